This is an optimization exercise on Yosys and OpenROAD, whose aim is small area, not a production implementation. At most, simulation tests tie the RTL to the original design; equivalence was not proved. The runs stand in the order in which they began. Some may have run side by side, so a run need not build on the results above it, and the first need not be the original design. Not every run is shown, and edits may drop behaviour that the tests do not exercise. The RTL of runs 3, 12, 15, 16 and 20 was laid out without a check of its function. The flow treats the clock pin as an ideal source, which a real chip does not have.

## constraint.sdc

```tcl
create_clock -name core_clock -period 5.0 [get_ports {i_local_clk}]
set_input_delay 1.0000 -clock core_clock [delete_from_list [all_inputs] [get_ports {i_local_clk}]]
set_output_delay 1.0000 -clock core_clock [all_outputs]
set_load 0.01 [all_outputs]
```

## run.sh

```bash
#!/bin/bash
# synth_recipe.tcl (not shown) runs the flow's synth.tcl, then flattens the netlist and writes it again
# the make line also repeats each setting of config.mk as NAME=value (left out here)
make -C /OpenROAD-flow-scripts/flow DESIGN_CONFIG=/design/flow/config.mk WORK_HOME=/design/flow/orfs CLKGATE_MAP_FILE= SYNTH_SCRIPT=/design/flow/synth_recipe.tcl finish
```

## config.mk

```make
export PLATFORM = sky130hd
export DESIGN_NAME = i2c_master
export DESIGN_NICKNAME = i2c_master
export VERILOG_FILES = /design/flow/design.v
export SDC_FILE = /design/flow/constraint.sdc
export NUM_CORES = 4
export LEC_CHECK = 0
export CAP_MARGIN = 20
export CORE_MARGIN = 2
export CORE_UTILIZATION = 40
export PLACE_DENSITY = 0.6
export SLEW_MARGIN = 20
```

## design.v

```verilog
module i2c_master #(
 parameter [15:0]  p_DIV = 16'd500
) (
 input                           i_rst_n
,input                           i_local_clk
,input                           i_start
,input         [8:0]             i_req_num
,input         [7:0]             i_device_addr
,input         [7:0]             i_reg_addr
,input         [7:0]             i_wr_data
,output reg                      o_wr_done
,output reg    [7:0]             o_rd_data
,output                          o_rd_valid
,output                          o_busy
,output        [7:0]             o_reg_addr
,output reg    [7:0]             o_ack_erro
,output reg                      o_erro_valid
,output                          o_scl
,input                           i_sda
,output                          o_sda
);
parameter        S_IDLE        = 4'h0     ;
parameter        S_START       = 4'h1     ;
parameter        S_DEV_ADDR    = 4'h2     ;
parameter        S_DEV_ACK     = 4'h3     ;
parameter        S_REG_ADDR    = 4'h4     ;
parameter        S_REG_ACK     = 4'h5     ;
parameter        S_WR_DATA     = 4'h6     ;
parameter        S_WR_DATA_ACK = 4'h7     ;
parameter        S_START2      = 4'h8     ;
parameter        S_DEV_ADDR_RD = 4'h9     ;
parameter        S_DEV_ACK_RD  = 4'ha     ;
parameter        S_RD_DATA     = 4'hb     ;
parameter        S_RD_DATA_ACK = 4'hc     ;
parameter        S_STOP        = 4'hd     ;
reg    [3:0]     r_cs                     ;
reg    [3:0]     r_ns                     ;
reg    [15:0]    r_div_cnt                ;
reg    [2:0]     r_bit_cnt                ;
reg    [8:0]     r_req_cnt                ;
reg    [7:0]     r_device_addr_temp       ;
reg    [7:0]     r_reg_addr_temp          ;
reg    [7:0]     r_device_addr            ;
reg    [7:0]     r_reg_addr_shift         ;
reg              r_scl                    ;
reg              r_sda                    ;
reg              r_scl_dly                ;
wire             w_scl_pos                ;
reg              r_scl_pos_dly            ;
reg    [3:0]     ri_sda                   ;
reg              r_sda_ack                ;
reg    [7:0]     r_rd_data                ;
reg              r_rd_valid               ;
reg    [7:0]     r_wr_data                ;
reg              r_wr_done                ;
wire             w_wr_rd                  ;
assign o_rd_valid  = r_rd_valid           ;
assign w_wr_rd     = r_device_addr_temp[0];
assign o_busy      = (r_cs != S_IDLE)     ;
assign o_reg_addr  = r_reg_addr_temp      ;
assign o_scl       = r_scl                ;
assign o_sda       = r_sda                ;
assign w_scl_pos   = ~r_scl_dly & r_scl   ;
always @(posedge i_local_clk or negedge i_rst_n) begin
	if(~i_rst_n)
		ri_sda <= 'd0;
	else
		ri_sda <= {ri_sda[2:0],i_sda};
end
always @(posedge i_local_clk or negedge i_rst_n) begin
	if(~i_rst_n)
		r_div_cnt <= 'd0;
	else if(r_ns == S_IDLE)
		r_div_cnt <= 'd0;
	else if(r_div_cnt == p_DIV-1)
		r_div_cnt <= 'd0;
	else
		r_div_cnt <= r_div_cnt+1;
end
always @(posedge i_local_clk or negedge i_rst_n) begin
	if(~i_rst_n)
		r_bit_cnt <= 'd0;
	else case(r_cs)
		S_DEV_ADDR,S_REG_ADDR,S_WR_DATA,S_DEV_ADDR_RD,S_RD_DATA:
			if(r_div_cnt == p_DIV-1)
				r_bit_cnt <= r_bit_cnt+1;
			else;
		default:r_bit_cnt <= 'd0;
	endcase
end
always @(posedge i_local_clk or negedge i_rst_n) begin
	if(~i_rst_n)
		r_req_cnt <= 'd0;
	else case(r_cs)
		S_IDLE:
			if(i_start)
				r_req_cnt <= 'd0;
		S_RD_DATA,S_WR_DATA:
			if(r_bit_cnt >= 8-1 && r_div_cnt == p_DIV-1)
				r_req_cnt <= r_req_cnt + 1;
		default:r_req_cnt <= r_req_cnt;
	endcase
end
always @(posedge i_local_clk or negedge i_rst_n) begin
	if(~i_rst_n) begin
		r_device_addr_temp <= 'd0;
		r_reg_addr_temp    <= 'd0;
	end else case(r_cs)
		S_IDLE:
			if(i_start) begin
				r_device_addr_temp <= i_device_addr;
				r_reg_addr_temp    <= i_reg_addr;
			end else ;
		S_WR_DATA_ACK:
			if(r_scl_pos_dly && ~r_sda_ack)
				r_reg_addr_temp    <= r_reg_addr_temp + 1;
			else ;
		S_RD_DATA_ACK:
			if(r_div_cnt == p_DIV[15:1]-1)
				r_reg_addr_temp    <= r_reg_addr_temp + 1;
			else ;
		default: begin
			r_device_addr_temp <= r_device_addr_temp;
			r_reg_addr_temp    <= r_reg_addr_temp;
		end
	endcase
end
always @(posedge i_local_clk or negedge i_rst_n) begin
	if(~i_rst_n)
		r_device_addr <= 'd0;
	else if(r_cs==S_START)
		r_device_addr <= {r_device_addr_temp[7:1],1'b0};
	else if(r_cs==S_START2)
		r_device_addr <= r_device_addr_temp;
	else if((r_cs==S_DEV_ADDR) || (r_cs==S_DEV_ADDR_RD))
		if(r_div_cnt == p_DIV[15:2]-1)
			r_device_addr <= {r_device_addr[6:0],1'b0};
		else ;
	else ;
end
always @(posedge i_local_clk or negedge i_rst_n) begin
	if(~i_rst_n)
		r_reg_addr_shift <= 'd0;
	else if(r_cs==S_START || r_cs==S_WR_DATA_ACK || r_cs==S_RD_DATA_ACK)
		r_reg_addr_shift <= r_reg_addr_temp;
	else if(r_cs==S_REG_ADDR)
		if(r_div_cnt == p_DIV[15:2]-1)
			r_reg_addr_shift <= {r_reg_addr_shift[6:0],1'b0};
		else ;
	else ;
end
always @(posedge i_local_clk or negedge i_rst_n) begin
	if(~i_rst_n)
		r_wr_data <= 'd0;
	else case(r_cs)
		S_REG_ACK,S_WR_DATA_ACK:
			r_wr_data <= i_wr_data;
		S_WR_DATA:
			if(r_div_cnt == p_DIV[15:2]-1)
				r_wr_data <= {r_wr_data[6:0],1'b0};
			else ;
		default:r_wr_data <= 'd0;
	endcase
end
always @(posedge i_local_clk or negedge i_rst_n) begin
	if(~i_rst_n)
		o_wr_done <= 'd0;
	else if(r_cs == S_WR_DATA_ACK && (r_div_cnt == p_DIV[15:1]+p_DIV[15:2]-1) && ~r_sda_ack)
		o_wr_done <= 'd1;
	else
		o_wr_done <= 'd0;
end
always @(posedge i_local_clk or negedge i_rst_n) begin
	if(~i_rst_n)
		r_sda_ack <= 'd1;
	else case(r_cs)
		S_DEV_ACK,S_REG_ACK,S_WR_DATA_ACK,S_DEV_ACK_RD:
			if(w_scl_pos)
				r_sda_ack <= ri_sda[3];
			else ;
		default:r_sda_ack <= 'd1;
	endcase
end
always @(posedge i_local_clk or negedge i_rst_n) begin
	if(~i_rst_n)
		r_rd_data <= 'd0;
	else if(r_ns == S_RD_DATA && r_div_cnt == p_DIV[15:1]-1)
		r_rd_data <= {r_rd_data[6:0],ri_sda[3]};
	else ;
end
always @(posedge i_local_clk or negedge i_rst_n) begin
	if(~i_rst_n)
		o_rd_data <= 'd0;
	else if(r_cs == S_RD_DATA && r_bit_cnt >= 8-1 && r_div_cnt == p_DIV-1)
		o_rd_data <= r_rd_data;
	else ;
end
always @(posedge i_local_clk or negedge i_rst_n) begin
	if(~i_rst_n)
		r_rd_valid <= 'd0;
	else if(r_cs == S_RD_DATA && r_bit_cnt >= 8-1 && r_div_cnt == p_DIV-1)
		r_rd_valid <= 'd1;
	else
		r_rd_valid <= 'd0;
end
always @(posedge i_local_clk or negedge i_rst_n) begin
	if(~i_rst_n) begin
		o_ack_erro   <= 'h0;
		o_erro_valid <= 'd0;
	end else case(r_cs)
		S_DEV_ACK:
			if(r_div_cnt == p_DIV-1 && r_sda_ack) begin
				o_ack_erro   <= 'h1;
				o_erro_valid <= 'd1;
			end else begin
				o_ack_erro   <= 'h0;
				o_erro_valid <= 'd0;
			end
		S_REG_ACK:
			if(r_div_cnt == p_DIV-1 && r_sda_ack) begin
				o_ack_erro   <= 'h2;
				o_erro_valid <= 'd1;
			end else begin
				o_ack_erro   <= 'h0;
				o_erro_valid <= 'd0;
			end
		S_WR_DATA_ACK:
			if(r_div_cnt == p_DIV-1 && r_sda_ack) begin
				o_ack_erro   <= 'h4;
				o_erro_valid <= 'd1;
			end else begin
				o_ack_erro   <= 'h0;
				o_erro_valid <= 'd0;
			end
		S_DEV_ACK_RD:
			if(r_div_cnt == p_DIV-1 && r_sda_ack) begin
				o_ack_erro   <= 'h8;
				o_erro_valid <= 'd1;
			end else begin
				o_ack_erro   <= 'h0;
				o_erro_valid <= 'd0;
			end
		default: begin
			o_ack_erro   <= 'd0;
			o_erro_valid <= 'd0;
		end
	endcase
end
always @(posedge i_local_clk or negedge i_rst_n) begin
	if(~i_rst_n) begin
		r_scl <= 'd1;
		r_sda <= 'd1;
	end else case(r_cs)
		S_IDLE: begin
			r_scl <= 'd1;
			r_sda <= 'd1;
		end
		S_START: begin
			if(r_div_cnt <= p_DIV[15:2]-1)
				r_sda <= 'd1;
			else
				r_sda <= 'd0;
			if(r_div_cnt <= p_DIV[15:1]-1)
				r_scl <= 'd1;
			else
				r_scl <= 'd0;
		end
		S_DEV_ADDR: begin
			if(r_div_cnt <= p_DIV[15:1]-1)
				r_scl <= 0;
			else
				r_scl <= 1;
			if(r_div_cnt == p_DIV[15:2]-1)
				r_sda <= r_device_addr[7];
			else ;
		end
		S_DEV_ACK: begin
			if(r_div_cnt <= p_DIV[15:1]-1)
				r_scl <= 0;
			else
				r_scl <= 1;
			if(r_div_cnt == p_DIV[15:2]-1)
				r_sda <= 1;
			else ;
		end
		S_REG_ADDR: begin
			if(r_div_cnt <= p_DIV[15:1]-1)
				r_scl <= 0;
			else
				r_scl <= 1;
			if(r_div_cnt == p_DIV[15:2]-1)
				r_sda <= r_reg_addr_shift[7];
			else ;
		end
		S_REG_ACK: begin
			if(r_div_cnt <= p_DIV[15:1]-1)
				r_scl <= 0;
			else
				r_scl <= 1;
			if(r_div_cnt == p_DIV[15:2]-1)
				r_sda <= 1;
			else ;
		end
		S_WR_DATA: begin
			if(r_div_cnt <= p_DIV[15:1]-1)
				r_scl <= 0;
			else
				r_scl <= 1;
			if(r_div_cnt == p_DIV[15:2]-1)
				r_sda <= r_wr_data[7];
			else ;
		end
		S_WR_DATA_ACK: begin
			if(r_div_cnt <= p_DIV[15:1]-1)
				r_scl <= 0;
			else
				r_scl <= 1;
			if(r_div_cnt == p_DIV[15:2]-1)
				r_sda <= 1;
			else ;
		end
		S_START2: begin
			if(r_div_cnt <= p_DIV[15:1]-1)
				r_sda <= 'd1;
			else
				r_sda <= 'd0;
			if(r_div_cnt <= p_DIV[15:2]-1 || r_div_cnt > p_DIV[15:1]+p_DIV[15:2]-1)
				r_scl <= 'd0;
			else
				r_scl <= 'd1;
		end
		S_DEV_ADDR_RD: begin
			if(r_div_cnt <= p_DIV[15:1]-1)
				r_scl <= 0;
			else
				r_scl <= 1;
			if(r_div_cnt == p_DIV[15:2]-1)
				r_sda <= r_device_addr[7];
			else ;
		end
		S_DEV_ACK_RD: begin
			if(r_div_cnt <= p_DIV[15:1]-1)
				r_scl <= 0;
			else
				r_scl <= 1;
			if(r_div_cnt == p_DIV[15:2]-1)
				r_sda <= 1;
			else ;
		end
		S_RD_DATA: begin
			if(r_div_cnt <= p_DIV[15:1]-1)
				r_scl <= 0;
			else
				r_scl <= 1;
			if(r_div_cnt == p_DIV[15:2]-1)
				r_sda <= 1;
			else ;
		end
		S_RD_DATA_ACK: begin
			if(r_div_cnt <= p_DIV[15:1]-1)
				r_scl <= 0;
			else
				r_scl <= 1;
			if(r_div_cnt == p_DIV[15:2]-1)
				if(i_req_num == r_req_cnt)
					r_sda <= 1;
				else
					r_sda <= 0;
			else ;
		end
		S_STOP: begin
			if(r_div_cnt == p_DIV[15:2]-1)
				r_sda <= 'd0;
			else if(r_div_cnt == p_DIV[15:1]+p_DIV[15:2]-1)
				r_sda <= 'd1;
			else ;
			if(r_div_cnt <= p_DIV[15:1]-1)
				r_scl <= 'd0;
			else
				r_scl <= 'd1;
		end
		default: begin
			r_scl <= 1;
			r_sda <= 1;
		end
	endcase
end
always @(posedge i_local_clk or negedge i_rst_n) begin
	if(~i_rst_n)
		r_scl_dly <= 'd0;
	else
		r_scl_dly <= r_scl;
end
always @(posedge i_local_clk or negedge i_rst_n) begin
	if(~i_rst_n)
		r_scl_pos_dly <= 'd0;
	else
		r_scl_pos_dly <= w_scl_pos;
end
always @(posedge i_local_clk or negedge i_rst_n) begin
	if(~i_rst_n)
		r_cs <= S_IDLE;
	else
		r_cs <= r_ns;
end
always @(*) begin
	if(~i_rst_n)
		r_ns = S_IDLE;
	else case(r_cs)
		S_IDLE:
			if(i_start)
				r_ns = S_START;
			else
				r_ns = S_IDLE;
		S_START:
			if(r_div_cnt == p_DIV-1)
				r_ns = S_DEV_ADDR;
			else
				r_ns = S_START;
		S_DEV_ADDR:
			if(r_bit_cnt >= 8-1 && r_div_cnt == p_DIV-1)
				r_ns = S_DEV_ACK;
			else
				r_ns = S_DEV_ADDR;
		S_DEV_ACK:
			if(r_div_cnt == p_DIV-1 && r_sda_ack)
				r_ns = S_STOP;
			else if(r_div_cnt == p_DIV-1 && ~r_sda_ack)
				r_ns = S_REG_ADDR;
			else
				r_ns = S_DEV_ACK;
		S_REG_ADDR:
			if(r_bit_cnt >= 8-1 && r_div_cnt == p_DIV-1)
				r_ns = S_REG_ACK;
			else
				r_ns = S_REG_ADDR;
		S_REG_ACK:
			if(r_div_cnt == p_DIV-1 && r_sda_ack)
				r_ns = S_STOP;
			else if(r_div_cnt == p_DIV-1 && ~r_sda_ack)
				if(~w_wr_rd)
					r_ns = S_WR_DATA;
				else
					r_ns = S_START2;
			else
				r_ns = S_REG_ACK;
		S_WR_DATA:
			if(r_bit_cnt >= 8-1 && r_div_cnt == p_DIV-1)
				r_ns = S_WR_DATA_ACK;
			else
				r_ns = S_WR_DATA;
		S_WR_DATA_ACK:
			if(r_div_cnt == p_DIV-1)
				if(r_sda_ack)
					r_ns = S_STOP;
				else if(i_req_num == r_req_cnt)
					r_ns = S_STOP;
				else
					r_ns = S_WR_DATA;
			else
				r_ns = S_WR_DATA_ACK;
		S_START2:
			if(r_div_cnt == p_DIV-1)
				r_ns = S_DEV_ADDR_RD;
			else
				r_ns = S_START2;
		S_DEV_ADDR_RD:
			if(r_bit_cnt >= 8-1 && r_div_cnt == p_DIV-1)
				r_ns = S_DEV_ACK_RD;
			else
				r_ns = S_DEV_ADDR_RD;
		S_DEV_ACK_RD:
			if(r_div_cnt == p_DIV-1 && r_sda_ack)
				r_ns = S_STOP;
			else if(r_div_cnt == p_DIV-1 && ~r_sda_ack)
				r_ns = S_RD_DATA;
			else
				r_ns = S_DEV_ACK_RD;
		S_RD_DATA:
			if(r_bit_cnt >= 8-1 && r_div_cnt == p_DIV-1)
				r_ns = S_RD_DATA_ACK;
			else
				r_ns = S_RD_DATA;
		S_RD_DATA_ACK:
			if(r_div_cnt == p_DIV-1)
				if(i_req_num == r_req_cnt)
					r_ns = S_STOP;
				else
					r_ns = S_RD_DATA;
			else
				r_ns = S_RD_DATA_ACK;
		S_STOP:
			if(r_div_cnt == p_DIV-1)
				r_ns = S_IDLE;
			else
				r_ns = S_STOP;
		default:
			r_ns = S_IDLE;
	endcase
end
endmodule
```

==> reports/qor.yml, run 1 <==
status: "timing/DRC/antenna clean"
overflow: 0
cts.sinks: 104
ant_nets: 0
grt_pass1_vias: 4255
min_from: "ri_sda[0]$_DFF_PN0_"
cp_max_fo: 29
setup_tns_ns: 0
pin_count: 67
post_drt_wl_per_cell_microns: 15.3
finalWirelength_microns: 12100
start_kind: "register"
arrival_ns: 3.63
initial_utilization: 0.411
whs_path_depth: 0
cap_violations: 0
nets: 657
cts_tree: "done"
row_count: 42
synth_top_family_by_area: "simple AND/OR/NAND/NOR gates"
setup_viol: 0
numCtsBuffers: 9
cts_resized: 0
required_ns: 5.24
max-slew-margin-rel: 0.382
fin_skew_ns: 0.00732
hold_viol_final: 0
synth_top_cell_area_share: 0.464
grt_pass1_wl_microns: 20900
grt_usage: 0.180
via_per_inst: 5.46
h-tree-depth: 3
portBuffers: 62
drt_iter0_drc: 317
synth_edf_count: 0
yosysTopAreaCell: "dfrtp_1"
worstMarginPinSlew_ns: 0.921
cts_root_buffer: "clkbuf_16"
synthFlopType: "dfrtp_1"
ctsHoldBuffers: 0
antenna_found_initial: 0
die_w_microns: 121
synthMuxAreaShare: 0.0814
rsz0062_at_grt: "no"
whs_ns: 0.352
min_path_type: "register to register"
num_vias: 4327
synth_xor_area_frac: 0.0499
synth_seq_area_share: 0.479
grt_max_degree: 73
period_minus_slack_ns: 3.39
maxSlewViolCount: 0
rr_worst_depth: 7
finalCritPeriodShare: 0.679
utilization: 0.489
clkSlewWorstSetupHoldPaths_ns: 0.07
cts_setup_buffers: 0
syn_area_sq_um: 5440
fmax_mhz: 295
setup.worst_path.start: "r_cs[0]$_DFF_PN0_"
synth_seq_cells: 104
yosys.cell_types.count: 65
whs_endpoint: "ri_sda[1]$_DFF_PN0_"
gp_congestion: 0.920
synth-simple-area-share: 0.209
area_growth_syn_to_layout_pct: 18.9
drive_gt1_frac: 0.107
ys_async_sr_fraction: 1.00
reg2reg_to: "r_rd_data[2]$_DFFE_PN0P_"
cts_buffer_depth: 2
dr.pass1.iters: 6
clk_latency_ns: 0.35
yosys.area_share.adder: 0.0184
synth_compound_area_frac: 0.131
core_sq_um: 13200
antenna_cells: 0
synth_area_leaders: "dfrtp_1 (46%), mux2_2 (5.4%), nor2_1 (5.1%)"
synth.avg_cell_area_sq_um: 9.70
yosysWarnings: 1
dp_hpwl_microns: 8440
reg2reg_from: "r_cs[0]$_DFF_PN0_"
fp.dieH_microns: 121
worstSetupPathType: "register to register"
ff2ff_setup_slack_ns: 1.61
drc: 0
dieArea_sq_um: 14600
postSynthCellCount: 561
end_kind: "register"
-- synthesized netlist by cell type, types with 2 or more instances --
library cell	n
nand3_1	19
nand2b_1	5
o21ai_0	21
a211o_1	2
or2_2	3
buf_4	5
and4_1	3
nand4_1	7
dfrtp_1	101
a211oi_1	3
ha_1	8
a32o_1	2
nor2b_1	9
nor3b_1	3
a21o_1	2
nor4_1	2
mux2i_1	15
nor2_1	74
nand3b_1	3
nand2_1	55
nor3_1	21
a21oi_1	54
o32ai_1	2
buf_1	3
xor2_1	15
a31oi_1	2
o221ai_1	2
or3_1	2
inv_1	9
nor4_4	2
xnor2_1	16
buf_2	3
dfstp_2	3
and3_1	7
clkbuf_1	18
o31ai_1	2
nor3_2	2
mux2_2	26
o22ai_1	4
-- flip-flops by register name (all words and copies together) (netlist names), 8 cells and up --
signal and flops:
r_wr_data 8, r_reg_addr_shift 8, r_div_cnt 16, r_rd_data 8, o_rd_data 8, r_req_cnt 9, r_device_addr_temp 8, r_reg_addr_temp 8
r_device_addr 8
-- worst max-delay path by stage --
stage | end | slack [ns]
after global placement | r_rd_data[1]$_DFFE_PN0P_ | 1.51
after floorplan | r_rd_data[0]$_DFFE_PN0P_ | 1.79
after global routing | r_div_cnt[2]$_DFF_PN0_ | 1.34
after CTS | r_div_cnt[4]$_DFF_PN0_ | 1.59
final | r_rd_data[2]$_DFFE_PN0P_ | 1.61
after detailed placement | r_rd_data[6]$_DFFE_PN0P_ | 1.39
-- per-layer routing --
layer / vias up / global-route usage / routed length, microns
li1: 2078 / - / -
met1: 2084 / 0.262 / 5860
met2: 147 / 0.264 / 5410
met3: 18 / 0.0453 / 713
met4: 0 / 0.0552 / 164
met5: - / 0 / 0
-- critical path, stage by stage, from the launching register on --
cell	delay [ns]
dfrtp_1	0.95
nand2b_1	0.29
nor2_1	0.60
o21a_1	0.22
o311ai_0	0.15
a21oi_2	0.28
and4bb_2	0.42
mux2_2	0.37
-- final cells by class --
cell class                 count  area (sq um)
clock buffer                  10           229
clock inverter                 6          46.3
fill                        1278          6770
inverter                       9          33.8
multi-input combinational    422          2690
sequential                   104          2610
tap                          176           220
timing repair buffer          66           648
-- metrics by stage --
step                      cell area [sq um]  setup slack [ns]  std cells
after CTS                              6470              1.59        793
final                                  6470              1.61        793
after global routing                   6470              1.34        793
after global placement                 6190              1.51        777
after floorplan                        5460              1.79        564
after detailed placement               6190              1.39        777
-- logic make-up (layout without fill, tap and decap cells) --
group | Yosys count | after routing
buffers and inverters | 38 | 91
AOI/OAI and AO/OA | 112 | 112
adders and majority gates | 8 | 8
DFF | 104 | 104
xor gates and xnor gates | 31 | 31
other | 1 | 4
and+or+nand+nor | 226 | 226
muxes | 41 | 41
-- layout by cell type (no fill, tap or decap), types with 8 or more instances in the layout --
cell	n
nor2b_1	9
nor3_1	21
mux2_2	26
clkbuf_16	9
ha_1	8
xor2_1	15
nor2_1	74
nand2_1	55
mux2i_1	15
inv_1	9
dfrtp_1	101
a21oi_1	53
nand3_1	19
xnor2_1	16
o21ai_0	20
clkdlybuf4s50_1	61
Power of run 1 is not shown: the default activity estimate is doubtful for this run.
==> run 2: changes to the inputs <==
==> design.v (replaced) <==
module i2c_master #(
 parameter [15:0]  p_DIV = 16'd500
) (
 input                           i_rst_n
,input                           i_local_clk
,input                           i_start
,input         [8:0]             i_req_num
,input         [7:0]             i_device_addr
,input         [7:0]             i_reg_addr
,input         [7:0]             i_wr_data
,output                          o_wr_done
,output        [7:0]             o_rd_data
,output                          o_rd_valid
,output                          o_busy
,output        [7:0]             o_reg_addr
,output        [7:0]             o_ack_erro
,output                          o_erro_valid
,output                          o_scl
,input                           i_sda
,output                          o_sda
);
localparam [3:0] S_IDLE   = 4'd0 ;
localparam [3:0] S_START  = 4'd1 ;
localparam [3:0] S_DEV    = 4'd2 ;
localparam [3:0] S_DACK   = 4'd3 ;
localparam [3:0] S_REG    = 4'd4 ;
localparam [3:0] S_RACK   = 4'd5 ;
localparam [3:0] S_DATA   = 4'd6 ;
localparam [3:0] S_DTACK  = 4'd7 ;
localparam [3:0] S_START2 = 4'd8 ;
localparam [3:0] S_DEVR   = 4'd9 ;
localparam [3:0] S_DACKR  = 4'd10;
localparam [3:0] S_STOPD  = 4'd11;   
localparam [3:0] S_STOP1  = 4'd12;   
localparam [3:0] S_STOP2  = 4'd13;   
localparam [3:0] S_STOP8  = 4'd14;   
reg    [3:0]     r_st     ;
reg    [6:0]     r_q      ;
reg    [1:0]     r_p      ;
reg    [2:0]     r_bit    ;
reg    [8:0]     r_cnt    ;
reg    [7:0]     r_rd_data;
reg              r_scl    ;
reg              r_sda    ;
wire   w_rd    = i_device_addr[0];
wire   w_qend  = (r_q == 7'd124);
wire   w_q0    = (r_q == 7'd0);
wire   w_e499  = w_qend & (r_p == 2'd3);
wire   w_d0    = w_q0 & (r_p == 2'd0);
wire   w_last  = (i_req_num == r_cnt);
wire   w_idle  = (r_st == S_IDLE);
wire   w_stop  = (r_st == S_STOPD) | (r_st == S_STOP1) | (r_st == S_STOP2) | (r_st == S_STOP8);
wire   w_shift = (r_st == S_DEV) | (r_st == S_REG) | (r_st == S_DATA) | (r_st == S_DEVR);
assign o_busy       = ~w_idle;
assign o_scl        = r_scl;
assign o_sda        = r_sda;
assign o_rd_data    = r_rd_data;
assign o_reg_addr   = i_reg_addr + r_cnt[7:0];
assign o_rd_valid   = (r_st == S_DTACK) & w_rd & w_d0;
assign o_wr_done    = (r_st == S_DTACK) & ~w_rd & w_q0 & (r_p == 2'd3) & ~i_sda;
assign o_erro_valid = w_d0 & ((r_st == S_STOP1) | (r_st == S_STOP2) | (r_st == S_STOP8) |
                              ((r_st == S_STOPD) & ~w_rd & i_sda));
assign o_ack_erro   = {4'd0, r_st == S_STOP8, r_st == S_STOPD, r_st == S_STOP2, r_st == S_STOP1};
always @(posedge i_local_clk or negedge i_rst_n) begin
	if(~i_rst_n) begin
		r_q <= 'd0;
		r_p <= 'd0;
	end else if(w_idle & ~i_start) begin
		r_q <= 'd0;
		r_p <= 'd0;
	end else if(w_qend) begin
		r_q <= 'd0;
		r_p <= r_p + 1'b1;
	end else
		r_q <= r_q + 1'b1;
end
always @(posedge i_local_clk or negedge i_rst_n) begin
	if(~i_rst_n)
		r_bit <= 'd0;
	else if(w_shift & w_e499)
		r_bit <= r_bit + 1'b1;
end
always @(posedge i_local_clk or negedge i_rst_n) begin
	if(~i_rst_n)
		r_cnt <= 'd0;
	else if(w_idle)
		r_cnt <= 'd0;
	else if((r_st == S_DTACK) & w_d0)
		r_cnt <= r_cnt + 1'b1;
end
always @(posedge i_local_clk) begin
	if(w_e499)
		r_rd_data <= {r_rd_data[6:0], i_sda};
end
reg w_bit;
always @(*) begin
	case(r_st)
		S_DEV, S_DEVR: w_bit = i_device_addr[~r_bit] & ~((r_st == S_DEV) & (r_bit == 3'd7));
		S_REG:         w_bit = i_reg_addr[~r_bit];
		default:       w_bit = i_wr_data[~r_bit] | w_rd;
	endcase
end
always @(posedge i_local_clk or negedge i_rst_n) begin
	if(~i_rst_n)
		r_sda <= 1'b1;
	else case(r_st)
		S_START:  r_sda <= (r_p == 2'd0);
		S_START2: r_sda <= ~r_p[1];
		default: if(w_qend) case(r_p)
			2'd0: case(r_st)
				S_STOPD, S_STOP1, S_STOP2, S_STOP8: r_sda <= 1'b0;
				S_DEV, S_DEVR, S_REG, S_DATA:       r_sda <= w_bit;
				S_DTACK:                            r_sda <= ~w_rd | w_last;
				default:                            r_sda <= 1'b1;
			endcase
			2'd2: if(w_stop) r_sda <= 1'b1;
			default: ;
		endcase
	endcase
end
always @(posedge i_local_clk or negedge i_rst_n) begin
	if(~i_rst_n)
		r_scl <= 1'b1;
	else case(r_st)
		S_IDLE:   r_scl <= 1'b1;
		S_START:  r_scl <= ~r_p[1];
		S_START2: r_scl <= r_p[1] ^ r_p[0];
		default:  r_scl <= r_p[1];
	endcase
end
always @(posedge i_local_clk or negedge i_rst_n) begin
	if(~i_rst_n)
		r_st <= S_IDLE;
	else case(r_st)
		S_IDLE:   if(i_start) r_st <= S_START;
		S_START:  if(w_e499) r_st <= S_DEV;
		S_DEV:    if(w_e499 & (r_bit == 3'd7)) r_st <= S_DACK;
		S_DACK:   if(w_e499) r_st <= i_sda ? S_STOP1 : S_REG;
		S_REG:    if(w_e499 & (r_bit == 3'd7)) r_st <= S_RACK;
		S_RACK:   if(w_e499) r_st <= i_sda ? S_STOP2 : (w_rd ? S_START2 : S_DATA);
		S_DATA:   if(w_e499 & (r_bit == 3'd7)) r_st <= S_DTACK;
		S_DTACK:  if(w_e499) r_st <= (w_last | (~w_rd & i_sda)) ? S_STOPD : S_DATA;
		S_START2: if(w_e499) r_st <= S_DEVR;
		S_DEVR:   if(w_e499 & (r_bit == 3'd7)) r_st <= S_DACKR;
		S_DACKR:  if(w_e499) r_st <= i_sda ? S_STOP8 : S_DATA;
		default:  if(w_e499) r_st <= S_IDLE;
	endcase
end
endmodule
==> run 2 against run 1 <==
Compared with the run above:
- still clean
- utilization up 4.6 points
- clock skew up 0.0025 ns
- synthesized area down 51%
- die area down 50%
- design area down 47%
- fmax down 24%
- global-route usage up 0.69 points
- highest routed layer unchanged
==> reports/qor.yml, run 2 <==
worstSetupPathType: "input pin to output port"
cts_buffer_depth: 2  # unchanged
grt_max_degree: 28  # -62%
finalWirelength_microns: 6510  # -46%
antenna_cells: 0  # unchanged
max-slew-margin-rel: 0.455  # +0.0727
period_minus_slack_ns: 4.46  # +1.07 ns
cts_setup_buffers: 0  # unchanged
grt_usage: 0.187  # +0.00690
synthFlopType: "dfrtp_1"
drc: 0  # unchanged
yosysTopAreaCell: "dfrtp_1"
setup_tns_ns: 0  # unchanged
cp_max_fo: 2  # -93%
via_per_inst: 5.27  # -3.3%
drt_iter0_drc: 139  # -56%
arrival_ns: 3.46  # -0.17 ns
clkSlewWorstSetupHoldPaths_ns: 0.07  # about the same
ctsHoldBuffers: 0  # unchanged
yosysWarnings: 1  # unchanged
clk_latency_ns: 0.29  # -0.06 ns
status: "timing/DRC/antenna clean"
end_kind: "output port"
synth_common_cells: "nor2_1 (37), dfrtp_1 (25), xnor2_1 (19), inv_1 (16), nand2_1 (16)"
h-tree-depth: 2  # -1
final_common_cell: "clkdlybuf4s50_1"
postSynthCellCount: 278  # -50%
syn_area_sq_um: 2670  # -51%
synth_edf_count: 8  # +8
synth_seq_cells: 35  # -66%
dieArea_sq_um: 7340  # -50%
dr.pass1.iters: 4  # -2
cts.sinks: 35  # -66%
grt_pass1_vias: 2133  # -50%
layout_common_cells: "clkdlybuf4s50_1 (62), nor2_1 (37), dfrtp_1 (25), xnor2_1 (19)"
area_growth_syn_to_layout_pct: 27.8
gp_congestion: 0.887  # -3.7%
worstMarginPinSlew_ns: 0.818  # -0.103 ns
synth_top_cell_area_share: 0.234  # -0.230
fin_skew_ns: 0.00978  # +0.00246 ns
fillers: 580  # -55%
min_path_type: "register to register"
dp_hpwl_microns: 4900  # -42%
synth_area_leaders: "dfrtp_1 (23%), edfxtp_1 (9.0%), ha_1 (7.0%)"
rr_worst_depth: 5  # -2
portBuffers: 62  # unchanged
die_w_microns: 85.7  # -29%
numCtsBuffers: 5  # -4
antenna_found_initial: 0  # unchanged
cap_violations: 0  # unchanged
hold_viol_final: 0  # unchanged
cts_tree: "done"
drive_gt1_frac: 0.0740  # -0.0330
top_register: "r_cnt"
num_vias: 2189  # -49%
required_ns: 4.00  # -1.24 ns
grt_pass1_wl_microns: 10900  # -48%
synth_seq_area_share: 0.344  # -0.135
post-synth-top-count-cell: "nor2_1"
reg_top3: "r_cnt: 9 flops, r_rd_data: 8 flops, r_q: 7 flops"
synth.avg_cell_area_sq_um: 9.60  # -1.0%
ant_nets: 0  # unchanged
row_count: 29  # -31%
nets: 390  # -41%
overflow: 0  # unchanged
fp.dieH_microns: 85.7  # -29%
whs_path_depth: 0  # unchanged
cts_resized: 0  # unchanged
initial_utilization: 0.418  # +0.00701
core_sq_um: 6390  # -52%
fmax_mhz: 224  # -24%
ys_async_sr_fraction: 0.771  # -0.229
pin_count: 67  # unchanged
start_kind: "input pin"
largest_register_ffs: 9  # -7
maxSlewViolCount: 0  # unchanged
rsz0062_at_grt: "no"
finalCritPeriodShare: 0.892  # +0.213
setup_viol: 0  # unchanged
cts_root_buffer: "clkbuf_8"
yosys.cell_types.count: 61  # -6.2%
post_drt_wl_per_cell_microns: 15.7  # +2.4%
## run 2: layout make-up
type                       count  area, sq um  share of cell area
sequential                    35          918               0.269
tap                           77         96.3              0.0282
clock buffer                   5         68.8              0.0202
multi-input combinational    214         1580               0.464
inverter                      16         60.1              0.0176
clock inverter                 3         43.8              0.0128
timing repair buffer          65          643               0.188
## run 2: path summary, 6_finish.rpt
kind,endpoint,slack [ns],start
max,o_reg_addr[6],0.54,i_reg_addr[0]
min,r_rd_data[6]$_DFFE_PP_,0.45,r_rd_data[5]$_DFFE_PP_
max reg2reg,r_cnt[8]$_DFFE_PN0P_,2.63,r_st[2]$_DFFE_PN0P_
min reg2reg,r_rd_data[6]$_DFFE_PP_,0.45,r_rd_data[5]$_DFFE_PP_
max in group asynchronous,r_scl$_DFF_PN1_,3.60,i_rst_n
min in group asynchronous,r_cnt[4]$_DFFE_PN0P_,1.08,i_rst_n
## run 2: metrics by stage
stage	worst slack (ns)	cell area [sq um]	cells	util	hold WS, ns
final	0.541	3410	415	0.534	0.451
after global routing	0.378	3410	415	0.534	0.466
after CTS	0.547	3410	415	0.534	0.455
after detailed placement	0.561	3300	407	0.517	0.437
after global placement	0.634	3300	407	0.517	0.437
after floorplan	1.67	2680	281	-	0.455
## run 2: cell families after synthesis
kind of cell               share of synthesized area
AOI/OAI and AO/OA                              0.115
and+or+nand+nor                                0.203
adders and majority gates                     0.0778
buffers and inverters                         0.0698
DFF                                            0.344
xor gates and xnor gates                       0.102
other                                        0.00140
muxes                                         0.0872
## run 2: worst max-delay path, cell delays in order
cell and delay, ns:
clkdlybuf4s50_1 0.48, ha_1 0.18, inv_1 0.07, fa_1 0.41
nor2b_1 0.12, o21ai_0 0.11, a21oi_1 0.22, o21a_1 0.13
nor2_1 0.04, xnor2_1 0.14, clkdlybuf4s50_1 0.56
## run 2: per-layer routing
metal,vias up,part of all wire,global-route usage
li1,1095,-,-
met1,1031,0.48,0.262
met2,56,0.47,0.301
met3,7,0.043,0.0318
met4,0,0.011,0.0491
met5,-,0,0
Power of run 2 is not shown: the default activity estimate is doubtful for this run.
==> run 3: changes to the inputs <==
--- a/design.v
+++ b/design.v
@@ -45,3 +45,3 @@
 wire   w_rd    = i_device_addr[0];
-wire   w_qend  = (r_q == 7'd124);
+wire   w_qend  = (r_q == 7'b1010000);   
 wire   w_q0    = (r_q == 7'd0);
@@ -74,3 +74,3 @@
 	end else
-		r_q <= r_q + 1'b1;
+		r_q <= {r_q[5:0], ~(r_q[6] ^ r_q[5])};
 end
==> flow/run.sh (new file) <==
#!/bin/bash
# Standard layout, with the port buffers made from the smallest buffer cell.
set -euo pipefail
export BUFFER_PORTS_ARGS="-buffer_cell sky130_fd_sc_hd__buf_1"
bash standard.sh > standard.log 2>&1
==> standard.sh (new file) <==
#!/bin/bash
# synth_recipe.tcl (not shown) runs the flow's synth.tcl, then flattens the netlist and writes it again
# the make line also repeats each setting of config.mk as NAME=value (left out here)
make -C /OpenROAD-flow-scripts/flow DESIGN_CONFIG=/design/flow/config.mk WORK_HOME=/design/flow/orfs CLKGATE_MAP_FILE= SYNTH_SCRIPT=/design/flow/synth_recipe.tcl "${@:-finish}"
removed: run.sh
==> run 3 against run 2 <==
Compared with the run above:
- via count shrank 5.1%
- first-iteration DRC count shrank 24%
- global-route usage is 1.4 points lower
- critical path depth unchanged
- fmax up 21%
- die area decreased by 5.7%
==> reports/qor.yml, run 3 <==
arrival_ns: 2.70  # -0.76 ns
post_drt_wl_per_cell_microns: 14.5  # -7.4%
fillers: 611  # +5.3%
cts_root_buffer: "clkbuf_8"
cts.sinks: 35  # unchanged
setup_viol: 0  # unchanged
whs_path_depth: 0  # unchanged
cts_tree: "done"
top_register: "r_cnt"
synth_edf_count: 8  # unchanged
die_w_microns: 83.2  # -2.9%
worstMarginPinSlew_ns: 0.706  # -0.112 ns
finalCritPeriodShare: 0.740  # -0.152
rr_worst_depth: 6  # +1
ctsHoldBuffers: 0  # unchanged
synth_common_cells: "nor2_1 (30), dfrtp_1 (25), nand2_1 (16), inv_1 (14)"
pin_count: 67  # unchanged
end_kind: "output port"
slowest_stage: "fa_1"
antenna_cells: 0  # unchanged
status: "timing/DRC/antenna clean"
final_common_cell: "buf_1"
ff2ff_setup_slack_ns: 2.28  # -0.35 ns
fin_skew_ns: 0.0134  # +0.00366 ns
synth_area_leaders: "dfrtp_1 (25%), edfxtp_1 (9.6%), ha_1 (6.5%)"
cts_setup_buffers: 0  # unchanged
max-slew-margin-rel: 0.529  # +0.0747
reg2reg_from: "r_st[0]$_DFFE_PN0P_"
synth.avg_cell_area_sq_um: 9.58  # -0.26%
initial_utilization: 0.419  # +0.000861
cts_buffer_depth: 2  # unchanged
cp_slowest_stage_delay_ns: 0.40  # -0.16 ns
yosysWarnings: 1  # unchanged
reg2reg_to: "r_st[2]$_DFFE_PN0P_"
setup_tns_ns: 0  # unchanged
drt_iter0_drc: 106  # -24%
overflow: 0  # unchanged
path_cells: "buf_1 > ha_1 > inv_1 > fa_1 > nor2b_1 > o21ai_0 > a21boi_0 > o21a_1 > nor2_1 > xnor2_1 > buf_1"
postSynthCellCount: 262  # -5.8%
portBuffers: 62  # unchanged
path_buf_inv: 3  # unchanged
core_sq_um: 5990  # -6.2%
ys_async_sr_fraction: 0.771  # unchanged
fmax_mhz: 270  # +21%
ant_nets: 0  # unchanged
syn_area_sq_um: 2510  # -6.0%
cpMostUsedCell: "buf_1"
cp.depth: 11  # unchanged
clkSlewWorstSetupHoldPaths_ns: 0.07  # about the same
dr.pass1.iters: 5  # +1
synth_top_cell_area_share: 0.249  # +0.0150
numCtsBuffers: 5  # unchanged
regArea_sq_um: 918  # unchanged
worstSetupPathType: "input pin to output port"
yosysTopAreaCell: "dfrtp_1"
rsz0062_at_grt: "no"
h-tree-depth: 2  # unchanged
area_growth_syn_to_layout_pct: 14.5
synth_seq_area_share: 0.366  # +0.0219
drc: 0  # unchanged
dp_hpwl_microns: 4370  # -11%
multi_input_area_sq_um: 1470  # -7.0%
yosys.cell_types.count: 55  # -9.8%
grt_max_degree: 28  # unchanged
nets: 372  # -4.6%
antenna_found_initial: 0  # unchanged
layout_common_cells: "buf_1 (62), nor2_1 (30), dfrtp_1 (25), nand2_1 (16), inv_1 (14)"
required_ns: 4.00  # about the same
grt_usage: 0.174  # -0.0137
min_from: "r_rd_data[2]$_DFFE_PP_"
drive_gt1_frac: 0.0839  # +0.00989
whs_endpoint: "r_rd_data[3]$_DFFE_PP_"
synthFlopType: "dfrtp_1"
critPathTopFamily: "adder cells"
cp_max_fo: 2  # unchanged
dieArea_sq_um: 6920  # -5.7%
row_count: 28  # -3.4%
via_per_inst: 5.23  # -0.81%
clk_latency_ns: 0.30  # about the same
cts_resized: 0  # unchanged
period_minus_slack_ns: 3.70  # -0.759 ns
post-synth-top-count-cell: "nor2_1"
grt_pass1_wl_microns: 9790  # -10%
cap_violations: 0  # unchanged
start_kind: "input pin"
largest_register_ffs: 9  # unchanged
synth_seq_cells: 35  # unchanged
hold_viol_final: 0  # unchanged
num_vias: 2077  # -5.1%
min_path_type: "register to register"
finalWirelength_microns: 5760  # -11%
reg_top3: "r_cnt: 9 flops, r_rd_data: 8 flops, r_q: 7 flops"
maxSlewViolCount: 0  # unchanged
grt_pass1_vias: 1997  # -6.4%
gp_congestion: 0.876  # -1.2%
fp.dieH_microns: 83.2  # -2.9%
run 3: cell count changes after synthesis, sizes merged, moves of 3 or more:
cell and delta:
nor2b +7, nand3b -3, xnor2 -8, a21oi -3
or3 +3, nor2 -6
run 3: logic make-up (layout without fill, tap and decap cells):
family / Yosys count / after routing / share of synthesized area
simple gates: 102 / 102 / 0.221
flops: 35 / 35 / 0.366
mux: 14 / 14 / 0.0877
fa+ha+maj: 14 / 14 / 0.0728
compound gates: 43 / 43 / 0.115
xor+xnor: 24 / 24 / 0.0837
other cells: 1 / 4 / 0.00149
buf+inv: 29 / 86 / 0.0523
run 3: worst reg2reg max path, stage by stage, from the launching register on:
cell	delay (ns)
dfrtp_1	0.62
nor4_4	0.65
inv_1	0.17
a222oi_1	0.52
buf_2	0.28
o41ai_1	0.11
a22o_1	0.26
run 3: cell type report:
type,instances,share of cell area
timing repair buffer,64,0.0854
multi-input combinational,201,0.512
inverter,14,0.0183
sequential,35,0.320
clock buffer,7,0.0301
tap,75,0.0327
clock inverter,1,0.00174
run 3: worst max path at each step:
stage | slack (ns) | startpoint | endpoint
6_report | 1.30 | i_reg_addr[0] | o_reg_addr[6]
5_1_grt | 1.09 | i_reg_addr[0] | o_reg_addr[6]
4_1_cts | 1.28 | i_reg_addr[0] | o_reg_addr[6]
3_5_place_dp | 1.29 | i_reg_addr[0] | o_reg_addr[6]
3_3_place_gp | 1.36 | i_reg_addr[0] | o_reg_addr[6]
2_1_floorplan | 1.63 | i_reg_addr[0] | o_reg_addr[6]
run 3: per-layer routing:
| layer | global-route usage | routed length, microns | vias up |
|---|---|---|---|
| li1 | - | - | 1046 |
| met1 | 0.245 | 2680 | 966 |
| met2 | 0.268 | 2750 | 58 |
| met3 | 0.0348 | 274 | 7 |
| met4 | 0.0551 | 59 | 0 |
| met5 | 0 | 0 | - |
run 3: stage by stage:
step	instances	instance area (sq um)	utilization	hold WS [ns]	setup WS, ns
3_5_place_dp	388	2780	0.463	0.437	1.29
3_3_place_gp	388	2780	0.463	0.431	1.36
5_1_grt	397	2870	0.480	0.466	1.09
6_report	397	2870	0.480	0.455	1.30
2_1_floorplan	265	2520	-	0.465	1.63
4_1_cts	396	2870	0.479	0.455	1.28
Power of run 3 is not shown: the default activity estimate is doubtful for this run.
==> run 4: changes to the inputs <==
==> design.v (replaced) <==
module i2c_master #(
 parameter [15:0]  p_DIV = 16'd500
) (
 input                           i_rst_n
,input                           i_local_clk
,input                           i_start
,input         [8:0]             i_req_num
,input         [7:0]             i_device_addr
,input         [7:0]             i_reg_addr
,input         [7:0]             i_wr_data
,output                          o_wr_done
,output        [7:0]             o_rd_data
,output                          o_rd_valid
,output                          o_busy
,output        [7:0]             o_reg_addr
,output        [7:0]             o_ack_erro
,output                          o_erro_valid
,output                          o_scl
,input                           i_sda
,output                          o_sda
);
localparam [1:0] K_SPEC = 2'b00;
localparam [1:0] K_BIT  = 2'b01;
localparam [1:0] K_ACK  = 2'b10;
localparam [1:0] K_STOP = 2'b11;
localparam [1:0] P_DEV  = 2'b00;
localparam [1:0] P_REG  = 2'b01;
localparam [1:0] P_DATA = 2'b10;
localparam [1:0] P_DEVR = 2'b11;
localparam [3:0] S_IDLE   = 4'b0000;
localparam [3:0] S_START  = 4'b0001;
localparam [3:0] S_START2 = 4'b0011;
reg    [3:0]     r_st     ;
reg    [6:0]     r_q      ;
reg    [1:0]     r_p      ;
reg    [2:0]     r_bit    ;
reg    [8:0]     r_cnt    ;
reg    [7:0]     r_rd_data;
reg              r_scl    ;
reg              r_sda    ;
wire   [1:0] w_k = r_st[3:2];
wire   [1:0] w_ph = r_st[1:0];
wire   w_rd    = i_device_addr[0];
wire   w_qend  = (r_q == 7'b1010000);   
wire   w_q0    = (r_q == 7'd0);
wire   w_e499  = w_qend & (r_p == 2'd3);
wire   w_d0    = w_q0 & (r_p == 2'd0);
wire   w_last  = (i_req_num == r_cnt);
wire   w_idle  = (r_st == S_IDLE);
wire   w_dtack = (r_st == {K_ACK, P_DATA});
wire   w_nack  = i_sda & ~((w_ph == P_DATA) & w_rd);
assign o_busy       = ~w_idle;
assign o_scl        = r_scl;
assign o_sda        = r_sda;
assign o_rd_data    = r_rd_data;
assign o_reg_addr   = i_reg_addr + r_cnt[7:0];
assign o_rd_valid   = w_dtack & w_rd & w_d0;
assign o_wr_done    = w_dtack & ~w_rd & w_q0 & (r_p == 2'd3) & ~i_sda;
assign o_erro_valid = w_d0 & (w_k == K_STOP) & ((w_ph != P_DATA) | (~w_rd & i_sda));
assign o_ack_erro   = {4'd0, w_ph == 2'd3, w_ph == 2'd2, w_ph == 2'd1, w_ph == 2'd0};
always @(posedge i_local_clk) begin
	if(w_idle) begin
		r_q <= {6'd0, i_start};
		r_p <= 'd0;
	end else if(w_qend) begin
		r_q <= 'd0;
		r_p <= r_p + 1'b1;
	end else
		r_q <= {r_q[5:0], ~(r_q[6] ^ r_q[5])};
end
always @(posedge i_local_clk or negedge i_rst_n) begin
	if(~i_rst_n)
		r_bit <= 'd0;
	else if((w_k == K_BIT) & w_e499)
		r_bit <= r_bit + 1'b1;
end
always @(posedge i_local_clk) begin
	if(w_idle)
		r_cnt <= 'd0;
	else if(w_dtack & w_d0)
		r_cnt <= r_cnt + 1'b1;
end
always @(posedge i_local_clk) begin
	if(w_e499)
		r_rd_data <= {r_rd_data[6:0], i_sda};
end
reg w_bit;
always @(*) begin
	case(w_ph)
		P_DEV:   w_bit = i_device_addr[~r_bit] & (r_bit != 3'd7);
		P_REG:   w_bit = i_reg_addr[~r_bit];
		P_DATA:  w_bit = i_wr_data[~r_bit] | w_rd;
		default: w_bit = i_device_addr[~r_bit];
	endcase
end
always @(posedge i_local_clk or negedge i_rst_n) begin
	if(~i_rst_n)
		r_sda <= 1'b1;
	else if(r_st == S_START)
		r_sda <= (r_p == 2'd0);
	else if(r_st == S_START2)
		r_sda <= ~r_p[1];
	else if(w_qend) case(r_p)
		2'd0: case(w_k)
			K_BIT:   r_sda <= w_bit;
			K_ACK:   r_sda <= ~((w_ph == P_DATA) & w_rd) | w_last;
			K_STOP:  r_sda <= 1'b0;
			default: r_sda <= 1'b1;
		endcase
		2'd2: if(w_k == K_STOP) r_sda <= 1'b1;
		default: ;
	endcase
end
always @(posedge i_local_clk or negedge i_rst_n) begin
	if(~i_rst_n)
		r_scl <= 1'b1;
	else case(r_st)
		S_IDLE:   r_scl <= 1'b1;
		S_START:  r_scl <= ~r_p[1];
		S_START2: r_scl <= r_p[1] ^ r_p[0];
		default:  r_scl <= r_p[1];
	endcase
end
always @(posedge i_local_clk or negedge i_rst_n) begin
	if(~i_rst_n)
		r_st <= S_IDLE;
	else if(w_idle) begin
		if(i_start) r_st <= S_START;
	end else if(w_e499) case(w_k)
		K_SPEC:  r_st <= (r_st == S_START) ? {K_BIT, P_DEV} : {K_BIT, P_DEVR};
		K_BIT:   if(r_bit == 3'd7) r_st <= {K_ACK, w_ph};
		K_ACK:
			if(w_nack)
				r_st <= {K_STOP, w_ph};
			else case(w_ph)
				P_DEV:   r_st <= {K_BIT, P_REG};
				P_REG:   r_st <= w_rd ? S_START2 : {K_BIT, P_DATA};
				P_DATA:  r_st <= w_last ? {K_STOP, P_DATA} : {K_BIT, P_DATA};
				default: r_st <= {K_BIT, P_DATA};
			endcase
		default: r_st <= S_IDLE;
	endcase
end
endmodule
--- a/config.mk
+++ b/config.mk
@@ -10,2 +10,5 @@
 export CORE_UTILIZATION = 40
+export CTS_BUF_LIST = sky130_fd_sc_hd__clkbuf_8 sky130_fd_sc_hd__clkbuf_16
+export CTS_CLUSTER_DIAMETER = 200
+export CTS_CLUSTER_SIZE = 40
 export PLACE_DENSITY = 0.6
==> run 4 against run 3 <==
Compared with the run above:
- design area decreased by 9.6%
- first-iteration DRC count decreased by 4.7%
- global-route usage increased by 0.36 points
- critical path depth decreased by 3
- fmax increased by 1.2%
- clock skew decreased by 0.0081 ns
- critical path type unchanged
==> reports/qor.yml, run 4 <==
pin_count: 67  # unchanged
ctsHoldBuffers: 0  # unchanged
yosysWarnings: 1  # unchanged
cts_resized: 0  # unchanged
status: "timing/DRC/antenna clean"
numCtsBuffers: 5  # unchanged
fmax_mhz: 274  # +1.2%
dieArea_sq_um: 6180  # -11%
cts_buffer_depth: 2  # unchanged
finalWirelength_microns: 5170  # -10%
top_register: "r_cnt"
yosysTopAreaCell: "dfxtp_1"
worstSetupPathType: "input pin to output port"
setup_tns_ns: 0  # unchanged
final_area_sq_um: 2600  # -9.6%
arrival_ns: 2.66  # -0.04 ns
post-synth-top-count-cell: "nand2_1"
reg_top3: "r_cnt: 9 flops, r_rd_data: 8 flops, r_q: 7 flops"
maxSlewViolCount: 0  # unchanged
synth_seq_cells: 35  # unchanged
synth_edf_count: 8  # unchanged
via_per_inst: 5.09  # -2.8%
synth_area_leaders: "dfxtp_1 (16%), edfxtp_1 (11%), dfrtp_1 (7.9%)"
initial_utilization: 0.409  # -0.00972
portBuffers: 62  # unchanged
clk_latency_ns: 0.28  # -0.02 ns
fp.dieH_microns: 78.6  # -5.6%
h-tree-depth: 2  # unchanged
grt_usage: 0.177  # +0.00361
die_w_microns: 78.6  # -5.6%
grt_pass1_wl_microns: 8550  # -13%
dp_hpwl_microns: 4040  # -7.4%
cts_root_buffer: "clkbuf_8"
num_vias: 1851  # -11%
antenna_found_initial: 0  # unchanged
setup_viol: 0  # unchanged
grt_max_degree: 18  # -36%
fin_skew_ns: 0.00538  # -0.00806 ns
rsz0062_at_grt: "no"
synth_common_cells: "nand2_1 (19), dfxtp_1 (18), nor2_1 (17)"
overflow: 0  # unchanged
cap_violations: 0  # unchanged
synth_top_cell_area_share: 0.162  # -0.0874
synthMuxAreaShare: 0.0978  # +0.0101
whs_ns: 0.452  # -0.00282 ns
nets: 342  # -8.1%
row_count: 27  # -3.6%
synth-simple-area-share: 0.196  # -0.0252
drc: 0  # unchanged
clkSlewWorstSetupHoldPaths_ns: 0.07  # about the same
post_drt_wl_per_cell_microns: 14.2  # -2.3%
cts.sinks: 35  # unchanged
drive_gt1_frac: 0.0753  # -0.00851
dr.pass1.iters: 4  # -1
cts_setup_buffers: 0  # unchanged
period_minus_slack_ns: 3.66  # -0.0455 ns
synthFlopType: "dfxtp_1"
postSynthCellCount: 229  # -13%
layout_common_cells: "buf_1 (62), nand2_1 (19), dfxtp_1 (18), nor2_1 (17), inv_1 (16)"
synth.avg_cell_area_sq_um: 9.72  # +1.5%
ant_nets: 0  # unchanged
cp_max_fo: 3  # +1
start_kind: "input pin"
synth_xor_area_frac: 0.102  # +0.0186
required_ns: 4.00  # about the same
hold_viol_final: 0  # unchanged
end_kind: "output port"
area_growth_syn_to_layout_pct: 16.7
core_sq_um: 5440  # -9.2%
finalCritPeriodShare: 0.731  # -0.00911
grt_pass1_vias: 1838  # -8.0%
ys_async_sr_fraction: 0.257  # -0.514
dpl_cell_area_sq_um: 2520  # -9.4%
largest_register_ffs: 9  # unchanged
yosys.area_share.adder: 0.0821  # +0.00929
synth_seq_area_share: 0.372  # +0.00622
synth_compound_area_frac: 0.0989  # -0.0162
yosys.cell_types.count: 44  # -20%
cts_tree: "done"
fillers: 540  # -12%
drt_iter0_drc: 101  # -4.7%
syn_area_sq_um: 2230  # -11%
antenna_cells: 0  # unchanged
gp_congestion: 0.830  # -5.2%
final_common_cell: "buf_1"
synth_top_family_by_area: "simple AND/OR/NAND/NOR gates"
min_path_type: "register to register"
run 4: per-stage QoR:
stage                     worst slack (ns)  utilization  std cells
final                                 1.34        0.478        364
after global routing                  1.22        0.478        364
after CTS                             1.34        0.478        364
after detailed placement              1.35        0.463        356
after global placement                1.42        0.463        356
after floorplan                       1.74            -        232
run 4: critical path, stage by stage:
cell and delay, ns:
buf_1 0.11, ha_1 0.30, a21o_1 0.18, a21oi_1 0.20
o21ai_0 0.16, o41ai_1 0.38, xnor2_1 0.16, buf_1 0.16
run 4: worst paths after layout:
kind | cells after the start | slack, ns | from | endpoint
worst min-delay path | 0 | 0.45 | r_rd_data[5]$_DFFE_PP_ | r_rd_data[6]$_DFFE_PP_
worst max register to register | 6 | 2.68 | r_q[1]$_SDFF_PP0_ | r_bit[2]$_DFFE_PN0P_
max in group asynchronous | 1 | 4.01 | i_rst_n | r_sda$_DFFE_PN1P_
worst min register to register | 0 | 0.45 | r_rd_data[5]$_DFFE_PP_ | r_rd_data[6]$_DFFE_PP_
worst max-delay path | 8 | 1.34 | i_reg_addr[1] | o_reg_addr[7]
min in group asynchronous | 1 | 0.64 | i_rst_n | r_st[1]$_DFFE_PN0P_
run 4: logic make-up (layout without fill, tap and decap cells):
kind of cell / after synthesis / after routing
simple gates: 78 / 78
other cells: 1 / 4
fa+ha+maj: 14 / 14
compound gates: 36 / 36
flops: 35 / 35
buf+inv: 25 / 85
mux: 14 / 14
xor+xnor: 26 / 26
run 4: area by class of cell:
cell class | count | area (sq um) | area share
multi-input cells | 172 | 1310 | 0.502
flip-flops and latches | 35 | 828 | 0.319
repair buffers | 63 | 240 | 0.0925
well taps | 72 | 90.1 | 0.0347
clock buffers | 5 | 68.8 | 0.0265
inverters | 14 | 52.6 | 0.0202
clock inverters | 3 | 12.5 | 0.00482
run 4: layer usage:
layer	vias up	share of wire	routed length [microns]	GRT usage
li1	924	-	-	-
met1	870	0.44	2290	0.222
met2	51	0.50	2570	0.295
met3	6	0.047	245	0.0414
met4	0	0.012	63	0.0684
met5	-	0	0	0
Power of run 4 is not shown: the default activity estimate is doubtful for this run.
==> run 5: changes to the inputs <==
--- a/config.mk
+++ b/config.mk
@@ -10,5 +10,2 @@
 export CORE_UTILIZATION = 40
-export CTS_BUF_LIST = sky130_fd_sc_hd__clkbuf_8 sky130_fd_sc_hd__clkbuf_16
-export CTS_CLUSTER_DIAMETER = 200
-export CTS_CLUSTER_SIZE = 40
 export PLACE_DENSITY = 0.6
==> run 5 against run 4 <==
Compared with the run above:
- first-iteration DRC count stayed put
- still clean
- worst hold slack hardly changed
- largest cell class unchanged
- final cell count stayed put
- critical path type unchanged
- wire length hardly changed
==> reports/qor.yml, run 5 <==
status: "timing/DRC/antenna clean"
num_vias: 1841  # -0.54%
postSynthCellCount: 229  # unchanged
hold_viol_final: 0  # unchanged
die_w_microns: 78.6  # unchanged
cp.depth: 8  # unchanged
clk_latency_ns: 0.28  # about the same
fp.dieH_microns: 78.6  # unchanged
yosys.cell_types.count: 44  # unchanged
end_kind: "output port"
portBuffers: 62  # unchanged
arrival_ns: 2.66  # about the same
whs_path_depth: 0  # unchanged
cp_max_fo: 3  # unchanged
period_minus_slack_ns: 3.66  # unchanged
synth_seq_cells: 35  # unchanged
path_cells: "buf_1 > ha_1 > a21o_1 > a21oi_1 > o21ai_0 > o41ai_1 > xnor2_1 > buf_1"
post-synth-top-count-cell: "nand2_1"
core_sq_um: 5440  # unchanged
grt_usage: 0.177  # unchanged
fin_ws_ns: 1.34  # unchanged
layout_common_cells: "buf_1 (62), nand2_1 (19), dfxtp_1 (18), nor2_1 (17)"
rr_worst_depth: 6  # unchanged
cts_root_buffer: "clkbuf_8"
reg_top3: "r_cnt: 9 flops, r_rd_data: 8 flops, r_q: 7 flops"
synth_top_family_by_area: "simple AND/OR/NAND/NOR gates"
dieArea_sq_um: 6180  # unchanged
h-tree-depth: 2  # unchanged
yosysTopAreaCell: "dfxtp_1"
drt_iter0_drc: 101  # unchanged
ff2ff_setup_slack_ns: 2.68  # about the same
cts_buffer_depth: 2  # unchanged
area_growth_syn_to_layout_pct: 16.7  # unchanged
clkSlewWorstSetupHoldPaths_ns: 0.07  # about the same
min_path_type: "register to register"
dp_cells: 356  # unchanged
numCtsBuffers: 5  # unchanged
setup_viol: 0  # unchanged
grt_pass1_vias: 1838  # unchanged
syn_area_sq_um: 2230  # unchanged
setup_tns_ns: 0  # unchanged
synth_common_cells: "nand2_1 (19), dfxtp_1 (18), nor2_1 (17)"
cpMostUsedCell: "buf_1"
critPathTopFamily: "compound AO/OA/AOI/OAI gates"
start_kind: "input pin"
synthMuxAreaShare: 0.0978  # unchanged
antenna_cells: 0  # unchanged
ant_nets: 0  # unchanged
synth_compound_area_frac: 0.0989  # unchanged
cts_resized: 0  # unchanged
synth_area_leaders: "dfxtp_1 (16%), edfxtp_1 (11%), dfrtp_1 (7.9%)"
ctsHoldBuffers: 0  # unchanged
synth_xor_area_frac: 0.102  # unchanged
cts.sinks: 35  # unchanged
cts_tree: "done"
slowest_stage: "o41ai_1"
fmax_mhz: 274  # unchanged
required_ns: 4.00  # about the same
initial_utilization: 0.409  # unchanged
synth_top_cell_area_share: 0.162  # unchanged
nets: 342  # unchanged
synthFlopType: "dfxtp_1"
gp_congestion: 0.830  # unchanged
path_buf_inv: 2  # unchanged
via_per_inst: 5.06  # -0.54%
dp_hpwl_microns: 4040  # unchanged
maxSlewViolCount: 0  # unchanged
fin_skew_ns: 0.00462  # -0.000756 ns
synth.avg_cell_area_sq_um: 9.72  # unchanged
synth-simple-area-share: 0.196  # unchanged
yosysWarnings: 1  # unchanged
top_register: "r_cnt"
synth_edf_count: 8  # unchanged
grt_pass1_wl_microns: 8550  # unchanged
drive_gt1_frac: 0.0753  # unchanged
place_ws_ns: 1.35  # unchanged
grt_max_degree: 18  # unchanged
ys_async_sr_fraction: 0.257  # unchanged
rsz0062_at_grt: "no"
overflow: 0  # unchanged
largest_register_ffs: 9  # unchanged
cp_slowest_stage_delay_ns: 0.38  # about the same
row_count: 27  # unchanged
cts_setup_buffers: 0  # unchanged
final_common_cell: "buf_1"
dr.pass1.iters: 4  # unchanged
stdcell_count: 364  # unchanged
drc: 0  # unchanged
pin_count: 67  # unchanged
cap_violations: 0  # unchanged
finalWirelength_microns: 5170  # about the same
finalCritPeriodShare: 0.731  # unchanged
antenna_found_initial: 0  # unchanged
worstSetupPathType: "input pin to output port"
synth_seq_area_share: 0.372  # unchanged
yosys.area_share.adder: 0.0821  # unchanged
post_drt_wl_per_cell_microns: 14.2  # about the same
run 5: cell families after synthesis:
group                    Yosys count
buffers and inverters             25
flip-flops                        35
AND/OR/NAND/NOR                   78
XOR/XNOR                          26
multiplexers                      14
other                              1
AO/OA/AOI/OAI                     36
adder cells (fa/ha/maj)           14
run 5: routing by layer:
layer  up-vias  wire [microns]  GRT usage
met5         -               0          0
met4         0              63     0.0684
met3         6             224     0.0414
met2        41            2570      0.295
met1       870            2310      0.222
li1        924               -          -
run 5: final timing paths:
kind / to / start
worst max register to register: r_bit[2]$_DFFE_PN0P_ / r_q[1]$_SDFF_PP0_
worst min register to register: r_rd_data[6]$_DFFE_PP_ / r_rd_data[5]$_DFFE_PP_
worst max-delay path: o_reg_addr[7] / i_reg_addr[1]
min in group asynchronous: r_st[1]$_DFFE_PN0P_ / i_rst_n
max in group asynchronous: r_sda$_DFFE_PN1P_ / i_rst_n
worst min-delay path: r_rd_data[6]$_DFFE_PP_ / r_rd_data[5]$_DFFE_PP_
run 5: final cells by class:
cell class | instances | area [sq um]
tap | 72 | 90.1
clock buffer | 7 | 76.3
sequential | 35 | 828
fill | 540 | 2840
timing repair buffer | 63 | 240
multi-input combinational | 172 | 1310
inverter | 14 | 52.6
clock inverter | 1 | 5.00
run 5: through the flow:
stage / util / hold WS, ns / instance area, sq um
2_1_floorplan: - / 0.431 / 2240
3_5_place_dp: 0.463 / 0.441 / 2520
3_3_place_gp: 0.463 / 0.426 / 2520
5_1_grt: 0.478 / 0.472 / 2600
6_report: 0.478 / 0.452 / 2600
4_1_cts: 0.478 / 0.459 / 2600
run 5: worst reg2reg max path, delay by kind of cell (launching register included):
| kind | cells | cell delay [ns] |
|---|---|---|
| muxes | 1 | 0.31 |
| buffers and inverters | 1 | 0.33 |
| and+or+nand+nor | 4 | 1.27 |
| DFF | 1 | 0.31 |
Power of run 5 is not shown: the default activity estimate is doubtful for this run.
==> run 6: changes to the inputs <==
==> run.sh (new file) <==
#!/bin/bash
# synth_recipe.tcl (not shown) runs the flow's synth.tcl, then flattens the netlist and writes it again
# the make line also repeats each setting of config.mk as NAME=value (left out here)
make -C /OpenROAD-flow-scripts/flow DESIGN_CONFIG=/design/flow/config.mk WORK_HOME=/design/flow/orfs CLKGATE_MAP_FILE= SYNTH_SCRIPT=/design/flow/synth_recipe.tcl finish
removed: flow/run.sh
removed: standard.sh
==> run 6 against run 5 <==
Compared with the run above:
- clock-buffer cell count decreased by 1
- fmax is 16% lower
- wire length increased by 5.3%
- final cell count unchanged
- clock skew about the same
- flip-flop and latch count stayed put
==> reports/qor.yml, run 6 <==
status: "timing/DRC/antenna clean"
reg2reg_to: "r_cnt[7]$_SDFFE_PP0P_"
grt_usage: 0.189  # +0.0114
start_kind: "input pin"
path_buf_inv: 3  # +1
clk_latency_ns: 0.28  # about the same
final_common_cell: "clkdlybuf4s50_1"
ant_nets: 0  # unchanged
path_cells: "clkdlybuf4s50_1 > ha_1 > inv_1 > fa_1 > nor2b_1 > o21ai_0 > nand2b_1 > a21o_1 > a21oi_1 > xnor2_1 > clkdlybuf4s50_1"
cp_max_fo: 2  # -1
arrival_ns: 3.36  # +0.70 ns
fillers: 499  # -7.6%
synth_xor_area_frac: 0.102  # unchanged
synth_seq_cells: 35  # unchanged
cp_slowest_stage_delay_ns: 0.56  # +0.18 ns
cts_resized: 0  # unchanged
dpl_cell_area_sq_um: 2900  # +15%
num_vias: 1808  # -1.8%
syn_area_sq_um: 2230  # unchanged
cts_root_buffer: "clkbuf_8"
final_area_sq_um: 3020  # +16%
portBuffers: 62  # unchanged
dr.pass1.iters: 4  # unchanged
ys_async_sr_fraction: 0.257  # unchanged
synth_seq_area_share: 0.372  # unchanged
ctsHoldBuffers: 0  # unchanged
rr_worst_depth: 5  # -1
synthMuxAreaShare: 0.0978  # unchanged
reg_top3: "r_cnt: 9 flops, r_rd_data: 8 flops, r_q: 7 flops"
grt_pass1_wl_microns: 9190  # +7.5%
cap_violations: 0  # unchanged
gp_congestion: 0.814  # -1.9%
nets: 342  # unchanged
antenna_cells: 0  # unchanged
slowest_stage: "clkdlybuf4s50_1"
clkSlewWorstSetupHoldPaths_ns: 0.07  # about the same
place_ws_ns: 0.638  # -0.713 ns
grt_pass1_vias: 1800  # -2.1%
synth_top_family_by_area: "simple AND/OR/NAND/NOR gates"
worstSetupPathType: "input pin to output port"
numCtsBuffers: 5  # unchanged
synth_edf_count: 8  # unchanged
yosysTopAreaCell: "dfxtp_1"
antenna_found_initial: 0  # unchanged
yosys.area_share.adder: 0.0821  # unchanged
whs_path_depth: 0  # unchanged
period_minus_slack_ns: 4.36  # +0.710 ns
setup_viol: 0  # unchanged
synth_common_cells: "nand2_1 (19), dfxtp_1 (18), nor2_1 (17)"
post-synth-top-count-cell: "nand2_1"
synth-simple-area-share: 0.196  # unchanged
synthFlopType: "dfxtp_1"
setup_tns_ns: 0  # unchanged
via_per_inst: 4.97  # -1.8%
synth.avg_cell_area_sq_um: 9.72  # unchanged
ff2ff_setup_slack_ns: 2.66  # -0.02 ns
largest_register_ffs: 9  # unchanged
top_register: "r_cnt"
fin_ws_ns: 0.635  # -0.710 ns
cts_tree: "done"
postSynthCellCount: 229  # unchanged
fin_skew_ns: 0.00472  # +0.000100 ns
drc: 0  # unchanged
layout_common_cells: "clkdlybuf4s50_1 (62), nand2_1 (19), dfxtp_1 (18), nor2_1 (17)"
dieArea_sq_um: 6180  # unchanged
row_count: 27  # unchanged
maxSlewViolCount: 0  # unchanged
cts_buffer_depth: 2  # unchanged
h-tree-depth: 2  # unchanged
reg2reg_from: "r_st[3]$_DFFE_PN0P_"
pin_count: 67  # unchanged
area_growth_syn_to_layout_pct: 35.8
synth_area_leaders: "dfxtp_1 (16%), edfxtp_1 (11%), dfrtp_1 (7.9%)"
critPathTopFamily: "buffers and inverters"
cpMostUsedCell: "clkdlybuf4s50_1"
fp.dieH_microns: 78.6  # unchanged
drive_gt1_frac: 0.0822  # +0.00685
finalWirelength_microns: 5440  # +5.3%
whs_endpoint: "r_rd_data[3]$_DFFE_PP_"
dp_hpwl_microns: 4300  # +6.3%
min_from: "r_rd_data[2]$_DFFE_PP_"
synth_compound_area_frac: 0.0989  # unchanged
yosysWarnings: 1  # unchanged
fmax_mhz: 229  # -16%
cts_setup_buffers: 0  # unchanged
min_path_type: "register to register"
yosys.cell_types.count: 44  # unchanged
finalCritPeriodShare: 0.873  # +0.142
die_w_microns: 78.6  # unchanged
overflow: 0  # unchanged
initial_utilization: 0.409  # unchanged
required_ns: 4.00  # about the same
synth_top_cell_area_share: 0.162  # unchanged
post_drt_wl_per_cell_microns: 14.9  # +5.3%
grt_max_degree: 18  # unchanged
end_kind: "output port"
rsz0062_at_grt: "no"
drt_iter0_drc: 122  # +21%
core_sq_um: 5440  # unchanged
cts.sinks: 35  # unchanged
hold_viol_final: 0  # unchanged
[run 6: cell counts after synthesis]
Identical to the previous run, type by type.
[run 6: routing by layer]
metal / wire length (microns) / vias to the layer above / global-route usage
li1: - / 928 / -
met1: 2650 / 845 / 0.272
met2: 2580 / 31 / 0.296
met3: 181 / 4 / 0.0356
met4: 28 / 0 / 0.0368
met5: 0 / - / 0
[run 6: worst max path at each step]
stage,endpoint,slack (ns),depth (start not counted),from
2_1_floorplan,o_reg_addr[7],1.74,6,i_reg_addr[1]
3_3_place_gp,o_reg_addr[7],0.71,8,i_reg_addr[1]
3_5_place_dp,o_reg_addr[6],0.64,11,i_reg_addr[0]
4_1_cts,o_reg_addr[6],0.63,11,i_reg_addr[0]
5_1_grt,o_reg_addr[7],0.41,8,i_reg_addr[1]
6_report,o_reg_addr[6],0.64,11,i_reg_addr[0]
[run 6: logic make-up after synthesis]
| family | Yosys count |
|---|---|
| buffers and inverters | 25 |
| AO/OA/AOI/OAI | 36 |
| multiplexers | 14 |
| flip-flops | 35 |
| XOR/XNOR | 26 |
| AND/OR/NAND/NOR | 78 |
| adder cells (fa/ha/maj) | 14 |
| other | 1 |
[run 6: final cells by class]
type | instances | area (sq um) | area share
timing repair buffer | 63 | 628 | 0.208
clock inverter | 2 | 35.0 | 0.0116
clock buffer | 6 | 82.6 | 0.0273
tap | 72 | 90.1 | 0.0298
sequential | 35 | 828 | 0.274
multi-input combinational | 172 | 1310 | 0.432
inverter | 14 | 52.6 | 0.0174
[run 6: through the flow]
stage,std cells,utilization,hold WS (ns)
after floorplan,232,-,0.431
after global placement,356,0.534,0.429
after detailed placement,356,0.534,0.437
after CTS,364,0.556,0.456
after global routing,364,0.556,0.461
final,364,0.556,0.452
Power of run 6 is not shown: the default activity estimate is doubtful for this run.
==> run 7: changes to the inputs <==
==> flow/run.sh (new file) <==
#!/bin/bash
# Standard layout, with the port buffers made from the smallest buffer cell
# and a clock tree of fewer, larger buffers.
set -euo pipefail
export BUFFER_PORTS_ARGS="-buffer_cell sky130_fd_sc_hd__buf_1"
export CTS_ARGS="-sink_clustering_enable -repair_clock_nets -sink_clustering_size 50 -sink_clustering_max_diameter 400 -buf_list sky130_fd_sc_hd__clkbuf_16"
bash standard.sh > standard.log 2>&1
==> standard.sh (new file) <==
#!/bin/bash
# synth_recipe.tcl (not shown) runs the flow's synth.tcl, then flattens the netlist and writes it again
# the make line also repeats each setting of config.mk as NAME=value (left out here)
make -C /OpenROAD-flow-scripts/flow DESIGN_CONFIG=/design/flow/config.mk WORK_HOME=/design/flow/orfs CLKGATE_MAP_FILE= SYNTH_SCRIPT=/design/flow/synth_recipe.tcl "${@:-finish}"
removed: run.sh
==> run 7 against run 6 <==
Compared with the run above:
- clock-buffer cell count fell by 1
- flip-flop and latch count unchanged
- wire length fell by 3.9%
- final cell count unchanged
- worst hold slack worse by 0.0023 ns
- fmax up 19%
- sequential share of layout area is 3.8 points higher
- critical endpoint is now o_reg_addr[7]
- setup slack better by 0.71 ns
- global-route usage fell by 0.58 points
- utilization is 6.8 points lower
- critical path depth fell by 3
==> reports/qor.yml, run 7 <==
area_growth_syn_to_layout_pct: 19.2
numCtsBuffers: 5  # unchanged
final_common_cell: "buf_1"
portBuffers: 62  # unchanged
maxSlewViolCount: 0  # unchanged
setup_viol: 0  # unchanged
cts_resized: 0  # unchanged
synth_seq_area_share: 0.372  # unchanged
ys_async_sr_fraction: 0.257  # unchanged
final_area_sq_um: 2650  # -12%
hold_viol_final: 0  # unchanged
ctsHoldBuffers: 0  # unchanged
required_ns: 4.00  # about the same
drc: 0  # unchanged
postSynthCellCount: 229  # unchanged
core_sq_um: 5440  # unchanged
regArea_sq_um: 828  # unchanged
clkSlewWorstSetupHoldPaths_ns: 0.05  # -0.02 ns
initial_utilization: 0.409  # unchanged
max-slew-margin-rel: 0.666
cp_max_fo: 3  # +1
cts_tree: "done"
grt_pass1_wl_microns: 8700  # -5.3%
yosysWarnings: 1  # unchanged
rsz0062_at_grt: "no"
synth_area_leaders: "dfxtp_1 (16%), edfxtp_1 (11%), dfrtp_1 (7.9%)"
start_kind: "input pin"
min_path_type: "register to register"
row_count: 27  # unchanged
yosys.cell_types.count: 44  # unchanged
dpl_cell_area_sq_um: 2520  # -13%
post_drt_wl_per_cell_microns: 14.4  # -3.9%
ant_nets: 0  # unchanged
fp.dieH_microns: 78.6  # unchanged
yosysTopAreaCell: "dfxtp_1"
post-synth-top-count-cell: "nand2_1"
clk_latency_ns: 0.28  # about the same
setup_tns_ns: 0  # unchanged
fin_skew_ns: 0.00475  # +0.0000263 ns
grt_usage: 0.183  # -0.00578
cts_buffer_depth: 2  # unchanged
overflow: 0  # unchanged
pin_count: 67  # unchanged
synth_common_cells: "nand2_1 (19), dfxtp_1 (18), nor2_1 (17)"
cts.sinks: 35  # unchanged
finalWirelength_microns: 5230  # -3.9%
dieArea_sq_um: 6180  # unchanged
finalCritPeriodShare: 0.732  # -0.141
drive_gt1_frac: 0.0753  # -0.00685
fillers: 541  # +8.4%
drt_iter0_drc: 73  # -40%
synth_seq_cells: 35  # unchanged
reg_top3: "r_cnt: 9 flops, r_rd_data: 8 flops, r_q: 7 flops"
antenna_cells: 0  # unchanged
multi_input_area_sq_um: 1310  # unchanged
synth_top_cell_area_share: 0.162  # unchanged
end_kind: "output port"
synth.avg_cell_area_sq_um: 9.72  # unchanged
dr.pass1.iters: 4  # unchanged
worstMarginPinSlew_ns: 0.501
gp_congestion: 0.830  # +2.0%
dp_hpwl_microns: 4040  # -6.0%
status: "timing/DRC/antenna clean"
synthFlopType: "dfxtp_1"
largest_register_ffs: 9  # unchanged
cap_violations: 0  # unchanged
h-tree-depth: 2  # unchanged
fmax_mhz: 273  # +19%
grt_pass1_vias: 1854  # +3.0%
period_minus_slack_ns: 3.66  # -0.707 ns
via_per_inst: 5.09  # +2.4%
syn_area_sq_um: 2230  # unchanged
arrival_ns: 2.66  # -0.70 ns
layout_common_cells: "buf_1 (62), nand2_1 (19), dfxtp_1 (18), nor2_1 (17), inv_1 (16)"
nets: 342  # unchanged
cts_setup_buffers: 0  # unchanged
synth_edf_count: 8  # unchanged
worstSetupPathType: "input pin to output port"
top_register: "r_cnt"
antenna_found_initial: 0  # unchanged
grt_max_degree: 18  # unchanged
cts_root_buffer: "clkbuf_16"
die_w_microns: 78.6  # unchanged
num_vias: 1851  # +2.4%
## run 7: critical path, stage by stage
cell     delay [ns]
buf_1          0.11
ha_1           0.30
a21o_1         0.18
a21oi_1        0.20
o21ai_0        0.16
o41ai_1        0.38
xnor2_1        0.16
buf_1          0.16
## run 7: stage by stage
stage,instances,setup slack (ns),hold slack [ns],utilization
floorplan,232,1.74,0.431,-
global placement,356,1.42,0.426,0.463
detailed placement,356,1.35,0.441,0.463
CTS,364,1.34,0.454,0.488
global route,364,1.22,0.467,0.488
finish,364,1.34,0.449,0.488
## run 7: layer usage
layer,part of all wire,GRT usage,vias up
met1,0.44,0.222,868
met2,0.49,0.302,45
met3,0.044,0.0448,8
li1,-,-,930
met4,0.019,0.0895,0
met5,0,0,-
## run 7: worst paths after layout
kind,startpoint,to,slack [ns],cells after the start
worst max-delay path,i_reg_addr[1],o_reg_addr[7],1.34,8
worst min-delay path,r_rd_data[5]$_DFFE_PP_,r_rd_data[6]$_DFFE_PP_,0.45,0
worst max register to register,r_st[3]$_DFFE_PN0P_,r_cnt[7]$_SDFFE_PP0P_,2.67,5
worst min register to register,r_rd_data[5]$_DFFE_PP_,r_rd_data[6]$_DFFE_PP_,0.45,0
max in group asynchronous,i_rst_n,r_sda$_DFFE_PN1P_,4.00,1
min in group asynchronous,i_rst_n,r_st[1]$_DFFE_PN0P_,0.65,1
## run 7: cells by family after synthesis
logic type	after synthesis	share of synthesized area
other cells	1	0.00168
compound gates	36	0.0989
fa+ha+maj	14	0.0821
mux	14	0.0978
simple gates	78	0.196
flops	35	0.372
xor+xnor	26	0.102
buf+inv	25	0.0495
## run 7: layout make-up
class	instances	share of cell area
Tap cell	72	0.0339
Multi-Input combinational cell	172	0.492
Inverter	14	0.0198
Clock buffer	5	0.0471
Timing Repair Buffer	63	0.0905
Sequential cell	35	0.312
Clock inverter	3	0.00471
Power of run 7 is not shown: the default activity estimate is doubtful for this run.
==> run 8: changes to the inputs <==
==> flow/run.sh (replaced) <==
#!/bin/bash
# Standard layout, with the port buffers made from the smallest buffer cell
# and non-critical gates downsized after global routing.
set -euo pipefail
export BUFFER_PORTS_ARGS="-buffer_cell sky130_fd_sc_hd__buf_1"
export RECOVER_POWER=100
bash standard.sh > standard.log 2>&1
==> run 8 against run 7 <==
Compared with the run above:
- still clean on timing, DRC and antenna
- register-to-register slack worse by 0.46 ns
- setup slack better by 0.0019 ns
- synthesized cell count stayed put
- non-clock buffer count stayed put
- wire length is 0.59% lower
- critical path depth stayed put
==> reports/qor.yml, run 8 <==
overflow: 0  # unchanged
fmax_mhz: 274  # about the same
whs_endpoint: "r_rd_data[6]$_DFFE_PP_"
cts_resized: 0  # unchanged
drt_iter0_drc: 97  # +33%
pin_count: 67  # unchanged
end_kind: "output port"
start_kind: "input pin"
initial_utilization: 0.409  # unchanged
grt_max_degree: 18  # unchanged
gp_congestion: 0.830  # unchanged
dpl_cell_area_sq_um: 2520  # unchanged
numCtsBuffers: 5  # unchanged
period_minus_slack_ns: 3.66  # -0.00194 ns
synth.avg_cell_area_sq_um: 9.72  # unchanged
finalCritPeriodShare: 0.731  # about the same
setup_viol: 0  # unchanged
yosys.cell_types.count: 44  # unchanged
arrival_ns: 2.66  # about the same
nets: 342  # unchanged
layout_common_cells: "buf_1 (60), nand2_1 (19), dfxtp_1 (18), nor2_1 (17)"
drive_gt1_frac: 0.0582  # -0.0171
area_growth_syn_to_layout_pct: 14.9
cts_root_buffer: "clkbuf_8"
postSynthCellCount: 229  # unchanged
ctsHoldBuffers: 0  # unchanged
reg2reg_to: "r_cnt[7]$_SDFFE_PP0P_"
row_count: 27  # unchanged
synth_seq_area_share: 0.372  # unchanged
drc: 0  # unchanged
antenna_cells: 0  # unchanged
cts_tree: "done"
portBuffers: 62  # unchanged
stdcell_count: 364  # unchanged
die_w_microns: 78.6  # unchanged
synthFlopType: "dfxtp_1"
dp_hpwl_microns: 4040  # unchanged
synth_edf_count: 8  # unchanged
worstMarginPinSlew_ns: 1.02  # +0.519 ns
dr.pass1.iters: 4  # unchanged
clkSlewWorstSetupHoldPaths_ns: 0.07  # +0.02 ns
final_area_sq_um: 2560  # -3.6%
synth_area_leaders: "dfxtp_1 (16%), edfxtp_1 (11%), dfrtp_1 (7.9%)"
reg2reg_from: "r_st[3]$_DFFE_PN0P_"
cts_setup_buffers: 0  # unchanged
setup_tns_ns: 0  # unchanged
top_register: "r_cnt"
status: "timing/DRC/antenna clean"
syn_area_sq_um: 2230  # unchanged
hold_viol_final: 0  # unchanged
via_per_inst: 5.06  # -0.43%
ys_async_sr_fraction: 0.257  # unchanged
slowest_stage: "o41ai_1"
whs_path_depth: 0  # unchanged
min_from: "r_rd_data[5]$_DFFE_PP_"
cts.sinks: 35  # unchanged
ant_nets: 0  # unchanged
min_path_type: "register to register"
cts_buffer_depth: 2  # unchanged
max-slew-margin-rel: 0.314  # -0.352
cpMostUsedCell: "buf_1"
largest_register_ffs: 9  # unchanged
rr_worst_depth: 5  # unchanged
clk_latency_ns: 0.29  # about the same
cp_slowest_stage_delay_ns: 0.38  # about the same
grt_pass1_wl_microns: 8550  # -1.7%
post-synth-top-count-cell: "nand2_1"
place_ws_ns: 1.35  # unchanged
grt_pass1_vias: 1838  # -0.86%
final_common_cell: "buf_1"
h-tree-depth: 2  # unchanged
cp_max_fo: 3  # unchanged
num_vias: 1843  # -0.43%
synth_seq_cells: 35  # unchanged
required_ns: 4.00  # about the same
post_drt_wl_per_cell_microns: 14.3  # -0.59%
fp.dieH_microns: 78.6  # unchanged
fillers: 545  # +0.74%
ff2ff_setup_slack_ns: 2.21  # -0.46 ns
worstSetupPathType: "input pin to output port"
cap_violations: 0  # unchanged
fin_skew_ns: 0.00457  # -0.000176 ns
grt_usage: 0.177  # -0.00566
dp_cells: 356  # unchanged
rsz0062_at_grt: "no"
maxSlewViolCount: 0  # unchanged
yosysTopAreaCell: "dfxtp_1"
finalWirelength_microns: 5200  # -0.59%
dieArea_sq_um: 6180  # unchanged
fin_ws_ns: 1.34  # +0.00194 ns
reg_top3: "r_cnt: 9 flops, r_rd_data: 8 flops, r_q: 7 flops"
yosysWarnings: 1  # unchanged
synth_common_cells: "nand2_1 (19), dfxtp_1 (18), nor2_1 (17)"
core_sq_um: 5440  # unchanged
path_cells: "buf_1 > ha_1 > a21o_1 > a21oi_1 > o21ai_0 > o41ai_1 > xnor2_1 > buf_1"
synth_top_cell_area_share: 0.162  # unchanged
antenna_found_initial: 0  # unchanged
run 8: cell counts after synthesis:
No cell type changed its count.
run 8: logic make-up (layout without fill, tap and decap cells):
group / count (synthesis) / in the layout / share of synthesized area
xor gates and xnor gates: 26 / 26 / 0.102
AOI/OAI and AO/OA: 36 / 36 / 0.0989
adders and majority gates: 14 / 14 / 0.0821
other: 1 / 4 / 0.00168
and+or+nand+nor: 78 / 78 / 0.196
muxes: 14 / 14 / 0.0978
DFF: 35 / 35 / 0.372
buffers and inverters: 25 / 85 / 0.0495
run 8: worst max-delay path by stage:
stage	end	cells past startpoint	slack, ns	from
final	o_reg_addr[7]	8	1.34	i_reg_addr[1]
after detailed placement	o_reg_addr[7]	8	1.35	i_reg_addr[1]
after floorplan	o_reg_addr[7]	6	1.74	i_reg_addr[1]
after global routing	o_reg_addr[7]	8	1.22	i_reg_addr[1]
after global placement	o_reg_addr[7]	8	1.42	i_reg_addr[1]
after CTS	o_reg_addr[7]	8	1.34	i_reg_addr[1]
run 8: per-stage QoR:
stage	utilization	hold WS (ns)
finish	0.470	0.452
global route	0.470	0.472
CTS	0.478	0.459
detailed placement	0.463	0.441
global placement	0.463	0.426
floorplan	-	0.431
run 8: worst max-delay path, delay by kind of cell:
family,cells,cell delay (ns)
adders and majority gates,1,0.30
buffers and inverters,2,0.27
AOI/OAI and AO/OA,4,0.92
xor gates and xnor gates,1,0.16
run 8: area by class of cell:
class | count | area (sq um) | share of cell area
sequential | 35 | 828 | 0.324
clock inverter | 1 | 5.00 | 0.00196
clock buffer | 7 | 76.3 | 0.0298
tap | 72 | 90.1 | 0.0352
inverter | 14 | 52.6 | 0.0205
multi-input combinational | 172 | 1270 | 0.496
timing repair buffer | 63 | 236 | 0.0925
run 8: metal layers:
metal  up-vias  global-route usage  routed length [microns]
met5         -                   0                        0
met4         0              0.0684                       57
met3         4              0.0414                      207
met2        37               0.295                     2610
met1       876               0.222                     2330
li1        926                   -                        -
Power of run 8 is not shown: the default activity estimate is doubtful for this run.
==> run 9: changes to the inputs <==
==> flow/run.sh (replaced) <==
#!/bin/bash
# Standard layout with three changes to how it is made:
#  - synthesis maps the logic with an area-oriented ABC script
#    (flow/abc_area.script) in place of ORFS's speed script; everything else
#    in the standard flow's synthesis script (synth_recipe.tcl) is kept as it is;
#  - the port buffers are made from the smallest buffer cell;
#  - non-critical gates are downsized after global routing.
set -euo pipefail
here=$(pwd)
{
  echo "proc abc {args} {"
  echo "  set i [lsearch \$args -script]"
  echo "  lset args [expr {\$i + 1}] $here/flow/abc_area.script"
  echo "  yosys abc {*}\$args"
  echo "}"
  cat synth_recipe.tcl
} > synth_area.tcl
export BUFFER_PORTS_ARGS="-buffer_cell sky130_fd_sc_hd__buf_1"
export RECOVER_POWER=100
bash standard.sh SYNTH_SCRIPT=$here/synth_area.tcl finish > standard.log 2>&1
==> flow/abc_area.script (new file) <==
&get -n
&st
&dch -f
&nf -R 1000 -p
&put
topo
dnsize -c
==> run 9 against run 8 <==
Compared with the run above:
- still clean on timing, DRC and antenna
- design area decreased by 3.0%
- worst hold slack got worse by 0.0025 ns
- sequential share of layout area up 1.0 points
- global-route usage decreased by 0.22 points
- die area down 6.0%
- flip-flop and latch count did not move
- clock skew increased by 0.0097 ns
- register-to-register slack better by 0.03 ns
- first-iteration DRC count down 31%
- wire length down 7.9%
- largest cell class unchanged
==> reports/qor.yml, run 9 <==
setup_viol: 0  # unchanged
ant_nets: 0  # unchanged
h-tree-depth: 2  # unchanged
fin_skew_ns: 0.0143  # +0.00974 ns
portBuffers: 62  # unchanged
whs_path_depth: 0  # unchanged
pin_count: 67  # unchanged
cts.sinks: 35  # unchanged
postSynthCellCount: 210  # -8.3%
multi_input_area_sq_um: 1200  # -5.3%
maxSlewViolCount: 0  # unchanged
dieArea_sq_um: 5810  # -6.0%
grt_pass1_vias: 1745  # -5.1%
rsz0062_at_grt: "no"
antenna_cells: 0  # unchanged
area_growth_syn_to_layout_pct: 18.9
cp_slowest_stage_delay_ns: 0.35  # -0.03 ns
syn_area_sq_um: 2090  # -6.3%
rr_worst_depth: 9  # +4
worstMarginPinSlew_ns: 0.561  # -0.459 ns
synth_area_leaders: "dfxtp_1 (17%), edfxtp_1 (12%), dfrtp_1 (8.4%)"
via_per_inst: 5.13  # +1.2%
critPathTopFamily: "compound AO/OA/AOI/OAI gates"
drt_iter0_drc: 67  # -31%
start_kind: "input pin"
status: "timing/DRC/antenna clean"
layout_common_cells: "buf_1 (60), dfxtp_1 (18), a21oi_1 (14), xor2_1 (14), o21ai_0 (14)"
nets: 330  # -3.5%
yosys.cell_types.count: 39  # -11%
largest_register_ffs: 9  # unchanged
period_minus_slack_ns: 3.74  # +0.0831 ns
reg_top3: "r_cnt: 9 flops, r_rd_data: 8 flops, r_q: 7 flops"
cts_root_buffer: "clkbuf_8"
clk_latency_ns: 0.29  # about the same
finalWirelength_microns: 4780  # -7.9%
antenna_found_initial: 0  # unchanged
gp_congestion: 0.826  # -0.54%
dr.pass1.iters: 4  # unchanged
grt_pass1_wl_microns: 8220  # -3.8%
top_register: "r_cnt"
final_common_cell: "buf_1"
row_count: 26  # -3.7%
hold_viol_final: 0  # unchanged
path_buf_inv: 2  # unchanged
cp_max_fo: 4  # +1
fp.dieH_microns: 76.2  # -3.0%
grt_usage: 0.175  # -0.00218
clkSlewWorstSetupHoldPaths_ns: 0.08  # about the same
core_sq_um: 5070  # -6.7%
drive_gt1_frac: 0.0571  # -0.00108
yosysTopAreaCell: "dfxtp_1"
ff2ff_setup_slack_ns: 2.24  # +0.03 ns
cap_violations: 0  # unchanged
cpMostUsedCell: "a21o_1"
synth.avg_cell_area_sq_um: 9.93  # +2.2%
synthFlopType: "dfxtp_1"
synth_edf_count: 8  # unchanged
max-slew-margin-rel: 0.625  # +0.311
cts_resized: 0  # unchanged
synth_common_cells: "dfxtp_1 (18), a21oi_1 (14), o21ai_0 (14), xor2_1 (14)"
ys_async_sr_fraction: 0.257  # unchanged
fmax_mhz: 267  # -2.2%
cts_buffer_depth: 2  # unchanged
initial_utilization: 0.411  # +0.00175
drc: 0  # unchanged
regArea_sq_um: 828  # unchanged
finalCritPeriodShare: 0.748  # +0.0166
dp_hpwl_microns: 3700  # -8.5%
cts_tree: "done"
overflow: 0  # unchanged
synth_seq_area_share: 0.397  # +0.0250
synth_seq_cells: 35  # unchanged
grt_max_degree: 15  # -3
setup_tns_ns: 0  # unchanged
numCtsBuffers: 5  # unchanged
fillers: 525  # -3.7%
cp.depth: 10  # +2
post_drt_wl_per_cell_microns: 13.7  # -4.3%
post-synth-top-count-cell: "dfxtp_1"
worstSetupPathType: "input pin to output port"
min_path_type: "register to register"
ctsHoldBuffers: 0  # unchanged
yosysWarnings: 1  # unchanged
cts_setup_buffers: 0  # unchanged
arrival_ns: 2.74  # +0.08 ns
end_kind: "output port"
path_cells: "buf_1 > ha_1 > a21oi_1 > nand2_1 > a21o_1 > a21o_1 > a21o_1 > a21oi_1 > xnor2_1 > buf_1"
die_w_microns: 76.2  # -3.0%
num_vias: 1794  # -2.7%
synth_top_cell_area_share: 0.173  # +0.0109
required_ns: 4.00  # about the same
slowest_stage: "ha_1"
run 9: cell types whose count changed after synthesis, sizes merged, moves of 4 or more:
cell,change
nor3,+4
xnor2,-6
and3,+4
mux2i,-5
nor2,-5
nand2,-6
a21oi,+7
a21o,+4
inv,-14
clkbuf,-5
clkinv,+10
run 9: worst paths after layout:
path                                   startpoint                     end
min in group asynchronous                 i_rst_n     r_st[3]$_DFFE_PN0P_
max reg2reg                   r_st[1]$_DFFE_PN0P_   r_cnt[8]$_SDFFE_PP0P_
min                        r_rd_data[3]$_DFFE_PP_  r_rd_data[4]$_DFFE_PP_
min reg2reg                r_rd_data[3]$_DFFE_PP_  r_rd_data[4]$_DFFE_PP_
max                                 i_reg_addr[2]           o_reg_addr[7]
max in group asynchronous                 i_rst_n         r_scl$_DFF_PN1_
run 9: routing by layer:
metal	part of all wire	routed length, microns	GRT usage
met4	0.0096	46	0.0491
met2	0.48	2310	0.285
met5	0	0	0
met1	0.47	2260	0.231
met3	0.036	171	0.0450
run 9: worst reg2reg max path, delay by kind of cell, from the launching register on:
kind / cells / cell delay, ns
AND/OR/NAND/NOR: 7 / 1.99
flip-flops: 1 / 0.46
AO/OA/AOI/OAI: 2 / 0.22
run 9: stage by stage:
stage                     instance area [sq um]  hold WS [ns]  setup slack [ns]  std cells   util
after floorplan                            2100         0.443              1.59        213      -
after global placement                     2390         0.433              1.31        342  0.472
after detailed placement                   2390         0.434              1.28        342  0.472
after CTS                                  2480         0.452              1.28        350  0.489
after global routing                       2480         0.462              1.20        350  0.489
final                                      2480         0.449              1.26        350  0.489
run 9: final cells by class:
class,instances,share of cell area
clock buffer,5,0.0277
clock inverter,3,0.00807
inverter,10,0.0151
multi-input combinational,164,0.484
sequential,35,0.334
tap,70,0.0353
timing repair buffer,63,0.0954
run 9: kinds of logic (layout without fill, tap and decap cells):
logic type,after synthesis,count (layout),share of synthesized area
multiplexers,11,11,0.0912
AO/OA/AOI/OAI,47,47,0.135
flip-flops,35,35,0.397
AND/OR/NAND/NOR,68,68,0.171
buffers and inverters,14,81,0.0324
adder cells (fa/ha/maj),14,14,0.0876
XOR/XNOR,20,20,0.0840
other,1,4,0.00180
Power of run 9 is not shown: the default activity estimate is doubtful for this run.
==> run 10: changes to the inputs <==
--- a/design.v
+++ b/design.v
@@ -70,6 +70,6 @@
 end
-always @(posedge i_local_clk or negedge i_rst_n) begin
-	if(~i_rst_n)
+always @(posedge i_local_clk) begin
+	if(w_k != K_BIT)
 		r_bit <= 'd0;
-	else if((w_k == K_BIT) & w_e499)
+	else if(w_e499)
 		r_bit <= r_bit + 1'b1;
==> run 10 against run 9 <==
Compared with the run above:
- first-iteration DRC count grew 88%
- clock-buffer cell count rose by 2
- sequential share of layout area down 0.25 points
- synthesized cell count up 2.4%
- setup slack better by 0.058 ns
- wire length is 5.9% lower
- flip-flop and latch count stayed put
- global-route usage is essentially flat
- non-clock buffer count is the same
- fmax is 1.6% higher
- critical endpoint unchanged
==> reports/qor.yml, run 10 <==
place_ws_ns: 1.32  # +0.0425 ns
fmax_mhz: 272  # +1.6%
cts_tree: "done"
clkSlewWorstSetupHoldPaths_ns: 0.07  # about the same
multi_input_area_sq_um: 1180  # -1.5%
drc: 0  # unchanged
fin_ws_ns: 1.32  # +0.0578 ns
setup_tns_ns: 0  # unchanged
yosysWarnings: 1  # unchanged
finalCritPeriodShare: 0.736  # -0.0116
grt_usage: 0.175  # about the same
layout_common_cells: "buf_1 (61), dfxtp_1 (21), nor2_1 (18), nand2_1 (17), a21oi_1 (16)"
end_kind: "output port"
dp_hpwl_microns: 3520  # -4.8%
path_cells: "buf_1 > ha_1 > a21oi_1 > nand2_1 > a21o_1 > a21o_1 > a21o_1 > a21oi_1 > xnor2_1 > buf_1"
row_count: 26  # unchanged
max-slew-margin-rel: 0.621  # -0.00396
rsz0062_at_grt: "no"
drive_gt1_frac: 0.0526  # -0.00451
dr.pass1.iters: 4  # unchanged
via_per_inst: 5.01  # -2.2%
hold_viol_final: 0  # unchanged
overflow: 0  # unchanged
syn_area_sq_um: 2060  # -1.4%
num_vias: 1780  # -0.78%
numCtsBuffers: 5  # unchanged
post-synth-top-count-cell: "dfxtp_1"
arrival_ns: 2.68  # -0.06 ns
grt_max_degree: 16  # +1
dieArea_sq_um: 5730  # -1.3%
slowest_stage: "ha_1"
clk_latency_ns: 0.28  # about the same
fp.dieH_microns: 75.7  # -0.66%
synth_seq_area_share: 0.395  # -0.00174
grt_pass1_wl_microns: 7420  # -9.7%
reg_top3: "r_cnt: 9 flops, r_rd_data: 8 flops, r_q: 7 flops"
synth_area_leaders: "dfxtp_1 (20%), edfxtp_1 (12%), ha_1 (7.9%)"
required_ns: 4.00  # about the same
dpl_cell_area_sq_um: 2370  # -1.2%
fin_skew_ns: 0.00359  # -0.0107 ns
cap_violations: 0  # unchanged
yosysTopAreaCell: "dfxtp_1"
ctsHoldBuffers: 0  # unchanged
final_common_cell: "buf_1"
maxSlewViolCount: 0  # unchanged
start_kind: "input pin"
h-tree-depth: 2  # unchanged
setup_viol: 0  # unchanged
postSynthCellCount: 215  # +2.4%
die_w_microns: 75.7  # -0.66%
worstMarginPinSlew_ns: 0.566  # +0.00500 ns
cts.sinks: 35  # unchanged
finalWirelength_microns: 4500  # -5.9%
portBuffers: 62  # unchanged
fillers: 487  # -7.2%
synth.avg_cell_area_sq_um: 9.57  # -3.7%
post_drt_wl_per_cell_microns: 12.7  # -7.2%
synth_common_cells: "dfxtp_1 (21), nor2_1 (18), nand2_1 (17), a21oi_1 (16), xor2_1 (14)"
ant_nets: 0  # unchanged
drt_iter0_drc: 126  # +88%
cts_root_buffer: "clkbuf_8"
worstSetupPathType: "input pin to output port"
synth_seq_cells: 35  # unchanged
min_path_type: "register to register"
yosys.cell_types.count: 37  # -5.1%
final_area_sq_um: 2450  # -1.1%
cp_max_fo: 4  # unchanged
antenna_found_initial: 0  # unchanged
cp_slowest_stage_delay_ns: 0.34  # about the same
nets: 335  # +1.5%
antenna_cells: 0  # unchanged
largest_register_ffs: 9  # unchanged
cts_resized: 0  # unchanged
synth_edf_count: 8  # unchanged
cts_setup_buffers: 0  # unchanged
synthFlopType: "dfxtp_1"
gp_congestion: 0.852  # +3.1%
period_minus_slack_ns: 3.68  # -0.0578 ns
ys_async_sr_fraction: 0.171  # -0.0857
top_register: "r_cnt"
initial_utilization: 0.408  # -0.00306
cpMostUsedCell: "a21o_1"
cts_buffer_depth: 2  # unchanged
area_growth_syn_to_layout_pct: 19.3
regArea_sq_um: 813  # -1.8%
synth_top_cell_area_share: 0.204  # +0.0316
core_sq_um: 5040  # -0.64%
status: "timing/DRC/antenna clean"
grt_pass1_vias: 1610  # -7.7%
pin_count: 67  # unchanged
run 10: cell count changes in the layout (fill, tap and decap cells not counted), moves of 2 or more:
cell	previous run	this run
nand2_1	13	17
nor3_1	9	7
dfxtp_1	18	21
clkinvlp_4	2	0
a21o_1	6	4
o31ai_1	1	3
nor2_1	12	18
a21oi_1	14	16
dfrtp_1	7	4
mux2_1	4	1
run 10: cell families after synthesis:
family	after synthesis	synth area share
flip-flops	35	0.395
other	1	0.00182
AND/OR/NAND/NOR	75	0.182
buffers and inverters	15	0.0347
multiplexers	8	0.0760
AO/OA/AOI/OAI	47	0.136
adder cells (fa/ha/maj)	14	0.0888
XOR/XNOR	20	0.0852
run 10: final cells by class:
| type | instances | area share |
|---|---|---|
| clock buffer | 7 | 0.0352 |
| inverter | 11 | 0.0168 |
| multi-input combinational | 168 | 0.482 |
| clock inverter | 1 | 0.00204 |
| tap | 70 | 0.0357 |
| timing repair buffer | 63 | 0.0964 |
| sequential | 35 | 0.331 |
run 10: per-layer routing:
metal	track usage	vias up	part of all wire
met2	0.271	60	0.44
li1	-	911	-
met4	0.0819	0	0.019
met1	0.226	799	0.48
met5	0	-	0
met3	0.0503	10	0.065
run 10: per-stage QoR:
step           utilization  instances  hold WS, ns
5_1_grt              0.487        355        0.467
2_1_floorplan            -        218        0.443
3_5_place_dp         0.469        347        0.439
3_3_place_gp         0.469        347        0.435
4_1_cts              0.487        355        0.456
6_report             0.487        355        0.456
run 10: critical path: cells and delay by family:
kind	cells	cell delay, ns
compound gates	5	0.85
xor+xnor	1	0.14
fa+ha+maj	1	0.34
buf+inv	2	0.26
simple gates	1	0.09
run 10: path summary, 6_finish.rpt:
kind                                             start                      to  slack [ns]  cells past startpoint
worst max-delay path                     i_reg_addr[2]           o_reg_addr[7]        1.32                     10
worst min-delay path            r_rd_data[2]$_DFFE_PP_  r_rd_data[3]$_DFFE_PP_        0.46                      0
worst max register to register     r_st[2]$_DFFE_PN0P_     r_st[0]$_DFFE_PN0P_        2.34                      6
worst min register to register  r_rd_data[2]$_DFFE_PP_  r_rd_data[3]$_DFFE_PP_        0.46                      0
max in group asynchronous                      i_rst_n       r_sda$_DFFE_PN1P_        4.14                      1
min in group asynchronous                      i_rst_n     r_st[3]$_DFFE_PN0P_        0.57                      1
Power of run 10 is not shown: the default activity estimate is doubtful for this run.
==> run 11: changes to the inputs <==
--- a/design.v
+++ b/design.v
@@ -29,5 +29,5 @@
 localparam [1:0] P_DEVR = 2'b11;
-localparam [3:0] S_IDLE   = 4'b0000;
-localparam [3:0] S_START  = 4'b0001;
-localparam [3:0] S_START2 = 4'b0011;
+localparam [3:0] S_IDLE   = {K_SPEC, 2'b00};
+localparam [3:0] S_START  = {K_SPEC, 2'b01};
+localparam [3:0] S_START2 = {K_SPEC, 2'b11};
 reg    [3:0]     r_st     ;
@@ -59,3 +59,3 @@
 assign o_erro_valid = w_d0 & (w_k == K_STOP) & ((w_ph != P_DATA) | (~w_rd & i_sda));
-assign o_ack_erro   = {4'd0, w_ph == 2'd3, w_ph == 2'd2, w_ph == 2'd1, w_ph == 2'd0};
+assign o_ack_erro   = {4'd0, w_ph == P_DEVR, w_ph == P_DATA, w_ph == P_REG, w_ph == P_DEV};
 always @(posedge i_local_clk) begin
--- a/flow/run.sh
+++ b/flow/run.sh
@@ -1,3 +1,3 @@
 #!/bin/bash
-# Standard layout with three changes to how it is made:
+# Standard layout with four changes to how it is made:
 #  - synthesis maps the logic with an area-oriented ABC script
@@ -6,3 +6,6 @@
 #  - the port buffers are made from the smallest buffer cell;
+#  - the clock tree is built by flow/clktree.tcl (a balanced two-level tree
+#    of four buffers) just before ORFS's CTS step;
 #  - non-critical gates are downsized after global routing.
+# Each tool's output is in standard.log (and ORFS's own logs under orfs/).
 set -euo pipefail
@@ -18,2 +21,3 @@
 export BUFFER_PORTS_ARGS="-buffer_cell sky130_fd_sc_hd__buf_1"
+export PRE_CTS_TCL=$here/flow/clktree.tcl
 export RECOVER_POWER=100
==> flow/clktree.tcl (new file) <==
# Run before CTS (PRE_CTS_TCL): a hand-made two-level clock tree. The
# flip-flops are split into three groups of about equal size by position
# (sorted along x); each group is driven by one clkbuf_8 placed at the
# group's centre, and the three leaf buffers by one clkbuf_2 root buffer on
# the clock port. The tree is balanced (every flip-flop is two buffers from
# the port); CTS then finds no unbuffered clock net left to build.
proc build_clock_tree { ngroups leaf_cell root_cell } {
  set block [ord::get_db_block]
  set sinks {}
  foreach iterm [[$block findNet i_local_clk] getITerms] {
    set inst [$iterm getInst]
    lassign [$inst getLocation] x y
    lappend sinks [list $x $y [$inst getName]/[[$iterm getMTerm] getName]]
  }
  set sinks [lsort -real -index 0 $sinks]
  set n [llength $sinks]
  set sumx 0
  set sumy 0
  for {set g 0} {$g < $ngroups} {incr g} {
    set lo [expr {$g * $n / $ngroups}]
    set hi [expr {($g + 1) * $n / $ngroups - 1}]
    set pins {}
    set sx 0
    set sy 0
    foreach s [lrange $sinks $lo $hi] {
      lappend pins [get_pins [lindex $s 2]]
      set sx [expr {$sx + [lindex $s 0]}]
      set sy [expr {$sy + [lindex $s 1]}]
    }
    set k [llength $pins]
    set cx [expr {$sx / $k / 1000.0}]
    set cy [expr {$sy / $k / 1000.0}]
    set sumx [expr {$sumx + $cx}]
    set sumy [expr {$sumy + $cy}]
    insert_buffer -buffer_cell $leaf_cell -net i_local_clk -load_pins $pins \
      -location [list $cx $cy] -buffer_name clkleaf_$g -net_name clkleaf_net_$g
  }
  insert_buffer -buffer_cell $root_cell -net i_local_clk \
    -location [list [expr {$sumx / $ngroups}] [expr {$sumy / $ngroups}]] \
    -buffer_name clkroot -net_name clkroot_net
}
build_clock_tree 3 sky130_fd_sc_hd__clkbuf_8 sky130_fd_sc_hd__clkbuf_2
==> run 11 against run 10 <==
Compared with the run above:
- still clean on timing, DRC and antenna
- design area shrank 1.8%
- setup slack is essentially flat
- sequential share of layout area grew 0.62 points
- wire length shrank 0.58%
- first-iteration DRC count shrank 39%
- global-route usage shrank 1.4 points
- synthesized area is the same
==> reports/qor.yml, run 11 <==
synth_edf_count: 8  # unchanged
pin_count: 67  # unchanged
cp_max_fo: 4  # unchanged
via_per_inst: 5.10  # +1.7%
cts_setup_buffers: 0  # unchanged
overflow: 0  # unchanged
post-synth-top-count-cell: "dfxtp_1"
fp.dieH_microns: 75.7  # unchanged
cpMostUsedCell: "a21o_1"
min_path_type: "register to register"
dp_cells: 347  # unchanged
final_common_cell: "buf_1"
yosysWarnings: 1  # unchanged
drt_iter0_drc: 77  # -39%
portBuffers: 62  # unchanged
synth_seq_cells: 35  # unchanged
regArea_sq_um: 813  # unchanged
finalCritPeriodShare: 0.736  # about the same
critPathTopFamily: "compound AO/OA/AOI/OAI gates"
grt_max_degree: 16  # unchanged
rsz0062_at_grt: "no"
synth_area_leaders: "dfxtp_1 (20%), edfxtp_1 (12%), ha_1 (7.9%)"
arrival_ns: 2.68  # about the same
antenna_cells: 0  # unchanged
path_cells: "buf_1 > ha_1 > a21oi_1 > nand2_1 > a21o_1 > a21o_1 > a21o_1 > a21oi_1 > xnor2_1 > buf_1"
required_ns: 4.00  # about the same
clkSlewWorstSetupHoldPaths_ns: 0.07  # about the same
drc: 0  # unchanged
core_sq_um: 5040  # unchanged
start_kind: "input pin"
cap_violations: 0  # unchanged
drive_gt1_frac: 0.0427  # -0.00993
end_kind: "output port"
initial_utilization: 0.408  # unchanged
gp_congestion: 0.852  # unchanged
post_drt_wl_per_cell_microns: 12.8  # +0.56%
stdcell_count: 351  # -1.1%
ant_nets: 0  # unchanged
fin_ws_ns: 1.32  # +0.0000700 ns
cp_slowest_stage_delay_ns: 0.34  # about the same
yosys.cell_types.count: 37  # unchanged
finalWirelength_microns: 4480  # -0.58%
reg_top3: "r_cnt: 9 flops, r_rd_data: 8 flops, r_q: 7 flops"
synthFlopType: "dfxtp_1"
synth.avg_cell_area_sq_um: 9.57  # unchanged
setup_viol: 0  # unchanged
row_count: 26  # unchanged
postSynthCellCount: 215  # unchanged
slowest_stage: "ha_1"
status: "timing/DRC/antenna clean"
area_growth_syn_to_layout_pct: 17.1
num_vias: 1789  # +0.51%
top_register: "r_cnt"
clk_latency_ns: 0.33  # +0.05 ns
hold_viol_final: 0  # unchanged
setup_tns_ns: 0  # unchanged
antenna_found_initial: 0  # unchanged
grt_usage: 0.160  # -0.0144
syn_area_sq_um: 2060  # unchanged
largest_register_ffs: 9  # unchanged
synth_common_cells: "dfxtp_1 (21), nor2_1 (18), nand2_1 (17), a21oi_1 (16), xor2_1 (14)"
dieArea_sq_um: 5730  # unchanged
worstMarginPinSlew_ns: 0.562  # -0.00451 ns
place_ws_ns: 1.32  # unchanged
ctsHoldBuffers: 0  # unchanged
yosysTopAreaCell: "dfxtp_1"
ys_async_sr_fraction: 0.171  # unchanged
die_w_microns: 75.7  # unchanged
layout_common_cells: "buf_1 (61), dfxtp_1 (21), nor2_1 (18), nand2_1 (17), a21oi_1 (16)"
fillers: 489  # +0.41%
utilization: 0.478  # -0.00893
grt_pass1_vias: 1610  # unchanged
maxSlewViolCount: 0  # unchanged
grt_pass1_wl_microns: 7330  # -1.2%
fin_skew_ns: 0.00800  # +0.00441 ns
synth_top_cell_area_share: 0.204  # unchanged
cts_resized: 0  # unchanged
max-slew-margin-rel: 0.624  # +0.00302
fmax_mhz: 272  # about the same
dp_hpwl_microns: 3520  # unchanged
worstSetupPathType: "input pin to output port"
nets: 334  # -0.30%
period_minus_slack_ns: 3.68  # -0.0000700 ns
synth_seq_area_share: 0.395  # unchanged
path_buf_inv: 2  # unchanged
multi_input_area_sq_um: 1180  # unchanged
dr.pass1.iters: 4  # unchanged
run 11: cell counts after synthesis:
Identical to the previous run, type by type.
run 11: cell type report, clock buffers not listed:
class | instances | share of cell area
inverter | 11 | 0.0171
multi-input combinational | 168 | 0.491
sequential | 35 | 0.338
tap | 70 | 0.0364
timing repair buffer | 63 | 0.0982
run 11: worst reg2reg max path: cells and delay by family (launching register included):
family	cells	cell delay, ns
buffers and inverters	2	0.89
and+or+nand+nor	2	0.52
AOI/OAI and AO/OA	2	0.66
DFF	1	0.49
run 11: stage by stage:
step           hold WS, ns  instance area (sq um)
6_report             0.459                   2410
5_1_grt              0.470                   2410
4_1_cts              0.439                   2410
3_5_place_dp         0.439                   2370
3_3_place_gp         0.435                   2370
2_1_floorplan        0.443                   2070
run 11: path summary, 6_finish.rpt:
| kind | startpoint | to | slack [ns] | cells after the start |
|---|---|---|---|---|
| max | i_reg_addr[2] | o_reg_addr[7] | 1.32 | 10 |
| min | r_rd_data[2]$_DFFE_PP_ | r_rd_data[3]$_DFFE_PP_ | 0.46 | 0 |
| max reg2reg | r_st[2]$_DFFE_PN0P_ | r_st[0]$_DFFE_PN0P_ | 2.34 | 6 |
| min reg2reg | r_rd_data[2]$_DFFE_PP_ | r_rd_data[3]$_DFFE_PP_ | 0.46 | 0 |
| max in group asynchronous | i_rst_n | r_scl$_DFF_PN1_ | 4.19 | 1 |
| min in group asynchronous | i_rst_n | r_st[2]$_DFFE_PN0P_ | 0.52 | 1 |
run 11: cells by family after synthesis:
logic type / after synthesis / synth area share
buffers and inverters: 15 / 0.0347
AOI/OAI and AO/OA: 47 / 0.136
adders and majority gates: 14 / 0.0888
and+or+nand+nor: 75 / 0.182
muxes: 8 / 0.0760
other: 1 / 0.00182
DFF: 35 / 0.395
xor gates and xnor gates: 20 / 0.0852
run 11: per-layer routing:
layer,track usage,part of all wire,vias up
met2,0.273,0.45,64
met4,0.0273,0.014,0
met1,0.223,0.48,812
met5,0,0,-
li1,-,-,906
met3,0.0198,0.065,7
Power of run 11 is not shown: the default activity estimate is doubtful for this run.
==> run 12: changes to the inputs <==
==> design.v (replaced) <==
module i2c_master #(
 parameter [15:0]  p_DIV = 16'd500
) (
 input                           i_rst_n
,input                           i_local_clk
,input                           i_start
,input         [8:0]             i_req_num
,input         [7:0]             i_device_addr
,input         [7:0]             i_reg_addr
,input         [7:0]             i_wr_data
,output                          o_wr_done
,output        [7:0]             o_rd_data
,output                          o_rd_valid
,output                          o_busy
,output        [7:0]             o_reg_addr
,output        [7:0]             o_ack_erro
,output                          o_erro_valid
,output                          o_scl
,input                           i_sda
,output                          o_sda
);
localparam [3:0] T_ACK   = 4'd8 ;
localparam [3:0] T_STOP  = 4'd9 ;
localparam [3:0] T_IDLE  = 4'd10;
localparam [3:0] T_START = 4'd15;
localparam [1:0] F_DEV  = 2'd0;
localparam [1:0] F_REG  = 2'd1;
localparam [1:0] F_DATA = 2'd2;
localparam [1:0] F_DEVR = 2'd3;
reg    [3:0]     r_slot   ;
reg    [1:0]     r_frame  ;
reg    [6:0]     r_q      ;
reg    [1:0]     r_p      ;
reg    [8:0]     r_cnt    ;
reg    [7:0]     r_rd_data;
reg              r_scl    ;
reg              r_sda    ;
wire   w_rd    = i_device_addr[0];
wire   w_qend  = (r_q == 7'b1010000);   
wire   w_q0    = (r_q == 7'd0);
wire   w_e499  = w_qend & (r_p == 2'd3);
wire   w_d0    = w_q0 & (r_p == 2'd0);
wire   w_last  = (i_req_num == r_cnt);
wire   w_idle  = (r_slot == T_IDLE);
wire   w_bits  = ~r_slot[3];
wire   w_ack   = (r_slot == T_ACK);
wire   w_stop  = (r_slot == T_STOP);
wire   w_st    = (r_slot == T_START);
wire   w_data  = (r_frame == F_DATA);
wire   w_dtack = w_ack & w_data;
wire   w_nack  = i_sda & ~(w_data & w_rd);
assign o_busy       = ~w_idle;
assign o_scl        = r_scl;
assign o_sda        = r_sda;
assign o_rd_data    = r_rd_data;
assign o_reg_addr   = i_reg_addr + r_cnt[7:0];
assign o_rd_valid   = w_dtack & w_rd & w_d0;
assign o_wr_done    = w_dtack & ~w_rd & w_q0 & (r_p == 2'd3) & ~i_sda;
assign o_erro_valid = w_d0 & w_stop & (~w_data | (~w_rd & i_sda));
assign o_ack_erro   = {4'd0, r_frame == F_DEVR, r_frame == F_DATA, r_frame == F_REG, r_frame == F_DEV};
always @(posedge i_local_clk) begin
	if(w_idle) begin
		r_q <= {6'd0, i_start};
		r_p <= 'd0;
	end else if(w_qend) begin
		r_q <= 'd0;
		r_p <= r_p + 1'b1;
	end else
		r_q <= {r_q[5:0], ~(r_q[6] ^ r_q[5])};
end
always @(posedge i_local_clk) begin
	if(w_idle)
		r_cnt <= 'd0;
	else if(w_dtack & w_d0)
		r_cnt <= r_cnt + 1'b1;
end
always @(posedge i_local_clk) begin
	if(w_e499)
		r_rd_data <= {r_rd_data[6:0], i_sda};
end
reg w_bit;
always @(*) begin
	case(r_frame)
		F_DEV:   w_bit = i_device_addr[~r_slot[2:0]] & (r_slot[2:0] != 3'd7);
		F_REG:   w_bit = i_reg_addr[~r_slot[2:0]];
		F_DATA:  w_bit = i_wr_data[~r_slot[2:0]] | w_rd;
		default: w_bit = i_device_addr[~r_slot[2:0]];
	endcase
end
always @(posedge i_local_clk or negedge i_rst_n) begin
	if(~i_rst_n)
		r_sda <= 1'b1;
	else if(w_st & (r_frame == F_DEV))
		r_sda <= (r_p == 2'd0);
	else if(w_st)
		r_sda <= ~r_p[1];
	else if(w_qend) case(r_p)
		2'd0:
			if(w_bits)
				r_sda <= w_bit;
			else if(w_ack)
				r_sda <= ~(w_data & w_rd) | w_last;
			else if(w_stop)
				r_sda <= 1'b0;
		2'd2: if(w_stop) r_sda <= 1'b1;
		default: ;
	endcase
end
always @(posedge i_local_clk or negedge i_rst_n) begin
	if(~i_rst_n)
		r_scl <= 1'b1;
	else if(w_idle)
		r_scl <= 1'b1;
	else if(w_st & (r_frame == F_DEV))
		r_scl <= ~r_p[1];
	else if(w_st)
		r_scl <= r_p[1] ^ r_p[0];
	else
		r_scl <= r_p[1];
end
always @(posedge i_local_clk or negedge i_rst_n) begin
	if(~i_rst_n)
		r_slot <= T_IDLE;
	else if(w_idle) begin
		if(i_start) r_slot <= T_START;
	end else if(w_e499) begin
		if(w_ack & ~w_nack & ~(w_data & w_last))
			r_slot <= ((r_frame == F_REG) & w_rd) ? T_START : 4'd0;
		else
			r_slot <= r_slot + 1'b1;
	end
end
always @(posedge i_local_clk) begin
	if(w_idle)
		r_frame <= F_DEV;
	else if(w_e499 & w_ack & ~w_nack) case(r_frame)
		F_DEV:   r_frame <= F_REG;
		F_REG:   r_frame <= w_rd ? F_DEVR : F_DATA;
		default: r_frame <= F_DATA;
	endcase
end
endmodule
==> run 12 against run 11 <==
Compared with the run above:
- still clean on timing, DRC and antenna
- final cell count up 0.85%
- wire length about the same
- global-route usage fell by 0.90 points
==> reports/qor.yml, run 12 <==
dieArea_sq_um: 5830  # +1.7%
start_kind: "input pin"
yosysWarnings: 1  # unchanged
initial_utilization: 0.412  # +0.00453
largest_register_ffs: 9  # unchanged
yosys.cell_types.count: 40  # +8.1%
grt_max_degree: 15  # -1
synth_top_family_by_area: "compound AO/OA/AOI/OAI gates"
row_count: 26  # unchanged
via_per_inst: 4.98  # -2.3%
synth_common_cells: "dfxtp_1 (20), nor2_1 (18), a21oi_1 (17), ha_1 (16), nand2_1 (16)"
yosysTopAreaCell: "dfxtp_1"
arrival_ns: 2.70  # +0.02 ns
cp_max_fo: 4  # unchanged
drt_iter0_drc: 97  # +26%
post_drt_wl_per_cell_microns: 12.7  # -0.78%
synth_seq_cells: 34  # -2.9%
fin_ws_ns: 1.30  # -0.0202 ns
status: "timing/DRC/antenna clean"
max-slew-margin-rel: 0.543  # -0.0812
drc: 0  # unchanged
overflow: 0  # unchanged
synth_area_leaders: "dfxtp_1 (19%), edfxtp_1 (11%), ha_1 (9.6%)"
regArea_sq_um: 796  # -2.2%
pin_count: 67  # unchanged
grt_pass1_vias: 1640  # +1.9%
synth_seq_area_share: 0.380  # -0.0152
dp_hpwl_microns: 3560  # +1.0%
drive_gt1_frac: 0.0423  # -0.000451
end_kind: "output port"
cap_violations: 0  # unchanged
portBuffers: 62  # unchanged
setup_tns_ns: 0  # unchanged
hold_viol_final: 0  # unchanged
fillers: 527  # +7.8%
worstMarginPinSlew_ns: 0.685  # +0.123 ns
gp_congestion: 0.825  # -3.1%
die_w_microns: 76.3  # +0.83%
nets: 340  # +1.8%
grt_usage: 0.152  # -0.00898
synth_compound_area_frac: 0.160  # +0.0233
fp.dieH_microns: 76.3  # +0.83%
top_register: "r_cnt"
clkSlewWorstSetupHoldPaths_ns: 0.08  # about the same
ant_nets: 0  # unchanged
reg_top3: "r_cnt: 9 flops, r_rd_data: 8 flops, r_q: 7 flops"
finalCritPeriodShare: 0.740  # +0.00404
dr.pass1.iters: 4  # unchanged
place_ws_ns: 1.29  # -0.0330 ns
fin_skew_ns: 0.00802  # +0.0000232 ns
fmax_mhz: 270  # -0.55%
ff2ff_setup_slack_ns: 2.40  # +0.06 ns
rsz0062_at_grt: "no"
synthFlopType: "dfxtp_1"
ctsHoldBuffers: 0  # unchanged
grt_pass1_wl_microns: 7570  # +3.2%
layout_common_cells: "buf_1 (61), dfxtp_1 (20), nor2_1 (18), a21oi_1 (17)"
synth-simple-area-share: 0.154  # -0.0283
worstSetupPathType: "input pin to output port"
synth_top_cell_area_share: 0.191  # -0.0131
core_sq_um: 5070  # +0.65%
cts_setup_buffers: 0  # unchanged
synthMuxAreaShare: 0.0789  # +0.00287
required_ns: 4.00  # about the same
syn_area_sq_um: 2090  # +1.8%
clk_latency_ns: 0.32  # about the same
area_growth_syn_to_layout_pct: 16.4
cts_resized: 0  # unchanged
post-synth-top-count-cell: "dfxtp_1"
synth.avg_cell_area_sq_um: 9.56  # about the same
finalWirelength_microns: 4480  # about the same
period_minus_slack_ns: 3.70  # +0.0202 ns
antenna_cells: 0  # unchanged
yosys.area_share.adder: 0.105  # +0.0164
setup_viol: 0  # unchanged
multi_input_area_sq_um: 1220  # +3.3%
maxSlewViolCount: 0  # unchanged
synth_xor_area_frac: 0.0795  # -0.00566
final_common_cell: "buf_1"
min_path_type: "register to register"
ys_async_sr_fraction: 0.176  # +0.00504
antenna_found_initial: 0  # unchanged
synth_edf_count: 8  # unchanged
num_vias: 1762  # -1.5%
postSynthCellCount: 219  # +1.9%
-- run 12: changes by cell type in the layout (fill, tap and decap cells not counted), sizes merged, moves of 3 or more --
cell and change:
a211oi -3, a31oi +6, and2 +8, and3 -7, ha +3, nand2b -6
nor3 -4
-- run 12: kinds of logic (layout without fill, tap and decap cells) --
logic type      count (synthesis)  in the layout
compound gates                 55             55
xor+xnor                       19             19
fa+ha+maj                      17             17
buf+inv                        18             80
flops                          34             34
mux                            10             10
other cells                     1              4
simple gates                   65             65
-- run 12: metrics by stage --
step	instance area (sq um)	util	std cells	hold slack [ns]
after floorplan	2100	-	222	0.431
after global placement	2390	0.472	350	0.434
after detailed placement	2390	0.472	350	0.441
after CTS	2440	0.481	354	0.442
after global routing	2440	0.480	354	0.475
final	2440	0.480	354	0.454
-- run 12: worst paths after layout --
path | startpoint | endpoint | depth (start not counted)
worst max-delay path | i_reg_addr[2] | o_reg_addr[7] | 10
worst min-delay path | r_q[3]$_SDFF_PP0_ | r_q[4]$_SDFF_PP0_ | 1
worst max register to register | r_q[0]$_DFF_P_ | r_cnt[8]$_SDFFE_PP0P_ | 7
worst min register to register | r_q[3]$_SDFF_PP0_ | r_q[4]$_SDFF_PP0_ | 1
max in group asynchronous | i_rst_n | r_scl$_DFF_PN1_ | 1
min in group asynchronous | i_rst_n | r_slot[2]$_DFFE_PN0P_ | 1
-- run 12: worst max-delay path, stage by stage --
cell	delay [ns]
buf_1	0.09
ha_1	0.35
a21oi_1	0.16
nand2_1	0.08
a21o_1	0.18
a21o_1	0.19
a21o_1	0.17
a21oi_1	0.17
xnor2_1	0.14
buf_1	0.17
-- run 12: final cells by class, clock buffers not listed --
cell class / instances / share of cell area
inverters: 13 / 0.0200
repair buffers: 63 / 0.0970
flip-flops and latches: 34 / 0.326
multi-input cells: 170 / 0.502
well taps: 70 / 0.0359
-- run 12: layer usage --
metal | part of all wire | track usage | wire length, microns
met2 | 0.49 | 0.272 | 2200
met3 | 0.043 | 0.0178 | 192
met4 | 0 | 0.00727 | 0
met1 | 0.47 | 0.207 | 2090
met5 | 0 | 0 | 0
Power of run 12 is not shown: the default activity estimate is doubtful for this run.
==> run 13: changes to the inputs <==
==> design.v: back to that of run 11 <==
--- a/flow/run.sh
+++ b/flow/run.sh
@@ -7,3 +7,3 @@
 #  - the clock tree is built by flow/clktree.tcl (a balanced two-level tree
-#    of four buffers) just before ORFS's CTS step;
+#    of five buffers) just before ORFS's CTS step;
 #  - non-critical gates are downsized after global routing.
--- a/flow/clktree.tcl
+++ b/flow/clktree.tcl
@@ -1,5 +1,5 @@
 # Run before CTS (PRE_CTS_TCL): a hand-made two-level clock tree. The
-# flip-flops are split into three groups of about equal size by position
-# (sorted along x); each group is driven by one clkbuf_8 placed at the
-# group's centre, and the three leaf buffers by one clkbuf_2 root buffer on
+# flip-flops are split into four groups of about equal size by position
+# (sorted along x); each group is driven by one clkbuf_4 placed at the
+# group's centre, and the four leaf buffers by one clkbuf_2 root buffer on
 # the clock port. The tree is balanced (every flip-flop is two buffers from
@@ -41,2 +41,2 @@
 }
-build_clock_tree 3 sky130_fd_sc_hd__clkbuf_8 sky130_fd_sc_hd__clkbuf_2
+build_clock_tree 4 sky130_fd_sc_hd__clkbuf_4 sky130_fd_sc_hd__clkbuf_2
--- a/config.mk
+++ b/config.mk
@@ -7,3 +7,3 @@
 export LEC_CHECK = 0
-export CAP_MARGIN = 20
+export CAP_MARGIN = 0
 export CORE_MARGIN = 2
@@ -11,2 +11,2 @@
 export PLACE_DENSITY = 0.6
-export SLEW_MARGIN = 20
+export SLEW_MARGIN = 0
==> run 13 against run 12 <==
Compared with the run above:
- still clean on timing, DRC and antenna
- clock skew is 0.0082 ns higher
- die area shrank 1.6%
- synthesized area is 1.7% lower
- global-route usage grew 1.0 points
- synthesized cell count shrank 1.8%
- largest cell class unchanged
- highest routed layer is now met4
==> reports/qor.yml, run 13 <==
num_vias: 1799  # +2.1%
path_cells: "buf_1 > ha_1 > a21oi_1 > nand2_1 > a21o_1 > a21o_1 > a21o_1 > a21oi_1 > xnor2_1 > buf_1"
syn_area_sq_um: 2060  # -1.7%
dr.pass1.iters: 4  # unchanged
via_per_inst: 5.11  # +2.7%
period_minus_slack_ns: 3.68  # -0.0202 ns
synth_edf_count: 8  # unchanged
synth_top_cell_area_share: 0.204  # +0.0131
initial_utilization: 0.408  # -0.00453
whs_path_depth: 0  # -1
maxSlewViolCount: 0  # unchanged
wl_met2_microns: 2010  # -8.7%
reg2reg_to: "r_st[0]$_DFFE_PN0P_"
cap_violations: 0  # unchanged
hold_viol_final: 0  # unchanged
reg2reg_from: "r_st[2]$_DFFE_PN0P_"
drc: 0  # unchanged
drt_iter0_drc: 126  # +30%
fp.dieH_microns: 75.7  # -0.83%
synth_area_leaders: "dfxtp_1 (20%), edfxtp_1 (12%), ha_1 (7.9%)"
grt_pass1_vias: 1621  # -1.2%
ctsHoldBuffers: 0  # unchanged
nets: 335  # -1.5%
dp_hpwl_microns: 3520  # -0.99%
postSynthCellCount: 215  # -1.8%
die_w_microns: 75.7  # -0.83%
dieArea_sq_um: 5730  # -1.6%
rsz0062_at_grt: "no"
met3_length_microns: 299  # +56%
finalCritPeriodShare: 0.736  # -0.00404
reg_top3: "r_cnt: 9 flops, r_rd_data: 8 flops, r_q: 7 flops"
min_from: "r_rd_data[3]$_DFFE_PP_"
ys_async_sr_fraction: 0.171  # -0.00504
row_count: 26  # unchanged
core_sq_um: 5040  # -0.64%
portBuffers: 62  # unchanged
critPathTopFamily: "compound AO/OA/AOI/OAI gates"
clkSlewWorstSetupHoldPaths_ns: 0.09  # about the same
overflow: 0  # unchanged
whs_endpoint: "r_rd_data[4]$_DFFE_PP_"
whs_ns: 0.466  # +0.0117 ns
fin_skew_ns: 0.0162  # +0.00821 ns
cp_max_fo: 4  # unchanged
cp_slowest_stage_delay_ns: 0.34  # about the same
worstMarginPinSlew_ns: 0.618  # -0.0669 ns
grt_max_degree: 16  # +1
setup.worst_path.start: "i_reg_addr[2]"
wl_met1_microns: 2130  # +1.8%
yosysTopAreaCell: "dfxtp_1"
synth.avg_cell_area_sq_um: 9.57  # about the same
synth_common_cells: "dfxtp_1 (21), nor2_1 (18), nand2_1 (17), a21oi_1 (16), xor2_1 (14)"
top_register: "r_cnt"
grt_pass1_wl_microns: 7390  # -2.4%
ant_nets: 0  # unchanged
fillers: 489  # -7.2%
cpMostUsedCell: "a21o_1"
slowest_stage: "ha_1"
worstSetupPathType: "input pin to output port"
path_buf_inv: 2  # unchanged
setup_viol: 0  # unchanged
yosysWarnings: 1  # unchanged
arrival_ns: 2.68  # -0.02 ns
rr_worst_depth: 6  # -1
end_kind: "output port"
area_growth_syn_to_layout_pct: 16.5  # about the same
layout_common_cells: "buf_1 (61), dfxtp_1 (21), nor2_1 (18), nand2_1 (17), a21oi_1 (16)"
finalWirelength_microns: 4490  # +0.29%
max-slew-margin-rel: 0.586  # +0.0433
start_kind: "input pin"
min_path_type: "register to register"
required_ns: 4.00  # about the same
post-synth-top-count-cell: "dfxtp_1"
synth_seq_area_share: 0.395  # +0.0152
cts_setup_buffers: 0  # unchanged
ff2ff_setup_slack_ns: 2.31  # -0.09 ns
final_common_cell: "buf_1"
cts_resized: 0  # unchanged
largest_register_ffs: 9  # unchanged
drive_gt1_frac: 0.0461  # +0.00385
gp_congestion: 0.852  # +3.2%
status: "timing/DRC/antenna clean"
synth_seq_cells: 35  # +2.9%
fmax_mhz: 272  # +0.55%
pin_count: 67  # unchanged
top_layer: "met4"
synthFlopType: "dfxtp_1"
post_drt_wl_per_cell_microns: 12.8  # +0.86%
clk_latency_ns: 0.34  # +0.02 ns
setup_tns_ns: 0  # unchanged
antenna_found_initial: 0  # unchanged
yosys.cell_types.count: 37  # -7.5%
antenna_cells: 0  # unchanged
grt_usage: 0.162  # +0.0101
[run 13: logic make-up (layout without fill, tap and decap cells)]
kind of cell,after synthesis,after routing,synth area share
AO/OA/AOI/OAI,47,47,0.136
XOR/XNOR,20,20,0.0852
adder cells (fa/ha/maj),14,14,0.0888
buffers and inverters,15,79,0.0347
flip-flops,35,35,0.395
multiplexers,8,8,0.0760
other,1,4,0.00182
AND/OR/NAND/NOR,75,75,0.182
[run 13: worst max path at each step]
stage / cells past startpoint / slack, ns / to
2_1_floorplan: 8 / 1.59 / o_reg_addr[7]
3_3_place_gp: 10 / 1.34 / o_reg_addr[7]
3_5_place_dp: 10 / 1.32 / o_reg_addr[7]
4_1_cts: 10 / 1.32 / o_reg_addr[7]
5_1_grt: 9 / 1.13 / o_reg_addr[6]
6_report: 10 / 1.32 / o_reg_addr[7]
[run 13: worst reg2reg max path: stages (launching register included)]
cell      delay [ns]
dfrtp_1         0.50
nor4_1          0.31
clkbuf_1        0.41
clkinv_1        0.48
a21oi_1         0.38
nand3b_1        0.21
o31ai_1         0.29
[run 13: layout make-up, clock buffers not listed]
type / instances / area [sq um] / area share
Inverter: 11 / 41.3 / 0.0172
Multi-Input combinational cell: 168 / 1180 / 0.494
Sequential cell: 35 / 813 / 0.339
Tap cell: 70 / 87.6 / 0.0365
Timing Repair Buffer: 63 / 236 / 0.0986
[run 13: layer usage]
metal / global-route usage / up-vias
met3: 0.0198 / 6
met1: 0.222 / 806
li1: - / 914
met4: 0.0312 / 0
met2: 0.276 / 73
met5: 0 / -
[run 13: through the flow]
stage          std cells   util  cell area [sq um]  setup WS (ns)
2_1_floorplan        218      -               2070           1.59
3_3_place_gp         347  0.469               2370           1.34
3_5_place_dp         347  0.469               2370           1.32
4_1_cts              352  0.476               2400           1.32
5_1_grt              352  0.475               2400           1.13
6_report             352  0.475               2400           1.32
Power of run 13 is not shown: the default activity estimate is doubtful for this run.
==> run 14: changes to the inputs <==
--- a/config.mk
+++ b/config.mk
@@ -7,3 +7,3 @@
 export LEC_CHECK = 0
-export CAP_MARGIN = 0
+export CAP_MARGIN = 20
 export CORE_MARGIN = 2
@@ -11,2 +11,2 @@
 export PLACE_DENSITY = 0.6
-export SLEW_MARGIN = 0
+export SLEW_MARGIN = 20
==> run 14 against run 13 <==
Compared with the run above:
- clock skew unchanged
- final cell count unchanged
- critical path depth unchanged
- wire length unchanged
- design area unchanged
- synthesized cell count unchanged
- synthesized area unchanged
- highest routed layer unchanged
==> reports/qor.yml, run 14 <==
setup_viol: 0  # unchanged
grt_pass1_wl_microns: 7390  # unchanged
ant_nets: 0  # unchanged
fin_skew_ns: 0.0162  # unchanged
fp.dieH_microns: 75.7  # unchanged
antenna_found_initial: 0  # unchanged
die_w_microns: 75.7  # unchanged
maxSlewViolCount: 0  # unchanged
cts_setup_buffers: 0  # unchanged
status: "timing/DRC/antenna clean"
start_kind: "input pin"
area_growth_syn_to_layout_pct: 16.5  # unchanged
postSynthCellCount: 215  # unchanged
pin_count: 67  # unchanged
dieArea_sq_um: 5730  # unchanged
dpl_cell_area_sq_um: 2370  # unchanged
yosysWarnings: 1  # unchanged
drt_iter0_drc: 126  # unchanged
synth_common_cells: "dfxtp_1 (21), nor2_1 (18), nand2_1 (17), a21oi_1 (16), xor2_1 (14)"
clk_latency_ns: 0.34  # about the same
dr.pass1.iters: 4  # unchanged
post_drt_wl_per_cell_microns: 12.8  # unchanged
synth_edf_count: 8  # unchanged
layout_common_cells: "buf_1 (61), dfxtp_1 (21), nor2_1 (18), nand2_1 (17), a21oi_1 (16)"
post-synth-top-count-cell: "dfxtp_1"
overflow: 0  # unchanged
ys_async_sr_fraction: 0.171  # unchanged
final_area_sq_um: 2400  # unchanged
grt_pass1_vias: 1621  # unchanged
synth_seq_area_share: 0.395  # unchanged
drc: 0  # unchanged
synthFlopType: "dfxtp_1"
worstMarginPinSlew_ns: 0.618  # unchanged
syn_area_sq_um: 2060  # unchanged
period_minus_slack_ns: 3.68  # unchanged
final_common_cell: "buf_1"
initial_utilization: 0.408  # unchanged
yosysTopAreaCell: "dfxtp_1"
gp_congestion: 0.852  # unchanged
fillers: 489  # unchanged
largest_register_ffs: 9  # unchanged
clkSlewWorstSetupHoldPaths_ns: 0.09  # about the same
row_count: 26  # unchanged
portBuffers: 62  # unchanged
synth_seq_cells: 35  # unchanged
grt_max_degree: 16  # unchanged
reg_top3: "r_cnt: 9 flops, r_rd_data: 8 flops, r_q: 7 flops"
antenna_cells: 0  # unchanged
cts_resized: 0  # unchanged
finalWirelength_microns: 4490  # unchanged
min_path_type: "register to register"
max-slew-margin-rel: 0.586  # unchanged
yosys.cell_types.count: 37  # unchanged
synth_area_leaders: "dfxtp_1 (20%), edfxtp_1 (12%), ha_1 (7.9%)"
ctsHoldBuffers: 0  # unchanged
via_per_inst: 5.11  # unchanged
worstSetupPathType: "input pin to output port"
fmax_mhz: 272  # unchanged
rsz0062_at_grt: "no"
synth_top_cell_area_share: 0.204  # unchanged
nets: 335  # unchanged
cp_max_fo: 4  # unchanged
grt_usage: 0.162  # unchanged
setup_tns_ns: 0  # unchanged
drive_gt1_frac: 0.0461  # unchanged
whs_ns: 0.466  # unchanged
arrival_ns: 2.68  # about the same
hold_viol_final: 0  # unchanged
end_kind: "output port"
top_register: "r_cnt"
finalCritPeriodShare: 0.736  # unchanged
required_ns: 4.00  # about the same
core_sq_um: 5040  # unchanged
dp_hpwl_microns: 3520  # unchanged
synth.avg_cell_area_sq_um: 9.57  # unchanged
num_vias: 1799  # unchanged
cap_violations: 0  # unchanged
[run 14: cell counts in the layout (fill, tap and decap cells not counted)]
Identical to the previous run, type by type.
[run 14: area by class of cell, clock buffers not listed]
class	instances	area (sq um)	share of cell area
Multi-Input combinational cell	168	1180	0.494
Sequential cell	35	813	0.339
Timing Repair Buffer	63	236	0.0986
Tap cell	70	87.6	0.0365
Inverter	11	41.3	0.0172
[run 14: cells by family after synthesis]
kind of cell,synth area share
multiplexers,0.0760
flip-flops,0.395
buffers and inverters,0.0347
XOR/XNOR,0.0852
AND/OR/NAND/NOR,0.182
AO/OA/AOI/OAI,0.136
adder cells (fa/ha/maj),0.0888
other,0.00182
[run 14: worst paths after layout]
path                                     endpoint  cells after the start  slack, ns              startpoint
min in group asynchronous     r_st[2]$_DFFE_PN0P_                      1       0.50                 i_rst_n
hold / removal             r_rd_data[4]$_DFFE_PP_                      0       0.47  r_rd_data[3]$_DFFE_PP_
setup / recovery                    o_reg_addr[7]                     10       1.32           i_reg_addr[2]
hold reg to reg            r_rd_data[4]$_DFFE_PP_                      0       0.47  r_rd_data[3]$_DFFE_PP_
setup reg to reg              r_st[0]$_DFFE_PN0P_                      6       2.31     r_st[2]$_DFFE_PN0P_
max in group asynchronous         r_scl$_DFF_PN1_                      1       4.19                 i_rst_n
[run 14: through the flow]
stage,utilization,worst slack (ns),std cells
after global routing,0.475,1.13,352
after floorplan,-,1.59,218
after global placement,0.469,1.34,347
after detailed placement,0.469,1.32,347
final,0.475,1.32,352
after CTS,0.476,1.32,352
[run 14: worst max-delay path, stage by stage]
cell and delay (ns):
buf_1 0.09, ha_1 0.34, a21oi_1 0.15, nand2_1 0.09, a21o_1 0.18, a21o_1 0.19
a21o_1 0.17, a21oi_1 0.16, xnor2_1 0.14, buf_1 0.17
[run 14: layer usage]
layer	track usage	part of all wire
met2	0.276	0.45
met1	0.222	0.47
met5	0	0
met4	0.0312	0.013
met3	0.0198	0.067
Power of run 14 is not shown: the default activity estimate is doubtful for this run.
==> run 15: changes to the inputs <==
--- a/design.v
+++ b/design.v
@@ -29,2 +29,6 @@
 localparam [1:0] P_DEVR = 2'b11;
+localparam [1:0] Q_0 = 2'b00;
+localparam [1:0] Q_1 = 2'b01;
+localparam [1:0] Q_2 = 2'b11;
+localparam [1:0] Q_3 = 2'b10;
 localparam [3:0] S_IDLE   = {K_SPEC, 2'b00};
@@ -34,3 +38,3 @@
 reg    [6:0]     r_q      ;
-reg    [1:0]     r_p      ;
+reg    [1:0]     r_p      ;   
 reg    [2:0]     r_bit    ;
@@ -45,4 +49,4 @@
 wire   w_q0    = (r_q == 7'd0);
-wire   w_e499  = w_qend & (r_p == 2'd3);
-wire   w_d0    = w_q0 & (r_p == 2'd0);
+wire   w_e499  = w_qend & (r_p == Q_3);
+wire   w_d0    = w_q0 & (r_p == Q_0);
 wire   w_last  = (i_req_num == r_cnt);
@@ -57,3 +61,3 @@
 assign o_rd_valid   = w_dtack & w_rd & w_d0;
-assign o_wr_done    = w_dtack & ~w_rd & w_q0 & (r_p == 2'd3) & ~i_sda;
+assign o_wr_done    = w_dtack & ~w_rd & w_q0 & (r_p == Q_3) & ~i_sda;
 assign o_erro_valid = w_d0 & (w_k == K_STOP) & ((w_ph != P_DATA) | (~w_rd & i_sda));
@@ -66,3 +70,3 @@
 		r_q <= 'd0;
-		r_p <= r_p + 1'b1;
+		r_p <= {r_p[0], ~r_p[1]};
 	end else
@@ -99,3 +103,3 @@
 	else if(r_st == S_START)
-		r_sda <= (r_p == 2'd0);
+		r_sda <= (r_p == Q_0);
 	else if(r_st == S_START2)
@@ -103,3 +107,3 @@
 	else if(w_qend) case(r_p)
-		2'd0: case(w_k)
+		Q_0: case(w_k)
 			K_BIT:   r_sda <= w_bit;
@@ -109,3 +113,3 @@
 		endcase
-		2'd2: if(w_k == K_STOP) r_sda <= 1'b1;
+		Q_2: if(w_k == K_STOP) r_sda <= 1'b1;
 		default: ;
@@ -119,3 +123,3 @@
 		S_START:  r_scl <= ~r_p[1];
-		S_START2: r_scl <= r_p[1] ^ r_p[0];
+		S_START2: r_scl <= r_p[0];
 		default:  r_scl <= r_p[1];
--- a/flow/run.sh
+++ b/flow/run.sh
@@ -7,3 +7,3 @@
 #  - the clock tree is built by flow/clktree.tcl (a balanced two-level tree
-#    of five buffers) just before ORFS's CTS step;
+#    of four buffers) just before ORFS's CTS step;
 #  - non-critical gates are downsized after global routing.
--- a/flow/clktree.tcl
+++ b/flow/clktree.tcl
@@ -1,5 +1,5 @@
 # Run before CTS (PRE_CTS_TCL): a hand-made two-level clock tree. The
-# flip-flops are split into four groups of about equal size by position
-# (sorted along x); each group is driven by one clkbuf_4 placed at the
-# group's centre, and the four leaf buffers by one clkbuf_2 root buffer on
+# flip-flops are split into three groups of about equal size by position
+# (sorted along x); each group is driven by one clkbuf_8 placed at the
+# group's centre, and the three leaf buffers by one clkbuf_2 root buffer on
 # the clock port. The tree is balanced (every flip-flop is two buffers from
@@ -41,2 +41,2 @@
 }
-build_clock_tree 4 sky130_fd_sc_hd__clkbuf_4 sky130_fd_sc_hd__clkbuf_2
+build_clock_tree 3 sky130_fd_sc_hd__clkbuf_8 sky130_fd_sc_hd__clkbuf_2
==> run 15 against run 14 <==
Compared with the run above:
- now fails the layout checks on capacitance limit, slew limit
- global-route usage about the same
- critical path type unchanged
- wire length increased by 3.2%
- critical path depth unchanged
- sequential share of layout area decreased by 0.14 points
- design area increased by 0.42%
- final cell count decreased by 0.57%
==> reports/qor.yml, run 15 <==
setup_tns_ns: 0  # unchanged
path_cells: "buf_1 > ha_1 > a21oi_1 > nand2_1 > a21o_1 > a21o_1 > a21o_1 > a21oi_1 > xnor2_1 > buf_1"
yosys.cell_types.count: 42  # +14%
multi_input_area_sq_um: 1200  # +1.2%
post-synth-top-count-cell: "nor2_1"
synth_area_leaders: "dfxtp_1 (20%), edfxtp_1 (12%), mux4_2 (6.6%)"
via_per_inst: 5.14  # +0.63%
cp_max_fo: 4  # unchanged
drt_iter0_drc: 116  # -7.9%
ff2ff_setup_slack_ns: 1.50  # -0.81 ns
synth_seq_area_share: 0.396  # about the same
cap_violations: 1  # +1
antenna_found_initial: 0  # unchanged
period_minus_slack_ns: 3.71  # +0.0283 ns
cpMostUsedCell: "a21o_1"
grt_pass1_vias: 1609  # -0.74%
arrival_ns: 2.71  # +0.03 ns
regArea_sq_um: 813  # unchanged
final_common_cell: "buf_1"
nets: 330  # -1.5%
synth_seq_cells: 35  # unchanged
portBuffers: 62  # unchanged
synth_top_family_by_area: "simple AND/OR/NAND/NOR gates"
clkSlewWorstSetupHoldPaths_ns: 0.08  # about the same
synth_edf_count: 8  # unchanged
dp_hpwl_microns: 3540  # +0.51%
end_kind: "output port"
clk_latency_ns: 0.33  # about the same
required_ns: 4.00  # about the same
die_w_microns: 75.7  # about the same
reg_top3: "r_cnt: 9 flops, r_rd_data: 8 flops, r_q: 7 flops"
synth-simple-area-share: 0.188  # +0.00620
grt_max_degree: 15  # -1
synth_compound_area_frac: 0.141  # +0.00434
post_drt_wl_per_cell_microns: 13.2  # +3.8%
syn_area_sq_um: 2060  # about the same
initial_utilization: 0.408  # about the same
setup.worst_path.start: "i_reg_addr[2]"
drc: 0  # unchanged
yosysWarnings: 1  # unchanged
fmax_mhz: 270  # -0.76%
yosys.area_share.adder: 0.0706  # -0.0182
max-slew-margin-rel: -0.223  # -0.809
synth_top_cell_area_share: 0.205  # about the same
start_kind: "input pin"
synthMuxAreaShare: 0.0907  # +0.0147
grt_usage: 0.162  # about the same
overflow: 0  # unchanged
slowest_stage: "ha_1"
dr.pass1.iters: 4  # unchanged
row_count: 26  # unchanged
ctsHoldBuffers: 0  # unchanged
largest_register_ffs: 9  # unchanged
layout_common_cells: "buf_1 (59), nor2_1 (23), dfxtp_1 (21), a21oi_1 (16), nand2_1 (16)"
top_register: "r_cnt"
gp_congestion: 0.771  # -9.4%
min_from: "r_rd_data[2]$_DFFE_PP_"
worstSetupPathType: "input pin to output port"
antenna_cells: 0  # unchanged
yosysTopAreaCell: "dfxtp_1"
cts_resized: 0  # unchanged
synth.avg_cell_area_sq_um: 9.61  # +0.41%
reg2reg_from: "r_q[1]$_SDFF_PP0_"
maxSlewViolCount: 13  # +13
postSynthCellCount: 214  # -0.47%
finalWirelength_microns: 4640  # +3.2%
ant_nets: 0  # unchanged
cts_setup_buffers: 0  # unchanged
num_vias: 1800  # +0.056%
area_growth_syn_to_layout_pct: 17.1
synthFlopType: "dfxtp_1"
rsz0062_at_grt: "no"
cp_slowest_stage_delay_ns: 0.35  # about the same
finalCritPeriodShare: 0.742  # +0.00567
synth_xor_area_frac: 0.0852  # about the same
setup_viol: 0  # unchanged
status: "complete, but fails checks"
pin_count: 67  # unchanged
grt_pass1_wl_microns: 7400  # about the same
violations: "capacitance limit, slew limit"
path_buf_inv: 2  # unchanged
fillers: 524  # +7.2%
worstMarginPinSlew_ns: 1.82  # +1.20 ns
drive_gt1_frac: 0.0393  # -0.00681
core_sq_um: 5040  # unchanged
fin_skew_ns: 0.00573  # -0.0105 ns
ys_async_sr_fraction: 0.171  # unchanged
hold_viol_final: 0  # unchanged
synth_common_cells: "nor2_1 (23), dfxtp_1 (21), a21oi_1 (16), nand2_1 (16), xor2_1 (14)"
critPathTopFamily: "compound AO/OA/AOI/OAI gates"
min_path_type: "register to register"
dieArea_sq_um: 5730  # about the same
fp.dieH_microns: 75.7  # about the same
run 15: cell count changes in the layout (fill, tap and decap cells not counted), moves of 3 or more:
cell      delta
nand2b_1     -4
clkbuf_8     +3
clkbuf_4     -4
ha_1         -3
clkinv_1     -4
o21ai_0      -3
mux2i_1      +3
nor2_1       +5
run 15: layout make-up, clock buffers not listed:
class,instances,area share
multi-input combinational,171,0.497
tap,70,0.0364
inverter,7,0.0109
timing repair buffer,63,0.0982
sequential,35,0.338
run 15: routing by layer:
| layer | vias up | global-route usage | share of wire |
|---|---|---|---|
| li1 | 913 | - | - |
| met1 | 824 | 0.223 | 0.47 |
| met2 | 59 | 0.282 | 0.46 |
| met3 | 4 | 0.0238 | 0.063 |
| met4 | 0 | 0.0117 | 0.0078 |
| met5 | - | 0 | 0 |
run 15: cell families after synthesis:
group,count (synthesis)
simple gates,79
compound gates,46
xor+xnor,20
buf+inv,11
flops,35
fa+ha+maj,11
other cells,1
mux,11
run 15: path summary, 6_finish.rpt:
path                                                to  cells after the start
worst max register to register     r_st[0]$_DFFE_PN0P_                      9
worst min-delay path            r_rd_data[3]$_DFFE_PP_                      0
worst min register to register  r_rd_data[3]$_DFFE_PP_                      0
min in group asynchronous          r_st[2]$_DFFE_PN0P_                      1
worst max-delay path                     o_reg_addr[7]                     10
max in group asynchronous              r_scl$_DFF_PN1_                      1
run 15: metrics by stage:
stage	utilization	setup slack, ns	cell area (sq um)	std cells	hold slack [ns]
3_3_place_gp	0.470	1.32	2370	346	0.428
6_report	0.477	1.29	2410	350	0.452
2_1_floorplan	-	1.59	2070	217	0.443
5_1_grt	0.477	1.13	2410	350	0.455
3_5_place_dp	0.470	1.30	2370	346	0.438
4_1_cts	0.479	1.29	2420	350	0.438
Power of run 15 is not shown: the default activity estimate is doubtful for this run.
==> run 16: changes to the inputs <==
--- a/flow/run.sh
+++ b/flow/run.sh
@@ -8,3 +8,4 @@
 #    of four buffers) just before ORFS's CTS step;
-#  - non-critical gates are downsized after global routing.
+#  - gates with slack to spare are downsized (flow/recover.tcl) just before
+#    global routing, ahead of ORFS's post-route repair of slew and load.
 # Each tool's output is in standard.log (and ORFS's own logs under orfs/).
@@ -22,3 +23,3 @@
 export PRE_CTS_TCL=$here/flow/clktree.tcl
-export RECOVER_POWER=100
+export PRE_GLOBAL_ROUTE_TCL=$here/flow/recover.tcl
 bash standard.sh SYNTH_SCRIPT=$here/synth_area.tcl finish > standard.log 2>&1
==> flow/recover.tcl (new file) <==
# Run before global routing (PRE_GLOBAL_ROUTE_TCL): downsize gates that have
# timing slack to spare. ORFS's own repair_design after global routing then
# fixes any slew or capacitance limit this leaves violated.
estimate_parasitics -placement
repair_timing -recover_power 100
==> run 16 against run 15 <==
Compared with the run above:
- the run now finishes clean
- design area grew 0.52%
- final cell count up 0.29%
- global-route usage stayed put
- sequential share of layout area fell by 0.17 points
- critical endpoint unchanged
- first-iteration DRC count up 6.0%
==> reports/qor.yml, run 16 <==
drt_iter0_drc: 123  # +6.0%
reg_top3: "r_cnt: 9 flops, r_rd_data: 8 flops, r_q: 7 flops"
clk_latency_ns: 0.33  # about the same
setup_tns_ns: 0  # unchanged
cts_resized: 0  # unchanged
stdcell_count: 351  # +0.29%
synth_top_cell_area_share: 0.205  # unchanged
min_path_type: "register to register"
initial_utilization: 0.408  # unchanged
die_w_microns: 75.7  # unchanged
ys_async_sr_fraction: 0.171  # unchanged
portBuffers: 62  # unchanged
ctsHoldBuffers: 0  # unchanged
drive_gt1_frac: 0.0498  # +0.0105
synth_area_leaders: "dfxtp_1 (20%), edfxtp_1 (12%), mux4_2 (6.6%)"
row_count: 26  # unchanged
yosysWarnings: 1  # unchanged
fin_skew_ns: 0.00420  # -0.00153 ns
antenna_found_initial: 0  # unchanged
end_kind: "output port"
maxSlewViolCount: 0  # -13
hold_viol_final: 0  # unchanged
synth_common_cells: "nor2_1 (23), dfxtp_1 (21), a21oi_1 (16), nand2_1 (16), xor2_1 (14)"
dp_hpwl_microns: 3540  # unchanged
path_buf_inv: 2  # unchanged
grt_usage: 0.162  # unchanged
cap_violations: 0  # -1
grt_max_degree: 15  # unchanged
critPathTopFamily: "compound AO/OA/AOI/OAI gates"
synthFlopType: "dfxtp_1"
path_cells: "buf_1 > ha_1 > a21oi_1 > nand2_1 > a21o_1 > a21o_1 > a21o_1 > a21oi_1 > xnor2_1 > buf_1"
required_ns: 4.00  # about the same
cpMostUsedCell: "a21o_1"
finalWirelength_microns: 4630  # about the same
post_drt_wl_per_cell_microns: 13.2  # -0.35%
period_minus_slack_ns: 3.71  # +0.0000300 ns
syn_area_sq_um: 2060  # unchanged
cts_setup_buffers: 0  # unchanged
status: "timing/DRC/antenna clean"
postSynthCellCount: 214  # unchanged
synth_seq_area_share: 0.396  # unchanged
yosysTopAreaCell: "dfxtp_1"
yosys.cell_types.count: 42  # unchanged
dieArea_sq_um: 5730  # unchanged
layout_common_cells: "buf_1 (59), nor2_1 (23), dfxtp_1 (21), a21oi_1 (16), nand2_1 (16)"
slowest_stage: "ha_1"
area_growth_syn_to_layout_pct: 17.7
worstSetupPathType: "input pin to output port"
max-slew-margin-rel: 0.573  # +0.796
core_sq_um: 5040  # unchanged
fmax_mhz: 270  # about the same
grt_pass1_wl_microns: 7400  # unchanged
setup_viol: 0  # unchanged
synth_seq_cells: 35  # unchanged
worstMarginPinSlew_ns: 0.637  # -1.18 ns
synth.avg_cell_area_sq_um: 9.61  # unchanged
via_per_inst: 5.16  # +0.38%
finalCritPeriodShare: 0.742  # about the same
ant_nets: 0  # unchanged
top_register: "r_cnt"
ff2ff_setup_slack_ns: 2.22  # +0.72 ns
antenna_cells: 0  # unchanged
num_vias: 1812  # +0.67%
largest_register_ffs: 9  # unchanged
fp.dieH_microns: 75.7  # unchanged
post-synth-top-count-cell: "nor2_1"
pin_count: 67  # unchanged
overflow: 0  # unchanged
cp_slowest_stage_delay_ns: 0.35  # about the same
grt_pass1_vias: 1609  # unchanged
drc: 0  # unchanged
rsz0062_at_grt: "no"
cp_max_fo: 4  # unchanged
clkSlewWorstSetupHoldPaths_ns: 0.08  # about the same
dp_cells: 346  # unchanged
gp_congestion: 0.771  # unchanged
synth_edf_count: 8  # unchanged
final_common_cell: "buf_1"
arrival_ns: 2.71  # about the same
dr.pass1.iters: 4  # unchanged
start_kind: "input pin"
nets: 331  # +0.30%
==> run 16: changes by cell type in the layout (fill, tap and decap cells not counted) <==
cell     previous run  this run
buf_4               0         1
nor3_2              0         1
dfstp_2             1         2
nor3_1              7         6
dfstp_1             1         0
==> run 16: path summary, 6_finish.rpt <==
| kind | from | endpoint | cells after the start |
|---|---|---|---|
| setup / recovery | i_reg_addr[2] | o_reg_addr[7] | 10 |
| hold reg to reg | r_rd_data[2]$_DFFE_PP_ | r_rd_data[3]$_DFFE_PP_ | 0 |
| max in group asynchronous | i_rst_n | r_scl$_DFF_PN1_ | 1 |
| hold / removal | r_rd_data[2]$_DFFE_PP_ | r_rd_data[3]$_DFFE_PP_ | 0 |
| min in group asynchronous | i_rst_n | r_st[2]$_DFFE_PN0P_ | 1 |
| setup reg to reg | r_st[1]$_DFFE_PN0P_ | r_cnt[8]$_SDFFE_PP0P_ | 9 |
==> run 16: logic make-up (layout without fill, tap and decap cells) <==
logic type | after synthesis | in the layout | share of synthesized area
adder cells (fa/ha/maj) | 11 | 11 | 0.0706
AND/OR/NAND/NOR | 79 | 79 | 0.188
flip-flops | 35 | 35 | 0.396
multiplexers | 11 | 11 | 0.0907
buffers and inverters | 11 | 75 | 0.0274
AO/OA/AOI/OAI | 46 | 46 | 0.141
XOR/XNOR | 20 | 20 | 0.0852
other | 1 | 4 | 0.00182
==> run 16: layout make-up, clock buffers not listed <==
class	instances	area, sq um
multi-input combinational	171	1200
timing repair buffer	64	244
sequential	35	813
tap	70	87.6
inverter	7	26.3
fill	523	2620
==> run 16: through the flow <==
step	utilization	worst slack, ns	cell area [sq um]	hold WS, ns
after floorplan	-	1.59	2070	0.443
after detailed placement	0.470	1.30	2370	0.438
after global routing	0.480	1.13	2420	0.455
after CTS	0.479	1.29	2420	0.438
final	0.480	1.29	2420	0.451
after global placement	0.470	1.32	2370	0.428
==> run 16: routing by layer <==
metal,wire (microns),track usage
met5,0,0
met4,47,0.0117
met3,307,0.0238
met2,2130,0.282
met1,2150,0.223
Power of run 16 is not shown: the default activity estimate is doubtful for this run.
==> run 17: changes to the inputs <==
--- a/design.v
+++ b/design.v
@@ -29,6 +29,2 @@
 localparam [1:0] P_DEVR = 2'b11;
-localparam [1:0] Q_0 = 2'b00;
-localparam [1:0] Q_1 = 2'b01;
-localparam [1:0] Q_2 = 2'b11;
-localparam [1:0] Q_3 = 2'b10;
 localparam [3:0] S_IDLE   = {K_SPEC, 2'b00};
@@ -38,3 +34,3 @@
 reg    [6:0]     r_q      ;
-reg    [1:0]     r_p      ;   
+reg    [1:0]     r_p      ;
 reg    [2:0]     r_bit    ;
@@ -49,4 +45,4 @@
 wire   w_q0    = (r_q == 7'd0);
-wire   w_e499  = w_qend & (r_p == Q_3);
-wire   w_d0    = w_q0 & (r_p == Q_0);
+wire   w_e499  = w_qend & (r_p == 2'd3);
+wire   w_d0    = w_q0 & (r_p == 2'd0);
 wire   w_last  = (i_req_num == r_cnt);
@@ -61,3 +57,3 @@
 assign o_rd_valid   = w_dtack & w_rd & w_d0;
-assign o_wr_done    = w_dtack & ~w_rd & w_q0 & (r_p == Q_3) & ~i_sda;
+assign o_wr_done    = w_dtack & ~w_rd & w_q0 & (r_p == 2'd3) & ~i_sda;
 assign o_erro_valid = w_d0 & (w_k == K_STOP) & ((w_ph != P_DATA) | (~w_rd & i_sda));
@@ -70,3 +66,3 @@
 		r_q <= 'd0;
-		r_p <= {r_p[0], ~r_p[1]};
+		r_p <= r_p + 1'b1;
 	end else
@@ -103,3 +99,3 @@
 	else if(r_st == S_START)
-		r_sda <= (r_p == Q_0);
+		r_sda <= (r_p == 2'd0);
 	else if(r_st == S_START2)
@@ -107,3 +103,3 @@
 	else if(w_qend) case(r_p)
-		Q_0: case(w_k)
+		2'd0: case(w_k)
 			K_BIT:   r_sda <= w_bit;
@@ -113,3 +109,3 @@
 		endcase
-		Q_2: if(w_k == K_STOP) r_sda <= 1'b1;
+		2'd2: if(w_k == K_STOP) r_sda <= 1'b1;
 		default: ;
@@ -123,3 +119,3 @@
 		S_START:  r_scl <= ~r_p[1];
-		S_START2: r_scl <= r_p[0];
+		S_START2: r_scl <= r_p[1] ^ r_p[0];
 		default:  r_scl <= r_p[1];
==> run 17 against run 16 <==
Compared with the run above:
- synthesized area hardly changed
- fmax is 0.77% higher
- still clean
- register-to-register slack improved by 0.12 ns
- setup slack gained 0.028 ns
- final cell count unchanged
- first-iteration DRC count down 37%
- utilization is 0.22 points lower
- flip-flop and latch count unchanged
- synthesized cell count increased by 0.47%
- global-route usage shrank 0.10 points
- largest cell class unchanged
- wire length decreased by 3.4%
- clock skew is 0.0038 ns higher
==> reports/qor.yml, run 17 <==
path_cells: "buf_1 > ha_1 > a21oi_1 > nand2_1 > a21o_1 > a21o_1 > a21o_1 > a21oi_1 > xnor2_1 > buf_1"
hold_viol_final: 0  # unchanged
drt_iter0_drc: 77  # -37%
dr.pass1.iters: 4  # unchanged
min_path_type: "register to register"
largest_register_ffs: 9  # unchanged
antenna_cells: 0  # unchanged
fin_skew_ns: 0.00800  # +0.00380 ns
critPathTopFamily: "compound AO/OA/AOI/OAI gates"
stdcell_count: 351  # unchanged
synth_top_cell_area_share: 0.204  # about the same
gp_congestion: 0.852  # +10%
drc: 0  # unchanged
cap_violations: 0  # unchanged
regArea_sq_um: 813  # unchanged
cts_setup_buffers: 0  # unchanged
dp_cells: 347  # +0.29%
finalCritPeriodShare: 0.736  # -0.00567
status: "timing/DRC/antenna clean"
ctsHoldBuffers: 0  # unchanged
antenna_found_initial: 0  # unchanged
initial_utilization: 0.408  # about the same
worstMarginPinSlew_ns: 0.562  # -0.0759 ns
overflow: 0  # unchanged
synth_seq_cells: 35  # unchanged
grt_pass1_vias: 1610  # +0.062%
yosys.cell_types.count: 37  # -12%
post-synth-top-count-cell: "dfxtp_1"
setup_tns_ns: 0  # unchanged
required_ns: 4.00  # about the same
period_minus_slack_ns: 3.68  # -0.0284 ns
start_kind: "input pin"
row_count: 26  # unchanged
synth_area_leaders: "dfxtp_1 (20%), edfxtp_1 (12%), ha_1 (7.9%)"
clk_latency_ns: 0.33  # about the same
postSynthCellCount: 215  # +0.47%
drive_gt1_frac: 0.0427  # -0.00712
yosysWarnings: 1  # unchanged
nets: 334  # +0.91%
ys_async_sr_fraction: 0.171  # unchanged
worstSetupPathType: "input pin to output port"
rsz0062_at_grt: "no"
multi_input_area_sq_um: 1180  # -1.6%
grt_usage: 0.160  # -0.00101
grt_max_degree: 16  # +1
area_growth_syn_to_layout_pct: 17.1
maxSlewViolCount: 0  # unchanged
cp_max_fo: 4  # unchanged
fillers: 489  # -6.5%
yosysTopAreaCell: "dfxtp_1"
portBuffers: 62  # unchanged
synth.avg_cell_area_sq_um: 9.57  # -0.40%
core_sq_um: 5040  # unchanged
synth_seq_area_share: 0.395  # about the same
cts_resized: 0  # unchanged
synth_edf_count: 8  # unchanged
clkSlewWorstSetupHoldPaths_ns: 0.07  # about the same
via_per_inst: 5.10  # -1.3%
post_drt_wl_per_cell_microns: 12.7  # -3.4%
cpMostUsedCell: "a21o_1"
end_kind: "output port"
dp_hpwl_microns: 3520  # -0.50%
num_vias: 1789  # -1.3%
final_common_cell: "buf_1"
grt_pass1_wl_microns: 7330  # -0.84%
die_w_microns: 75.7  # about the same
top_register: "r_cnt"
reg_top3: "r_cnt: 9 flops, r_rd_data: 8 flops, r_q: 7 flops"
arrival_ns: 2.68  # -0.03 ns
slowest_stage: "ha_1"
finalWirelength_microns: 4480  # -3.4%
dieArea_sq_um: 5730  # about the same
setup_viol: 0  # unchanged
cp_slowest_stage_delay_ns: 0.34  # about the same
fp.dieH_microns: 75.7  # about the same
synthFlopType: "dfxtp_1"
syn_area_sq_um: 2060  # about the same
pin_count: 67  # unchanged
max-slew-margin-rel: 0.624  # +0.0508
path_buf_inv: 2  # unchanged
synth_common_cells: "dfxtp_1 (21), nor2_1 (18), nand2_1 (17), a21oi_1 (16), xor2_1 (14)"
layout_common_cells: "buf_1 (60), dfxtp_1 (21), nor2_1 (18), nand2_1 (17), a21oi_1 (16)"
fmax_mhz: 272  # +0.77%
ant_nets: 0  # unchanged
-- run 17: cell count changes after synthesis, sizes merged, moves of 3 or more --
| cell | change |
|---|---|
| ha | +3 |
| o21ai | +3 |
| nor2 | -5 |
| nand2b | +4 |
| mux2i | -3 |
| clkinv | +4 |
-- run 17: worst paths after layout --
kind                                               end  cells after the start  slack (ns)                    from
worst min-delay path            r_rd_data[3]$_DFFE_PP_                      0        0.46  r_rd_data[2]$_DFFE_PP_
min in group asynchronous          r_st[2]$_DFFE_PN0P_                      1        0.52                 i_rst_n
max in group asynchronous              r_scl$_DFF_PN1_                      1        4.19                 i_rst_n
worst max-delay path                     o_reg_addr[7]                     10        1.32           i_reg_addr[2]
worst max register to register     r_st[0]$_DFFE_PN0P_                      6        2.34     r_st[2]$_DFFE_PN0P_
worst min register to register  r_rd_data[3]$_DFFE_PP_                      0        0.46  r_rd_data[2]$_DFFE_PP_
-- run 17: logic make-up after synthesis --
kind of cell	share of synthesized area
AND/OR/NAND/NOR	0.182
AO/OA/AOI/OAI	0.136
flip-flops	0.395
XOR/XNOR	0.0852
buffers and inverters	0.0347
adder cells (fa/ha/maj)	0.0888
multiplexers	0.0760
other	0.00182
-- run 17: cell type report, clock buffers not listed --
class	instances	area share
timing repair buffer	63	0.0982
tap	70	0.0364
inverter	11	0.0171
sequential	35	0.338
multi-input combinational	168	0.491
-- run 17: per-layer routing --
metal | track usage | vias to the layer above | routed length [microns]
met5 | 0 | - | 0
met4 | 0.0273 | 0 | 63
met3 | 0.0198 | 7 | 289
met2 | 0.273 | 64 | 2000
met1 | 0.223 | 812 | 2130
li1 | - | 906 | -
-- run 17: per-stage QoR --
| step | hold WS [ns] | utilization | setup WS [ns] | cell area [sq um] |
|---|---|---|---|---|
| after floorplan | 0.443 | - | 1.59 | 2070 |
| after CTS | 0.439 | 0.478 | 1.32 | 2410 |
| after detailed placement | 0.439 | 0.469 | 1.32 | 2370 |
| after global placement | 0.435 | 0.469 | 1.34 | 2370 |
| final | 0.459 | 0.478 | 1.32 | 2410 |
| after global routing | 0.470 | 0.478 | 1.13 | 2410 |
Power of run 17 is not shown: the default activity estimate is doubtful for this run.
==> run 18: changes to the inputs <==
--- a/flow/run.sh
+++ b/flow/run.sh
@@ -7,5 +7,4 @@
 #  - the clock tree is built by flow/clktree.tcl (a balanced two-level tree
-#    of four buffers) just before ORFS's CTS step;
-#  - gates with slack to spare are downsized (flow/recover.tcl) just before
-#    global routing, ahead of ORFS's post-route repair of slew and load.
+#    of five buffers) just before ORFS's CTS step;
+#  - non-critical gates are downsized after global routing.
 # Each tool's output is in standard.log (and ORFS's own logs under orfs/).
@@ -23,3 +22,3 @@
 export PRE_CTS_TCL=$here/flow/clktree.tcl
-export PRE_GLOBAL_ROUTE_TCL=$here/flow/recover.tcl
+export RECOVER_POWER=100
 bash standard.sh SYNTH_SCRIPT=$here/synth_area.tcl finish > standard.log 2>&1
--- a/flow/clktree.tcl
+++ b/flow/clktree.tcl
@@ -1,5 +1,5 @@
 # Run before CTS (PRE_CTS_TCL): a hand-made two-level clock tree. The
-# flip-flops are split into three groups of about equal size by position
-# (sorted along x); each group is driven by one clkbuf_8 placed at the
-# group's centre, and the three leaf buffers by one clkbuf_2 root buffer on
+# flip-flops are split into four groups of about equal size by position
+# (sorted along x); each group is driven by one clkbuf_4 placed at the
+# group's centre, and the four leaf buffers by one clkbuf_2 root buffer on
 # the clock port. The tree is balanced (every flip-flop is two buffers from
@@ -41,2 +41,2 @@
 }
-build_clock_tree 3 sky130_fd_sc_hd__clkbuf_8 sky130_fd_sc_hd__clkbuf_2
+build_clock_tree 4 sky130_fd_sc_hd__clkbuf_4 sky130_fd_sc_hd__clkbuf_2
--- a/config.mk
+++ b/config.mk
@@ -9,4 +9,4 @@
 export CORE_MARGIN = 2
-export CORE_UTILIZATION = 40
-export PLACE_DENSITY = 0.6
+export CORE_UTILIZATION = 60
+export PLACE_DENSITY = 0.8
 export SLEW_MARGIN = 20
removed: flow/recover.tcl
==> run 18 against run 17 <==
Compared with the run above:
- largest cell class unchanged
- via count up 1.1%
- fmax down 0.68%
- flip-flop and latch count unchanged
- register-to-register slack worse by 0.16 ns
- global-route usage grew 7.2 points
- critical path type unchanged
- critical endpoint unchanged
- wire length is 1.3% lower
==> reports/qor.yml, run 18 <==
dr.pass1.iters: 4  # unchanged
reg_top3: "r_cnt: 9 flops, r_rd_data: 8 flops, r_q: 7 flops"
layout_common_cells: "buf_1 (61), dfxtp_1 (21), nor2_1 (18), nand2_1 (17), a21oi_1 (16)"
cp_max_fo: 4  # unchanged
reg2reg_from: "r_st[2]$_DFFE_PN0P_"
ys_async_sr_fraction: 0.171  # unchanged
required_ns: 4.00  # about the same
syn_area_sq_um: 2060  # unchanged
reg2reg_to: "r_st[0]$_DFFE_PN0P_"
row_count: 21  # -19%
grt_usage: 0.232  # +0.0717
cap_violations: 0  # unchanged
portBuffers: 62  # unchanged
yosys.area_share.adder: 0.0888  # unchanged
grt_max_degree: 16  # unchanged
status: "timing/DRC/antenna clean"
area_growth_syn_to_layout_pct: 15.1
finalWirelength_microns: 4420  # -1.3%
antenna_found_initial: 0  # unchanged
synth_xor_area_frac: 0.0852  # unchanged
post_drt_wl_per_cell_microns: 13.5  # +5.6%
maxSlewViolCount: 0  # unchanged
end_kind: "output port"
synth_top_family_by_area: "simple AND/OR/NAND/NOR gates"
drt_iter0_drc: 148  # +92%
core_sq_um: 3310  # -34%
gp_congestion: 0.911  # +7.0%
synth_seq_area_share: 0.395  # unchanged
synth_compound_area_frac: 0.136  # unchanged
die_w_microns: 62.6  # -17%
yosys.cell_types.count: 37  # unchanged
nets: 335  # +0.30%
ff2ff_setup_slack_ns: 2.18  # -0.16 ns
clkSlewWorstSetupHoldPaths_ns: 0.10  # +0.03 ns
fp.dieH_microns: 62.6  # -17%
finalCritPeriodShare: 0.741  # +0.00507
synth_edf_count: 8  # unchanged
dp_hpwl_microns: 3470  # -1.4%
via_per_inst: 5.52  # +8.2%
max-slew-margin-rel: 0.608  # -0.0163
dieArea_sq_um: 3910  # -32%
postSynthCellCount: 215  # unchanged
synthFlopType: "dfxtp_1"
whs_path_depth: 0  # unchanged
pin_count: 67  # unchanged
setup_viol: 0  # unchanged
yosysTopAreaCell: "dfxtp_1"
top_register: "r_cnt"
drc: 0  # unchanged
final_common_cell: "buf_1"
synth_area_leaders: "dfxtp_1 (20%), edfxtp_1 (12%), ha_1 (7.9%)"
fin_skew_ns: 0.0112  # +0.00324 ns
synth-simple-area-share: 0.182  # unchanged
whs_endpoint: "r_rd_data[4]$_DFFE_PP_"
worstSetupPathType: "input pin to output port"
yosysWarnings: 1  # unchanged
setup_tns_ns: 0  # unchanged
arrival_ns: 2.71  # +0.03 ns
antenna_cells: 0  # unchanged
post-synth-top-count-cell: "dfxtp_1"
grt_pass1_wl_microns: 7640  # +4.1%
fmax_mhz: 270  # -0.68%
ctsHoldBuffers: 0  # unchanged
cts_setup_buffers: 0  # unchanged
worstMarginPinSlew_ns: 0.583  # +0.0212 ns
min_path_type: "register to register"
period_minus_slack_ns: 3.71  # +0.0254 ns
rsz0062_at_grt: "no"
overflow: 0  # unchanged
grt_pass1_vias: 1741  # +8.1%
drive_gt1_frac: 0.0461  # +0.00339
num_vias: 1809  # +1.1%
min_from: "r_rd_data[3]$_DFFE_PP_"
synthMuxAreaShare: 0.0760  # unchanged
hold_viol_final: 0  # unchanged
clk_latency_ns: 0.35  # +0.02 ns
synth_common_cells: "dfxtp_1 (21), nor2_1 (18), nand2_1 (17), a21oi_1 (16), xor2_1 (14)"
ant_nets: 0  # unchanged
synth_top_cell_area_share: 0.204  # unchanged
synth_seq_cells: 35  # unchanged
rr_worst_depth: 6  # unchanged
initial_utilization: 0.621  # +0.213
synth.avg_cell_area_sq_um: 9.57  # unchanged
start_kind: "input pin"
cts_resized: 0  # unchanged
largest_register_ffs: 9  # unchanged
==> run 18: kinds of logic (layout without fill, tap and decap cells) <==
kind of cell             Yosys count  count (layout)
AO/OA/AOI/OAI                     47              47
other                              1               4
multiplexers                       8               8
flip-flops                        35              35
AND/OR/NAND/NOR                   75              75
buffers and inverters             15              79
adder cells (fa/ha/maj)           14              14
XOR/XNOR                          20              20
==> run 18: layout make-up, clock buffers not listed <==
type	count	area (sq um)
Fill cell	286	943
Multi-Input combinational cell	168	1180
Sequential cell	35	813
Tap cell	46	57.6
Timing Repair Buffer	63	236
Inverter	11	41.3
==> run 18: worst max path at each step <==
stage	startpoint	end	slack [ns]
2_1_floorplan	i_reg_addr[2]	o_reg_addr[7]	1.59
3_3_place_gp	i_reg_addr[2]	o_reg_addr[7]	1.35
3_5_place_dp	i_reg_addr[2]	o_reg_addr[7]	1.29
4_1_cts	i_reg_addr[2]	o_reg_addr[7]	1.28
5_1_grt	i_reg_addr[2]	o_reg_addr[7]	1.13
6_report	i_reg_addr[2]	o_reg_addr[7]	1.29
==> run 18: layer usage <==
metal  track usage  vias up  share of wire
met4        0.0472        0          0.014
li1              -      907              -
met5             0        -              0
met3        0.0252       11          0.056
met1         0.303      828           0.44
met2         0.418       63           0.49
==> run 18: critical path: stages <==
cell and delay, ns:
buf_1 0.09, ha_1 0.34, a21oi_1 0.15, nand2_1 0.09
a21o_1 0.18, a21o_1 0.19, a21o_1 0.18, a21oi_1 0.18
xnor2_1 0.15, buf_1 0.17
==> run 18: through the flow <==
stage / hold WS (ns) / area (sq um) / utilization / setup slack [ns] / cells
after floorplan: 0.443 / 2070 / - / 1.59 / 218
after global placement: 0.429 / 2340 / 0.706 / 1.35 / 323
after detailed placement: 0.444 / 2340 / 0.706 / 1.29 / 323
after CTS: 0.444 / 2370 / 0.716 / 1.28 / 328
after global routing: 0.486 / 2370 / 0.715 / 1.13 / 328
final: 0.446 / 2370 / 0.715 / 1.29 / 328
Power of run 18 is not shown: the default activity estimate is doubtful for this run.
==> run 19: changes to the inputs <==
--- a/config.mk
+++ b/config.mk
@@ -9,4 +9,4 @@
 export CORE_MARGIN = 2
-export CORE_UTILIZATION = 60
-export PLACE_DENSITY = 0.8
+export CORE_UTILIZATION = 25
+export PLACE_DENSITY = 0.4
 export SLEW_MARGIN = 20
==> run 19 against run 18 <==
Compared with the run above:
- fmax about the same
- design area up 3.1%
- critical path type unchanged
- via count down 1.2%
- still clean on timing, DRC and antenna
- largest cell class unchanged
- synthesized cell count unchanged
- first-iteration DRC count down 66%
- global-route usage down 11 points
==> reports/qor.yml, run 19 <==
status: "timing/DRC/antenna clean"
cp_slowest_stage_delay_ns: 0.34  # about the same
nets: 335  # unchanged
synth_edf_count: 8  # unchanged
synthMuxAreaShare: 0.0760  # unchanged
min_path_type: "register to register"
drc: 0  # unchanged
synth_xor_area_frac: 0.0852  # unchanged
die_w_microns: 94.7  # +51%
synth.avg_cell_area_sq_um: 9.57  # unchanged
clkSlewWorstSetupHoldPaths_ns: 0.09  # about the same
synth_compound_area_frac: 0.136  # unchanged
grt_pass1_wl_microns: 8800  # +15%
pin_count: 67  # unchanged
arrival_ns: 2.71  # about the same
ant_nets: 0  # unchanged
yosysTopAreaCell: "dfxtp_1"
max-slew-margin-rel: 0.593  # -0.0153
cts_resized: 0  # unchanged
hold_viol_final: 0  # unchanged
end_kind: "output port"
drive_gt1_frac: 0.0426  # -0.00355
yosysWarnings: 1  # unchanged
area_growth_syn_to_layout_pct: 18.7
period_minus_slack_ns: 3.71  # -0.00148 ns
drt_iter0_drc: 50  # -66%
dp_hpwl_microns: 4190  # +21%
cts_setup_buffers: 0  # unchanged
finalCritPeriodShare: 0.741  # about the same
utilization: 0.302  # -0.413
postSynthCellCount: 215  # unchanged
synth_top_cell_area_share: 0.204  # unchanged
dieArea_sq_um: 8970  # +130%
cpMostUsedCell: "a21o_1"
overflow: 0  # unchanged
syn_area_sq_um: 2060  # unchanged
worstMarginPinSlew_ns: 0.609  # +0.0261 ns
row_count: 33  # +57%
post_drt_wl_per_cell_microns: 13.7  # +2.1%
synthFlopType: "dfxtp_1"
via_per_inst: 4.62  # -16%
required_ns: 4.00  # about the same
grt_usage: 0.121  # -0.111
cp_max_fo: 4  # unchanged
synth_area_leaders: "dfxtp_1 (20%), edfxtp_1 (12%), ha_1 (7.9%)"
top_register: "r_cnt"
portBuffers: 62  # unchanged
post-synth-top-count-cell: "dfxtp_1"
rsz0062_at_grt: "no"
cap_violations: 0  # unchanged
ctsHoldBuffers: 0  # unchanged
initial_utilization: 0.254  # -0.367
yosys.area_share.adder: 0.0888  # unchanged
finalWirelength_microns: 5320  # +20%
reg_top3: "r_cnt: 9 flops, r_rd_data: 8 flops, r_q: 7 flops"
slowest_stage: "ha_1"
fillers: 926  # +220%
clk_latency_ns: 0.34  # about the same
yosys.cell_types.count: 37  # unchanged
setup_tns_ns: 0  # unchanged
synth_seq_cells: 35  # unchanged
largest_register_ffs: 9  # unchanged
whs_ns: 0.455  # +0.00855 ns
synth_top_family_by_area: "simple AND/OR/NAND/NOR gates"
worstSetupPathType: "input pin to output port"
layout_common_cells: "buf_1 (61), dfxtp_1 (21), nor2_1 (18), nand2_1 (17), a21oi_1 (16)"
dr.pass1.iters: 4  # unchanged
fp.dieH_microns: 94.7  # +51%
fin_skew_ns: 0.0155  # +0.00424 ns
synth_seq_area_share: 0.395  # unchanged
core_sq_um: 8090  # +140%
grt_max_degree: 16  # unchanged
synth_common_cells: "dfxtp_1 (21), nor2_1 (18), nand2_1 (17), a21oi_1 (16), xor2_1 (14)"
start_kind: "input pin"
gp_congestion: 0.824  # -9.6%
synth-simple-area-share: 0.182  # unchanged
grt_pass1_vias: 1811  # +4.0%
num_vias: 1788  # -1.2%
final_common_cell: "buf_1"
fmax_mhz: 270  # about the same
setup_viol: 0  # unchanged
antenna_found_initial: 0  # unchanged
maxSlewViolCount: 0  # unchanged
path_cells: "buf_1 > ha_1 > a21oi_1 > nand2_1 > a21o_1 > a21o_1 > a21o_1 > a21oi_1 > xnor2_1 > buf_1"
antenna_cells: 0  # unchanged
ys_async_sr_fraction: 0.171  # unchanged
==> run 19: worst max-delay path: cells and delay by family <==
family | cells | cell delay, ns
buffers and inverters | 2 | 0.26
and+or+nand+nor | 1 | 0.09
adders and majority gates | 1 | 0.34
AOI/OAI and AO/OA | 5 | 0.89
xor gates and xnor gates | 1 | 0.13
==> run 19: path summary, 6_finish.rpt <==
check	depth (start not counted)	start	slack [ns]	endpoint
max	10	i_reg_addr[2]	1.29	o_reg_addr[7]
min	0	r_rd_data[3]$_DFFE_PP_	0.45	r_rd_data[4]$_DFFE_PP_
max reg2reg	6	r_st[2]$_DFFE_PN0P_	2.25	r_st[0]$_DFFE_PN0P_
min reg2reg	0	r_rd_data[3]$_DFFE_PP_	0.45	r_rd_data[4]$_DFFE_PP_
max in group asynchronous	1	i_rst_n	4.18	r_scl$_DFF_PN1_
min in group asynchronous	1	i_rst_n	0.51	r_st[2]$_DFFE_PN0P_
==> run 19: layout make-up, clock buffers not listed <==
class	count	area, sq um	area share
tap	105	131	0.0538
inverter	11	41.3	0.0169
multi-input combinational	168	1180	0.485
timing repair buffer	63	236	0.0969
sequential	35	813	0.333
==> run 19: cell families (layout without fill, tap and decap cells) <==
group           count (synthesis)  in the layout
buf+inv                        15             79
compound gates                 47             47
fa+ha+maj                      14             14
simple gates                   75             75
mux                             8              8
xor+xnor                       20             20
other cells                     1              4
flops                          35             35
==> run 19: stage by stage <==
| step | cells | instance area [sq um] | setup WS [ns] |
|---|---|---|---|
| after global placement | 382 | 2410 | 1.32 |
| after global routing | 387 | 2440 | 1.15 |
| after CTS | 387 | 2440 | 1.29 |
| after floorplan | 218 | 2070 | 1.59 |
| final | 387 | 2440 | 1.29 |
| after detailed placement | 382 | 2410 | 1.30 |
==> run 19: per-layer routing <==
layer	vias to the layer above	share of wire	GRT usage
li1	908	-	-
met1	831	0.46	0.165
met2	47	0.48	0.212
met3	2	0.056	0.0168
met4	0	0.0066	0.0109
met5	-	0	0
Power of run 19 is not shown: the default activity estimate is doubtful for this run.
==> run 20: changes to the inputs <==
--- a/design.v
+++ b/design.v
@@ -55,3 +55,17 @@
 assign o_rd_data    = r_rd_data;
-assign o_reg_addr   = i_reg_addr + r_cnt[7:0];
+reg    [7:0] w_ra_c;
+integer i;
+always @(*) begin
+	w_ra_c[0] = 1'b0;
+	for(i = 0; i < 7; i = i + 1)
+		w_ra_c[i+1] = (i_reg_addr[i] & r_cnt[i]) | ((i_reg_addr[i] ^ r_cnt[i]) & w_ra_c[i]);
+end
+assign o_reg_addr   = i_reg_addr ^ r_cnt[7:0] ^ w_ra_c;
+reg    [8:0] w_cnt_c;
+integer j;
+always @(*) begin
+	w_cnt_c[0] = w_dtack & w_d0;
+	for(j = 0; j < 8; j = j + 1)
+		w_cnt_c[j+1] = r_cnt[j] & w_cnt_c[j];
+end
 assign o_rd_valid   = w_dtack & w_rd & w_d0;
@@ -79,4 +93,4 @@
 		r_cnt <= 'd0;
-	else if(w_dtack & w_d0)
-		r_cnt <= r_cnt + 1'b1;
+	else
+		r_cnt <= r_cnt ^ w_cnt_c;
 end
--- a/config.mk
+++ b/config.mk
@@ -9,4 +9,4 @@
 export CORE_MARGIN = 2
-export CORE_UTILIZATION = 25
-export PLACE_DENSITY = 0.4
+export CORE_UTILIZATION = 40
+export PLACE_DENSITY = 0.6
 export SLEW_MARGIN = 20
==> run 20 against run 19 <==
Compared with the run above:
- still clean
- register-to-register slack got worse by 0.13 ns
- synthesized cell count down 17%
- wire length shrank 23%
- fmax decreased by 24%
- design area is 4.4% lower
- flip-flop and latch count stayed put
- utilization rose by 19 points
- sequential share of layout area up 1.5 points
- clock skew is 0.0052 ns lower
- first-iteration DRC count increased by 64%
- largest cell class unchanged
- highest routed layer unchanged
==> reports/qor.yml, run 20 <==
fillers: 489  # -47%
num_vias: 1532  # -14%
finalCritPeriodShare: 0.976  # +0.235
fp.dieH_microns: 74.3  # -22%
gp_congestion: 0.806  # -2.2%
drc: 0  # unchanged
postSynthCellCount: 178  # -17%
area_growth_syn_to_layout_pct: 18.1
synth_seq_area_share: 0.411  # +0.0160
path_cells: "buf_1 > ha_1 > fa_1 > fa_2 > fa_2 > fa_2 > fa_2 > fa_2 > xnor2_2 > xnor2_1 > buf_2"
portBuffers: 62  # unchanged
ant_nets: 0  # unchanged
overflow: 0  # unchanged
place_ws_ns: -0.160  # -1.46 ns
post_drt_wl_per_cell_microns: 13.1  # -4.3%
final_common_cell: "buf_1"
dp_hpwl_microns: 3270  # -22%
top_register: "r_cnt"
rsz0062_at_grt: "no"
setup_viol: 0  # unchanged
grt_pass1_vias: 1448  # -20%
yosys.cell_types.count: 38  # +2.7%
fin_skew_ns: 0.0103  # -0.00518 ns
status: "timing/DRC/antenna clean"
min_path_type: "register to register"
arrival_ns: 3.88  # +1.17 ns
path_buf_inv: 2  # unchanged
cp_slowest_stage_delay_ns: 0.38  # +0.04 ns
drive_gt1_frac: 0.0816  # +0.0391
grt_max_degree: 14  # -2
cts_setup_buffers: 0  # unchanged
required_ns: 4.00  # about the same
ys_async_sr_fraction: 0.171  # unchanged
synth.avg_cell_area_sq_um: 11.1  # +16%
fin_ws_ns: 0.121  # -1.17 ns
dr.pass1.iters: 4  # unchanged
yosysTopAreaCell: "dfxtp_1"
synth_area_leaders: "dfxtp_1 (21%), edfxtp_1 (12%), ha_1 (8.9%)"
nets: 304  # -9.3%
antenna_cells: 0  # unchanged
synthFlopType: "dfxtp_1"
row_count: 25  # -24%
clkSlewWorstSetupHoldPaths_ns: 0.08  # about the same
core_sq_um: 4750  # -41%
grt_pass1_wl_microns: 6780  # -23%
die_w_microns: 74.3  # -22%
initial_utilization: 0.416  # +0.162
layout_common_cells: "buf_1 (59), dfxtp_1 (21), ha_1 (14), nor2b_1 (13), nor2_1 (12)"
drt_iter0_drc: 82  # +64%
start_kind: "input pin"
ctsHoldBuffers: 0  # unchanged
finalWirelength_microns: 4100  # -23%
clk_latency_ns: 0.33  # about the same
worstSetupPathType: "input pin to output port"
yosysWarnings: 1  # unchanged
end_kind: "output port"
dieArea_sq_um: 5520  # -38%
max-slew-margin-rel: 0.633  # +0.0400
cp_max_fo: 2  # -2
slowest_stage: "fa_1"
utilization: 0.491  # +0.189
post-synth-top-count-cell: "dfxtp_1"
synth_seq_cells: 35  # unchanged
reg_top3: "r_cnt: 9 flops, r_rd_data: 8 flops, r_q: 7 flops"
synth_common_cells: "dfxtp_1 (21), ha_1 (14), nor2b_1 (13), nor2_1 (12), nand2_1 (11)"
antenna_found_initial: 0  # unchanged
largest_register_ffs: 9  # unchanged
via_per_inst: 4.91  # +6.3%
cap_violations: 0  # unchanged
synth_top_cell_area_share: 0.213  # +0.00828
fmax_mhz: 205  # -24%
hold_viol_final: 0  # unchanged
syn_area_sq_um: 1980  # -3.9%
grt_usage: 0.154  # +0.0330
worstMarginPinSlew_ns: 0.551  # -0.0577 ns
period_minus_slack_ns: 4.88  # +1.17 ns
maxSlewViolCount: 0  # unchanged
cpMostUsedCell: "fa_2"
synth_edf_count: 8  # unchanged
pin_count: 67  # unchanged
critPathTopFamily: "adder cells"
-- run 20: cell count changes in the layout (fill, tap and decap cells not counted), sizes merged, moves of 6 or more --
| cell | before | now |
|---|---|---|
| clkinv | 11 | 5 |
| nand2 | 17 | 11 |
| a21oi | 16 | 5 |
| nor3 | 7 | 1 |
| nor2b | 4 | 13 |
| nor2 | 18 | 12 |
-- run 20: per-stage QoR --
step	instances	area (sq um)	hold WS [ns]	setup TNS, ns
6_report	312	2330	0.451	0
4_1_cts	312	2330	0.432	0
2_1_floorplan	181	1990	0.453	0
3_5_place_dp	307	2280	0.432	-0.160
5_1_grt	312	2330	0.473	0
3_3_place_gp	307	2280	0.435	-0.133
-- run 20: timing repair --
action                                  in CTS  in global routing
resized for setup                            5                  2
pin swaps                                    1                  1
endpoints found under the setup margin       1                  1
-- run 20: cells by family after synthesis --
family,after synthesis,synth area share
mux,12,0.101
fa+ha+maj,20,0.149
xor+xnor,14,0.0620
flops,35,0.411
simple gates,62,0.169
compound gates,25,0.0804
buf+inv,9,0.0247
other cells,1,0.00190
-- run 20: routing by layer --
layer / up-vias / track usage / wire length [microns]
met5: - / 0 / 0
met4: 0 / 0.0119 / 29
met3: 2 / 0.0176 / 245
met2: 50 / 0.263 / 1860
met1: 699 / 0.222 / 1970
li1: 781 / - / -
-- run 20: worst reg2reg max path, delay by kind of cell (launching register included) --
family | cells | cell delay (ns)
and+or+nand+nor | 5 | 1.16
adders and majority gates | 8 | 1.26
DFF | 1 | 0.32
-- run 20: cell type report, clock buffers not listed --
| cell class | count | area (sq um) | area share |
|---|---|---|---|
| sequential | 35 | 813 | 0.348 |
| timing repair buffer | 63 | 238 | 0.102 |
| tap | 67 | 83.8 | 0.0359 |
| multi-input combinational | 137 | 1150 | 0.491 |
| inverter | 5 | 18.8 | 0.00804 |
-- run 20: final timing paths --
check | start | endpoint | slack (ns) | cells past startpoint
setup / recovery | i_reg_addr[0] | o_reg_addr[7] | 0.12 | 11
max in group asynchronous | i_rst_n | r_scl$_DFF_PN1_ | 4.20 | 1
min in group asynchronous | i_rst_n | r_st[2]$_DFFE_PN0P_ | 0.52 | 1
hold reg to reg | r_rd_data[0]$_DFFE_PP_ | r_rd_data[1]$_DFFE_PP_ | 0.45 | 0
setup reg to reg | r_q[1]$_SDFF_PP0_ | r_cnt[7]$_SDFF_PP0_ | 2.12 | 13
hold / removal | r_rd_data[0]$_DFFE_PP_ | r_rd_data[1]$_DFFE_PP_ | 0.45 | 0
Power of run 20 is not shown: the default activity estimate is doubtful for this run.
==> run 21: changes to the inputs <==
--- a/design.v
+++ b/design.v
@@ -80,3 +80,3 @@
 		r_q <= 'd0;
-		r_p <= r_p + 1'b1;
+		r_p <= {r_p[1] ^ r_p[0], ~r_p[0]};
 	end else
@@ -88,3 +88,3 @@
 	else if(w_e499)
-		r_bit <= r_bit + 1'b1;
+		r_bit <= {r_bit[2] ^ (r_bit[1] & r_bit[0]), r_bit[1] ^ r_bit[0], ~r_bit[0]};
 end
==> run 21 against run 20 <==
Compared with the run above:
- synthesized area decreased by 0.25%
- final cell count unchanged
- via count rose by 2.0%
- flip-flop and latch count unchanged
- critical path type unchanged
- worst hold slack lost 0.0051 ns
==> reports/qor.yml, run 21 <==
postSynthCellCount: 178  # unchanged
synth_common_cells: "dfxtp_1 (21), ha_1 (14), nor2b_1 (13)"
drive_gt1_frac: 0.0612  # -0.0204
antenna_cells: 0  # unchanged
row_count: 25  # unchanged
cp_max_fo: 2  # unchanged
whs_path_depth: 0  # unchanged
ctsHoldBuffers: 0  # unchanged
synth_top_cell_area_share: 0.213  # +0.000540
reg2reg_to: "r_cnt[7]$_SDFF_PP0_"
yosysWarnings: 1  # unchanged
ff2ff_setup_slack_ns: 2.09  # -0.03 ns
synth_area_leaders: "dfxtp_1 (21%), edfxtp_1 (12%), ha_1 (8.9%)"
ys_async_sr_fraction: 0.171  # unchanged
fin_ws_ns: 0.164  # +0.0425 ns
die_w_microns: 74.2  # -0.12%
dp_cells: 307  # unchanged
clk_latency_ns: 0.36  # +0.03 ns
synthFlopType: "dfxtp_1"
post-synth-top-count-cell: "dfxtp_1"
rsz0062_at_grt: "no"
fin_skew_ns: 0.0199  # +0.00957 ns
ant_nets: 0  # unchanged
setup_viol: 0  # unchanged
reg2reg_from: "r_q[3]$_SDFF_PP0_"
area_growth_syn_to_layout_pct: 17.3
required_ns: 4.00  # about the same
arrival_ns: 3.84  # -0.04 ns
finalCritPeriodShare: 0.967  # -0.00850
dieArea_sq_um: 5510  # -0.24%
dp_hpwl_microns: 3340  # +2.1%
whs_endpoint: "r_rd_data[4]$_DFFE_PP_"
maxSlewViolCount: 0  # unchanged
end_kind: "output port"
setup_tns_ns: 0  # unchanged
initial_utilization: 0.417  # +0.00169
portBuffers: 62  # unchanged
cap_violations: 0  # unchanged
stdcell_count: 312  # unchanged
status: "timing/DRC/antenna clean"
drt_iter0_drc: 115  # +40%
fmax_mhz: 207  # +0.88%
start_kind: "input pin"
grt_max_degree: 14  # unchanged
fillers: 483  # -1.2%
cts_setup_buffers: 0  # unchanged
grt_usage: 0.158  # +0.00415
post_drt_wl_per_cell_microns: 13.4  # +2.1%
yosysTopAreaCell: "dfxtp_1"
min_path_type: "register to register"
layout_common_cells: "buf_1 (59), dfxtp_1 (21), ha_1 (14), nor2b_1 (13)"
largest_register_ffs: 9  # unchanged
final_common_cell: "buf_1"
nets: 304  # unchanged
synth_seq_area_share: 0.412  # +0.00104
synth.avg_cell_area_sq_um: 11.1  # -0.25%
grt_pass1_wl_microns: 6980  # +2.8%
period_minus_slack_ns: 4.84  # -0.0425 ns
pin_count: 67  # unchanged
antenna_found_initial: 0  # unchanged
finalWirelength_microns: 4190  # +2.1%
utilization: 0.490  # -0.00152
min_from: "r_rd_data[3]$_DFFE_PP_"
syn_area_sq_um: 1970  # -0.25%
place_ws_ns: 0.0221  # +0.182 ns
clkSlewWorstSetupHoldPaths_ns: 0.11  # +0.03 ns
core_sq_um: 4720  # -0.66%
gp_congestion: 0.924  # +15%
num_vias: 1563  # +2.0%
drc: 0  # unchanged
overflow: 0  # unchanged
rr_worst_depth: 13  # unchanged
worstSetupPathType: "input pin to output port"
top_register: "r_cnt"
reg_top3: "r_cnt: 9 flops, r_rd_data: 8 flops, r_q: 7 flops"
grt_pass1_vias: 1485  # +2.6%
dr.pass1.iters: 4  # unchanged
yosys.cell_types.count: 33  # -13%
via_per_inst: 5.01  # +2.0%
synth_edf_count: 8  # unchanged
fp.dieH_microns: 74.2  # -0.12%
hold_viol_final: 0  # unchanged
synth_seq_cells: 35  # unchanged
## run 21: layer usage
layer,part of all wire,wire length [microns],global-route usage,vias up
met5,0,0,0,-
met4,0.016,65,0.0238,0
met3,0.063,263,0.0217,9
met2,0.46,1940,0.269,50
met1,0.46,1920,0.222,734
li1,-,-,-,770
## run 21: through the flow
step                cell area (sq um)  hold WS [ns]
floorplan                        1980         0.453
global placement                 2280         0.433
detailed placement               2280         0.430
CTS                              2310         0.430
global route                     2310         0.466
finish                           2310         0.446
## run 21: area by class of cell, clock buffers not listed
type,count,area [sq um],area share
inverter,4,15.0,0.00649
sequential,35,813,0.352
timing repair buffer,63,238,0.103
tap,67,83.8,0.0363
multi-input combinational,138,1130,0.488
## run 21: timing repair
| item | CTS | global route |
|---|---|---|
| hold endpoints to repair | 0 | 0 |
| gates resized for setup | 0 | 3 |
| setup endpoints to repair | 0 | 1 |
## run 21: worst max-delay path by stage
stage                  start             to  slack (ns)
3_3_place_gp   i_reg_addr[0]  o_reg_addr[7]        0.07
5_1_grt        i_reg_addr[0]  o_reg_addr[7]      0.0004
3_5_place_dp   i_reg_addr[0]  o_reg_addr[7]        0.02
6_report       i_reg_addr[0]  o_reg_addr[7]        0.16
4_1_cts        i_reg_addr[0]  o_reg_addr[7]        0.04
2_1_floorplan  i_reg_addr[0]  o_reg_addr[7]        0.29
## run 21: critical path, stage by stage
cell and delay (ns):
buf_1 0.08, ha_1 0.20, fa_1 0.38, fa_1 0.39, fa_2 0.36, fa_1 0.38, fa_1 0.39, fa_1 0.38
xnor2_1 0.13, buf_2 0.14
## run 21: cells by family (layout without fill, tap and decap cells)
group                    Yosys count  count (layout)  share of synthesized area
AO/OA/AOI/OAI                     27              27                     0.0850
AND/OR/NAND/NOR                   61              61                      0.164
other                              1               4                    0.00190
multiplexers                      12              12                      0.102
buffers and inverters              8              72                     0.0228
XOR/XNOR                          14              14                     0.0622
adder cells (fa/ha/maj)           20              20                      0.150
flip-flops                        35              35                      0.412
Power of run 21 is not shown: the default activity estimate is doubtful for this run.
==> run 22: changes to the inputs <==
--- a/config.mk
+++ b/config.mk
@@ -11,2 +11,3 @@
 export PLACE_DENSITY = 0.6
+export SETUP_SLACK_MARGIN = 0.3
 export SLEW_MARGIN = 20
==> run 22 against run 21 <==
Compared with the run above:
- setup slack better by 0.067 ns
- synthesized area stayed put
- register-to-register slack is essentially flat
- sequential share of layout area fell by 0.36 points
- design area up 1.0%
- final cell count unchanged
==> reports/qor.yml, run 22 <==
arrival_ns: 3.77  # -0.07 ns
maxSlewViolCount: 0  # unchanged
ys_async_sr_fraction: 0.171  # unchanged
die_w_microns: 74.2  # unchanged
utilization: 0.495  # +0.00503
finalWirelength_microns: 4330  # +3.4%
portBuffers: 62  # unchanged
critPathTopFamily: "adder cells"
reg_top3: "r_cnt: 9 flops, r_rd_data: 8 flops, r_q: 7 flops"
final_common_cell: "buf_1"
period_minus_slack_ns: 4.77  # -0.0669 ns
largest_register_ffs: 9  # unchanged
core_sq_um: 4720  # unchanged
ant_nets: 0  # unchanged
cpMostUsedCell: "fa_2"
grt_pass1_vias: 1503  # +1.2%
layout_common_cells: "buf_1 (57), dfxtp_1 (21), ha_1 (14), nor2b_1 (13)"
yosysWarnings: 1  # unchanged
yosys.cell_types.count: 33  # unchanged
dp_hpwl_microns: 3500  # +4.8%
synth_edf_count: 8  # unchanged
top_register: "r_cnt"
slowest_stage: "fa_1"
rsz0062_at_grt: "yes"
area_growth_syn_to_layout_pct: 18.5
cap_violations: 0  # unchanged
reg2reg_from: "r_bit[0]$_SDFFE_PN0P_"
dieArea_sq_um: 5510  # unchanged
post-synth-top-count-cell: "dfxtp_1"
synth_seq_cells: 35  # unchanged
wl_met2_microns: 1980  # +2.1%
required_ns: 4.00  # about the same
path_cells: "clkbuf_1 > ha_1 > fa_1 > fa_2 > fa_2 > fa_2 > fa_2 > fa_2 > xnor2_2 > clkbuf_1"
end_kind: "output port"
synth_seq_area_share: 0.412  # unchanged
drc: 0  # unchanged
setup.worst_path.start: "i_reg_addr[0]"
pin_count: 67  # unchanged
overflow: 0  # unchanged
antenna_found_initial: 0  # unchanged
ff2ff_setup_slack_ns: 2.09  # about the same
drive_gt1_frac: 0.0816  # +0.0204
post_drt_wl_per_cell_microns: 13.9  # +3.4%
top_layer: "met4"
setup.worst_path.end: "o_reg_addr[7]"
dr.pass1.iters: 4  # unchanged
grt_usage: 0.165  # +0.00705
nets: 304  # unchanged
hold_viol_final: 0  # unchanged
synth_area_leaders: "dfxtp_1 (21%), edfxtp_1 (12%), ha_1 (8.9%)"
grt_max_degree: 14  # unchanged
max-slew-margin-rel: 0.660
ctsHoldBuffers: 0  # unchanged
cp_max_fo: 2  # unchanged
cp.depth: 10  # unchanged
worstSetupPathType: "input pin to output port"
postSynthCellCount: 178  # unchanged
wl_met1_microns: 2030  # +5.8%
synthFlopType: "dfxtp_1"
cp_slowest_stage_delay_ns: 0.38  # about the same
met3_length_microns: 272  # +3.4%
setup_viol: 0  # unchanged
initial_utilization: 0.417  # unchanged
status: "timing/DRC/antenna clean"
worstMarginPinSlew_ns: 0.509
synth.avg_cell_area_sq_um: 11.1  # unchanged
clkSlewWorstSetupHoldPaths_ns: 0.08  # -0.03 ns
syn_area_sq_um: 1970  # unchanged
synth_common_cells: "dfxtp_1 (21), ha_1 (14), nor2b_1 (13)"
finalCritPeriodShare: 0.954  # -0.0134
path_buf_inv: 2  # unchanged
num_vias: 1546  # -1.1%
via_per_inst: 4.96  # -1.1%
rr_worst_depth: 7  # -6
yosysTopAreaCell: "dfxtp_1"
gp_congestion: 0.878  # -4.9%
fmax_mhz: 210  # +1.4%
fillers: 466  # -3.5%
reg2reg_to: "r_sda$_DFFE_PN1P_"
start_kind: "input pin"
antenna_cells: 0  # unchanged
min_path_type: "register to register"
clk_latency_ns: 0.32  # -0.04 ns
synth_top_cell_area_share: 0.213  # unchanged
fp.dieH_microns: 74.2  # unchanged
drt_iter0_drc: 114  # -0.87%
grt_pass1_wl_microns: 7220  # +3.5%
row_count: 25  # unchanged
fin_skew_ns: 0.0142  # -0.00565 ns
==> run 22: area by class of cell, clock buffers not listed <==
class                      count  area, sq um  area share
multi-input combinational    138         1140       0.490
inverter                       4         15.0     0.00643
sequential                    35          813       0.348
tap                           67         83.8      0.0359
timing repair buffer          63          244       0.104
==> run 22: layer usage <==
metal | GRT usage | vias to the layer above
li1 | - | 766
met1 | 0.239 | 721
met2 | 0.271 | 55
met3 | 0.0230 | 4
met4 | 0.0278 | 0
met5 | 0 | -
==> run 22: cells by family after synthesis <==
logic type / share of synthesized area
adders and majority gates: 0.150
AOI/OAI and AO/OA: 0.0850
other: 0.00190
xor gates and xnor gates: 0.0622
DFF: 0.412
buffers and inverters: 0.0228
muxes: 0.102
and+or+nand+nor: 0.164
==> run 22: worst min path at each step <==
stage / depth (start not counted) / startpoint / slack (ns) / to
after global placement: 0 / r_rd_data[6]$_DFFE_PP_ / 0.44 / r_rd_data[7]$_DFFE_PP_
after global routing: 0 / r_rd_data[3]$_DFFE_PP_ / 0.48 / r_rd_data[4]$_DFFE_PP_
after CTS: 0 / r_rd_data[1]$_DFFE_PP_ / 0.44 / r_rd_data[2]$_DFFE_PP_
after detailed placement: 0 / r_rd_data[1]$_DFFE_PP_ / 0.44 / r_rd_data[2]$_DFFE_PP_
final: 0 / r_rd_data[4]$_DFFE_PP_ / 0.46 / r_rd_data[5]$_DFFE_PP_
after floorplan: 1 / r_q[3]$_SDFF_PP0_ / 0.45 / r_q[4]$_SDFF_PP0_
==> run 22: stage by stage <==
| step | area (sq um) | setup slack (ns) | cells | hold slack [ns] | setup TNS (ns) |
|---|---|---|---|---|---|
| global placement | 2280 | -0.00321 | 307 | 0.439 | -0.00321 |
| floorplan | 1990 | 0.304 | 181 | 0.453 | 0 |
| CTS | 2340 | 0.297 | 312 | 0.435 | 0 |
| detailed placement | 2280 | -0.0344 | 307 | 0.435 | -0.0344 |
| finish | 2340 | 0.231 | 312 | 0.457 | 0 |
| global route | 2340 | 0.148 | 312 | 0.483 | 0 |
==> run 22: repair_timing <==
action | CTS | global route
buffers inserted | 0 | 0
resized for setup | 8 | 4
endpoints found under the setup margin | 2 | 2
Power of run 22 is not shown: the default activity estimate is doubtful for this run.
==> run 23: changes to the inputs <==
--- a/flow/run.sh
+++ b/flow/run.sh
@@ -7,3 +7,3 @@
 #  - the clock tree is built by flow/clktree.tcl (a balanced two-level tree
-#    of five buffers) just before ORFS's CTS step;
+#    of four buffers) just before ORFS's CTS step;
 #  - non-critical gates are downsized after global routing.
--- a/flow/clktree.tcl
+++ b/flow/clktree.tcl
@@ -1,5 +1,5 @@
 # Run before CTS (PRE_CTS_TCL): a hand-made two-level clock tree. The
-# flip-flops are split into four groups of about equal size by position
-# (sorted along x); each group is driven by one clkbuf_4 placed at the
-# group's centre, and the four leaf buffers by one clkbuf_2 root buffer on
+# flip-flops are split into three groups of about equal size by position
+# (sorted along x); each group is driven by one clkbuf_8 placed at the
+# group's centre, and the three leaf buffers by one clkbuf_2 root buffer on
 # the clock port. The tree is balanced (every flip-flop is two buffers from
@@ -41,2 +41,2 @@
 }
-build_clock_tree 4 sky130_fd_sc_hd__clkbuf_4 sky130_fd_sc_hd__clkbuf_2
+build_clock_tree 3 sky130_fd_sc_hd__clkbuf_8 sky130_fd_sc_hd__clkbuf_2
--- a/config.mk
+++ b/config.mk
@@ -11,3 +11,2 @@
 export PLACE_DENSITY = 0.6
-export SETUP_SLACK_MARGIN = 0.3
 export SLEW_MARGIN = 20
==> run 23 against run 22 <==
Compared with the run above:
- first-iteration DRC count grew 8.8%
- synthesized cell count is the same
- global-route usage shrank 1.0 points
- still clean on timing, DRC and antenna
- die area is the same
- flip-flop and latch count is the same
- design area shrank 0.54%
- final cell count shrank 0.32%
==> reports/qor.yml, run 23 <==
synth.avg_cell_area_sq_um: 11.1  # unchanged
grt_usage: 0.155  # -0.0102
nets: 303  # -0.33%
layout_common_cells: "buf_1 (58), dfxtp_1 (21), ha_1 (14), nor2b_1 (13)"
clkSlewWorstSetupHoldPaths_ns: 0.07  # about the same
syn_area_sq_um: 1970  # unchanged
largest_register_ffs: 9  # unchanged
grt_pass1_vias: 1464  # -2.6%
ys_async_sr_fraction: 0.171  # unchanged
gp_congestion: 0.924  # +5.2%
start_kind: "input pin"
synth_edf_count: 8  # unchanged
antenna_found_initial: 0  # unchanged
yosysWarnings: 1  # unchanged
antenna_cells: 0  # unchanged
finalWirelength_microns: 4110  # -5.2%
drive_gt1_frac: 0.0574  # -0.0243
grt_pass1_wl_microns: 6840  # -5.3%
final_common_cell: "buf_1"
synth_seq_cells: 35  # unchanged
clk_latency_ns: 0.33  # about the same
cap_violations: 0  # unchanged
via_per_inst: 5.05  # +1.9%
drt_iter0_drc: 124  # +8.8%
fin_skew_ns: 0.00721  # -0.00701 ns
required_ns: 4.00  # about the same
setup_viol: 0  # unchanged
regArea_sq_um: 813  # unchanged
fmax_mhz: 207  # -1.4%
yosysTopAreaCell: "dfxtp_1"
grt_max_degree: 14  # unchanged
synth_area_leaders: "dfxtp_1 (21%), edfxtp_1 (12%), ha_1 (8.9%)"
reg_top3: "r_cnt: 9 flops, r_rd_data: 8 flops, r_q: 7 flops"
top_register: "r_cnt"
period_minus_slack_ns: 4.83  # +0.0655 ns
cp_max_fo: 2  # unchanged
post_drt_wl_per_cell_microns: 13.2  # -4.9%
drc: 0  # unchanged
worstSetupPathType: "input pin to output port"
initial_utilization: 0.417  # unchanged
multi_input_area_sq_um: 1130  # -1.5%
dr.pass1.iters: 4  # unchanged
fillers: 478  # +2.6%
row_count: 25  # unchanged
dp_hpwl_microns: 3340  # -4.6%
synth_top_cell_area_share: 0.213  # unchanged
yosys.cell_types.count: 33  # unchanged
rsz0062_at_grt: "no"
finalCritPeriodShare: 0.967  # +0.0131
status: "timing/DRC/antenna clean"
ant_nets: 0  # unchanged
core_sq_um: 4720  # unchanged
portBuffers: 62  # unchanged
postSynthCellCount: 178  # unchanged
setup_tns_ns: 0  # unchanged
min_path_type: "register to register"
ctsHoldBuffers: 0  # unchanged
overflow: 0  # unchanged
pin_count: 67  # unchanged
synth_common_cells: "dfxtp_1 (21), ha_1 (14), nor2b_1 (13)"
whs_ns: 0.445  # -0.0115 ns
arrival_ns: 3.83  # +0.06 ns
dieArea_sq_um: 5510  # unchanged
maxSlewViolCount: 0  # unchanged
hold_viol_final: 0  # unchanged
end_kind: "output port"
synth_seq_area_share: 0.412  # unchanged
post-synth-top-count-cell: "dfxtp_1"
synthFlopType: "dfxtp_1"
area_growth_syn_to_layout_pct: 17.8
fp.dieH_microns: 74.2  # unchanged
num_vias: 1570  # +1.6%
die_w_microns: 74.2  # unchanged
## run 23: cell count changes in the layout (fill, tap and decap cells not counted)
cell	previous run	this run
fa_1	1	5
fa_2	5	1
buf_1	57	58
xnor2_2	1	0
buf_6	1	0
buf_2	0	1
clkbuf_1	5	4
xnor2_1	3	4
clkbuf_4	4	0
clkbuf_8	0	3
## run 23: critical path, stage by stage
cell     delay [ns]
buf_1          0.08
ha_1           0.20
fa_1           0.38
fa_1           0.39
fa_2           0.36
fa_1           0.38
fa_1           0.39
fa_1           0.38
xnor2_1        0.13
buf_2          0.14
## run 23: logic make-up (layout without fill, tap and decap cells)
family          after synthesis  in the layout  share of synthesized area
buf+inv                       8             71                     0.0228
flops                        35             35                      0.412
mux                          12             12                      0.102
simple gates                 61             61                      0.164
compound gates               27             27                     0.0850
other cells                   1              4                    0.00190
fa+ha+maj                    20             20                      0.150
xor+xnor                     14             14                     0.0622
## run 23: worst paths after layout
kind / from / to / slack, ns / cells past startpoint
worst max-delay path: i_reg_addr[0] / o_reg_addr[7] / 0.17 / 10
min in group asynchronous: i_rst_n / r_st[0]$_DFFE_PN0P_ / 0.52 / 1
max in group asynchronous: i_rst_n / r_sda$_DFFE_PN1P_ / 4.21 / 1
worst min register to register: r_rd_data[0]$_DFFE_PP_ / r_rd_data[1]$_DFFE_PP_ / 0.45 / 0
worst min-delay path: r_rd_data[0]$_DFFE_PP_ / r_rd_data[1]$_DFFE_PP_ / 0.45 / 0
worst max register to register: r_q[3]$_SDFF_PP0_ / r_cnt[7]$_SDFF_PP0_ / 2.11 / 13
## run 23: stage by stage
stage	setup WS, ns	instances	utilization	instance area, sq um
2_1_floorplan	0.286	181	-	1980
3_3_place_gp	0.0699	307	0.482	2280
3_5_place_dp	0.0221	307	0.482	2280
4_1_cts	0.0411	311	0.492	2320
5_1_grt	0.000399	311	0.492	2320
6_report	0.165	311	0.492	2320
## run 23: timing repair
item                                    4_1_cts  5_1_grt
endpoints found under the setup margin        0        1
resized for setup                             0        3
buffers inserted                              0        0
## run 23: layout make-up, clock buffers not listed
cell class	count	area share
timing repair buffer	63	0.102
inverter	4	0.00646
multi-input combinational	138	0.485
tap	67	0.0361
sequential	35	0.350
## run 23: per-layer routing
| layer | routed length (microns) | track usage | vias up |
|---|---|---|---|
| met1 | 1870 | 0.221 | 738 |
| li1 | - | - | 772 |
| met5 | 0 | 0 | - |
| met4 | 42 | 0.0179 | 0 |
| met2 | 1900 | 0.261 | 56 |
| met3 | 294 | 0.0230 | 4 |
Power of run 23 is not shown: the default activity estimate is doubtful for this run.
==> run 24: changes to the inputs <==
--- a/flow/run.sh
+++ b/flow/run.sh
@@ -8,3 +8,4 @@
 #    of four buffers) just before ORFS's CTS step;
-#  - non-critical gates are downsized after global routing.
+#  - gates with slack to spare are downsized (flow/recover.tcl) just before
+#    global routing, ahead of ORFS's post-route repair of slew and load.
 # Each tool's output is in standard.log (and ORFS's own logs under orfs/).
@@ -22,3 +23,3 @@
 export PRE_CTS_TCL=$here/flow/clktree.tcl
-export RECOVER_POWER=100
+export PRE_GLOBAL_ROUTE_TCL=$here/flow/recover.tcl
 bash standard.sh SYNTH_SCRIPT=$here/synth_area.tcl finish > standard.log 2>&1
==> flow/recover.tcl (new file) <==
# Run before global routing (PRE_GLOBAL_ROUTE_TCL): downsize gates that have
# timing slack to spare. ORFS's own repair_design after global routing then
# fixes any slew or capacitance limit this leaves violated.
estimate_parasitics -placement
repair_timing -recover_power 100
==> run 24 against run 23 <==
Compared with the run above:
- largest cell class unchanged
- highest routed layer unchanged
- setup slack unchanged
- via count decreased by 0.19%
- register-to-register slack about the same
==> reports/qor.yml, run 24 <==
status: "timing/DRC/antenna clean"
area_growth_syn_to_layout_pct: 17.8  # unchanged
synth_seq_cells: 35  # unchanged
path_buf_inv: 2  # unchanged
antenna_cells: 0  # unchanged
dr.pass1.iters: 4  # unchanged
synth_area_leaders: "dfxtp_1 (21%), edfxtp_1 (12%), ha_1 (8.9%)"
fillers: 478  # unchanged
start_kind: "input pin"
grt_pass1_vias: 1464  # unchanged
slowest_stage: "fa_1"
gp_congestion: 0.924  # unchanged
arrival_ns: 3.83  # about the same
setup_tns_ns: 0  # unchanged
antenna_found_initial: 0  # unchanged
min_path_type: "register to register"
finalCritPeriodShare: 0.967  # unchanged
postSynthCellCount: 178  # unchanged
synth_seq_area_share: 0.412  # unchanged
initial_utilization: 0.417  # unchanged
synthFlopType: "dfxtp_1"
final_common_cell: "buf_1"
drive_gt1_frac: 0.0574  # unchanged
pin_count: 67  # unchanged
nets: 303  # unchanged
rsz0062_at_grt: "no"
top_register: "r_cnt"
end_kind: "output port"
synth_common_cells: "dfxtp_1 (21), ha_1 (14), nor2b_1 (13)"
dieArea_sq_um: 5510  # unchanged
num_vias: 1567  # -0.19%
fmax_mhz: 207  # unchanged
cts_setup_buffers: 0  # unchanged
grt_max_degree: 14  # unchanged
ctsHoldBuffers: 0  # unchanged
cts_resized: 0  # unchanged
yosysWarnings: 1  # unchanged
hold_viol_final: 0  # unchanged
row_count: 25  # unchanged
cp_max_fo: 2  # unchanged
multi_input_area_sq_um: 1130  # unchanged
required_ns: 4.00  # about the same
maxSlewViolCount: 0  # unchanged
synth_top_cell_area_share: 0.213  # unchanged
setup_viol: 0  # unchanged
place_ws_ns: 0.0221  # unchanged
via_per_inst: 5.04  # -0.19%
regArea_sq_um: 813  # unchanged
worstSetupPathType: "input pin to output port"
drt_iter0_drc: 124  # unchanged
die_w_microns: 74.2  # unchanged
fin_skew_ns: 0.00724  # +0.0000333 ns
largest_register_ffs: 9  # unchanged
yosys.cell_types.count: 33  # unchanged
synth.avg_cell_area_sq_um: 11.1  # unchanged
portBuffers: 62  # unchanged
grt_pass1_wl_microns: 6840  # unchanged
clkSlewWorstSetupHoldPaths_ns: 0.07  # about the same
cpMostUsedCell: "fa_1"
cp_slowest_stage_delay_ns: 0.39  # about the same
cap_violations: 0  # unchanged
period_minus_slack_ns: 4.83  # unchanged
dp_hpwl_microns: 3340  # unchanged
core_sq_um: 4720  # unchanged
post_drt_wl_per_cell_microns: 13.2  # about the same
critPathTopFamily: "adder cells"
synth_edf_count: 8  # unchanged
layout_common_cells: "buf_1 (59), dfxtp_1 (21), ha_1 (14), nor2b_1 (13)"
syn_area_sq_um: 1970  # unchanged
post-synth-top-count-cell: "dfxtp_1"
reg_top3: "r_cnt: 9 flops, r_rd_data: 8 flops, r_q: 7 flops"
overflow: 0  # unchanged
fin_ws_ns: 0.165  # unchanged
path_cells: "buf_1 > ha_1 > fa_1 > fa_1 > fa_2 > fa_1 > fa_1 > fa_1 > xnor2_1 > buf_2"
finalWirelength_microns: 4100  # about the same
clk_latency_ns: 0.33  # about the same
ant_nets: 0  # unchanged
ys_async_sr_fraction: 0.171  # unchanged
fp.dieH_microns: 74.2  # unchanged
drc: 0  # unchanged
grt_usage: 0.155  # unchanged
yosysTopAreaCell: "dfxtp_1"
## run 24: final cells by class, clock buffers not listed
cell class / count / area share
multi-input cells: 138 / 0.485
flip-flops and latches: 35 / 0.350
repair buffers: 63 / 0.102
well taps: 67 / 0.0361
inverters: 4 / 0.00646
## run 24: worst paths after layout
kind                            cells after the start  slack (ns)              startpoint                endpoint
worst max-delay path                               10        0.17           i_reg_addr[0]           o_reg_addr[7]
worst min-delay path                                0        0.45  r_rd_data[0]$_DFFE_PP_  r_rd_data[1]$_DFFE_PP_
worst max register to register                     13        2.10       r_q[3]$_SDFF_PP0_     r_cnt[7]$_SDFF_PP0_
worst min register to register                      0        0.45  r_rd_data[0]$_DFFE_PP_  r_rd_data[1]$_DFFE_PP_
max in group asynchronous                           1        4.21                 i_rst_n       r_sda$_DFFE_PN1P_
min in group asynchronous                           1        0.52                 i_rst_n     r_st[0]$_DFFE_PN0P_
## run 24: through the flow
step	instance area, sq um	hold WS (ns)	cells	util
6_report	2320	0.445	311	0.492
5_1_grt	2320	0.455	311	0.492
4_1_cts	2320	0.430	311	0.492
3_5_place_dp	2280	0.430	307	0.482
3_3_place_gp	2280	0.433	307	0.482
2_1_floorplan	1980	0.453	181	-
## run 24: kinds of logic after synthesis
| group | Yosys count | share of synthesized area |
|---|---|---|
| simple gates | 61 | 0.164 |
| flops | 35 | 0.412 |
| compound gates | 27 | 0.0850 |
| fa+ha+maj | 20 | 0.150 |
| xor+xnor | 14 | 0.0622 |
| mux | 12 | 0.102 |
| buf+inv | 8 | 0.0228 |
| other cells | 1 | 0.00190 |
## run 24: routing by layer
layer	vias to the layer above	share of wire	GRT usage	wire length, microns
met5	-	0	0	0
met4	0	0.010	0.0179	42
met3	4	0.069	0.0230	285
met2	56	0.46	0.261	1890
met1	735	0.46	0.221	1880
li1	772	-	-	-
## run 24: worst reg2reg max path, stage by stage, from the launching register on
cell	delay (ns)
dfxtp_1	0.32
nor4_1	0.35
nor4b_1	0.38
nand2_1	0.14
nor2_1	0.17
ha_1	0.18
ha_1	0.16
ha_1	0.14
ha_1	0.16
ha_1	0.14
ha_1	0.15
ha_1	0.14
ha_1	0.21
nor2b_1	0.13
Power of run 24 is not shown: the default activity estimate is doubtful for this run.
==> run 25: changes to the inputs <==
--- a/design.v
+++ b/design.v
@@ -22,11 +22,11 @@
 localparam [1:0] K_SPEC = 2'b00;
-localparam [1:0] K_BIT  = 2'b01;
-localparam [1:0] K_ACK  = 2'b10;
+localparam [1:0] K_BIT  = 2'b10;
+localparam [1:0] K_ACK  = 2'b01;
 localparam [1:0] K_STOP = 2'b11;
-localparam [1:0] P_DEV  = 2'b00;
-localparam [1:0] P_REG  = 2'b01;
-localparam [1:0] P_DATA = 2'b10;
+localparam [1:0] P_DEV  = 2'b10;
+localparam [1:0] P_REG  = 2'b00;
+localparam [1:0] P_DATA = 2'b01;
 localparam [1:0] P_DEVR = 2'b11;
 localparam [3:0] S_IDLE   = {K_SPEC, 2'b00};
-localparam [3:0] S_START  = {K_SPEC, 2'b01};
+localparam [3:0] S_START  = {K_SPEC, 2'b10};
 localparam [3:0] S_START2 = {K_SPEC, 2'b11};
==> flow/recover.tcl (replaced) <==
# Run before global routing (PRE_GLOBAL_ROUTE_TCL): downsize gates that have
# timing slack to spare, keeping 0.3 ns of setup slack in hand. ORFS's own
# repair_design after global routing then fixes any slew or capacitance
# limit this leaves violated.
estimate_parasitics -placement
repair_timing -recover_power 100 -setup_margin 0.3
==> run 25 against run 24 <==
Compared with the run above:
- synthesized cell count stayed put
- still clean on timing, DRC and antenna
- design area down 0.70%
- worst hold slack improved by 0.0048 ns
- via count shrank 4.2%
- highest routed layer unchanged
- fmax decreased by 1.6%
- critical path depth did not move
- die area down 1.2%
- utilization down 0.34 points
- flip-flop and latch count did not move
- first-iteration DRC count decreased by 27%
- clock skew grew 0.0039 ns
- setup slack lost 0.078 ns
==> reports/qor.yml, run 25 <==
overflow: 0  # unchanged
cts_setup_buffers: 0  # unchanged
dieArea_sq_um: 5440  # -1.2%
setup_tns_ns: 0  # unchanged
dp_hpwl_microns: 3250  # -2.6%
layout_common_cells: "buf_1 (59), dfxtp_1 (21), nand2_1 (14), ha_1 (14), nor2b_1 (12)"
fillers: 449  # -6.1%
gp_congestion: 0.843  # -8.7%
core_sq_um: 4720  # unchanged
num_vias: 1501  # -4.2%
synth_seq_cells: 35  # unchanged
status: "timing/DRC/antenna clean"
end_kind: "output port"
fp.dieH_microns: 73.8  # -0.60%
synth_seq_area_share: 0.418  # +0.00530
post-synth-top-count-cell: "dfxtp_1"
cp_slowest_stage_delay_ns: 0.40  # about the same
yosysTopAreaCell: "dfxtp_1"
critPathTopFamily: "adder cells"
reg2reg_from: "r_q[3]$_SDFF_PP0_"
path_cells: "buf_1 > ha_1 > fa_1 > fa_2 > fa_1 > fa_1 > fa_2 > fa_1 > xnor2_1 > buf_2"
hold_viol_final: 0  # unchanged
multi_input_area_sq_um: 1100  # -2.4%
slowest_stage: "fa_1"
maxSlewViolCount: 0  # unchanged
cap_violations: 0  # unchanged
fin_skew_ns: 0.0112  # +0.00392 ns
arrival_ns: 3.91  # +0.08 ns
synth_edf_count: 8  # unchanged
grt_usage: 0.154  # -0.000978
portBuffers: 62  # unchanged
row_count: 25  # unchanged
worstSetupPathType: "input pin to output port"
synth_common_cells: "dfxtp_1 (21), ha_1 (14), nand2_1 (14), nor2b_1 (12), o21ai_0 (11)"
ctsHoldBuffers: 0  # unchanged
ant_nets: 0  # unchanged
initial_utilization: 0.412  # -0.00530
syn_area_sq_um: 1950  # -1.3%
postSynthCellCount: 178  # unchanged
antenna_cells: 0  # unchanged
setup.worst_path.start: "i_reg_addr[0]"
min_path_type: "register to register"
path_buf_inv: 2  # unchanged
pin_count: 67  # unchanged
drive_gt1_frac: 0.0656  # +0.00820
yosys.cell_types.count: 36  # +9.1%
post_drt_wl_per_cell_microns: 13.2  # -0.24%
finalCritPeriodShare: 0.982  # +0.0155
worstMarginPinSlew_ns: 0.632
cts_resized: 1  # +1
synth.avg_cell_area_sq_um: 10.9  # -1.3%
die_w_microns: 73.8  # -0.60%
drc: 0  # unchanged
grt_pass1_wl_microns: 6760  # -1.1%
min_from: "r_rd_data[2]$_DFFE_PP_"
nets: 303  # unchanged
grt_pass1_vias: 1467  # +0.20%
largest_register_ffs: 9  # unchanged
dr.pass1.iters: 4  # unchanged
setup_viol: 0  # unchanged
clk_latency_ns: 0.34  # about the same
drt_iter0_drc: 91  # -27%
max-slew-margin-rel: 0.579
synthFlopType: "dfxtp_1"
fmax_mhz: 204  # -1.6%
clkSlewWorstSetupHoldPaths_ns: 0.07  # about the same
synth_top_cell_area_share: 0.216  # +0.00274
yosysWarnings: 1  # unchanged
start_kind: "input pin"
cpMostUsedCell: "fa_1"
via_per_inst: 4.83  # -4.2%
rsz0062_at_grt: "no"
cp_max_fo: 2  # unchanged
finalWirelength_microns: 4090  # -0.24%
reg_top3: "r_cnt: 9 flops, r_rd_data: 8 flops, r_q: 7 flops"
final_common_cell: "buf_1"
area_growth_syn_to_layout_pct: 18.5
period_minus_slack_ns: 4.91  # +0.0776 ns
antenna_found_initial: 0  # unchanged
regArea_sq_um: 813  # unchanged
synth_area_leaders: "dfxtp_1 (22%), edfxtp_1 (12%), ha_1 (9.0%)"
ys_async_sr_fraction: 0.171  # unchanged
top_register: "r_cnt"
grt_max_degree: 14  # unchanged
required_ns: 4.00  # about the same
run 25: logic make-up (layout without fill, tap and decap cells):
kind of cell	after synthesis	in the layout	share of synthesized area
DFF	35	35	0.418
and+or+nand+nor	60	60	0.165
adders and majority gates	20	20	0.152
AOI/OAI and AO/OA	28	28	0.0868
buffers and inverters	11	74	0.0289
other	1	4	0.00193
muxes	9	9	0.0855
xor gates and xnor gates	14	14	0.0630
run 25: final timing paths:
| path | end | slack, ns | cells after the start |
|---|---|---|---|
| max | o_reg_addr[7] | 0.09 | 10 |
| min | r_rd_data[3]$_DFFE_PP_ | 0.45 | 0 |
| max reg2reg | r_cnt[7]$_SDFF_PP0_ | 2.06 | 13 |
| min reg2reg | r_rd_data[3]$_DFFE_PP_ | 0.45 | 0 |
| max in group asynchronous | r_scl$_DFF_PN1_ | 4.19 | 1 |
| min in group asynchronous | r_st[2]$_DFFE_PN0P_ | 0.51 | 1 |
run 25: layout make-up, clock buffers not listed:
type	instances	share of cell area
sequential	35	0.352
timing repair buffer	63	0.103
tap	67	0.0363
multi-input combinational	135	0.477
inverter	7	0.0114
run 25: per-stage QoR:
| stage | hold slack [ns] | area [sq um] | util | cells | setup WS [ns] |
|---|---|---|---|---|---|
| floorplan | 0.453 | 1960 | - | 181 | 0.286 |
| global placement | 0.436 | 2260 | 0.478 | 307 | 0.0661 |
| detailed placement | 0.433 | 2260 | 0.478 | 307 | 0.00294 |
| CTS | 0.433 | 2310 | 0.488 | 311 | 0.0193 |
| global route | 0.466 | 2310 | 0.488 | 311 | 0.00764 |
| finish | 0.450 | 2310 | 0.488 | 311 | 0.0876 |
run 25: metal layers:
metal  track usage  part of all wire
met3        0.0261             0.077
met5             0                 0
met2         0.253              0.46
met4       0.00808            0.0039
met1         0.225              0.46
Power of run 25 is not shown: the default activity estimate is doubtful for this run.
==> run 26: changes to the inputs <==
--- a/config.mk
+++ b/config.mk
@@ -11,2 +11,3 @@
 export PLACE_DENSITY = 0.6
+export SETUP_SLACK_MARGIN = 0.25
 export SLEW_MARGIN = 20
==> run 26 against run 25 <==
Compared with the run above:
- sequential share of layout area fell by 0.27 points
- still clean
- via count is essentially flat
- setup slack improved by 0.21 ns
- utilization increased by 0.37 points
- die area unchanged
- worst hold slack barely moved
- design area up 0.76%
- synthesized cell count is the same
- clock skew hardly changed
- fmax is 4.5% higher
- critical endpoint unchanged
==> reports/qor.yml, run 26 <==
via_per_inst: 4.83  # about the same
top_register: "r_cnt"
rr_worst_depth: 13  # unchanged
grt_pass1_vias: 1466  # -0.068%
synth_edf_count: 8  # unchanged
yosysTopAreaCell: "dfxtp_1"
core_sq_um: 4720  # unchanged
area_growth_syn_to_layout_pct: 19.4
clk_latency_ns: 0.33  # about the same
largest_register_ffs: 9  # unchanged
drc: 0  # unchanged
layout_common_cells: "buf_1 (58), dfxtp_1 (21), nand2_1 (14), ha_1 (14), nor2b_1 (12)"
setup_viol: 0  # unchanged
worstMarginPinSlew_ns: 0.625  # -0.00747 ns
die_w_microns: 73.8  # unchanged
dieArea_sq_um: 5440  # unchanged
multi_input_area_sq_um: 1110  # +0.91%
rsz0062_at_grt: "yes"
ys_async_sr_fraction: 0.171  # unchanged
dp_hpwl_microns: 3250  # unchanged
grt_max_degree: 14  # unchanged
required_ns: 4.00  # about the same
antenna_found_initial: 0  # unchanged
period_minus_slack_ns: 4.70  # -0.210 ns
hold_viol_final: 0  # unchanged
finalWirelength_microns: 4110  # +0.56%
antenna_cells: 0  # unchanged
pin_count: 67  # unchanged
post-synth-top-count-cell: "dfxtp_1"
nets: 303  # unchanged
num_vias: 1502  # +0.067%
post_drt_wl_per_cell_microns: 13.2  # +0.56%
syn_area_sq_um: 1950  # unchanged
grt_pass1_wl_microns: 6780  # +0.19%
reg_top3: "r_cnt: 9 flops, r_rd_data: 8 flops, r_q: 7 flops"
finalCritPeriodShare: 0.940  # -0.0421
fmax_mhz: 213  # +4.5%
ctsHoldBuffers: 0  # unchanged
gp_congestion: 0.843  # unchanged
synth_common_cells: "dfxtp_1 (21), ha_1 (14), nand2_1 (14), nor2b_1 (12), o21ai_0 (11)"
path_cells: "buf_1 > ha_1 > fa_2 > fa_2 > fa_2 > fa_2 > fa_2 > fa_2 > xnor2_1 > buf_2"
fp.dieH_microns: 73.8  # unchanged
drt_iter0_drc: 77  # -15%
path_buf_inv: 2  # unchanged
cap_violations: 0  # unchanged
row_count: 25  # unchanged
worstSetupPathType: "input pin to output port"
slowest_stage: "fa_2"
synthFlopType: "dfxtp_1"
min_path_type: "register to register"
final_common_cell: "buf_1"
fin_skew_ns: 0.0111  # -0.0000836 ns
synth_area_leaders: "dfxtp_1 (22%), edfxtp_1 (12%), ha_1 (9.0%)"
status: "timing/DRC/antenna clean"
ant_nets: 0  # unchanged
regArea_sq_um: 813  # unchanged
grt_usage: 0.155  # +0.000287
fillers: 446  # -0.67%
cp.depth: 10  # unchanged
portBuffers: 62  # unchanged
start_kind: "input pin"
synth_seq_cells: 35  # unchanged
cpMostUsedCell: "fa_2"
clkSlewWorstSetupHoldPaths_ns: 0.07  # about the same
postSynthCellCount: 178  # unchanged
synth_seq_area_share: 0.418  # unchanged
arrival_ns: 3.70  # -0.21 ns
initial_utilization: 0.412  # unchanged
yosysWarnings: 1  # unchanged
maxSlewViolCount: 0  # unchanged
dr.pass1.iters: 4  # unchanged
end_kind: "output port"
overflow: 0  # unchanged
synth.avg_cell_area_sq_um: 10.9  # unchanged
yosys.cell_types.count: 36  # unchanged
cp_max_fo: 2  # unchanged
setup_tns_ns: 0  # unchanged
max-slew-margin-rel: 0.584  # +0.00498
whs_path_depth: 0  # unchanged
synth_top_cell_area_share: 0.216  # unchanged
cp_slowest_stage_delay_ns: 0.36  # -0.04 ns
drive_gt1_frac: 0.0861  # +0.0205
critPathTopFamily: "adder cells"
==> run 26: final cells by class, clock buffers not listed <==
class / count / area share
inverters: 7 / 0.0113
flip-flops and latches: 35 / 0.350
repair buffers: 63 / 0.105
multi-input cells: 135 / 0.477
well taps: 67 / 0.0361
==> run 26: layer usage <==
| metal | GRT usage | vias up | part of all wire |
|---|---|---|---|
| met5 | 0 | - | 0 |
| met4 | 0.00808 | 0 | 0.0039 |
| met1 | 0.226 | 681 | 0.46 |
| met3 | 0.0261 | 2 | 0.079 |
| li1 | - | 764 | - |
| met2 | 0.253 | 55 | 0.46 |
==> run 26: worst paths after layout <==
path / startpoint / to / slack, ns
max: i_reg_addr[0] / o_reg_addr[7] / 0.30
min: r_rd_data[2]$_DFFE_PP_ / r_rd_data[3]$_DFFE_PP_ / 0.45
max reg2reg: r_q[3]$_SDFF_PP0_ / r_cnt[7]$_SDFF_PP0_ / 2.06
min reg2reg: r_rd_data[2]$_DFFE_PP_ / r_rd_data[3]$_DFFE_PP_ / 0.45
max in group asynchronous: i_rst_n / r_scl$_DFF_PN1_ / 4.19
min in group asynchronous: i_rst_n / r_st[2]$_DFFE_PN0P_ / 0.51
==> run 26: cell families (layout without fill, tap and decap cells) <==
| family | count (synthesis) | count (layout) | share of synthesized area |
|---|---|---|---|
| other cells | 1 | 4 | 0.00193 |
| compound gates | 28 | 28 | 0.0868 |
| fa+ha+maj | 20 | 20 | 0.152 |
| simple gates | 60 | 60 | 0.165 |
| flops | 35 | 35 | 0.418 |
| xor+xnor | 14 | 14 | 0.0630 |
| buf+inv | 11 | 74 | 0.0289 |
| mux | 9 | 9 | 0.0855 |
==> run 26: through the flow <==
step / instance area (sq um) / instances / hold WS (ns) / utilization / setup slack, ns
after floorplan: 1960 / 181 / 0.453 / - / 0.286
after global placement: 2260 / 307 / 0.436 / 0.478 / 0.0661
after detailed placement: 2260 / 307 / 0.433 / 0.478 / 0.00294
after CTS: 2320 / 311 / 0.433 / 0.490 / 0.216
after global routing: 2320 / 311 / 0.466 / 0.492 / 0.237
final: 2320 / 311 / 0.450 / 0.492 / 0.298
==> run 26: timing repair <==
| item | CTS | global route |
|---|---|---|
| hold endpoints to repair | 0 | 0 |
| pin swaps | 0 | 1 |
| resized for setup | 5 | 8 |
| setup buffers | 0 | 0 |
| setup endpoints to repair | 2 | 2 |
Power of run 26 is not shown: the default activity estimate is doubtful for this run.
==> run 27: changes to the inputs <==
==> flow/recover.tcl (replaced) <==
# Run before global routing (PRE_GLOBAL_ROUTE_TCL): downsize gates that have
# timing slack to spare. ORFS's own repair_design after global routing then
# fixes any slew or capacitance limit this leaves violated.
estimate_parasitics -placement
repair_timing -recover_power 100
--- a/config.mk
+++ b/config.mk
@@ -11,3 +11,2 @@
 export PLACE_DENSITY = 0.6
-export SETUP_SLACK_MARGIN = 0.25
 export SLEW_MARGIN = 20
==> run 27 against run 26 <==
Compared with the run above:
- critical path depth unchanged
- final cell count is the same
- worst hold slack hardly changed
- wire length fell by 0.56%
- register-to-register slack hardly changed
- first-iteration DRC count increased by 18%
- highest routed layer unchanged
- critical endpoint unchanged
- clock skew about the same
- global-route usage hardly changed
==> reports/qor.yml, run 27 <==
status: "timing/DRC/antenna clean"
num_vias: 1501  # -0.067%
rr_worst_depth: 13  # unchanged
finalWirelength_microns: 4090  # -0.56%
met3_length_microns: 317  # -3.1%
cp_slowest_stage_delay_ns: 0.40  # +0.04 ns
overflow: 0  # unchanged
rsz0062_at_grt: "no"
pin_count: 67  # unchanged
final_common_cell: "buf_1"
reg_top3: "r_cnt: 9 flops, r_rd_data: 8 flops, r_q: 7 flops"
cp_max_fo: 2  # unchanged
post-synth-top-count-cell: "dfxtp_1"
post_drt_wl_per_cell_microns: 13.2  # -0.56%
worstSetupPathType: "input pin to output port"
fillers: 449  # +0.67%
nets: 303  # unchanged
worstMarginPinSlew_ns: 0.632  # +0.00747 ns
wl_met2_microns: 1880  # -0.95%
dr.pass1.iters: 4  # unchanged
initial_utilization: 0.412  # unchanged
largest_register_ffs: 9  # unchanged
hold_viol_final: 0  # unchanged
min_from: "r_rd_data[2]$_DFFE_PP_"
drc: 0  # unchanged
setup_viol: 0  # unchanged
dp_hpwl_microns: 3250  # unchanged
fin_ws_ns: 0.0876  # -0.210 ns
cts_setup_buffers: 0  # unchanged
ff2ff_setup_slack_ns: 2.06  # about the same
fmax_mhz: 204  # -4.3%
yosysWarnings: 1  # unchanged
arrival_ns: 3.91  # +0.21 ns
yosysTopAreaCell: "dfxtp_1"
path_buf_inv: 2  # unchanged
layout_common_cells: "buf_1 (59), dfxtp_1 (21), nand2_1 (14), ha_1 (14), nor2b_1 (12)"
reg2reg_from: "r_q[3]$_SDFF_PP0_"
place_ws_ns: 0.00294  # unchanged
path_cells: "buf_1 > ha_1 > fa_1 > fa_2 > fa_1 > fa_1 > fa_2 > fa_1 > xnor2_1 > buf_2"
cpMostUsedCell: "fa_1"
maxSlewViolCount: 0  # unchanged
yosys.cell_types.count: 36  # unchanged
via_per_inst: 4.83  # about the same
start_kind: "input pin"
required_ns: 4.00  # about the same
postSynthCellCount: 178  # unchanged
cap_violations: 0  # unchanged
dieArea_sq_um: 5440  # unchanged
utilization: 0.488  # -0.00371
grt_usage: 0.154  # -0.000287
portBuffers: 62  # unchanged
drt_iter0_drc: 91  # +18%
synth.avg_cell_area_sq_um: 10.9  # unchanged
critPathTopFamily: "adder cells"
setup_tns_ns: 0  # unchanged
slowest_stage: "fa_1"
ctsHoldBuffers: 0  # unchanged
top_register: "r_cnt"
syn_area_sq_um: 1950  # unchanged
synthFlopType: "dfxtp_1"
gp_congestion: 0.843  # unchanged
synth_top_cell_area_share: 0.216  # unchanged
fp.dieH_microns: 73.8  # unchanged
whs_path_depth: 0  # unchanged
wl_met1_microns: 1880  # +0.27%
core_sq_um: 4720  # unchanged
synth_common_cells: "dfxtp_1 (21), ha_1 (14), nand2_1 (14), nor2b_1 (12), o21ai_0 (11)"
row_count: 25  # unchanged
synth_seq_cells: 35  # unchanged
die_w_microns: 73.8  # unchanged
synth_area_leaders: "dfxtp_1 (22%), edfxtp_1 (12%), ha_1 (9.0%)"
antenna_cells: 0  # unchanged
grt_max_degree: 14  # unchanged
area_growth_syn_to_layout_pct: 18.5
synth_seq_area_share: 0.418  # unchanged
top_layer: "met4"
reg2reg_to: "r_cnt[7]$_SDFF_PP0_"
period_minus_slack_ns: 4.91  # +0.210 ns
finalCritPeriodShare: 0.982  # +0.0421
synth_edf_count: 8  # unchanged
ys_async_sr_fraction: 0.171  # unchanged
end_kind: "output port"
grt_pass1_vias: 1467  # +0.068%
antenna_found_initial: 0  # unchanged
fin_skew_ns: 0.0112  # +0.0000836 ns
grt_pass1_wl_microns: 6760  # -0.19%
drive_gt1_frac: 0.0656  # -0.0205
ant_nets: 0  # unchanged
max-slew-margin-rel: 0.579  # -0.00498
clk_latency_ns: 0.34  # about the same
clkSlewWorstSetupHoldPaths_ns: 0.07  # about the same
whs_endpoint: "r_rd_data[3]$_DFFE_PP_"
min_path_type: "register to register"
run 27: area by class of cell, clock buffers not listed:
class | instances | area, sq um | share of cell area
Timing Repair Buffer | 63 | 238 | 0.103
Sequential cell | 35 | 813 | 0.352
Multi-Input combinational cell | 135 | 1100 | 0.477
Inverter | 7 | 26.3 | 0.0114
Tap cell | 67 | 83.8 | 0.0363
run 27: metrics by stage:
| step | hold slack, ns | instances | area [sq um] |
|---|---|---|---|
| finish | 0.450 | 311 | 2310 |
| global route | 0.466 | 311 | 2310 |
| CTS | 0.433 | 311 | 2310 |
| detailed placement | 0.433 | 307 | 2260 |
| global placement | 0.436 | 307 | 2260 |
| floorplan | 0.453 | 181 | 1960 |
run 27: routing by layer:
metal	global-route usage	vias to the layer above
li1	-	766
met1	0.225	677
met2	0.253	56
met3	0.0261	2
met4	0.00808	0
met5	0	-
run 27: logic make-up after synthesis:
logic type | after synthesis | share of synthesized area
fa+ha+maj | 20 | 0.152
simple gates | 60 | 0.165
xor+xnor | 14 | 0.0630
mux | 9 | 0.0855
other cells | 1 | 0.00193
compound gates | 28 | 0.0868
flops | 35 | 0.418
buf+inv | 11 | 0.0289
run 27: worst max-delay path by stage:
stage / start / endpoint / slack (ns) / cells past startpoint
5_1_grt: i_reg_addr[0] / o_reg_addr[7] / 0.008 / 10
2_1_floorplan: i_reg_addr[0] / o_reg_addr[7] / 0.29 / 8
3_5_place_dp: i_reg_addr[0] / o_reg_addr[7] / 0.003 / 10
4_1_cts: i_reg_addr[0] / o_reg_addr[7] / 0.02 / 10
3_3_place_gp: i_reg_addr[0] / o_reg_addr[7] / 0.07 / 10
6_report: i_reg_addr[0] / o_reg_addr[7] / 0.09 / 10
run 27: repair_timing:
action                                 CTS  global route
setup endpoints to repair                1             2
resized for setup                        1             2
endpoints found under the hold margin    0             0
Power of run 27 is not shown: the default activity estimate is doubtful for this run.
==> run 28: changes to the inputs <==
==> run.sh (new file) <==
#!/bin/bash
# synth_recipe.tcl (not shown) runs the flow's synth.tcl, then flattens the netlist and writes it again
# the make line also repeats each setting of config.mk as NAME=value (left out here)
make -C /OpenROAD-flow-scripts/flow DESIGN_CONFIG=/design/flow/config.mk WORK_HOME=/design/flow/orfs CLKGATE_MAP_FILE= SYNTH_SCRIPT=/design/flow/synth_recipe.tcl finish
removed: flow/run.sh
removed: flow/abc_area.script
removed: flow/clktree.tcl
removed: flow/recover.tcl
removed: standard.sh
==> run 28 against run 27 <==
Compared with the run above:
- setup slack worse by 0.028 ns
- first-iteration DRC count fell by 18%
- fmax shrank 0.58%
- global-route usage grew 2.5 points
- design area up 25%
- critical endpoint unchanged
- highest routed layer unchanged
==> reports/qor.yml, run 28 <==
synth_common_cells: "dfxtp_1 (21), nand2_1 (16), nor2b_1 (16), ha_1 (14), nor2_1 (11)"
top_register: "r_cnt"
postSynthCellCount: 201  # +13%
nets: 317  # +4.6%
finalCritPeriodShare: 0.988  # +0.00569
synth_area_leaders: "dfxtp_1 (20%), edfxtp_1 (11%), ha_1 (8.4%)"
synth.avg_cell_area_sq_um: 10.4  # -4.7%
yosysWarnings: 1  # unchanged
grt_max_degree: 21  # +7
required_ns: 4.00  # about the same
setup_tns_ns: 0  # unchanged
overflow: 0  # unchanged
cts_buffer_depth: 2
dr.pass1.iters: 4  # unchanged
hold_viol_final: 0  # unchanged
antenna_cells: 0  # unchanged
synth_top_cell_area_share: 0.201  # -0.0152
grt_pass1_wl_microns: 8270  # +22%
grt_usage: 0.179  # +0.0253
syn_area_sq_um: 2090  # +7.6%
status: "timing/DRC/antenna clean"
dpl_cell_area_sq_um: 2750  # +22%
fin_skew_ns: 0.00674  # -0.00442 ns
antenna_found_initial: 0  # unchanged
cts_tree: "done"
rsz0062_at_grt: "yes"
pin_count: 67  # unchanged
area_growth_syn_to_layout_pct: 37.6
rr_worst_depth: 12  # -1
setup_viol: 0  # unchanged
numCtsBuffers: 5
dieArea_sq_um: 5830  # +7.2%
final_common_cell: "clkdlybuf4s50_1"
cts.sinks: 35
portBuffers: 62  # unchanged
ff2ff_setup_slack_ns: 2.10  # +0.04 ns
start_kind: "input pin"
layout_common_cells: "clkdlybuf4s50_1 (57), dfxtp_1 (21), nand2_1 (16), nor2b_1 (16), ha_1 (13)"
whs_path_depth: 2  # +2
synth-simple-area-share: 0.170  # +0.00513
reg_top3: "r_cnt: 9 flops, r_rd_data: 8 flops, r_q: 7 flops"
row_count: 26  # +4.0%
end_kind: "output port"
worstMarginPinSlew_ns: 0.682  # +0.0495 ns
cts_root_buffer: "clkbuf_8"
largest_register_ffs: 9  # unchanged
synth_seq_cells: 35  # unchanged
multi_input_area_sq_um: 1230  # +12%
maxSlewViolCount: 0  # unchanged
post-synth-top-count-cell: "dfxtp_1"
synthMuxAreaShare: 0.0789  # -0.00662
cap_violations: 0  # unchanged
drc: 0  # unchanged
synthFlopType: "dfxtp_1"
ant_nets: 0  # unchanged
regArea_sq_um: 813  # unchanged
synth_compound_area_frac: 0.108  # +0.0208
cts_setup_buffers: 0  # unchanged
drive_gt1_frac: 0.123  # +0.0570
gp_congestion: 0.798  # -5.4%
ys_async_sr_fraction: 0.171  # unchanged
dp_hpwl_microns: 3710  # +14%
fmax_mhz: 202  # -0.58%
initial_utilization: 0.413  # +0.000537
yosys.cell_types.count: 50  # +39%
synth_xor_area_frac: 0.0627  # -0.000258
core_sq_um: 5070  # +7.4%
yosys.area_share.adder: 0.141  # -0.0107
num_vias: 1636  # +9.0%
ctsHoldBuffers: 0  # unchanged
yosysTopAreaCell: "dfxtp_1"
drt_iter0_drc: 75  # -18%
cp_max_fo: 2  # unchanged
post_drt_wl_per_cell_microns: 14.0  # +6.1%
min_path_type: "register to register"
clkSlewWorstSetupHoldPaths_ns: 0.07  # about the same
h-tree-depth: 2
synth_edf_count: 8  # unchanged
die_w_microns: 76.4  # +3.5%
fillers: 466  # +3.8%
clk_latency_ns: 0.28  # -0.06 ns
synth_seq_area_share: 0.388  # -0.0294
via_per_inst: 4.94  # +2.4%
grt_pass1_vias: 1727  # +18%
synth_top_family_by_area: "simple AND/OR/NAND/NOR gates"
finalWirelength_microns: 4620  # +13%
max-slew-margin-rel: 0.534  # -0.0447
arrival_ns: 3.94  # +0.03 ns
worstSetupPathType: "input pin to output port"
fp.dieH_microns: 76.4  # +3.5%
period_minus_slack_ns: 4.94  # +0.0285 ns
final_area_sq_um: 2880  # +25%
==> run 28: cell types whose count changed after synthesis, moves of 2 or more <==
cell and change:
or4_4 +2, nor3_1 +4, and3_1 -5, nor4_1 -2, clkinv_1 -7, inv_1 +7
nor2b_1 +4, clkbuf_1 +9, nand3_1 -3, nand2_1 +2
==> run 28: worst paths after layout <==
check,end,from
max,o_reg_addr[7],i_reg_addr[0]
min,r_q[5]$_SDFF_PP0_,r_q[4]$_SDFF_PP0_
max reg2reg,r_cnt[7]$_SDFF_PP0_,r_st[0]$_DFFE_PN0P_
min reg2reg,r_q[5]$_SDFF_PP0_,r_q[4]$_SDFF_PP0_
max in group asynchronous,r_sda$_DFFE_PN1P_,i_rst_n
min in group asynchronous,r_st[2]$_DFFE_PN0P_,i_rst_n
==> run 28: layout make-up <==
| class | instances | share of cell area |
|---|---|---|
| inverters | 8 | 0.0104 |
| clock inverters | 1 | 0.00174 |
| multi-input cells | 147 | 0.426 |
| clock buffers | 7 | 0.0300 |
| well taps | 70 | 0.0304 |
| repair buffers | 63 | 0.219 |
| flip-flops and latches | 35 | 0.282 |
==> run 28: critical path, cell delays in order <==
cell     delay [ns]
buf_8          0.10
ha_4           0.15
fa_2           0.39
fa_2           0.40
fa_2           0.40
fa_2           0.41
fa_2           0.40
fa_2           0.40
xnor2_2        0.13
buf_2          0.14
==> run 28: cell families after synthesis <==
family          count (synthesis)
simple gates                   65
flops                          35
compound gates                 34
buf+inv                        22
fa+ha+maj                      20
xor+xnor                       15
mux                             9
other cells                     1
==> run 28: through the flow <==
step | hold slack [ns] | worst slack (ns) | util | cells
after floorplan | 0.423 | 0.286 | - | 204
after global placement | 0.441 | -0.647 | 0.542 | 323
after detailed placement | 0.442 | -0.715 | 0.542 | 323
after CTS | 0.453 | 0.00268 | 0.562 | 331
after global routing | 0.474 | -0.0213 | 0.568 | 331
final | 0.449 | 0.0591 | 0.568 | 331
==> run 28: timing repair <==
item	CTS	global route
setup endpoints to repair	3	2
pin swaps	0	7
resized for setup	16	10
==> run 28: metal layers <==
layer	GRT usage	share of wire	vias up
met5	0	0	-
li1	-	-	828
met2	0.284	0.48	42
met1	0.235	0.46	760
met4	0.0545	0.013	0
met3	0.0581	0.053	6
Power of run 28 is not shown: the default activity estimate is doubtful for this run.
==> run 29: changes to the inputs <==
==> flow/run.sh (new file) <==
#!/bin/bash
# Standard layout with four changes to how it is made:
#  - synthesis maps the logic with an area-oriented ABC script
#    (flow/abc_area.script) in place of ORFS's speed script; everything else
#    in the standard flow's synthesis script (synth_recipe.tcl) is kept as it is;
#  - the port buffers are made from the smallest buffer cell;
#  - the clock tree is built by flow/clktree.tcl (a balanced two-level tree
#    of five buffers) just before ORFS's CTS step;
#  - gates with slack to spare are downsized (flow/recover.tcl) just before
#    global routing, ahead of ORFS's post-route repair of slew and load.
# Each tool's output is in standard.log (and ORFS's own logs under orfs/).
set -euo pipefail
here=$(pwd)
{
  echo "proc abc {args} {"
  echo "  set i [lsearch \$args -script]"
  echo "  lset args [expr {\$i + 1}] $here/flow/abc_area.script"
  echo "  yosys abc {*}\$args"
  echo "}"
  cat synth_recipe.tcl
} > synth_area.tcl
export BUFFER_PORTS_ARGS="-buffer_cell sky130_fd_sc_hd__buf_1"
export PRE_CTS_TCL=$here/flow/clktree.tcl
export PRE_GLOBAL_ROUTE_TCL=$here/flow/recover.tcl
bash standard.sh SYNTH_SCRIPT=$here/synth_area.tcl finish > standard.log 2>&1
==> flow/abc_area.script (new file) <==
&get -n
&st
&dch -f
&nf -R 1000 -p
&put
topo
dnsize -c
==> flow/clktree.tcl (new file) <==
# Run before CTS (PRE_CTS_TCL): a hand-made two-level clock tree. The
# flip-flops are split into four groups of about equal size by position
# (sorted along x); each group is driven by one clkbuf_4 placed at the
# group's centre, and the four leaf buffers by one clkbuf_2 root buffer on
# the clock port. The tree is balanced (every flip-flop is two buffers from
# the port); CTS then finds no unbuffered clock net left to build.
proc build_clock_tree { ngroups leaf_cell root_cell } {
  set block [ord::get_db_block]
  set sinks {}
  foreach iterm [[$block findNet i_local_clk] getITerms] {
    set inst [$iterm getInst]
    lassign [$inst getLocation] x y
    lappend sinks [list $x $y [$inst getName]/[[$iterm getMTerm] getName]]
  }
  set sinks [lsort -real -index 0 $sinks]
  set n [llength $sinks]
  set sumx 0
  set sumy 0
  for {set g 0} {$g < $ngroups} {incr g} {
    set lo [expr {$g * $n / $ngroups}]
    set hi [expr {($g + 1) * $n / $ngroups - 1}]
    set pins {}
    set sx 0
    set sy 0
    foreach s [lrange $sinks $lo $hi] {
      lappend pins [get_pins [lindex $s 2]]
      set sx [expr {$sx + [lindex $s 0]}]
      set sy [expr {$sy + [lindex $s 1]}]
    }
    set k [llength $pins]
    set cx [expr {$sx / $k / 1000.0}]
    set cy [expr {$sy / $k / 1000.0}]
    set sumx [expr {$sumx + $cx}]
    set sumy [expr {$sumy + $cy}]
    insert_buffer -buffer_cell $leaf_cell -net i_local_clk -load_pins $pins \
      -location [list $cx $cy] -buffer_name clkleaf_$g -net_name clkleaf_net_$g
  }
  insert_buffer -buffer_cell $root_cell -net i_local_clk \
    -location [list [expr {$sumx / $ngroups}] [expr {$sumy / $ngroups}]] \
    -buffer_name clkroot -net_name clkroot_net
}
build_clock_tree 4 sky130_fd_sc_hd__clkbuf_4 sky130_fd_sc_hd__clkbuf_2
==> flow/recover.tcl (new file) <==
# Run before global routing (PRE_GLOBAL_ROUTE_TCL): downsize gates that have
# timing slack to spare. ORFS's own repair_design after global routing then
# fixes any slew or capacitance limit this leaves violated.
estimate_parasitics -placement
repair_timing -recover_power 100
==> standard.sh (new file) <==
#!/bin/bash
# synth_recipe.tcl (not shown) runs the flow's synth.tcl, then flattens the netlist and writes it again
# the make line also repeats each setting of config.mk as NAME=value (left out here)
make -C /OpenROAD-flow-scripts/flow DESIGN_CONFIG=/design/flow/config.mk WORK_HOME=/design/flow/orfs CLKGATE_MAP_FILE= SYNTH_SCRIPT=/design/flow/synth_recipe.tcl "${@:-finish}"
removed: run.sh
==> run 29 against run 28 <==
Compared with the run above:
- still clean
- design area is 20% lower
- register-to-register slack got worse by 0.02 ns
- worst hold slack better by 0.0094 ns
- critical path type unchanged
- critical endpoint unchanged
==> reports/qor.yml, run 29 <==
reg_top3: "r_cnt: 9 flops, r_rd_data: 8 flops, r_q: 7 flops"
arrival_ns: 3.91  # -0.03 ns
period_minus_slack_ns: 4.91  # -0.0341 ns
synth_top_cell_area_share: 0.216  # +0.0152
setup_tns_ns: 0  # unchanged
gp_congestion: 0.843  # +5.7%
status: "timing/DRC/antenna clean"
slowest_stage: "fa_1"
grt_usage: 0.154  # -0.0253
post_drt_wl_per_cell_microns: 13.1  # -6.2%
postSynthCellCount: 178  # -11%
via_per_inst: 4.85  # -2.0%
cap_violations: 0  # unchanged
stdcell_count: 312  # -5.7%
antenna_found_initial: 0  # unchanged
utilization: 0.486  # -0.0817
required_ns: 4.00  # about the same
post-synth-top-count-cell: "dfxtp_1"
row_count: 25  # -3.8%
overflow: 0  # unchanged
dr.pass1.iters: 4  # unchanged
pin_count: 67  # unchanged
ctsHoldBuffers: 0  # unchanged
path_buf_inv: 2  # unchanged
grt_max_degree: 14  # -33%
largest_register_ffs: 9  # unchanged
synth_edf_count: 8  # unchanged
antenna_cells: 0  # unchanged
setup_viol: 0  # unchanged
dieArea_sq_um: 5440  # -6.7%
synth_seq_area_share: 0.418  # +0.0294
end_kind: "output port"
regArea_sq_um: 813  # unchanged
ant_nets: 0  # unchanged
dp_cells: 307  # -5.0%
whs_ns: 0.459  # +0.00937 ns
yosys.cell_types.count: 36  # -28%
yosysTopAreaCell: "dfxtp_1"
synth_common_cells: "dfxtp_1 (21), ha_1 (14), nand2_1 (14), nor2b_1 (12), o21ai_0 (11)"
synthFlopType: "dfxtp_1"
num_vias: 1512  # -7.6%
final_common_cell: "buf_1"
drt_iter0_drc: 96  # +28%
min_path_type: "register to register"
critPathTopFamily: "adder cells"
multi_input_area_sq_um: 1100  # -10%
initial_utilization: 0.412  # -0.000537
hold_viol_final: 0  # unchanged
die_w_microns: 73.8  # -3.4%
maxSlewViolCount: 0  # unchanged
grt_pass1_wl_microns: 6750  # -18%
dp_hpwl_microns: 3250  # -12%
worstSetupPathType: "input pin to output port"
clkSlewWorstSetupHoldPaths_ns: 0.09  # +0.02 ns
clk_latency_ns: 0.34  # +0.06 ns
layout_common_cells: "buf_1 (59), dfxtp_1 (21), nand2_1 (14), ha_1 (14), nor2b_1 (12)"
path_cells: "buf_1 > ha_1 > fa_1 > fa_2 > fa_1 > fa_1 > fa_2 > fa_1 > xnor2_1 > buf_2"
syn_area_sq_um: 1950  # -7.0%
core_sq_um: 4720  # -6.9%
fillers: 450  # -3.4%
max-slew-margin-rel: 0.577  # +0.0430
synth_area_leaders: "dfxtp_1 (22%), edfxtp_1 (12%), ha_1 (9.0%)"
nets: 304  # -4.1%
drive_gt1_frac: 0.0694  # -0.0532
fin_skew_ns: 0.0114  # +0.00467 ns
fmax_mhz: 204  # +0.70%
cp_slowest_stage_delay_ns: 0.40  # about the same
drc: 0  # unchanged
area_growth_syn_to_layout_pct: 17.9
ys_async_sr_fraction: 0.171  # unchanged
finalWirelength_microns: 4090  # -12%
synth.avg_cell_area_sq_um: 10.9  # +5.0%
cpMostUsedCell: "fa_1"
rsz0062_at_grt: "no"
grt_pass1_vias: 1483  # -14%
cp_max_fo: 2  # unchanged
fp.dieH_microns: 73.8  # -3.4%
start_kind: "input pin"
worstMarginPinSlew_ns: 0.635  # -0.0469 ns
synth_seq_cells: 35  # unchanged
yosysWarnings: 1  # unchanged
top_register: "r_cnt"
portBuffers: 62  # unchanged
finalCritPeriodShare: 0.981  # -0.00682
[run 29: changes by cell type after synthesis, moves of 2 or more]
cell      previous run  this run
clkbuf_1             9         0
nand3_1              1         4
inv_1                7         0
nand2_1             16        14
or4_4                2         0
nor4_1               3         5
nor2b_1             16        12
and3_1               0         5
clkinv_1             0         7
nor3_1               4         0
[run 29: logic make-up after synthesis]
logic type      after synthesis  synth area share
buf+inv                      11            0.0289
xor+xnor                     14            0.0630
other cells                   1           0.00193
simple gates                 60             0.165
fa+ha+maj                    20             0.152
compound gates               28            0.0868
flops                        35             0.418
mux                           9            0.0855
[run 29: layer usage]
metal	vias to the layer above	share of wire	global-route usage
li1	763	-	-
met1	684	0.45	0.217
met2	63	0.47	0.261
met3	2	0.078	0.0261
met4	0	0.0056	0.0101
met5	-	0	0
[run 29: worst register-to-register path: cells and delay by family (launching register included)]
family        cells  cell delay [ns]
fa+ha+maj         8             1.26
simple gates      5             1.21
flops             1             0.33
[run 29: per-stage QoR]
stage	instance area [sq um]	worst slack, ns
after floorplan	1960	0.286
after global placement	2260	0.0661
after detailed placement	2260	0.00294
after CTS	2290	0.0193
after global routing	2300	0.00764
final	2300	0.0932
[run 29: area by class of cell, clock buffers not listed]
class,instances,area share
sequential,35,0.354
multi-input combinational,135,0.479
inverter,7,0.0114
tap,67,0.0365
timing repair buffer,63,0.104
[run 29: worst paths after layout]
check,startpoint,to,slack (ns),depth (start not counted)
min reg2reg,r_rd_data[6]$_DFFE_PP_,r_rd_data[7]$_DFFE_PP_,0.46,0
min in group asynchronous,i_rst_n,r_st[2]$_DFFE_PN0P_,0.50,1
max in group asynchronous,i_rst_n,r_scl$_DFF_PN1_,4.20,1
max,i_reg_addr[0],o_reg_addr[7],0.09,10
min,r_rd_data[6]$_DFFE_PP_,r_rd_data[7]$_DFFE_PP_,0.46,0
max reg2reg,r_q[3]$_SDFF_PP0_,r_cnt[7]$_SDFF_PP0_,2.08,13
[run 29: repair_timing]
action                                  CTS  global route
endpoints found under the setup margin    1             2
setup buffers                             0             0
endpoints found under the hold margin     0             0
gates resized for setup                   1             2
Power of run 29 is not shown: the default activity estimate is doubtful for this run.

[what the ideal ports hide]
In the flow no input, the clock included, has a driving cell. The finished layouts below were timed again as built, in two steps. Step 1 (the two cells are an assumption about what drives the block):
set clk [get_ports {i_local_clk}]
set_driving_cell -lib_cell sky130_fd_sc_hd__clkbuf_16 $clk
set_driving_cell -lib_cell sky130_fd_sc_hd__buf_2 [delete_from_list [all_inputs] $clk]
Step 2, shift: input delay + t, output delay - t, t = (earliest + latest rising clock arrival at the registers) / 2. This alone moves slack from input paths to output paths. Slacks: ideal / step 1 / step 2; pairs: ideal / step 1.
run | t, ns | setup slack, ns | latest minus earliest clock arrival (ns)
run 1 | 0.391 | 1.606 / 1.606 / 1.395 | 0.008 / 0.007
run 2 | 0.317 | 0.541 / 0.517 / 0.517 | 0.009 / 0.010
run 3 | 0.318 | 1.299 / 1.277 / 1.277 | 0.014 / 0.014
run 4 | 0.310 | 1.345 / 1.325 / 1.325 | 0.005 / 0.005
run 5 | 0.310 | 1.345 / 1.325 / 1.325 | 0.005 / 0.004
run 6 | 0.308 | 0.635 / 0.613 / 0.613 | 0.005 / 0.005
run 7 | 0.311 | 1.342 / 1.323 / 1.323 | 0.005 / 0.005
run 8 | 0.312 | 1.344 / 1.324 / 1.324 | 0.005 / 0.005
run 9 | 0.315 | 1.261 / 1.241 / 1.241 | 0.015 / 0.014
run 10 | 0.307 | 1.319 / 1.296 / 1.296 | 0.004 / 0.004
run 11 | 0.346 | 1.319 / 1.296 / 1.296 | 0.008 / 0.008
run 12 | 0.336 | 1.299 / 1.279 / 1.279 | 0.008 / 0.008
run 13 | 0.353 | 1.319 / 1.296 / 1.296 | 0.016 / 0.016
run 14 | 0.353 | 1.319 / 1.296 / 1.296 | 0.016 / 0.016
run 15 | 0.351 | 1.291 / 1.268 / 1.268 | 0.005 / 0.006
run 16 | 0.350 | 1.290 / 1.268 / 1.268 | 0.005 / 0.004
run 17 | 0.346 | 1.319 / 1.296 / 1.296 | 0.008 / 0.008
run 18 | 0.369 | 1.294 / 1.274 / 1.274 | 0.011 / 0.012
run 19 | 0.362 | 1.295 / 1.275 / 1.275 | 0.015 / 0.015
run 20 | 0.349 | 0.121 / 0.100 / 0.100 | 0.010 / 0.010
run 21 | 0.374 | 0.164 / 0.142 / 0.142 | 0.019 / 0.020
run 22 | 0.343 | 0.231 / 0.211 / 0.211 | 0.014 / 0.015
run 23 | 0.354 | 0.165 / 0.143 / 0.143 | 0.007 / 0.007
run 24 | 0.355 | 0.165 / 0.143 / 0.143 | 0.007 / 0.008
run 25 | 0.353 | 0.088 / 0.068 / 0.068 | 0.011 / 0.011
run 26 | 0.353 | 0.298 / 0.278 / 0.278 | 0.011 / 0.011
run 27 | 0.353 | 0.088 / 0.068 / 0.068 | 0.011 / 0.011
run 28 | 0.306 | 0.059 / 0.021 / 0.021 | 0.006 / 0.006
run 29 | 0.358 | 0.093 / 0.073 / 0.073 | 0.011 / 0.012
The setup slack of run 1, which loses most, moves by 0.000 ns with the drivers and by -0.211 ns with both steps.
